Background: an optimization exercise with open tools, aiming at small area. Do not read the settings as production practice.
At most, simulation tests tie the RTL to the original design; equivalence was not proved.
Runs are listed by start time; runs that overlapped did not see each other's results, and the first one shown may already differ from the original design.
Not every run is shown, and edits may drop behaviour that the tests do not exercise.
No functional check of the RTL was part of run 2.
Power and IR drop assume default switching activity.

### design/flow/constraint.sdc
create_clock -name core_clock -period 5.5 [get_ports {clk}]
set_input_delay 1.1000 -clock core_clock [delete_from_list [all_inputs] [get_ports {clk}]]
set_output_delay 1.1000 -clock core_clock [all_outputs]
set_load 0.01 [all_outputs]
### design/flow/design.v
module ALU (
  input wire clk,
  input wire reset,
  input wire [3:0] ALUop,
  input wire [31:0] rs1,
  input wire [31:0] rs2,
  input wire [13:0] imm,
  input wire [4:0] SA,
  input wire ALUEnable,
  output wire [31:0] result,
  output wire zero
);
  reg [31:0] reg_rd;
  reg zero_reg;
  reg [31:0] next_rd;
  always @(*) begin
      case (ALUop)
        4'b0000:  
          next_rd = rs1 & rs2;
        4'b0001:  
          next_rd = rs1 + rs2;
        4'b0010:  
          next_rd = rs1 - rs2;
        4'b0011:  
          next_rd = reg_rd;
        4'b0100:  
          next_rd = rs1 & { {18{imm[13]}}, imm };  
        4'b0101:  
          next_rd = rs1 + { {18{imm[13]}}, imm };  
        4'b0110:  
          next_rd = rs1 + imm;
        4'b0111:  
          next_rd = rs1 + imm;
        4'b1000:  
          next_rd = reg_rd;
        4'b1011:  
          next_rd = rs1 <<< SA;
        4'b1100:  
          next_rd = rs1 >>> SA;
        4'b1101:  
          next_rd = rs1 <<< rs2;
        4'b1110:  
          next_rd = rs1 >>> rs2;
        default:
          next_rd = 0;
      endcase
  end
  always @(posedge clk or posedge reset) begin
    if (reset) begin
      reg_rd <= 0;
      zero_reg <= 0;
    end
    else begin
      if (ALUEnable == 1'b1) begin
        reg_rd <= next_rd;
        if (ALUop == 4'b0011)       
          zero_reg <= (rs1 < rs2);
        else if (ALUop == 4'b1000)  
          zero_reg <= (rs1 == rs2);
        else
          zero_reg <= (next_rd == 0);
      end
    end
  end
  assign result = reg_rd;
  assign zero = zero_reg;
endmodule
### design/flow/config.mk
export PLATFORM = sky130hd
export DESIGN_NAME = ALU
export DESIGN_NICKNAME = ALU
export VERILOG_FILES = /design/flow/design.v
export SDC_FILE = /design/flow/constraint.sdc
export NUM_CORES = 4
export LEC_CHECK = 0
export CAP_MARGIN = 20
export CORE_MARGIN = 2
export CORE_UTILIZATION = 40
export SLEW_MARGIN = 20
### design/flow/run.sh
#!/bin/bash
# synth_recipe.tcl (not shown) runs the flow's synth.tcl, then flattens the netlist and writes it again
# the make line also repeats each setting of config.mk as NAME=value (left out here)
make -C /OpenROAD-flow-scripts/flow DESIGN_CONFIG=/design/flow/config.mk WORK_HOME=/design/flow/orfs CLKGATE_MAP_FILE= SYNTH_SCRIPT=/design/flow/synth_recipe.tcl finish
==> impl_metrics.tcl, run 1 <==
set metrics [dict create \
    syn_nets 1698 \
    critPathMaxFanout 11 \
    hold_viol 0 \
    dieArea_sq_um 27500 \
    die_w_microns 166 \
    grt_max_degree 42 \
    crit_arrival_ns 5.52 \
    htreeDepth 2 \
    fin_nets 1956 \
    synth_area_leaders "mux2i_1 (12%), dfrtp_1 (7.9%), ha_1 (7.9%)" \
    overflow 0 \
    drc 0 \
    antenna_found_initial 1 \
    power.leakage_nw 6.05 \
    dp_hpwl_mm 48.8 \
    rsz0062_at_grt "no" \
    drtIter0Drc 1827 \
    grt_pass1_wl_mm 85.5 \
    clk_latency_ns 0.30 \
    antennaDiodeCount 0 \
    core_sq_um 25900 \
    synth_flop_cell "dfrtp_1" \
    syn_avg_cell_area_sq_um 6.81 \
    largest_reg_flops 32 \
    placedCellCount 2123 \
    ios 123 \
    area_delta_synth_final_pct 32.3 \
    clock-sinks 33 \
    grt_pass1_vias 13312 \
    async_flop_share_pct 100 \
    n_fill_cell 2642 \
    worst_hold_path_type "reg -> reg" \
    fp.dieH_microns 166 \
    setup_viol 0 \
    postRouteAntennaNets 0 \
    finalWirelength_mm 59.0 \
    port_buffers 122 \
    max_slew_margin_pct 23.6 \
    p_per_area_nw_per_um2 176 \
    start_kind "primary input" \
    stdcell_count 2134 \
    start_util_pct 40.5 \
    drv_slew 0 \
    ir_worst_vdd_mv 0.138 \
    num_vias 14268 \
    cts_max_path_buffers 2 \
    synth_top_area_cell "mux2i_1" \
    fin_crit_ns 5.32 \
    finClkSkew_ns 0.0162 \
    synth_top_area_share_pct 12.0 \
    path_class "in -> reg" \
    fin_tns_setup_ns 0 \
    syn-cell-area_sq_um 10500 \
    max_freq_ghz 0.188 \
    via_per_inst 6.69 \
    routedWlPerCell_microns 27.7 \
    endpoint_kind "register" \
    synthDistinctLibCells 87 \
    first_pass_iters 6 \
    cts_buffers 5 \
    syn_inst 1540 \
    gp_congestion 1.08 \
    postCtsHoldBufs 0 \
    drv_cap 0 \
    worst_hold_slack_ns 0.539 \
    root_buffer "clkbuf_16" \
    synth-edff-count 0 \
    fin_crit_sh_pct 96.7 \
    critical_path_required_ns 5.70 \
    worst_pin_slew_ns 1.14 \
    ys_ff_latch 33 \
    drive_gt1_share_pct 18.4 \
    ys_warn_count 1 \
    status "timing/DRC/antenna clean" \
    grt_usage_pct 40.6 \
    cts_tree "built" \
    rows 59 \
    path_clk_slew_ns 0.07 \
    yosysSeqAreaShare_pct 7.87 \
]
where the power goes:
group | switching (W) | internal, W | leakage [nW]
clock network | 0.000131 | 0.000215 | 0.0800
registers | 0.0000588 | 0.000287 | 0.407
logic | 0.000993 | 0.000753 | 5.57
cell usage after synthesis, types with 5 or more instances:
| library cell | number |
|---|---|
| dfrtp_1 | 33 |
| nor2_1 | 118 |
| mux2_2 | 28 |
| a31oi_1 | 18 |
| o21a_1 | 31 |
| nand2b_1 | 16 |
| or3_1 | 8 |
| a221oi_1 | 24 |
| o211ai_1 | 27 |
| a21o_1 | 17 |
| clkbuf_1 | 76 |
| nand3_1 | 42 |
| xnor2_1 | 25 |
| nand2_1 | 207 |
| ha_1 | 66 |
| or2_2 | 5 |
| nor3_1 | 39 |
| a211o_1 | 9 |
| xor2_1 | 18 |
| buf_1 | 9 |
| inv_1 | 60 |
| a211oi_1 | 17 |
| o221ai_1 | 12 |
| o22ai_1 | 29 |
| buf_2 | 15 |
| o21ai_0 | 120 |
| mux4_2 | 5 |
| a21oi_1 | 130 |
| nor2b_1 | 7 |
| mux2i_1 | 126 |
| nand4_1 | 22 |
| a32oi_1 | 15 |
| and2_1 | 7 |
| a31o_2 | 5 |
| nor4_1 | 25 |
| a22oi_1 | 17 |
| and3_1 | 13 |
cell type report:
class,count,area (sq um),area share [%]
Clock inverter,3,46.3,0.333
Tap cell,335,419,3.02
Inverter,61,229,1.65
Timing Repair Buffer,358,3110,22.4
Sequential cell,33,826,5.95
Clock buffer,5,125,0.901
Multi-Input combinational cell,1339,9130,65.8
cell usage in the layout, fill, tap and decap left out, types with 18 or more instances in the layout:
| master | n |
|---|---|
| a21oi_1 | 128 |
| a221oi_1 | 23 |
| a31oi_1 | 18 |
| buf_4 | 227 |
| clkdlybuf4s50_1 | 121 |
| dfrtp_1 | 33 |
| ha_1 | 66 |
| inv_1 | 60 |
| mux2_2 | 28 |
| mux2i_1 | 121 |
| nand2_1 | 207 |
| nand3_1 | 42 |
| nand4_1 | 22 |
| nor2_1 | 117 |
| nor3_1 | 36 |
| nor4_1 | 19 |
| o211ai_1 | 27 |
| o21a_1 | 31 |
| o21ai_0 | 118 |
| o22ai_1 | 29 |
| xnor2_1 | 25 |
| xor2_1 | 18 |
per-stage QoR:
step	instance area, sq um	setup slack [ns]	total power [W]	util (%)
3_3_place_gp	13600	-0.200	0.00201	52.4
6_report	13900	0.181	0.00244	53.6
2_1_floorplan	10500	0.163	0.00122	-
5_1_grt	13900	0.00251	0.00254	53.6
3_5_place_dp	13600	-0.274	0.00201	52.4
4_1_cts	13800	0.0147	0.00236	53.1
timing repair:
action	4_1_cts	5_1_grt
resized for setup	0	19
setup buffers	0	2
endpoints found under the setup margin	0	1
per-layer routing:
| layer | vias to the layer above | wire length [microns] | GRT usage (%) |
|---|---|---|---|
| li1 | 6340 | - | - |
| met1 | 6807 | 24400 | 56.5 |
| met2 | 970 | 25200 | 62.5 |
| met3 | 151 | 6750 | 7.24 |
| met4 | 0 | 2620 | 15.0 |
| met5 | - | 0 | 0 |
path summary, 6_finish.rpt:
kind                       cells after the start          to        from  slack [ns]
min reg2reg                                    1  reg_rd[28]  reg_rd[28]        0.54
max                                           16    zero_reg    ALUop[0]        0.18
min in group asynchronous                      3  reg_rd[20]       reset        1.24
max in group asynchronous                      3   reg_rd[6]       reset        3.87
min                                            1  reg_rd[28]  reg_rd[28]        0.54
max reg2reg                                   11    zero_reg  reg_rd[12]        2.72
critical path: stages:
cell,delay (ns)
clkdlybuf4s50_1,0.50
buf_4,0.16
nand4b_4,0.17
buf_4,0.25
buf_4,0.18
mux2_2,0.44
buf_4,0.22
nand4_1,0.09
nand4_1,0.46
and3_1,0.40
nor4_1,0.43
nand2_1,0.17
nor4_2,0.32
nand4_1,0.16
nand4bb_1,0.23
o41ai_2,0.21
kinds of logic after synthesis:
family	synth area share, %
muxes	16.9
AOI/OAI and AO/OA	32.5
and+or+nand+nor	24.4
adders and majority gates	8.25
xor gates and xnor gates	3.59
DFF	7.87
buffers and inverters	6.46
==> run 2, diff against run 1 <==
==> design/flow/design.v (replaced) <==
module ALU (
  input wire clk,
  input wire reset,
  input wire [3:0] ALUop,
  input wire [31:0] rs1,
  input wire [31:0] rs2,
  input wire [13:0] imm,
  input wire [4:0] SA,
  input wire ALUEnable,
  output wire [31:0] result,
  output wire zero
);
  reg [31:0] reg_rd;
  reg zero_reg;
  wire op_and  = (ALUop == 4'b0000) | (ALUop == 4'b0100);      
  wire op_sub  = (ALUop == 4'b0010) | (ALUop == 4'b0011) | (ALUop == 4'b1000);  
  wire op_arith = (ALUop == 4'b0001) | (ALUop == 4'b0010) | (ALUop == 4'b0101) |
                  (ALUop == 4'b0110) | (ALUop == 4'b0111) | (ALUop == 4'b1000);
  wire op_cmp  = (ALUop == 4'b0011);
  wire op_hold = (ALUop == 4'b0011) | (ALUop == 4'b1000);     
  wire op_imm  = ~ALUop[3] & ALUop[2];                         
  wire op_sext = ~ALUop[3] & ALUop[2] & ~ALUop[1];             
  wire op_shl  = (ALUop == 4'b1011) | (ALUop == 4'b1101);      
  wire op_shr  = (ALUop == 4'b1100) | (ALUop == 4'b1110);      
  wire op_var  = (ALUop == 4'b1101) | (ALUop == 4'b1110);      
  wire [31:0] immx = { {18{imm[13] & op_sext}}, imm };
  wire [31:0] b = op_imm ? immx : (rs2 ^ {32{op_sub}});
  wire [32:0] sum = {1'b0, rs1} + {1'b0, b} + {32'd0, op_sub};
  wire [31:0] andv = rs1 & b;
  wire [4:0] amt = op_var ? rs2[4:0] : SA;
  wire big = op_var & (|rs2[31:5]);
  reg [31:0] shin;
  integer i;
  always @(*) for (i = 0; i < 32; i = i + 1) shin[i] = op_shr ? rs1[31-i] : rs1[i];
  wire [31:0] sho = shin << amt;
  reg [31:0] shv;
  always @(*) for (i = 0; i < 32; i = i + 1)
    shv[i] = ~big & ((op_shl & sho[i]) | (op_shr & sho[31-i]));
  wire [31:0] nr = ({32{op_arith}} & sum[31:0]) | ({32{op_and}} & andv) | shv;
  wire nz = op_cmp ? ~sum[32] : ~|nr;
  always @(posedge clk or posedge reset) begin
    if (reset) begin
      reg_rd <= 0;
      zero_reg <= 0;
    end
    else if (ALUEnable) begin
      if (!op_hold)
        reg_rd <= nr;
      zero_reg <= nz;
    end
  end
  assign result = reg_rd;
  assign zero = zero_reg;
endmodule
==> design/flow/flow/run.sh (new file) <==
#!/bin/bash
# Standard ORFS layout, with the port buffers made of the smallest buffer cell.
set -euo pipefail
bash standard.sh synth > synth.log 2>&1
bash standard.sh 'BUFFER_PORTS_ARGS=-buffer_cell sky130_fd_sc_hd__buf_1' finish > layout.log 2>&1
==> design/flow/standard.sh (new file) <==
#!/bin/bash
# synth_recipe.tcl (not shown) runs the flow's synth.tcl, then flattens the netlist and writes it again
# the make line also repeats each setting of config.mk as NAME=value (left out here)
make -C /OpenROAD-flow-scripts/flow DESIGN_CONFIG=/design/flow/config.mk WORK_HOME=/design/flow/orfs CLKGATE_MAP_FILE= SYNTH_SCRIPT=/design/flow/synth_recipe.tcl "${@:-finish}"
==> design/flow/config.mk (replaced) <==
export PLATFORM = sky130hd
export DESIGN_NAME = ALU
export DESIGN_NICKNAME = ALU
export VERILOG_FILES = /design/flow/design.v
export SDC_FILE = /design/flow/constraint.sdc
export NUM_CORES = 4
export LEC_CHECK = 0
export CAP_MARGIN = 0
export CORE_MARGIN = 2
export CORE_UTILIZATION = 60
export GPL_TIMING_DRIVEN = 0
export SLEW_MARGIN = 0
removed: design/flow/run.sh
==> run 2 against run 1 <==
Net effect: the layout now fails its checks (negative setup slack); largest cell class unchanged; combinational power fell by 31%; synthesized area fell by 37%; die area fell by 57%; utilization rose by 20 points.
==> impl_metrics.tcl, run 2 <==
set metrics [dict create \
    num_vias 8532 \
    worstHoldStart "reg_rd[0]" \
    synth_top_area_share_pct 12.5 \
    port_buffers 120 \
    synth.most_common_cell "nand2_1" \
    grt_pass1_vias 7635 \
    syn-cell-area_sq_um 6620 \
    postCtsHoldBufs 0 \
    root_buffer "clkbuf_8" \
    worst_hold_path_type "reg -> reg" \
    start_util_pct 61.3 \
    slowest_delay_ns 0.56 \
    core_sq_um 10800 \
    path_class "in -> reg" \
    yosysSeqAreaShare_pct 12.5 \
    overflow 0 \
    cp_slowest_cell "or4_4" \
    setup_viol 1 \
    worst_hold_slack_ns 0.521 \
    setup_ws_ns -0.293 \
    async_flop_share_pct 100 \
    die_w_microns 109 \
    syn_nets 1011 \
    area_delta_synth_final_pct 19.8 \
    final_common_cell "buf_1" \
    finalWirelength_mm 29.6 \
    synth_area_leaders "dfrtp_1 (12%), mux2i_1 (10%), xnor2_1 (6.5%)" \
    postRouteAntennaNets 0 \
    fin_nets 1164 \
    crit_arrival_ns 6.00 \
    clock-sinks 33 \
    start_kind "primary input" \
    so.violations "negative setup slack" \
    finClkSkew_ns 0 \
    worstPathCellList "buf_1 -> buf_6 -> a21oi_4 -> buf_12 -> buf_4 -> buf_4 -> inv_1 -> fa_2 -> inv_2 -> fa_2 -> a21o_1 -> a311oi_2 -> nor2_2 -> a211oi_2 -> o21ai_0 -> xnor2_1 -> nor2_1 -> nor4_4 -> nand2_1 -> nor4_2 -> nand4_1 -> or4_4 -> o31ai_4" \
    synthDistinctLibCells 82 \
    p_per_area_nw_per_um2 218 \
    critical_path_required_ns 5.71 \
    syn_avg_cell_area_sq_um 7.46 \
    fin_util_pct 73.5 \
    rrSetupSlack_ns 4.62 \
    cts_tree "built" \
    holdPathEnd "reg_rd[0]" \
    synth_top_area_cell "dfrtp_1" \
    critPathMaxFanout 10 \
    rsz0062_at_grt "yes" \
    htreeDepth 2 \
    syn_inst 887 \
    synth_flop_cell "dfrtp_1" \
    gp_congestion 1.17 \
    ys_warn_count 1 \
    rows 38 \
    rr_endpoint "zero_reg" \
    cts_buffers 5 \
    largest_reg_flops 32 \
    finalPower_w 0.00173 \
    endpoint_kind "register" \
    drv_cap 0 \
    drtIter0Drc 1319 \
    fp.dieH_microns 109 \
    ios 123 \
    cts_max_path_buffers 2 \
    path_clk_slew_ns 0.07 \
    dieArea_sq_um 11900 \
    hold_depth 1 \
    synth-edff-count 0 \
    status "complete, but fails checks" \
    routedWlPerCell_microns 25.1 \
    max_slew_margin_pct 29.7 \
    drv_slew 0 \
    r2r.worst_path.cells 2 \
    clk_latency_ns 0.29 \
    fin_crit_ns 5.79 \
    ys_ff_latch 33 \
    ir_worst_vdd_mv 0.210 \
    grt_pass1_wl_mm 43.2 \
    first_pass_iters 8 \
    antenna_found_initial 2 \
    worst_pin_slew_ns 1.05 \
    hold_viol 0 \
    grt_max_degree 34 \
    mostFrequentLayoutCells "buf_1 (123), nand2_1 (92), nor2_1 (86), a21oi_1 (76), mux2i_1 (67)" \
    fin_crit_sh_pct 105 \
    dp_hpwl_mm 22.8 \
    rr_startpoint "zero_reg" \
    grt_usage_pct 48.2 \
    drc 0 \
    max_freq_ghz 0.173 \
    via_per_inst 7.22 \
    power.leakage_nw 3.26 \
    drive_gt1_share_pct 14.7 \
    yosys-top-cells-count "nand2_1 (93), nor2_1 (88), a21oi_1 (82)" \
]
-- run 2: cells by family (layout without fill, tap and decap cells) --
family                   count (synthesis)  count (layout)  synth area share, %
AO/OA/AOI/OAI                          312             312                 32.8
XOR/XNOR                                57              57                 7.82
adder cells (fa/ha/maj)                 34              34                 6.65
buffers and inverters                   62             216                 4.61
flip-flops                              33              33                 12.5
multiplexers                            86              86                 13.6
other                                    0               1                    0
AND/OR/NAND/NOR                        303             303                 22.1
-- run 2: critical path, delay by kind of cell --
kind | cells | cell delay [ns]
simple gates | 7 | 1.78
fa+ha+maj | 2 | 0.60
compound gates | 6 | 1.23
xor+xnor | 1 | 0.29
buf+inv | 7 | 0.95
-- run 2: layer usage --
metal / share of wire (%) / vias to the layer above / wire length (microns) / track usage [%]
li1: - / 3691 / - / -
met1: 37 / 3887 / 10900 / 61.4
met2: 41 / 732 / 12200 / 71.4
met3: 14 / 220 / 4260 / 16.4
met4: 7.7 / 2 / 2290 / 25.5
met5: 0.044 / - / 13 / 0
-- run 2: cell type report --
cell class              count  area [sq um]
diodes                      1          2.50
plain buffers              51           325
clock buffers               7          96.3
clock inverters             1          5.00
fillers                   870          2860
inverters                   8          30.0
multi-input cells         792          5770
flip-flops and latches     33           826
well taps                 140           175
repair buffers            149           701
-- run 2: worst max-delay path by stage --
stage / start / end / slack [ns]
detailed placement: ALUop[2] / zero_reg / -1.07
finish: ALUop[2] / zero_reg / -0.29
CTS: ALUop[2] / zero_reg / 0.01
floorplan: ALUop[1] / zero_reg / 0.02
global route: ALUop[0] / zero_reg / -0.41
global placement: ALUop[2] / zero_reg / -1.04
-- run 2: through the flow --
step / setup TNS [ns] / instance area (sq um) / worst slack [ns] / instances
2_1_floorplan: 0 / 6670 / 0.0218 / 887
3_3_place_gp: -1.26 / 7290 / -1.04 / 1147
3_5_place_dp: -1.61 / 7290 / -1.07 / 1147
4_1_cts: 0 / 7750 / 0.00992 / 1172
5_1_grt: -0.407 / 7930 / -0.407 / 1181
6_report: -0.293 / 7930 / -0.293 / 1182
-- run 2: repair_timing --
| item | CTS | global route |
|---|---|---|
| cloned | 0 | 0 |
| pin swaps | 21 | 18 |
| hold endpoints to repair | 0 | 0 |
| setup endpoints to repair | 2 | 1 |
| setup buffers | 18 | 10 |
| resized for setup | 56 | 24 |
-- run 2: report_power, final --
part	total (W)	internal, W	leakage [nW]	switching [W]
Clock	0.000202	0.000113	0.0542	0.0000893
Sequential	0.000317	0.000290	0.401	0.0000270
Combinational	0.00121	0.000455	2.81	0.000752
==> run 3, diff against run 2 <==
==> design/flow/design.v (replaced) <==
module ALU (
  input wire clk,
  input wire reset,
  input wire [3:0] ALUop,
  input wire [31:0] rs1,
  input wire [31:0] rs2,
  input wire [13:0] imm,
  input wire [4:0] SA,
  input wire ALUEnable,
  output wire [31:0] result,
  output wire zero
);
  reg [31:0] reg_rd;
  reg zero_reg;
  wire op_hold  = (ALUop == 4'b0011) | (ALUop == 4'b1000);       
  wire op_and   = (ALUop == 4'b0000) | (ALUop == 4'b0100);       
  wire op_arith = (ALUop == 4'b0001) | (ALUop == 4'b0010) | (ALUop == 4'b0101) |
                  (ALUop == 4'b0110) | (ALUop == 4'b0111);       
  wire op_sub   = (ALUop == 4'b0010) | (ALUop == 4'b0011) | (ALUop == 4'b1000);  
  wire op_imm   = ~ALUop[3] & ALUop[2];                           
  wire op_sext  = ~ALUop[3] & ALUop[2] & ~ALUop[1];               
  wire op_shl   = (ALUop == 4'b1011) | (ALUop == 4'b1101);       
  wire op_shr   = (ALUop == 4'b1100) | (ALUop == 4'b1110);       
  wire op_var   = (ALUop == 4'b1101) | (ALUop == 4'b1110);       
  wire op_cmp   = (ALUop == 4'b0011);
  wire op_beq   = (ALUop == 4'b1000);
  wire nimm = ~op_imm;
  wire nsub = ~op_sub;
  wire bv = op_imm ? (imm[13] & op_sext) : op_sub;    
  wire np0;
  wire [4:0] amt = op_var ? rs2[4:0] : SA;
  wire big = op_var & (|rs2[31:5]);
  wire [4:0] sn = ~amt;
  wire [4:0] sl = {5{op_shl}} & amt;
  wire [4:0] sr = {5{op_shr}} & amt;
  wire selh  = ~ALUEnable | op_hold;
  wire sela  = ALUEnable & op_arith;
  wire nselb = ~(ALUEnable & op_and);
  wire nsels = ~(ALUEnable & (op_shl | op_shr) & ~big);
  wire [31:0] d;
  wire n1, n2, n3, n4, n5, n6, n7, n8, n9, n10, n11, n12, n13, n14, n15, n16, n17, n18, n19, n20, n21, n22, n23, n24, n25, n26, n27, n28, n29, n30, n31, n32, n33, n34, n35, n36, n37, n38, n39, n40, n41, n42, n43, n44, n45, n46, n47, n48, n49, n50, n51, n52, n53, n54, n55, n56, n57, n58, n59, n60, n61, n62, n63, n64, n65, n66, n67, n68, n69, n70, n71, n72, n73, n74, n75, n76, n77, n78, n79, n80, n81, n82, n83, n84, n85, n86, n87, n88, n89, n90, n91, n92, n93, n94, n95, n96, n97, n98, n99, n100, n101, n102, n103, n104, n105, n106, n107, n108, n109, n110, n111, n112, n113, n114, n115, n116, n117, n118, n119, n120, n121, n122, n123, n124, n125, n126, n127, n128, n129, n130, n131, n132, n133, n134, n135, n136, n137, n138, n139, n140, n141, n142, n143, n144, n145, n146, n147, n148, n149, n150, n151, n152, n153, n154, n155, n156, n157, n158, n159, n160, n161, n162, n163, n164, n165, n166, n167, n168, n169, n170, n171, n172, n173, n174, n175, n176, n177, n178, n179, n180, n181, n182, n183, n184, n185, n186, n187, n188, n189, n190, n191, n192, n193, n194, n195, n196, n197, n198, n199, n200, n201, n202, n203, n204, n205, n206, n207, n208, n209, n210, n211, n212, n213, n214, n215, n216, n217, n218, n219, n220, n221, n222, n223, n224, n225, n226, n227, n228, n229, n230, n231, n232, n233, n234, n235, n236, n237, n238, n239, n240, n241, n242, n243, n244, n245, n246, n247, n248, n249, n250, n251, n252, n253, n254, n255, n256, n257, n258, n259, n260, n261, n262, n263, n264, n265, n266, n267, n268, n269, n270, n271, n272, n273, n274, n275, n276, n277, n278, n279, n280, n281, n282, n283, n284, n285, n286, n287, n288, n289, n290, n291, n292, n293, n294, n295, n296, n297, n298, n299, n300, n301, n302, n303, n304, n305, n306, n307, n308, n309, n310, n311, n312, n313, n314, n315, n316, n317, n318, n319, n320, n321, n322, n323, n324, n325, n326, n327, n328, n329, n330, n331, n332, n333, n334, n335, n336, n337, n338, n339, n340, n341, n342, n343, n344, n345, n346, n347, n348, n349, n350, n351, n352, n353, n354, n355, n356, n357, n358, n359, n360, n361, n362, n363, n364, n365, n366, n367, n368, n369, n370, n371, n372, n373, n374, n375, n376, n377, n378, n379, n380, n381, n382, n383, n384, n385, n386, n387, n388, n389, n390, n391, n392, n393, n394, n395, n396, n397, n398, n399, n400, n401, n402, n403, n404, n405, n406, n407, n408, n409, n410, n411, n412, n413, n414, n415, n416, n417, n418, n419, n420, n421, n422, n423, n424, n425, n426, n427, n428, n430, n432, n434, n436, n438, n440, n442, n444, n446, n448, n450, n452, n454, n456, n458, n460, n462, n464, n466, n468, n470, n472, n474, n476, n478, n480, n482, n484, n486, n488, n490, n492, n493, n494, n495, n496, n497, n498, n499, n500, n501, n502;
  c_a22oi u1 (.a1(op_imm), .a2(imm[0]), .b1(nimm), .b2(rs2[0]), .y(n1));
  c_xnor2 u2 (.a(n1), .b(op_sub), .y(n2));
  c_a22oi u3 (.a1(op_imm), .a2(imm[1]), .b1(nimm), .b2(rs2[1]), .y(n3));
  c_xnor2 u4 (.a(n3), .b(op_sub), .y(n4));
  c_a22oi u5 (.a1(op_imm), .a2(imm[2]), .b1(nimm), .b2(rs2[2]), .y(n5));
  c_xnor2 u6 (.a(n5), .b(op_sub), .y(n6));
  c_a22oi u7 (.a1(op_imm), .a2(imm[3]), .b1(nimm), .b2(rs2[3]), .y(n7));
  c_xnor2 u8 (.a(n7), .b(op_sub), .y(n8));
  c_a22oi u9 (.a1(op_imm), .a2(imm[4]), .b1(nimm), .b2(rs2[4]), .y(n9));
  c_xnor2 u10 (.a(n9), .b(op_sub), .y(n10));
  c_a22oi u11 (.a1(op_imm), .a2(imm[5]), .b1(nimm), .b2(rs2[5]), .y(n11));
  c_xnor2 u12 (.a(n11), .b(op_sub), .y(n12));
  c_a22oi u13 (.a1(op_imm), .a2(imm[6]), .b1(nimm), .b2(rs2[6]), .y(n13));
  c_xnor2 u14 (.a(n13), .b(op_sub), .y(n14));
  c_a22oi u15 (.a1(op_imm), .a2(imm[7]), .b1(nimm), .b2(rs2[7]), .y(n15));
  c_xnor2 u16 (.a(n15), .b(op_sub), .y(n16));
  c_a22oi u17 (.a1(op_imm), .a2(imm[8]), .b1(nimm), .b2(rs2[8]), .y(n17));
  c_xnor2 u18 (.a(n17), .b(op_sub), .y(n18));
  c_a22oi u19 (.a1(op_imm), .a2(imm[9]), .b1(nimm), .b2(rs2[9]), .y(n19));
  c_xnor2 u20 (.a(n19), .b(op_sub), .y(n20));
  c_a22oi u21 (.a1(op_imm), .a2(imm[10]), .b1(nimm), .b2(rs2[10]), .y(n21));
  c_xnor2 u22 (.a(n21), .b(op_sub), .y(n22));
  c_a22oi u23 (.a1(op_imm), .a2(imm[11]), .b1(nimm), .b2(rs2[11]), .y(n23));
  c_xnor2 u24 (.a(n23), .b(op_sub), .y(n24));
  c_a22oi u25 (.a1(op_imm), .a2(imm[12]), .b1(nimm), .b2(rs2[12]), .y(n25));
  c_xnor2 u26 (.a(n25), .b(op_sub), .y(n26));
  c_a22oi u27 (.a1(op_imm), .a2(imm[13]), .b1(nimm), .b2(rs2[13]), .y(n27));
  c_xnor2 u28 (.a(n27), .b(op_sub), .y(n28));
  c_nand2 u29 (.a(rs2[14]), .b(nimm), .y(n29));
  c_xnor2 u30 (.a(n29), .b(bv), .y(n30));
  c_nand2 u31 (.a(rs2[15]), .b(nimm), .y(n31));
  c_xnor2 u32 (.a(n31), .b(bv), .y(n32));
  c_nand2 u33 (.a(rs2[16]), .b(nimm), .y(n33));
  c_xnor2 u34 (.a(n33), .b(bv), .y(n34));
  c_nand2 u35 (.a(rs2[17]), .b(nimm), .y(n35));
  c_xnor2 u36 (.a(n35), .b(bv), .y(n36));
  c_nand2 u37 (.a(rs2[18]), .b(nimm), .y(n37));
  c_xnor2 u38 (.a(n37), .b(bv), .y(n38));
  c_nand2 u39 (.a(rs2[19]), .b(nimm), .y(n39));
  c_xnor2 u40 (.a(n39), .b(bv), .y(n40));
  c_nand2 u41 (.a(rs2[20]), .b(nimm), .y(n41));
  c_xnor2 u42 (.a(n41), .b(bv), .y(n42));
  c_nand2 u43 (.a(rs2[21]), .b(nimm), .y(n43));
  c_xnor2 u44 (.a(n43), .b(bv), .y(n44));
  c_nand2 u45 (.a(rs2[22]), .b(nimm), .y(n45));
  c_xnor2 u46 (.a(n45), .b(bv), .y(n46));
  c_nand2 u47 (.a(rs2[23]), .b(nimm), .y(n47));
  c_xnor2 u48 (.a(n47), .b(bv), .y(n48));
  c_nand2 u49 (.a(rs2[24]), .b(nimm), .y(n49));
  c_xnor2 u50 (.a(n49), .b(bv), .y(n50));
  c_nand2 u51 (.a(rs2[25]), .b(nimm), .y(n51));
  c_xnor2 u52 (.a(n51), .b(bv), .y(n52));
  c_nand2 u53 (.a(rs2[26]), .b(nimm), .y(n53));
  c_xnor2 u54 (.a(n53), .b(bv), .y(n54));
  c_nand2 u55 (.a(rs2[27]), .b(nimm), .y(n55));
  c_xnor2 u56 (.a(n55), .b(bv), .y(n56));
  c_nand2 u57 (.a(rs2[28]), .b(nimm), .y(n57));
  c_xnor2 u58 (.a(n57), .b(bv), .y(n58));
  c_nand2 u59 (.a(rs2[29]), .b(nimm), .y(n59));
  c_xnor2 u60 (.a(n59), .b(bv), .y(n60));
  c_nand2 u61 (.a(rs2[30]), .b(nimm), .y(n61));
  c_xnor2 u62 (.a(n61), .b(bv), .y(n62));
  c_nand2 u63 (.a(rs2[31]), .b(nimm), .y(n63));
  c_xnor2 u64 (.a(n63), .b(bv), .y(n64));
  c_xor2 u65 (.a(rs1[0]), .b(n2), .y(n65));
  c_xor2 u66 (.a(rs1[1]), .b(n4), .y(n66));
  c_xor2 u67 (.a(rs1[2]), .b(n6), .y(n67));
  c_xor2 u68 (.a(rs1[3]), .b(n8), .y(n68));
  c_xor2 u69 (.a(rs1[4]), .b(n10), .y(n69));
  c_xor2 u70 (.a(rs1[5]), .b(n12), .y(n70));
  c_xor2 u71 (.a(rs1[6]), .b(n14), .y(n71));
  c_xor2 u72 (.a(rs1[7]), .b(n16), .y(n72));
  c_xor2 u73 (.a(rs1[8]), .b(n18), .y(n73));
  c_xor2 u74 (.a(rs1[9]), .b(n20), .y(n74));
  c_xor2 u75 (.a(rs1[10]), .b(n22), .y(n75));
  c_xor2 u76 (.a(rs1[11]), .b(n24), .y(n76));
  c_xor2 u77 (.a(rs1[12]), .b(n26), .y(n77));
  c_xor2 u78 (.a(rs1[13]), .b(n28), .y(n78));
  c_xor2 u79 (.a(rs1[14]), .b(n30), .y(n79));
  c_xor2 u80 (.a(rs1[15]), .b(n32), .y(n80));
  c_xor2 u81 (.a(rs1[16]), .b(n34), .y(n81));
  c_xor2 u82 (.a(rs1[17]), .b(n36), .y(n82));
  c_xor2 u83 (.a(rs1[18]), .b(n38), .y(n83));
  c_xor2 u84 (.a(rs1[19]), .b(n40), .y(n84));
  c_xor2 u85 (.a(rs1[20]), .b(n42), .y(n85));
  c_xor2 u86 (.a(rs1[21]), .b(n44), .y(n86));
  c_xor2 u87 (.a(rs1[22]), .b(n46), .y(n87));
  c_xor2 u88 (.a(rs1[23]), .b(n48), .y(n88));
  c_xor2 u89 (.a(rs1[24]), .b(n50), .y(n89));
  c_xor2 u90 (.a(rs1[25]), .b(n52), .y(n90));
  c_xor2 u91 (.a(rs1[26]), .b(n54), .y(n91));
  c_xor2 u92 (.a(rs1[27]), .b(n56), .y(n92));
  c_xor2 u93 (.a(rs1[28]), .b(n58), .y(n93));
  c_xor2 u94 (.a(rs1[29]), .b(n60), .y(n94));
  c_xor2 u95 (.a(rs1[30]), .b(n62), .y(n95));
  c_xor2 u96 (.a(rs1[31]), .b(n64), .y(n96));
  c_nand2 u97 (.a(rs1[0]), .b(n2), .y(n97));
  c_nand2 u98 (.a(rs1[1]), .b(n4), .y(n98));
  c_nand2 u99 (.a(rs1[2]), .b(n6), .y(n99));
  c_nand2 u100 (.a(rs1[3]), .b(n8), .y(n100));
  c_nand2 u101 (.a(rs1[4]), .b(n10), .y(n101));
  c_nand2 u102 (.a(rs1[5]), .b(n12), .y(n102));
  c_nand2 u103 (.a(rs1[6]), .b(n14), .y(n103));
  c_nand2 u104 (.a(rs1[7]), .b(n16), .y(n104));
  c_nand2 u105 (.a(rs1[8]), .b(n18), .y(n105));
  c_nand2 u106 (.a(rs1[9]), .b(n20), .y(n106));
  c_nand2 u107 (.a(rs1[10]), .b(n22), .y(n107));
  c_nand2 u108 (.a(rs1[11]), .b(n24), .y(n108));
  c_nand2 u109 (.a(rs1[12]), .b(n26), .y(n109));
  c_nand2 u110 (.a(rs1[13]), .b(n28), .y(n110));
  c_nand2 u111 (.a(rs1[14]), .b(n30), .y(n111));
  c_nand2 u112 (.a(rs1[15]), .b(n32), .y(n112));
  c_nand2 u113 (.a(rs1[16]), .b(n34), .y(n113));
  c_nand2 u114 (.a(rs1[17]), .b(n36), .y(n114));
  c_nand2 u115 (.a(rs1[18]), .b(n38), .y(n115));
  c_nand2 u116 (.a(rs1[19]), .b(n40), .y(n116));
  c_nand2 u117 (.a(rs1[20]), .b(n42), .y(n117));
  c_nand2 u118 (.a(rs1[21]), .b(n44), .y(n118));
  c_nand2 u119 (.a(rs1[22]), .b(n46), .y(n119));
  c_nand2 u120 (.a(rs1[23]), .b(n48), .y(n120));
  c_nand2 u121 (.a(rs1[24]), .b(n50), .y(n121));
  c_nand2 u122 (.a(rs1[25]), .b(n52), .y(n122));
  c_nand2 u123 (.a(rs1[26]), .b(n54), .y(n123));
  c_nand2 u124 (.a(rs1[27]), .b(n56), .y(n124));
  c_nand2 u125 (.a(rs1[28]), .b(n58), .y(n125));
  c_nand2 u126 (.a(rs1[29]), .b(n60), .y(n126));
  c_nand2 u127 (.a(rs1[30]), .b(n62), .y(n127));
  c_nand2 u128 (.a(rs1[31]), .b(n64), .y(n128));
  c_o21ai u129 (.a1(np0), .a2(nsub), .b1(n97), .y(n129));
  c_a21boi u130 (.a1(n66), .a2(n129), .b1n(n98), .y(n130));
  c_inv u131 (.a(n99), .y(n131));
  c_a21boi u132 (.a1(n68), .a2(n131), .b1n(n100), .y(n132));
  c_nand2 u133 (.a(n68), .b(n67), .y(n133));
  c_inv u134 (.a(n101), .y(n134));
  c_a21boi u135 (.a1(n70), .a2(n134), .b1n(n102), .y(n135));
  c_nand2 u136 (.a(n70), .b(n69), .y(n136));
  c_inv u137 (.a(n103), .y(n137));
  c_a21boi u138 (.a1(n72), .a2(n137), .b1n(n104), .y(n138));
  c_nand2 u139 (.a(n72), .b(n71), .y(n139));
  c_inv u140 (.a(n105), .y(n140));
  c_a21boi u141 (.a1(n74), .a2(n140), .b1n(n106), .y(n141));
  c_nand2 u142 (.a(n74), .b(n73), .y(n142));
  c_inv u143 (.a(n107), .y(n143));
  c_a21boi u144 (.a1(n76), .a2(n143), .b1n(n108), .y(n144));
  c_nand2 u145 (.a(n76), .b(n75), .y(n145));
  c_inv u146 (.a(n109), .y(n146));
  c_a21boi u147 (.a1(n78), .a2(n146), .b1n(n110), .y(n147));
  c_nand2 u148 (.a(n78), .b(n77), .y(n148));
  c_inv u149 (.a(n111), .y(n149));
  c_a21boi u150 (.a1(n80), .a2(n149), .b1n(n112), .y(n150));
  c_nand2 u151 (.a(n80), .b(n79), .y(n151));
  c_inv u152 (.a(n113), .y(n152));
  c_a21boi u153 (.a1(n82), .a2(n152), .b1n(n114), .y(n153));
  c_nand2 u154 (.a(n82), .b(n81), .y(n154));
  c_inv u155 (.a(n115), .y(n155));
  c_a21boi u156 (.a1(n84), .a2(n155), .b1n(n116), .y(n156));
  c_nand2 u157 (.a(n84), .b(n83), .y(n157));
  c_inv u158 (.a(n117), .y(n158));
  c_a21boi u159 (.a1(n86), .a2(n158), .b1n(n118), .y(n159));
  c_nand2 u160 (.a(n86), .b(n85), .y(n160));
  c_inv u161 (.a(n119), .y(n161));
  c_a21boi u162 (.a1(n88), .a2(n161), .b1n(n120), .y(n162));
  c_nand2 u163 (.a(n88), .b(n87), .y(n163));
  c_inv u164 (.a(n121), .y(n164));
  c_a21boi u165 (.a1(n90), .a2(n164), .b1n(n122), .y(n165));
  c_nand2 u166 (.a(n90), .b(n89), .y(n166));
  c_inv u167 (.a(n123), .y(n167));
  c_a21boi u168 (.a1(n92), .a2(n167), .b1n(n124), .y(n168));
  c_nand2 u169 (.a(n92), .b(n91), .y(n169));
  c_inv u170 (.a(n125), .y(n170));
  c_a21boi u171 (.a1(n94), .a2(n170), .b1n(n126), .y(n171));
  c_nand2 u172 (.a(n94), .b(n93), .y(n172));
  c_inv u173 (.a(n127), .y(n173));
  c_a21boi u174 (.a1(n96), .a2(n173), .b1n(n128), .y(n174));
  c_nand2 u175 (.a(n96), .b(n95), .y(n175));
  c_o21ai u176 (.a1(n133), .a2(n130), .b1(n132), .y(n176));
  c_o21ai u177 (.a1(n139), .a2(n135), .b1(n138), .y(n177));
  c_nor2 u178 (.a(n139), .b(n136), .y(n178));
  c_o21ai u179 (.a1(n145), .a2(n141), .b1(n144), .y(n179));
  c_nor2 u180 (.a(n145), .b(n142), .y(n180));
  c_o21ai u181 (.a1(n151), .a2(n147), .b1(n150), .y(n181));
  c_nor2 u182 (.a(n151), .b(n148), .y(n182));
  c_o21ai u183 (.a1(n157), .a2(n153), .b1(n156), .y(n183));
  c_nor2 u184 (.a(n157), .b(n154), .y(n184));
  c_o21ai u185 (.a1(n163), .a2(n159), .b1(n162), .y(n185));
  c_nor2 u186 (.a(n163), .b(n160), .y(n186));
  c_o21ai u187 (.a1(n169), .a2(n165), .b1(n168), .y(n187));
  c_nor2 u188 (.a(n169), .b(n166), .y(n188));
  c_o21ai u189 (.a1(n175), .a2(n171), .b1(n174), .y(n189));
  c_nor2 u190 (.a(n175), .b(n172), .y(n190));
  c_a21oi u191 (.a1(n178), .a2(n176), .b1(n177), .y(n191));
  c_a21oi u192 (.a1(n182), .a2(n179), .b1(n181), .y(n192));
  c_nand2 u193 (.a(n182), .b(n180), .y(n193));
  c_a21oi u194 (.a1(n186), .a2(n183), .b1(n185), .y(n194));
  c_nand2 u195 (.a(n186), .b(n184), .y(n195));
  c_a21oi u196 (.a1(n190), .a2(n187), .b1(n189), .y(n196));
  c_nand2 u197 (.a(n190), .b(n188), .y(n197));
  c_o21ai u198 (.a1(n193), .a2(n191), .b1(n192), .y(n198));
  c_o21ai u199 (.a1(n197), .a2(n194), .b1(n196), .y(n199));
  c_nor2 u200 (.a(n197), .b(n195), .y(n200));
  c_a21oi u201 (.a1(n200), .a2(n198), .b1(n199), .y(n201));
  c_inv u202 (.a(n198), .y(n202));
  c_o21ai u203 (.a1(n195), .a2(n202), .b1(n194), .y(n203));
  c_inv u204 (.a(n191), .y(n204));
  c_a21oi u205 (.a1(n180), .a2(n204), .b1(n179), .y(n205));
  c_a21oi u206 (.a1(n184), .a2(n198), .b1(n183), .y(n206));
  c_a21oi u207 (.a1(n188), .a2(n203), .b1(n187), .y(n207));
  c_inv u208 (.a(n176), .y(n208));
  c_o21ai u209 (.a1(n136), .a2(n208), .b1(n135), .y(n209));
  c_o21ai u210 (.a1(n142), .a2(n191), .b1(n141), .y(n210));
  c_o21ai u211 (.a1(n148), .a2(n205), .b1(n147), .y(n211));
  c_o21ai u212 (.a1(n154), .a2(n202), .b1(n153), .y(n212));
  c_o21ai u213 (.a1(n160), .a2(n206), .b1(n159), .y(n213));
  c_inv u214 (.a(n203), .y(n214));
  c_o21ai u215 (.a1(n166), .a2(n214), .b1(n165), .y(n215));
  c_o21ai u216 (.a1(n172), .a2(n207), .b1(n171), .y(n216));
  c_inv u217 (.a(n67), .y(n217));
  c_o21ai u218 (.a1(n217), .a2(n130), .b1(n99), .y(n218));
  c_a21boi u219 (.a1(n69), .a2(n176), .b1n(n101), .y(n219));
  c_a21boi u220 (.a1(n71), .a2(n209), .b1n(n103), .y(n220));
  c_a21boi u221 (.a1(n73), .a2(n204), .b1n(n105), .y(n221));
  c_a21boi u222 (.a1(n75), .a2(n210), .b1n(n107), .y(n222));
  c_inv u223 (.a(n77), .y(n223));
  c_o21ai u224 (.a1(n223), .a2(n205), .b1(n109), .y(n224));
  c_a21boi u225 (.a1(n79), .a2(n211), .b1n(n111), .y(n225));
  c_a21boi u226 (.a1(n81), .a2(n198), .b1n(n113), .y(n226));
  c_a21boi u227 (.a1(n83), .a2(n212), .b1n(n115), .y(n227));
  c_inv u228 (.a(n85), .y(n228));
  c_o21ai u229 (.a1(n228), .a2(n206), .b1(n117), .y(n229));
  c_a21boi u230 (.a1(n87), .a2(n213), .b1n(n119), .y(n230));
  c_a21boi u231 (.a1(n89), .a2(n203), .b1n(n121), .y(n231));
  c_a21boi u232 (.a1(n91), .a2(n215), .b1n(n123), .y(n232));
  c_inv u233 (.a(n93), .y(n233));
  c_o21ai u234 (.a1(n233), .a2(n207), .b1(n125), .y(n234));
  c_a21boi u235 (.a1(n95), .a2(n216), .b1n(n127), .y(n235));
  c_xor2 u236 (.a(n65), .b(op_sub), .y(n236));
  c_xor2 u237 (.a(n66), .b(n129), .y(n237));
  c_xnor2 u238 (.a(n67), .b(n130), .y(n238));
  c_xor2 u239 (.a(n68), .b(n218), .y(n239));
  c_xor2 u240 (.a(n69), .b(n176), .y(n240));
  c_xnor2 u241 (.a(n70), .b(n219), .y(n241));
  c_xor2 u242 (.a(n71), .b(n209), .y(n242));
  c_xnor2 u243 (.a(n72), .b(n220), .y(n243));
  c_xnor2 u244 (.a(n73), .b(n191), .y(n244));
  c_xnor2 u245 (.a(n74), .b(n221), .y(n245));
  c_xor2 u246 (.a(n75), .b(n210), .y(n246));
  c_xnor2 u247 (.a(n76), .b(n222), .y(n247));
  c_xnor2 u248 (.a(n77), .b(n205), .y(n248));
  c_xor2 u249 (.a(n78), .b(n224), .y(n249));
  c_xor2 u250 (.a(n79), .b(n211), .y(n250));
  c_xnor2 u251 (.a(n80), .b(n225), .y(n251));
  c_xor2 u252 (.a(n81), .b(n198), .y(n252));
  c_xnor2 u253 (.a(n82), .b(n226), .y(n253));
  c_xor2 u254 (.a(n83), .b(n212), .y(n254));
  c_xnor2 u255 (.a(n84), .b(n227), .y(n255));
  c_xnor2 u256 (.a(n85), .b(n206), .y(n256));
  c_xor2 u257 (.a(n86), .b(n229), .y(n257));
  c_xor2 u258 (.a(n87), .b(n213), .y(n258));
  c_xnor2 u259 (.a(n88), .b(n230), .y(n259));
  c_xor2 u260 (.a(n89), .b(n203), .y(n260));
  c_xnor2 u261 (.a(n90), .b(n231), .y(n261));
  c_xor2 u262 (.a(n91), .b(n215), .y(n262));
  c_xnor2 u263 (.a(n92), .b(n232), .y(n263));
  c_xnor2 u264 (.a(n93), .b(n207), .y(n264));
  c_xor2 u265 (.a(n94), .b(n234), .y(n265));
  c_xor2 u266 (.a(n95), .b(n216), .y(n266));
  c_xnor2 u267 (.a(n96), .b(n235), .y(n267));
  c_a22oi u268 (.a1(sn[4]), .a2(rs1[0]), .b1(sr[4]), .b2(rs1[16]), .y(n268));
  c_a22oi u269 (.a1(sn[4]), .a2(rs1[1]), .b1(sr[4]), .b2(rs1[17]), .y(n269));
  c_a22oi u270 (.a1(sn[4]), .a2(rs1[2]), .b1(sr[4]), .b2(rs1[18]), .y(n270));
  c_a22oi u271 (.a1(sn[4]), .a2(rs1[3]), .b1(sr[4]), .b2(rs1[19]), .y(n271));
  c_a22oi u272 (.a1(sn[4]), .a2(rs1[4]), .b1(sr[4]), .b2(rs1[20]), .y(n272));
  c_a22oi u273 (.a1(sn[4]), .a2(rs1[5]), .b1(sr[4]), .b2(rs1[21]), .y(n273));
  c_a22oi u274 (.a1(sn[4]), .a2(rs1[6]), .b1(sr[4]), .b2(rs1[22]), .y(n274));
  c_a22oi u275 (.a1(sn[4]), .a2(rs1[7]), .b1(sr[4]), .b2(rs1[23]), .y(n275));
  c_a22oi u276 (.a1(sn[4]), .a2(rs1[8]), .b1(sr[4]), .b2(rs1[24]), .y(n276));
  c_a22oi u277 (.a1(sn[4]), .a2(rs1[9]), .b1(sr[4]), .b2(rs1[25]), .y(n277));
  c_a22oi u278 (.a1(sn[4]), .a2(rs1[10]), .b1(sr[4]), .b2(rs1[26]), .y(n278));
  c_a22oi u279 (.a1(sn[4]), .a2(rs1[11]), .b1(sr[4]), .b2(rs1[27]), .y(n279));
  c_a22oi u280 (.a1(sn[4]), .a2(rs1[12]), .b1(sr[4]), .b2(rs1[28]), .y(n280));
  c_a22oi u281 (.a1(sn[4]), .a2(rs1[13]), .b1(sr[4]), .b2(rs1[29]), .y(n281));
  c_a22oi u282 (.a1(sn[4]), .a2(rs1[14]), .b1(sr[4]), .b2(rs1[30]), .y(n282));
  c_a22oi u283 (.a1(sn[4]), .a2(rs1[15]), .b1(sr[4]), .b2(rs1[31]), .y(n283));
  c_a22oi u284 (.a1(sn[4]), .a2(rs1[16]), .b1(sl[4]), .b2(rs1[0]), .y(n284));
  c_a22oi u285 (.a1(sn[4]), .a2(rs1[17]), .b1(sl[4]), .b2(rs1[1]), .y(n285));
  c_a22oi u286 (.a1(sn[4]), .a2(rs1[18]), .b1(sl[4]), .b2(rs1[2]), .y(n286));
  c_a22oi u287 (.a1(sn[4]), .a2(rs1[19]), .b1(sl[4]), .b2(rs1[3]), .y(n287));
  c_a22oi u288 (.a1(sn[4]), .a2(rs1[20]), .b1(sl[4]), .b2(rs1[4]), .y(n288));
  c_a22oi u289 (.a1(sn[4]), .a2(rs1[21]), .b1(sl[4]), .b2(rs1[5]), .y(n289));
  c_a22oi u290 (.a1(sn[4]), .a2(rs1[22]), .b1(sl[4]), .b2(rs1[6]), .y(n290));
  c_a22oi u291 (.a1(sn[4]), .a2(rs1[23]), .b1(sl[4]), .b2(rs1[7]), .y(n291));
  c_a22oi u292 (.a1(sn[4]), .a2(rs1[24]), .b1(sl[4]), .b2(rs1[8]), .y(n292));
  c_a22oi u293 (.a1(sn[4]), .a2(rs1[25]), .b1(sl[4]), .b2(rs1[9]), .y(n293));
  c_a22oi u294 (.a1(sn[4]), .a2(rs1[26]), .b1(sl[4]), .b2(rs1[10]), .y(n294));
  c_a22oi u295 (.a1(sn[4]), .a2(rs1[27]), .b1(sl[4]), .b2(rs1[11]), .y(n295));
  c_a22oi u296 (.a1(sn[4]), .a2(rs1[28]), .b1(sl[4]), .b2(rs1[12]), .y(n296));
  c_a22oi u297 (.a1(sn[4]), .a2(rs1[29]), .b1(sl[4]), .b2(rs1[13]), .y(n297));
  c_a22oi u298 (.a1(sn[4]), .a2(rs1[30]), .b1(sl[4]), .b2(rs1[14]), .y(n298));
  c_a22oi u299 (.a1(sn[4]), .a2(rs1[31]), .b1(sl[4]), .b2(rs1[15]), .y(n299));
  c_a221oi u300 (.a1(sn[0]), .a2(n268), .b1(sr[0]), .b2(n269), .c1(sl[0]), .y(n300));
  c_a222oi u301 (.a1(sn[0]), .a2(n269), .b1(sl[0]), .b2(n268), .c1(sr[0]), .c2(n270), .y(n301));
  c_a222oi u302 (.a1(sn[0]), .a2(n270), .b1(sl[0]), .b2(n269), .c1(sr[0]), .c2(n271), .y(n302));
  c_a222oi u303 (.a1(sn[0]), .a2(n271), .b1(sl[0]), .b2(n270), .c1(sr[0]), .c2(n272), .y(n303));
  c_a222oi u304 (.a1(sn[0]), .a2(n272), .b1(sl[0]), .b2(n271), .c1(sr[0]), .c2(n273), .y(n304));
  c_a222oi u305 (.a1(sn[0]), .a2(n273), .b1(sl[0]), .b2(n272), .c1(sr[0]), .c2(n274), .y(n305));
  c_a222oi u306 (.a1(sn[0]), .a2(n274), .b1(sl[0]), .b2(n273), .c1(sr[0]), .c2(n275), .y(n306));
  c_a222oi u307 (.a1(sn[0]), .a2(n275), .b1(sl[0]), .b2(n274), .c1(sr[0]), .c2(n276), .y(n307));
  c_a222oi u308 (.a1(sn[0]), .a2(n276), .b1(sl[0]), .b2(n275), .c1(sr[0]), .c2(n277), .y(n308));
  c_a222oi u309 (.a1(sn[0]), .a2(n277), .b1(sl[0]), .b2(n276), .c1(sr[0]), .c2(n278), .y(n309));
  c_a222oi u310 (.a1(sn[0]), .a2(n278), .b1(sl[0]), .b2(n277), .c1(sr[0]), .c2(n279), .y(n310));
  c_a222oi u311 (.a1(sn[0]), .a2(n279), .b1(sl[0]), .b2(n278), .c1(sr[0]), .c2(n280), .y(n311));
  c_a222oi u312 (.a1(sn[0]), .a2(n280), .b1(sl[0]), .b2(n279), .c1(sr[0]), .c2(n281), .y(n312));
  c_a222oi u313 (.a1(sn[0]), .a2(n281), .b1(sl[0]), .b2(n280), .c1(sr[0]), .c2(n282), .y(n313));
  c_a222oi u314 (.a1(sn[0]), .a2(n282), .b1(sl[0]), .b2(n281), .c1(sr[0]), .c2(n283), .y(n314));
  c_a222oi u315 (.a1(sn[0]), .a2(n283), .b1(sl[0]), .b2(n282), .c1(sr[0]), .c2(n284), .y(n315));
  c_a222oi u316 (.a1(sn[0]), .a2(n284), .b1(sl[0]), .b2(n283), .c1(sr[0]), .c2(n285), .y(n316));
  c_a222oi u317 (.a1(sn[0]), .a2(n285), .b1(sl[0]), .b2(n284), .c1(sr[0]), .c2(n286), .y(n317));
  c_a222oi u318 (.a1(sn[0]), .a2(n286), .b1(sl[0]), .b2(n285), .c1(sr[0]), .c2(n287), .y(n318));
  c_a222oi u319 (.a1(sn[0]), .a2(n287), .b1(sl[0]), .b2(n286), .c1(sr[0]), .c2(n288), .y(n319));
  c_a222oi u320 (.a1(sn[0]), .a2(n288), .b1(sl[0]), .b2(n287), .c1(sr[0]), .c2(n289), .y(n320));
  c_a222oi u321 (.a1(sn[0]), .a2(n289), .b1(sl[0]), .b2(n288), .c1(sr[0]), .c2(n290), .y(n321));
  c_a222oi u322 (.a1(sn[0]), .a2(n290), .b1(sl[0]), .b2(n289), .c1(sr[0]), .c2(n291), .y(n322));
  c_a222oi u323 (.a1(sn[0]), .a2(n291), .b1(sl[0]), .b2(n290), .c1(sr[0]), .c2(n292), .y(n323));
  c_a222oi u324 (.a1(sn[0]), .a2(n292), .b1(sl[0]), .b2(n291), .c1(sr[0]), .c2(n293), .y(n324));
  c_a222oi u325 (.a1(sn[0]), .a2(n293), .b1(sl[0]), .b2(n292), .c1(sr[0]), .c2(n294), .y(n325));
  c_a222oi u326 (.a1(sn[0]), .a2(n294), .b1(sl[0]), .b2(n293), .c1(sr[0]), .c2(n295), .y(n326));
  c_a222oi u327 (.a1(sn[0]), .a2(n295), .b1(sl[0]), .b2(n294), .c1(sr[0]), .c2(n296), .y(n327));
  c_a222oi u328 (.a1(sn[0]), .a2(n296), .b1(sl[0]), .b2(n295), .c1(sr[0]), .c2(n297), .y(n328));
  c_a222oi u329 (.a1(sn[0]), .a2(n297), .b1(sl[0]), .b2(n296), .c1(sr[0]), .c2(n298), .y(n329));
  c_a222oi u330 (.a1(sn[0]), .a2(n298), .b1(sl[0]), .b2(n297), .c1(sr[0]), .c2(n299), .y(n330));
  c_a221oi u331 (.a1(sn[0]), .a2(n299), .b1(sl[0]), .b2(n298), .c1(sr[0]), .y(n331));
  c_a22oi u332 (.a1(sn[3]), .a2(n300), .b1(sr[3]), .b2(n308), .y(n332));
  c_a22oi u333 (.a1(sn[3]), .a2(n301), .b1(sr[3]), .b2(n309), .y(n333));
  c_a22oi u334 (.a1(sn[3]), .a2(n302), .b1(sr[3]), .b2(n310), .y(n334));
  c_a22oi u335 (.a1(sn[3]), .a2(n303), .b1(sr[3]), .b2(n311), .y(n335));
  c_a22oi u336 (.a1(sn[3]), .a2(n304), .b1(sr[3]), .b2(n312), .y(n336));
  c_a22oi u337 (.a1(sn[3]), .a2(n305), .b1(sr[3]), .b2(n313), .y(n337));
  c_a22oi u338 (.a1(sn[3]), .a2(n306), .b1(sr[3]), .b2(n314), .y(n338));
  c_a22oi u339 (.a1(sn[3]), .a2(n307), .b1(sr[3]), .b2(n315), .y(n339));
  c_a222oi u340 (.a1(sn[3]), .a2(n308), .b1(sl[3]), .b2(n300), .c1(sr[3]), .c2(n316), .y(n340));
  c_a222oi u341 (.a1(sn[3]), .a2(n309), .b1(sl[3]), .b2(n301), .c1(sr[3]), .c2(n317), .y(n341));
  c_a222oi u342 (.a1(sn[3]), .a2(n310), .b1(sl[3]), .b2(n302), .c1(sr[3]), .c2(n318), .y(n342));
  c_a222oi u343 (.a1(sn[3]), .a2(n311), .b1(sl[3]), .b2(n303), .c1(sr[3]), .c2(n319), .y(n343));
  c_a222oi u344 (.a1(sn[3]), .a2(n312), .b1(sl[3]), .b2(n304), .c1(sr[3]), .c2(n320), .y(n344));
  c_a222oi u345 (.a1(sn[3]), .a2(n313), .b1(sl[3]), .b2(n305), .c1(sr[3]), .c2(n321), .y(n345));
  c_a222oi u346 (.a1(sn[3]), .a2(n314), .b1(sl[3]), .b2(n306), .c1(sr[3]), .c2(n322), .y(n346));
  c_a222oi u347 (.a1(sn[3]), .a2(n315), .b1(sl[3]), .b2(n307), .c1(sr[3]), .c2(n323), .y(n347));
  c_a222oi u348 (.a1(sn[3]), .a2(n316), .b1(sl[3]), .b2(n308), .c1(sr[3]), .c2(n324), .y(n348));
  c_a222oi u349 (.a1(sn[3]), .a2(n317), .b1(sl[3]), .b2(n309), .c1(sr[3]), .c2(n325), .y(n349));
  c_a222oi u350 (.a1(sn[3]), .a2(n318), .b1(sl[3]), .b2(n310), .c1(sr[3]), .c2(n326), .y(n350));
  c_a222oi u351 (.a1(sn[3]), .a2(n319), .b1(sl[3]), .b2(n311), .c1(sr[3]), .c2(n327), .y(n351));
  c_a222oi u352 (.a1(sn[3]), .a2(n320), .b1(sl[3]), .b2(n312), .c1(sr[3]), .c2(n328), .y(n352));
  c_a222oi u353 (.a1(sn[3]), .a2(n321), .b1(sl[3]), .b2(n313), .c1(sr[3]), .c2(n329), .y(n353));
  c_a222oi u354 (.a1(sn[3]), .a2(n322), .b1(sl[3]), .b2(n314), .c1(sr[3]), .c2(n330), .y(n354));
  c_a222oi u355 (.a1(sn[3]), .a2(n323), .b1(sl[3]), .b2(n315), .c1(sr[3]), .c2(n331), .y(n355));
  c_a22oi u356 (.a1(sn[3]), .a2(n324), .b1(sl[3]), .b2(n316), .y(n356));
  c_a22oi u357 (.a1(sn[3]), .a2(n325), .b1(sl[3]), .b2(n317), .y(n357));
  c_a22oi u358 (.a1(sn[3]), .a2(n326), .b1(sl[3]), .b2(n318), .y(n358));
  c_a22oi u359 (.a1(sn[3]), .a2(n327), .b1(sl[3]), .b2(n319), .y(n359));
  c_a22oi u360 (.a1(sn[3]), .a2(n328), .b1(sl[3]), .b2(n320), .y(n360));
  c_a22oi u361 (.a1(sn[3]), .a2(n329), .b1(sl[3]), .b2(n321), .y(n361));
  c_a22oi u362 (.a1(sn[3]), .a2(n330), .b1(sl[3]), .b2(n322), .y(n362));
  c_a22oi u363 (.a1(sn[3]), .a2(n331), .b1(sl[3]), .b2(n323), .y(n363));
  c_a221oi u364 (.a1(sn[1]), .a2(n332), .b1(sr[1]), .b2(n334), .c1(sl[1]), .y(n364));
  c_a221oi u365 (.a1(sn[1]), .a2(n333), .b1(sr[1]), .b2(n335), .c1(sl[1]), .y(n365));
  c_a222oi u366 (.a1(sn[1]), .a2(n334), .b1(sl[1]), .b2(n332), .c1(sr[1]), .c2(n336), .y(n366));
  c_a222oi u367 (.a1(sn[1]), .a2(n335), .b1(sl[1]), .b2(n333), .c1(sr[1]), .c2(n337), .y(n367));
  c_a222oi u368 (.a1(sn[1]), .a2(n336), .b1(sl[1]), .b2(n334), .c1(sr[1]), .c2(n338), .y(n368));
  c_a222oi u369 (.a1(sn[1]), .a2(n337), .b1(sl[1]), .b2(n335), .c1(sr[1]), .c2(n339), .y(n369));
  c_a222oi u370 (.a1(sn[1]), .a2(n338), .b1(sl[1]), .b2(n336), .c1(sr[1]), .c2(n340), .y(n370));
  c_a222oi u371 (.a1(sn[1]), .a2(n339), .b1(sl[1]), .b2(n337), .c1(sr[1]), .c2(n341), .y(n371));
  c_a222oi u372 (.a1(sn[1]), .a2(n340), .b1(sl[1]), .b2(n338), .c1(sr[1]), .c2(n342), .y(n372));
  c_a222oi u373 (.a1(sn[1]), .a2(n341), .b1(sl[1]), .b2(n339), .c1(sr[1]), .c2(n343), .y(n373));
  c_a222oi u374 (.a1(sn[1]), .a2(n342), .b1(sl[1]), .b2(n340), .c1(sr[1]), .c2(n344), .y(n374));
  c_a222oi u375 (.a1(sn[1]), .a2(n343), .b1(sl[1]), .b2(n341), .c1(sr[1]), .c2(n345), .y(n375));
  c_a222oi u376 (.a1(sn[1]), .a2(n344), .b1(sl[1]), .b2(n342), .c1(sr[1]), .c2(n346), .y(n376));
  c_a222oi u377 (.a1(sn[1]), .a2(n345), .b1(sl[1]), .b2(n343), .c1(sr[1]), .c2(n347), .y(n377));
  c_a222oi u378 (.a1(sn[1]), .a2(n346), .b1(sl[1]), .b2(n344), .c1(sr[1]), .c2(n348), .y(n378));
  c_a222oi u379 (.a1(sn[1]), .a2(n347), .b1(sl[1]), .b2(n345), .c1(sr[1]), .c2(n349), .y(n379));
  c_a222oi u380 (.a1(sn[1]), .a2(n348), .b1(sl[1]), .b2(n346), .c1(sr[1]), .c2(n350), .y(n380));
  c_a222oi u381 (.a1(sn[1]), .a2(n349), .b1(sl[1]), .b2(n347), .c1(sr[1]), .c2(n351), .y(n381));
  c_a222oi u382 (.a1(sn[1]), .a2(n350), .b1(sl[1]), .b2(n348), .c1(sr[1]), .c2(n352), .y(n382));
  c_a222oi u383 (.a1(sn[1]), .a2(n351), .b1(sl[1]), .b2(n349), .c1(sr[1]), .c2(n353), .y(n383));
  c_a222oi u384 (.a1(sn[1]), .a2(n352), .b1(sl[1]), .b2(n350), .c1(sr[1]), .c2(n354), .y(n384));
  c_a222oi u385 (.a1(sn[1]), .a2(n353), .b1(sl[1]), .b2(n351), .c1(sr[1]), .c2(n355), .y(n385));
  c_a222oi u386 (.a1(sn[1]), .a2(n354), .b1(sl[1]), .b2(n352), .c1(sr[1]), .c2(n356), .y(n386));
  c_a222oi u387 (.a1(sn[1]), .a2(n355), .b1(sl[1]), .b2(n353), .c1(sr[1]), .c2(n357), .y(n387));
  c_a222oi u388 (.a1(sn[1]), .a2(n356), .b1(sl[1]), .b2(n354), .c1(sr[1]), .c2(n358), .y(n388));
  c_a222oi u389 (.a1(sn[1]), .a2(n357), .b1(sl[1]), .b2(n355), .c1(sr[1]), .c2(n359), .y(n389));
  c_a222oi u390 (.a1(sn[1]), .a2(n358), .b1(sl[1]), .b2(n356), .c1(sr[1]), .c2(n360), .y(n390));
  c_a222oi u391 (.a1(sn[1]), .a2(n359), .b1(sl[1]), .b2(n357), .c1(sr[1]), .c2(n361), .y(n391));
  c_a222oi u392 (.a1(sn[1]), .a2(n360), .b1(sl[1]), .b2(n358), .c1(sr[1]), .c2(n362), .y(n392));
  c_a222oi u393 (.a1(sn[1]), .a2(n361), .b1(sl[1]), .b2(n359), .c1(sr[1]), .c2(n363), .y(n393));
  c_a221oi u394 (.a1(sn[1]), .a2(n362), .b1(sl[1]), .b2(n360), .c1(sr[1]), .y(n394));
  c_a221oi u395 (.a1(sn[1]), .a2(n363), .b1(sl[1]), .b2(n361), .c1(sr[1]), .y(n395));
  c_a22oi u396 (.a1(sn[2]), .a2(n364), .b1(sr[2]), .b2(n368), .y(n396));
  c_a22oi u397 (.a1(sn[2]), .a2(n365), .b1(sr[2]), .b2(n369), .y(n397));
  c_a22oi u398 (.a1(sn[2]), .a2(n366), .b1(sr[2]), .b2(n370), .y(n398));
  c_a22oi u399 (.a1(sn[2]), .a2(n367), .b1(sr[2]), .b2(n371), .y(n399));
  c_a222oi u400 (.a1(sn[2]), .a2(n368), .b1(sl[2]), .b2(n364), .c1(sr[2]), .c2(n372), .y(n400));
  c_a222oi u401 (.a1(sn[2]), .a2(n369), .b1(sl[2]), .b2(n365), .c1(sr[2]), .c2(n373), .y(n401));
  c_a222oi u402 (.a1(sn[2]), .a2(n370), .b1(sl[2]), .b2(n366), .c1(sr[2]), .c2(n374), .y(n402));
  c_a222oi u403 (.a1(sn[2]), .a2(n371), .b1(sl[2]), .b2(n367), .c1(sr[2]), .c2(n375), .y(n403));
  c_a222oi u404 (.a1(sn[2]), .a2(n372), .b1(sl[2]), .b2(n368), .c1(sr[2]), .c2(n376), .y(n404));
  c_a222oi u405 (.a1(sn[2]), .a2(n373), .b1(sl[2]), .b2(n369), .c1(sr[2]), .c2(n377), .y(n405));
  c_a222oi u406 (.a1(sn[2]), .a2(n374), .b1(sl[2]), .b2(n370), .c1(sr[2]), .c2(n378), .y(n406));
  c_a222oi u407 (.a1(sn[2]), .a2(n375), .b1(sl[2]), .b2(n371), .c1(sr[2]), .c2(n379), .y(n407));
  c_a222oi u408 (.a1(sn[2]), .a2(n376), .b1(sl[2]), .b2(n372), .c1(sr[2]), .c2(n380), .y(n408));
  c_a222oi u409 (.a1(sn[2]), .a2(n377), .b1(sl[2]), .b2(n373), .c1(sr[2]), .c2(n381), .y(n409));
  c_a222oi u410 (.a1(sn[2]), .a2(n378), .b1(sl[2]), .b2(n374), .c1(sr[2]), .c2(n382), .y(n410));
  c_a222oi u411 (.a1(sn[2]), .a2(n379), .b1(sl[2]), .b2(n375), .c1(sr[2]), .c2(n383), .y(n411));
  c_a222oi u412 (.a1(sn[2]), .a2(n380), .b1(sl[2]), .b2(n376), .c1(sr[2]), .c2(n384), .y(n412));
  c_a222oi u413 (.a1(sn[2]), .a2(n381), .b1(sl[2]), .b2(n377), .c1(sr[2]), .c2(n385), .y(n413));
  c_a222oi u414 (.a1(sn[2]), .a2(n382), .b1(sl[2]), .b2(n378), .c1(sr[2]), .c2(n386), .y(n414));
  c_a222oi u415 (.a1(sn[2]), .a2(n383), .b1(sl[2]), .b2(n379), .c1(sr[2]), .c2(n387), .y(n415));
  c_a222oi u416 (.a1(sn[2]), .a2(n384), .b1(sl[2]), .b2(n380), .c1(sr[2]), .c2(n388), .y(n416));
  c_a222oi u417 (.a1(sn[2]), .a2(n385), .b1(sl[2]), .b2(n381), .c1(sr[2]), .c2(n389), .y(n417));
  c_a222oi u418 (.a1(sn[2]), .a2(n386), .b1(sl[2]), .b2(n382), .c1(sr[2]), .c2(n390), .y(n418));
  c_a222oi u419 (.a1(sn[2]), .a2(n387), .b1(sl[2]), .b2(n383), .c1(sr[2]), .c2(n391), .y(n419));
  c_a222oi u420 (.a1(sn[2]), .a2(n388), .b1(sl[2]), .b2(n384), .c1(sr[2]), .c2(n392), .y(n420));
  c_a222oi u421 (.a1(sn[2]), .a2(n389), .b1(sl[2]), .b2(n385), .c1(sr[2]), .c2(n393), .y(n421));
  c_a222oi u422 (.a1(sn[2]), .a2(n390), .b1(sl[2]), .b2(n386), .c1(sr[2]), .c2(n394), .y(n422));
  c_a222oi u423 (.a1(sn[2]), .a2(n391), .b1(sl[2]), .b2(n387), .c1(sr[2]), .c2(n395), .y(n423));
  c_a22oi u424 (.a1(sn[2]), .a2(n392), .b1(sl[2]), .b2(n388), .y(n424));
  c_a22oi u425 (.a1(sn[2]), .a2(n393), .b1(sl[2]), .b2(n389), .y(n425));
  c_a22oi u426 (.a1(sn[2]), .a2(n394), .b1(sl[2]), .b2(n390), .y(n426));
  c_a22oi u427 (.a1(sn[2]), .a2(n395), .b1(sl[2]), .b2(n391), .y(n427));
  c_a22oi u428 (.a1(selh), .a2(reg_rd[0]), .b1(sela), .b2(n236), .y(n428));
  c_o221ai u429 (.a1(nsels), .a2(n396), .b1(nselb), .b2(n97), .c1(n428), .y(d[0]));
  c_a22oi u430 (.a1(selh), .a2(reg_rd[1]), .b1(sela), .b2(n237), .y(n430));
  c_o221ai u431 (.a1(nsels), .a2(n397), .b1(nselb), .b2(n98), .c1(n430), .y(d[1]));
  c_a22oi u432 (.a1(selh), .a2(reg_rd[2]), .b1(sela), .b2(n238), .y(n432));
  c_o221ai u433 (.a1(nsels), .a2(n398), .b1(nselb), .b2(n99), .c1(n432), .y(d[2]));
  c_a22oi u434 (.a1(selh), .a2(reg_rd[3]), .b1(sela), .b2(n239), .y(n434));
  c_o221ai u435 (.a1(nsels), .a2(n399), .b1(nselb), .b2(n100), .c1(n434), .y(d[3]));
  c_a22oi u436 (.a1(selh), .a2(reg_rd[4]), .b1(sela), .b2(n240), .y(n436));
  c_o221ai u437 (.a1(nsels), .a2(n400), .b1(nselb), .b2(n101), .c1(n436), .y(d[4]));
  c_a22oi u438 (.a1(selh), .a2(reg_rd[5]), .b1(sela), .b2(n241), .y(n438));
  c_o221ai u439 (.a1(nsels), .a2(n401), .b1(nselb), .b2(n102), .c1(n438), .y(d[5]));
  c_a22oi u440 (.a1(selh), .a2(reg_rd[6]), .b1(sela), .b2(n242), .y(n440));
  c_o221ai u441 (.a1(nsels), .a2(n402), .b1(nselb), .b2(n103), .c1(n440), .y(d[6]));
  c_a22oi u442 (.a1(selh), .a2(reg_rd[7]), .b1(sela), .b2(n243), .y(n442));
  c_o221ai u443 (.a1(nsels), .a2(n403), .b1(nselb), .b2(n104), .c1(n442), .y(d[7]));
  c_a22oi u444 (.a1(selh), .a2(reg_rd[8]), .b1(sela), .b2(n244), .y(n444));
  c_o221ai u445 (.a1(nsels), .a2(n404), .b1(nselb), .b2(n105), .c1(n444), .y(d[8]));
  c_a22oi u446 (.a1(selh), .a2(reg_rd[9]), .b1(sela), .b2(n245), .y(n446));
  c_o221ai u447 (.a1(nsels), .a2(n405), .b1(nselb), .b2(n106), .c1(n446), .y(d[9]));
  c_a22oi u448 (.a1(selh), .a2(reg_rd[10]), .b1(sela), .b2(n246), .y(n448));
  c_o221ai u449 (.a1(nsels), .a2(n406), .b1(nselb), .b2(n107), .c1(n448), .y(d[10]));
  c_a22oi u450 (.a1(selh), .a2(reg_rd[11]), .b1(sela), .b2(n247), .y(n450));
  c_o221ai u451 (.a1(nsels), .a2(n407), .b1(nselb), .b2(n108), .c1(n450), .y(d[11]));
  c_a22oi u452 (.a1(selh), .a2(reg_rd[12]), .b1(sela), .b2(n248), .y(n452));
  c_o221ai u453 (.a1(nsels), .a2(n408), .b1(nselb), .b2(n109), .c1(n452), .y(d[12]));
  c_a22oi u454 (.a1(selh), .a2(reg_rd[13]), .b1(sela), .b2(n249), .y(n454));
  c_o221ai u455 (.a1(nsels), .a2(n409), .b1(nselb), .b2(n110), .c1(n454), .y(d[13]));
  c_a22oi u456 (.a1(selh), .a2(reg_rd[14]), .b1(sela), .b2(n250), .y(n456));
  c_o221ai u457 (.a1(nsels), .a2(n410), .b1(nselb), .b2(n111), .c1(n456), .y(d[14]));
  c_a22oi u458 (.a1(selh), .a2(reg_rd[15]), .b1(sela), .b2(n251), .y(n458));
  c_o221ai u459 (.a1(nsels), .a2(n411), .b1(nselb), .b2(n112), .c1(n458), .y(d[15]));
  c_a22oi u460 (.a1(selh), .a2(reg_rd[16]), .b1(sela), .b2(n252), .y(n460));
  c_o221ai u461 (.a1(nsels), .a2(n412), .b1(nselb), .b2(n113), .c1(n460), .y(d[16]));
  c_a22oi u462 (.a1(selh), .a2(reg_rd[17]), .b1(sela), .b2(n253), .y(n462));
  c_o221ai u463 (.a1(nsels), .a2(n413), .b1(nselb), .b2(n114), .c1(n462), .y(d[17]));
  c_a22oi u464 (.a1(selh), .a2(reg_rd[18]), .b1(sela), .b2(n254), .y(n464));
  c_o221ai u465 (.a1(nsels), .a2(n414), .b1(nselb), .b2(n115), .c1(n464), .y(d[18]));
  c_a22oi u466 (.a1(selh), .a2(reg_rd[19]), .b1(sela), .b2(n255), .y(n466));
  c_o221ai u467 (.a1(nsels), .a2(n415), .b1(nselb), .b2(n116), .c1(n466), .y(d[19]));
  c_a22oi u468 (.a1(selh), .a2(reg_rd[20]), .b1(sela), .b2(n256), .y(n468));
  c_o221ai u469 (.a1(nsels), .a2(n416), .b1(nselb), .b2(n117), .c1(n468), .y(d[20]));
  c_a22oi u470 (.a1(selh), .a2(reg_rd[21]), .b1(sela), .b2(n257), .y(n470));
  c_o221ai u471 (.a1(nsels), .a2(n417), .b1(nselb), .b2(n118), .c1(n470), .y(d[21]));
  c_a22oi u472 (.a1(selh), .a2(reg_rd[22]), .b1(sela), .b2(n258), .y(n472));
  c_o221ai u473 (.a1(nsels), .a2(n418), .b1(nselb), .b2(n119), .c1(n472), .y(d[22]));
  c_a22oi u474 (.a1(selh), .a2(reg_rd[23]), .b1(sela), .b2(n259), .y(n474));
  c_o221ai u475 (.a1(nsels), .a2(n419), .b1(nselb), .b2(n120), .c1(n474), .y(d[23]));
  c_a22oi u476 (.a1(selh), .a2(reg_rd[24]), .b1(sela), .b2(n260), .y(n476));
  c_o221ai u477 (.a1(nsels), .a2(n420), .b1(nselb), .b2(n121), .c1(n476), .y(d[24]));
  c_a22oi u478 (.a1(selh), .a2(reg_rd[25]), .b1(sela), .b2(n261), .y(n478));
  c_o221ai u479 (.a1(nsels), .a2(n421), .b1(nselb), .b2(n122), .c1(n478), .y(d[25]));
  c_a22oi u480 (.a1(selh), .a2(reg_rd[26]), .b1(sela), .b2(n262), .y(n480));
  c_o221ai u481 (.a1(nsels), .a2(n422), .b1(nselb), .b2(n123), .c1(n480), .y(d[26]));
  c_a22oi u482 (.a1(selh), .a2(reg_rd[27]), .b1(sela), .b2(n263), .y(n482));
  c_o221ai u483 (.a1(nsels), .a2(n423), .b1(nselb), .b2(n124), .c1(n482), .y(d[27]));
  c_a22oi u484 (.a1(selh), .a2(reg_rd[28]), .b1(sela), .b2(n264), .y(n484));
  c_o221ai u485 (.a1(nsels), .a2(n424), .b1(nselb), .b2(n125), .c1(n484), .y(d[28]));
  c_a22oi u486 (.a1(selh), .a2(reg_rd[29]), .b1(sela), .b2(n265), .y(n486));
  c_o221ai u487 (.a1(nsels), .a2(n425), .b1(nselb), .b2(n126), .c1(n486), .y(d[29]));
  c_a22oi u488 (.a1(selh), .a2(reg_rd[30]), .b1(sela), .b2(n266), .y(n488));
  c_o221ai u489 (.a1(nsels), .a2(n426), .b1(nselb), .b2(n127), .c1(n488), .y(d[30]));
  c_a22oi u490 (.a1(selh), .a2(reg_rd[31]), .b1(sela), .b2(n267), .y(n490));
  c_o221ai u491 (.a1(nsels), .a2(n427), .b1(nselb), .b2(n128), .c1(n490), .y(d[31]));
  c_nand4 u492 (.a(n65), .b(n66), .c(n67), .d(n68), .y(n492));
  c_nand4 u493 (.a(n69), .b(n70), .c(n71), .d(n72), .y(n493));
  c_nand4 u494 (.a(n73), .b(n74), .c(n75), .d(n76), .y(n494));
  c_nand4 u495 (.a(n77), .b(n78), .c(n79), .d(n80), .y(n495));
  c_nand4 u496 (.a(n81), .b(n82), .c(n83), .d(n84), .y(n496));
  c_nand4 u497 (.a(n85), .b(n86), .c(n87), .d(n88), .y(n497));
  c_nand4 u498 (.a(n89), .b(n90), .c(n91), .d(n92), .y(n498));
  c_nand4 u499 (.a(n93), .b(n94), .c(n95), .d(n96), .y(n499));
  c_nor4 u500 (.a(n492), .b(n493), .c(n494), .d(n495), .y(n500));
  c_nor4 u501 (.a(n496), .b(n497), .c(n498), .d(n499), .y(n501));
  c_nand2 u502 (.a(n500), .b(n501), .y(n502));
  assign np0 = ~n65;
  reg zmode;
  wire cmp_lt = n201;
  wire flag_next = op_cmp ? cmp_lt : ~n502;
  always @(posedge clk or posedge reset) begin
    if (reset) begin
      reg_rd <= 0;
      zero_reg <= 0;
      zmode <= 0;
    end
    else begin
      reg_rd <= d;
      if (ALUEnable) begin
        zmode <= ~op_hold;
        if (op_hold)
          zero_reg <= flag_next;
      end
    end
  end
  assign result = reg_rd;
  assign zero = zmode ? ~|reg_rd : zero_reg;
endmodule
module c_a21boi (input wire a1, input wire a2, input wire b1n, output wire y);
  assign y = ~((a1 & a2) | ~b1n);
endmodule
module c_a21oi (input wire a1, input wire a2, input wire b1, output wire y);
  assign y = ~((a1 & a2) | b1);
endmodule
module c_a221oi (input wire a1, input wire a2, input wire b1, input wire b2, input wire c1, output wire y);
  assign y = ~((a1 & a2) | (b1 & b2) | c1);
endmodule
module c_a222oi (input wire a1, input wire a2, input wire b1, input wire b2, input wire c1, input wire c2, output wire y);
  assign y = ~((a1 & a2) | (b1 & b2) | (c1 & c2));
endmodule
module c_a22oi (input wire a1, input wire a2, input wire b1, input wire b2, output wire y);
  assign y = ~((a1 & a2) | (b1 & b2));
endmodule
module c_inv (input wire a, output wire y);
  assign y = ~a;
endmodule
module c_nand2 (input wire a, input wire b, output wire y);
  assign y = ~(a & b);
endmodule
module c_nand4 (input wire a, input wire b, input wire c, input wire d, output wire y);
  assign y = ~(a & b & c & d);
endmodule
module c_nor2 (input wire a, input wire b, output wire y);
  assign y = ~(a | b);
endmodule
module c_nor4 (input wire a, input wire b, input wire c, input wire d, output wire y);
  assign y = ~(a | b | c | d);
endmodule
module c_o21ai (input wire a1, input wire a2, input wire b1, output wire y);
  assign y = ~((a1 | a2) & b1);
endmodule
module c_o221ai (input wire a1, input wire a2, input wire b1, input wire b2, input wire c1, output wire y);
  assign y = ~((a1 | a2) & (b1 | b2) & c1);
endmodule
module c_xnor2 (input wire a, input wire b, output wire y);
  assign y = ~(a ^ b);
endmodule
module c_xor2 (input wire a, input wire b, output wire y);
  assign y = a ^ b;
endmodule
==> design/flow/flow/run.sh (replaced) <==
#!/bin/bash
# The standard layout, with two changes: every logic cell starts from its smallest size before
# floorplanning (repair sizes up where timing needs it), and the port buffers are the smallest
# buffer cell. Each step's full output is in the logs of orfs/logs and in synth.log/layout.log.
set -euo pipefail
W=$(pwd)
bash standard.sh synth > synth.log 2>&1
bash standard.sh "PRE_FLOORPLAN_TCL=$W/flow/downsize.tcl" \
  'BUFFER_PORTS_ARGS=-buffer_cell sky130_fd_sc_hd__buf_1' finish > layout.log 2>&1
==> design/flow/flow/downsize.tcl (new file) <==
# Before floorplanning: every logic cell at its smallest drive strength. The flow's repair
# steps size up again where timing needs it. Flip-flops, clock cells and ties stay as they are.
set db [ord::get_db]
set n 0
foreach inst [[ord::get_db_block] getInsts] {
  set m [[$inst getMaster] getName]
  if { ![regexp {^(sky130_fd_sc_hd__([a-z0-9]+))_([0-9]+)$} $m -> base kind sz] } { continue }
  if { $sz <= 1 } { continue }
  if { [regexp {^(df|dl|sdf|edf|sedf|clk|conb|tap|fill|decap|diode|lpflow)} $kind] } { continue }
  foreach cand [list ${base}_1 ${base}_0] {
    if { [$db findMaster $cand] != "NULL" && [llength [get_lib_cells -quiet */$cand]] > 0 } {
      replace_cell [$inst getName] $cand
      incr n
      break
    }
  }
}
puts "downsize: $n cells set to their smallest size"
--- a/design/flow/config.mk
+++ b/design/flow/config.mk
@@ -7,6 +7,7 @@
 export LEC_CHECK = 0
 export CAP_MARGIN = 0
 export CORE_MARGIN = 2
-export CORE_UTILIZATION = 60
-export GPL_TIMING_DRIVEN = 0
+export CORE_UTILIZATION = 45
+export GPL_TIMING_DRIVEN = 1
 export SLEW_MARGIN = 0
+export SYNTH_HIERARCHICAL = 1
==> run 3 against run 2 <==
Net effect: the run now finishes clean; wire length decreased by 25%; largest cell class unchanged; critical path type unchanged; worst setup slack gained 0.54 ns; fmax rose by 10%.
==> impl_metrics.tcl, run 3 <==
set metrics [dict create \
    worst_pin_slew_ns 1.23 \
    rr_endpoint "reg_rd[25]" \
    final_area_sq_um 6020 \
    core_sq_um 10800 \
    rsz0062_at_grt "no" \
    cts_max_path_buffers 2 \
    path_clk_slew_ns 0.08 \
    fin_crit_ns 5.25 \
    hold_depth 1 \
    place_area_sq_um 5900 \
    switching_power_w 0.000736 \
    worst_hold_slack_ns 0.522 \
    crit_family "compound AO/OA/AOI/OAI gates" \
    grt_pass1_vias 5837 \
    cts_tree "built" \
    drtIter0Drc 1377 \
    path_common_cell "a222oi_1" \
    ios 123 \
    rrSetupSlack_ns 4.55 \
    slowest_delay_ns 0.94 \
    setup_ws_ns 0.245 \
    worstHoldStart "zero_reg" \
    path_buf_inv 2 \
    power_frac_clock_pct 17.0 \
    postCtsHoldBufs 0 \
    n_fill_cell 1058 \
    overflow 0 \
    dp_hpwl_mm 17.1 \
    path_class "in -> reg" \
    fin_util_pct 55.5 \
    mostFrequentLayoutCells "buf_1 (122), a22oi_1 (102), a222oi_1 (98), nand2_1 (71), xor2_1 (50)" \
    drc 0 \
    port_buffers 122 \
    grt_usage_pct 37.3 \
    num_vias 6745 \
    gp_congestion 0.937 \
    htreeDepth 2 \
    critical_path_required_ns 5.73 \
    via_per_inst 7.45 \
    cp_slowest_cell "nor2_1" \
    hold_viol 0 \
    fin_tns_setup_ns 0 \
    worstPathCellList "buf_1 -> and3_1 -> mux2i_2 -> nor2_1 -> a22oi_1 -> a222oi_1 -> a222oi_1 -> buf_4 -> a222oi_1 -> a222oi_1 -> o221ai_1" \
    drive_gt1_share_pct 6.27 \
    start_util_pct 46.1 \
    status "timing/DRC/antenna clean" \
    start_kind "primary input" \
    syn_inst 609 \
    seq_power_share_pct 23.9 \
    rows 38 \
    cts_buffers 5 \
    drv_slew 0 \
    final_common_cell "buf_1" \
    grt_pass1_wl_mm 33.7 \
    pre_cts_ws_ns -0.0319 \
    rr_startpoint "reg_rd[25]" \
    antenna_found_initial 0 \
    cts_resized 0 \
    endpoint_kind "register" \
    routedWlPerCell_microns 24.6 \
    fin_nets 855 \
    postCtsSetupBuffers 0 \
    r2r.worst_path.cells 2 \
    clock-sinks 34 \
    syn_nets 699 \
    ys_warn_count 7 \
    crit_arrival_ns 5.48 \
    power.leakage_nw 2.15 \
    finalWirelength_mm 22.3 \
    p_sw_share_pct 47.7 \
    max_freq_ghz 0.190 \
    pwr-share-comb_pct 59.1 \
    root_buffer "clkbuf_8" \
    die_w_microns 109 \
    drv_cap 0 \
    antennaDiodeCount 0 \
    p_per_area_nw_per_um2 256 \
    setup_viol 0 \
    holdPathEnd "zero_reg" \
    fin_crit_sh_pct 95.5 \
    worst_hold_path_type "reg -> reg" \
    grt_max_degree 35 \
    p_int_w 0.000808 \
    max_slew_margin_pct 17.7 \
    postRouteAntennaNets 0 \
    clk_latency_ns 0.31 \
    largest_reg_flops 32 \
    fp.dieH_microns 109 \
    critPathMaxFanout 16 \
    first_pass_iters 17 \
    ir_worst_vdd_mv 0.154 \
    dieArea_sq_um 12000 \
    finClkSkew_ns 0 \
]
-- run 3: cell type report --
cell class | instances | area, sq um | area share [%]
sequential | 34 | 851 | 14.1
multi-input combinational | 543 | 4090 | 67.9
inverter | 28 | 105 | 1.75
tap | 140 | 175 | 2.91
clock inverter | 1 | 30.0 | 0.499
clock buffer | 6 | 82.6 | 1.37
timing repair buffer | 153 | 691 | 11.5
-- run 3: power groups by stage --
stage | clock (W) | combinational [W] | sequential, W
after floorplan | 0 | 0.000586 | 0.000378
after global placement | 0 | 0.000880 | 0.000368
after detailed placement | 0 | 0.000887 | 0.000369
after CTS | 0.000267 | 0.000892 | 0.000364
after global routing | 0.000276 | 0.000988 | 0.000372
final | 0.000263 | 0.000912 | 0.000368
-- run 3: how the worst max path moves through the flow --
| stage | cells past startpoint | slack, ns | endpoint | startpoint |
|---|---|---|---|---|
| finish | 11 | 0.25 | reg_rd[19] | ALUop[3] |
| global route | 20 | 0.02 | reg_rd[31] | ALUop[3] |
| CTS | 20 | 0.31 | reg_rd[31] | ALUop[3] |
| detailed placement | 20 | -0.03 | reg_rd[31] | ALUop[3] |
| global placement | 20 | 0.04 | reg_rd[31] | ALUop[3] |
| floorplan | 20 | 0.07 | reg_rd[31] | ALUop[1] |
-- run 3: per-layer routing --
| layer | global-route usage [%] | part of all wire, % | vias up | wire length (microns) |
|---|---|---|---|---|
| met5 | 0 | 0 | - | 0 |
| met4 | 18.2 | 4.6 | 0 | 1020 |
| met3 | 7.71 | 12 | 57 | 2600 |
| met2 | 58.0 | 45 | 520 | 10100 |
| met1 | 49.1 | 38 | 3192 | 8570 |
| li1 | - | - | 2976 | - |
-- run 3: metrics by stage --
step	power [W]	std cells
after global placement	0.00125	898
after detailed placement	0.00126	898
after floorplan	0.000965	609
after global routing	0.00164	905
after CTS	0.00152	905
final	0.00154	905
==> run 4, diff against run 3 <==
==> design/flow/design.v (replaced) <==
module ALU (
  input wire clk,
  input wire reset,
  input wire [3:0] ALUop,
  input wire [31:0] rs1,
  input wire [31:0] rs2,
  input wire [13:0] imm,
  input wire [4:0] SA,
  input wire ALUEnable,
  output wire [31:0] result,
  output wire zero
);
  reg [31:0] reg_rd;
  reg zero_reg;
  wire op_hold  = (ALUop == 4'b0011) | (ALUop == 4'b1000);       
  wire op_and   = (ALUop == 4'b0000) | (ALUop == 4'b0100);       
  wire op_arith = (ALUop == 4'b0001) | (ALUop == 4'b0010) | (ALUop == 4'b0101) |
                  (ALUop == 4'b0110) | (ALUop == 4'b0111);       
  wire op_sub   = (ALUop == 4'b0010) | (ALUop == 4'b0011) | (ALUop == 4'b1000);  
  wire op_imm   = ~ALUop[3] & ALUop[2];                           
  wire op_sext  = ~ALUop[3] & ALUop[2] & ~ALUop[1];               
  wire op_shl   = (ALUop == 4'b1011) | (ALUop == 4'b1101);       
  wire op_shr   = (ALUop == 4'b1100) | (ALUop == 4'b1110);       
  wire op_var   = (ALUop == 4'b1101) | (ALUop == 4'b1110);       
  wire op_cmp   = (ALUop == 4'b0011);
  wire op_beq   = (ALUop == 4'b1000);
  wire nimm = ~op_imm;
  wire nsub = ~op_sub;
  wire bv = op_imm ? (imm[13] & op_sext) : op_sub;    
  wire big = op_var & (|rs2[31:5]);
  wire nvar = ~op_var;
  wire nshr = ~op_shr;
  wire [4:0] namt, amt;
  wire selh  = ~ALUEnable | op_hold;
  wire sela  = ALUEnable & op_arith;
  wire nselb = ~(ALUEnable & op_and);
  wire sels = ALUEnable & (op_shl | op_shr) & ~big;
  wire gl = sels & op_shl;
  wire gr = sels & op_shr;
  wire [31:0] d;
  wire n1, n2, n3, n4, n5, n6, n7, n8, n9, n10, n11, n12, n13, n14, n15, n16, n17, n18, n19, n20, n21, n22, n23, n24, n25, n26, n27, n28, n29, n30, n31, n32, n33, n34, n35, n36, n37, n38, n39, n40, n41, n42, n43, n44, n45, n46, n47, n48, n49, n50, n51, n52, n53, n54, n55, n56, n57, n58, n59, n60, n61, n62, n63, n64, n65, n66, n67, n68, n69, n70, n71, n72, n73, n74, n75, n76, n77, n78, n79, n80, n81, n82, n83, n84, n85, n86, n87, n88, n89, n90, n91, n92, n93, n94, n95, n96, n97, n98, n99, n100, n101, n102, n103, n104, n105, n106, n107, n108, n109, n110, n111, n112, n113, n114, n115, n116, n117, n118, n119, n120, n121, n122, n123, n124, n125, n126, n127, n128, n129, n130, n131, n132, n133, n134, n135, n136, n137, n138, n139, n140, n141, n142, n143, n144, n145, n146, n147, n148, n149, n150, n151, n152, n153, n154, n155, n156, n157, n158, n159, n160, n161, n162, n163, n164, n165, n166, n167, n168, n169, n170, n171, n172, n173, n174, n175, n176, n177, n178, n179, n180, n181, n182, n183, n184, n185, n186, n187, n188, n189, n190, n191, n192, n193, n194, n195, n196, n197, n198, n199, n200, n201, n202, n203, n204, n205, n206, n207, n208, n209, n210, n211, n212, n213, n214, n215, n216, n217, n218, n219, n220, n221, n222, n223, n224, n225, n226, n227, n228, n229, n230, n231, n232, n233, n234, n235, n236, n237, n238, n239, n240, n241, n242, n243, n244, n245, n246, n247, n248, n249, n250, n251, n252, n253, n264, n265, n266, n267, n268, n269, n270, n271, n272, n273, n274, n275, n276, n277, n278, n279, n280, n281, n282, n283, n284, n285, n286, n287, n288, n289, n290, n291, n292, n293, n294, n295, n296, n297, n298, n299, n300, n301, n302, n303, n304, n305, n306, n307, n308, n309, n310, n311, n312, n313, n314, n315, n316, n317, n318, n319, n320, n321, n322, n323, n324, n325, n326, n327, n328, n329, n330, n331, n332, n333, n334, n335, n336, n337, n338, n339, n340, n341, n342, n343, n344, n345, n346, n347, n348, n349, n350, n351, n352, n353, n354, n355, n356, n357, n358, n359, n360, n361, n362, n363, n364, n365, n366, n367, n368, n369, n370, n371, n372, n373, n374, n375, n376, n377, n378, n379, n380, n381, n382, n383, n384, n385, n386, n387, n388, n389, n390, n391, n392, n393, n394, n395, n396, n397, n398, n399, n400, n401, n402, n403, n404, n405, n406, n407, n408, n409, n410, n411, n412, n413, n414, n415, n416, n417, n418, n419, n420, n421, n422, n423, n424, n425, n426, n427, n428, n429, n430, n431, n432, n433, n434, n435, n436, n437, n438, n439, n440, n441, n442, n443, n444, n445, n446, n447, n448, n449, n450, n451, n452, n453, n454, n455, n456, n457, n458, n459, n460, n461, n462, n463, n464, n465, n466, n467, n468, n469, n470, n471, n472, n473, n474, n475, n476, n477, n478, n479, n480, n481, n482, n483, n484, n485, n486, n487, n488, n490, n492, n494, n496, n498, n500, n502, n504, n506, n508, n510, n512, n514, n516, n518, n520, n522, n524, n526, n528, n530, n532, n534, n536, n538, n540, n542, n544, n546, n548, n550, n552, n553;
  c_o22ai u1 (.a1(nimm), .a2(imm[0]), .b1(op_imm), .b2(rs2[0]), .y(n1));
  c_xnor2 u2 (.a(n1), .b(op_sub), .y(n2));
  c_o22ai u3 (.a1(nimm), .a2(imm[1]), .b1(op_imm), .b2(rs2[1]), .y(n3));
  c_xnor2 u4 (.a(n3), .b(op_sub), .y(n4));
  c_o22ai u5 (.a1(nimm), .a2(imm[2]), .b1(op_imm), .b2(rs2[2]), .y(n5));
  c_xnor2 u6 (.a(n5), .b(op_sub), .y(n6));
  c_o22ai u7 (.a1(nimm), .a2(imm[3]), .b1(op_imm), .b2(rs2[3]), .y(n7));
  c_xnor2 u8 (.a(n7), .b(op_sub), .y(n8));
  c_o22ai u9 (.a1(nimm), .a2(imm[4]), .b1(op_imm), .b2(rs2[4]), .y(n9));
  c_xnor2 u10 (.a(n9), .b(op_sub), .y(n10));
  c_o22ai u11 (.a1(nimm), .a2(imm[5]), .b1(op_imm), .b2(rs2[5]), .y(n11));
  c_xnor2 u12 (.a(n11), .b(op_sub), .y(n12));
  c_o22ai u13 (.a1(nimm), .a2(imm[6]), .b1(op_imm), .b2(rs2[6]), .y(n13));
  c_xnor2 u14 (.a(n13), .b(op_sub), .y(n14));
  c_o22ai u15 (.a1(nimm), .a2(imm[7]), .b1(op_imm), .b2(rs2[7]), .y(n15));
  c_xnor2 u16 (.a(n15), .b(op_sub), .y(n16));
  c_o22ai u17 (.a1(nimm), .a2(imm[8]), .b1(op_imm), .b2(rs2[8]), .y(n17));
  c_xnor2 u18 (.a(n17), .b(op_sub), .y(n18));
  c_o22ai u19 (.a1(nimm), .a2(imm[9]), .b1(op_imm), .b2(rs2[9]), .y(n19));
  c_xnor2 u20 (.a(n19), .b(op_sub), .y(n20));
  c_o22ai u21 (.a1(nimm), .a2(imm[10]), .b1(op_imm), .b2(rs2[10]), .y(n21));
  c_xnor2 u22 (.a(n21), .b(op_sub), .y(n22));
  c_o22ai u23 (.a1(nimm), .a2(imm[11]), .b1(op_imm), .b2(rs2[11]), .y(n23));
  c_xnor2 u24 (.a(n23), .b(op_sub), .y(n24));
  c_o22ai u25 (.a1(nimm), .a2(imm[12]), .b1(op_imm), .b2(rs2[12]), .y(n25));
  c_xnor2 u26 (.a(n25), .b(op_sub), .y(n26));
  c_o22ai u27 (.a1(nimm), .a2(imm[13]), .b1(op_imm), .b2(rs2[13]), .y(n27));
  c_xnor2 u28 (.a(n27), .b(op_sub), .y(n28));
  c_nand2 u29 (.a(rs2[14]), .b(nimm), .y(n29));
  c_xnor2 u30 (.a(n29), .b(bv), .y(n30));
  c_nand2 u31 (.a(rs2[15]), .b(nimm), .y(n31));
  c_xnor2 u32 (.a(n31), .b(bv), .y(n32));
  c_nand2 u33 (.a(rs2[16]), .b(nimm), .y(n33));
  c_xnor2 u34 (.a(n33), .b(bv), .y(n34));
  c_nand2 u35 (.a(rs2[17]), .b(nimm), .y(n35));
  c_xnor2 u36 (.a(n35), .b(bv), .y(n36));
  c_nand2 u37 (.a(rs2[18]), .b(nimm), .y(n37));
  c_xnor2 u38 (.a(n37), .b(bv), .y(n38));
  c_nand2 u39 (.a(rs2[19]), .b(nimm), .y(n39));
  c_xnor2 u40 (.a(n39), .b(bv), .y(n40));
  c_nand2 u41 (.a(rs2[20]), .b(nimm), .y(n41));
  c_xnor2 u42 (.a(n41), .b(bv), .y(n42));
  c_nand2 u43 (.a(rs2[21]), .b(nimm), .y(n43));
  c_xnor2 u44 (.a(n43), .b(bv), .y(n44));
  c_nand2 u45 (.a(rs2[22]), .b(nimm), .y(n45));
  c_xnor2 u46 (.a(n45), .b(bv), .y(n46));
  c_nand2 u47 (.a(rs2[23]), .b(nimm), .y(n47));
  c_xnor2 u48 (.a(n47), .b(bv), .y(n48));
  c_nand2 u49 (.a(rs2[24]), .b(nimm), .y(n49));
  c_xnor2 u50 (.a(n49), .b(bv), .y(n50));
  c_nand2 u51 (.a(rs2[25]), .b(nimm), .y(n51));
  c_xnor2 u52 (.a(n51), .b(bv), .y(n52));
  c_nand2 u53 (.a(rs2[26]), .b(nimm), .y(n53));
  c_xnor2 u54 (.a(n53), .b(bv), .y(n54));
  c_nand2 u55 (.a(rs2[27]), .b(nimm), .y(n55));
  c_xnor2 u56 (.a(n55), .b(bv), .y(n56));
  c_nand2 u57 (.a(rs2[28]), .b(nimm), .y(n57));
  c_xnor2 u58 (.a(n57), .b(bv), .y(n58));
  c_nand2 u59 (.a(rs2[29]), .b(nimm), .y(n59));
  c_xnor2 u60 (.a(n59), .b(bv), .y(n60));
  c_nand2 u61 (.a(rs2[30]), .b(nimm), .y(n61));
  c_xnor2 u62 (.a(n61), .b(bv), .y(n62));
  c_nand2 u63 (.a(rs2[31]), .b(nimm), .y(n63));
  c_xnor2 u64 (.a(n63), .b(bv), .y(n64));
  c_xnor2 u65 (.a(rs1[0]), .b(n2), .y(n65));
  c_xnor2 u66 (.a(rs1[1]), .b(n4), .y(n66));
  c_xnor2 u67 (.a(rs1[2]), .b(n6), .y(n67));
  c_xnor2 u68 (.a(rs1[3]), .b(n8), .y(n68));
  c_xnor2 u69 (.a(rs1[4]), .b(n10), .y(n69));
  c_xnor2 u70 (.a(rs1[5]), .b(n12), .y(n70));
  c_xnor2 u71 (.a(rs1[6]), .b(n14), .y(n71));
  c_xnor2 u72 (.a(rs1[7]), .b(n16), .y(n72));
  c_xnor2 u73 (.a(rs1[8]), .b(n18), .y(n73));
  c_xnor2 u74 (.a(rs1[9]), .b(n20), .y(n74));
  c_xnor2 u75 (.a(rs1[10]), .b(n22), .y(n75));
  c_xnor2 u76 (.a(rs1[11]), .b(n24), .y(n76));
  c_xnor2 u77 (.a(rs1[12]), .b(n26), .y(n77));
  c_xnor2 u78 (.a(rs1[13]), .b(n28), .y(n78));
  c_xnor2 u79 (.a(rs1[14]), .b(n30), .y(n79));
  c_xnor2 u80 (.a(rs1[15]), .b(n32), .y(n80));
  c_xnor2 u81 (.a(rs1[16]), .b(n34), .y(n81));
  c_xnor2 u82 (.a(rs1[17]), .b(n36), .y(n82));
  c_xnor2 u83 (.a(rs1[18]), .b(n38), .y(n83));
  c_xnor2 u84 (.a(rs1[19]), .b(n40), .y(n84));
  c_xnor2 u85 (.a(rs1[20]), .b(n42), .y(n85));
  c_xnor2 u86 (.a(rs1[21]), .b(n44), .y(n86));
  c_xnor2 u87 (.a(rs1[22]), .b(n46), .y(n87));
  c_xnor2 u88 (.a(rs1[23]), .b(n48), .y(n88));
  c_xnor2 u89 (.a(rs1[24]), .b(n50), .y(n89));
  c_xnor2 u90 (.a(rs1[25]), .b(n52), .y(n90));
  c_xnor2 u91 (.a(rs1[26]), .b(n54), .y(n91));
  c_xnor2 u92 (.a(rs1[27]), .b(n56), .y(n92));
  c_xnor2 u93 (.a(rs1[28]), .b(n58), .y(n93));
  c_xnor2 u94 (.a(rs1[29]), .b(n60), .y(n94));
  c_xnor2 u95 (.a(rs1[30]), .b(n62), .y(n95));
  c_xnor2 u96 (.a(rs1[31]), .b(n64), .y(n96));
  c_nand2 u97 (.a(rs1[0]), .b(n2), .y(n97));
  c_nand2 u98 (.a(rs1[1]), .b(n4), .y(n98));
  c_nand2 u99 (.a(rs1[2]), .b(n6), .y(n99));
  c_nand2 u100 (.a(rs1[3]), .b(n8), .y(n100));
  c_nand2 u101 (.a(rs1[4]), .b(n10), .y(n101));
  c_nand2 u102 (.a(rs1[5]), .b(n12), .y(n102));
  c_nand2 u103 (.a(rs1[6]), .b(n14), .y(n103));
  c_nand2 u104 (.a(rs1[7]), .b(n16), .y(n104));
  c_nand2 u105 (.a(rs1[8]), .b(n18), .y(n105));
  c_nand2 u106 (.a(rs1[9]), .b(n20), .y(n106));
  c_nand2 u107 (.a(rs1[10]), .b(n22), .y(n107));
  c_nand2 u108 (.a(rs1[11]), .b(n24), .y(n108));
  c_nand2 u109 (.a(rs1[12]), .b(n26), .y(n109));
  c_nand2 u110 (.a(rs1[13]), .b(n28), .y(n110));
  c_nand2 u111 (.a(rs1[14]), .b(n30), .y(n111));
  c_nand2 u112 (.a(rs1[15]), .b(n32), .y(n112));
  c_nand2 u113 (.a(rs1[16]), .b(n34), .y(n113));
  c_nand2 u114 (.a(rs1[17]), .b(n36), .y(n114));
  c_nand2 u115 (.a(rs1[18]), .b(n38), .y(n115));
  c_nand2 u116 (.a(rs1[19]), .b(n40), .y(n116));
  c_nand2 u117 (.a(rs1[20]), .b(n42), .y(n117));
  c_nand2 u118 (.a(rs1[21]), .b(n44), .y(n118));
  c_nand2 u119 (.a(rs1[22]), .b(n46), .y(n119));
  c_nand2 u120 (.a(rs1[23]), .b(n48), .y(n120));
  c_nand2 u121 (.a(rs1[24]), .b(n50), .y(n121));
  c_nand2 u122 (.a(rs1[25]), .b(n52), .y(n122));
  c_nand2 u123 (.a(rs1[26]), .b(n54), .y(n123));
  c_nand2 u124 (.a(rs1[27]), .b(n56), .y(n124));
  c_nand2 u125 (.a(rs1[28]), .b(n58), .y(n125));
  c_nand2 u126 (.a(rs1[29]), .b(n60), .y(n126));
  c_nand2 u127 (.a(rs1[30]), .b(n62), .y(n127));
  c_nand2 u128 (.a(rs1[31]), .b(n64), .y(n128));
  c_o21ai u129 (.a1(n65), .a2(nsub), .b1(n97), .y(n129));
  c_inv u130 (.a(n129), .y(n130));
  c_o21ai u131 (.a1(n66), .a2(n130), .b1(n98), .y(n131));
  c_o21ai u132 (.a1(n68), .a2(n99), .b1(n100), .y(n132));
  c_nor2 u133 (.a(n68), .b(n67), .y(n133));
  c_o21ai u134 (.a1(n70), .a2(n101), .b1(n102), .y(n134));
  c_nor2 u135 (.a(n70), .b(n69), .y(n135));
  c_o21ai u136 (.a1(n72), .a2(n103), .b1(n104), .y(n136));
  c_nor2 u137 (.a(n72), .b(n71), .y(n137));
  c_o21ai u138 (.a1(n74), .a2(n105), .b1(n106), .y(n138));
  c_nor2 u139 (.a(n74), .b(n73), .y(n139));
  c_o21ai u140 (.a1(n76), .a2(n107), .b1(n108), .y(n140));
  c_nor2 u141 (.a(n76), .b(n75), .y(n141));
  c_o21ai u142 (.a1(n78), .a2(n109), .b1(n110), .y(n142));
  c_nor2 u143 (.a(n78), .b(n77), .y(n143));
  c_o21ai u144 (.a1(n80), .a2(n111), .b1(n112), .y(n144));
  c_nor2 u145 (.a(n80), .b(n79), .y(n145));
  c_o21ai u146 (.a1(n82), .a2(n113), .b1(n114), .y(n146));
  c_nor2 u147 (.a(n82), .b(n81), .y(n147));
  c_o21ai u148 (.a1(n84), .a2(n115), .b1(n116), .y(n148));
  c_nor2 u149 (.a(n84), .b(n83), .y(n149));
  c_o21ai u150 (.a1(n86), .a2(n117), .b1(n118), .y(n150));
  c_nor2 u151 (.a(n86), .b(n85), .y(n151));
  c_o21ai u152 (.a1(n88), .a2(n119), .b1(n120), .y(n152));
  c_nor2 u153 (.a(n88), .b(n87), .y(n153));
  c_o21ai u154 (.a1(n90), .a2(n121), .b1(n122), .y(n154));
  c_nor2 u155 (.a(n90), .b(n89), .y(n155));
  c_o21ai u156 (.a1(n92), .a2(n123), .b1(n124), .y(n156));
  c_nor2 u157 (.a(n92), .b(n91), .y(n157));
  c_o21ai u158 (.a1(n94), .a2(n125), .b1(n126), .y(n158));
  c_nor2 u159 (.a(n94), .b(n93), .y(n159));
  c_o21ai u160 (.a1(n96), .a2(n127), .b1(n128), .y(n160));
  c_nor2 u161 (.a(n96), .b(n95), .y(n161));
  c_a21oi u162 (.a1(n133), .a2(n131), .b1(n132), .y(n162));
  c_a21oi u163 (.a1(n137), .a2(n134), .b1(n136), .y(n163));
  c_nand2 u164 (.a(n137), .b(n135), .y(n164));
  c_a21oi u165 (.a1(n141), .a2(n138), .b1(n140), .y(n165));
  c_nand2 u166 (.a(n141), .b(n139), .y(n166));
  c_a21oi u167 (.a1(n145), .a2(n142), .b1(n144), .y(n167));
  c_nand2 u168 (.a(n145), .b(n143), .y(n168));
  c_a21oi u169 (.a1(n149), .a2(n146), .b1(n148), .y(n169));
  c_nand2 u170 (.a(n149), .b(n147), .y(n170));
  c_a21oi u171 (.a1(n153), .a2(n150), .b1(n152), .y(n171));
  c_nand2 u172 (.a(n153), .b(n151), .y(n172));
  c_a21oi u173 (.a1(n157), .a2(n154), .b1(n156), .y(n173));
  c_nand2 u174 (.a(n157), .b(n155), .y(n174));
  c_a21oi u175 (.a1(n161), .a2(n158), .b1(n160), .y(n175));
  c_nand2 u176 (.a(n161), .b(n159), .y(n176));
  c_o21ai u177 (.a1(n164), .a2(n162), .b1(n163), .y(n177));
  c_o21ai u178 (.a1(n168), .a2(n165), .b1(n167), .y(n178));
  c_nor2 u179 (.a(n168), .b(n166), .y(n179));
  c_o21ai u180 (.a1(n172), .a2(n169), .b1(n171), .y(n180));
  c_nor2 u181 (.a(n172), .b(n170), .y(n181));
  c_o21ai u182 (.a1(n176), .a2(n173), .b1(n175), .y(n182));
  c_nor2 u183 (.a(n176), .b(n174), .y(n183));
  c_a21oi u184 (.a1(n179), .a2(n177), .b1(n178), .y(n184));
  c_a21oi u185 (.a1(n183), .a2(n180), .b1(n182), .y(n185));
  c_nand2 u186 (.a(n183), .b(n181), .y(n186));
  c_o21ai u187 (.a1(n186), .a2(n184), .b1(n185), .y(n187));
  c_inv u188 (.a(n184), .y(n188));
  c_a21oi u189 (.a1(n181), .a2(n188), .b1(n180), .y(n189));
  c_inv u190 (.a(n177), .y(n190));
  c_o21ai u191 (.a1(n166), .a2(n190), .b1(n165), .y(n191));
  c_o21ai u192 (.a1(n170), .a2(n184), .b1(n169), .y(n192));
  c_o21ai u193 (.a1(n174), .a2(n189), .b1(n173), .y(n193));
  c_inv u194 (.a(n162), .y(n194));
  c_a21oi u195 (.a1(n135), .a2(n194), .b1(n134), .y(n195));
  c_a21oi u196 (.a1(n139), .a2(n177), .b1(n138), .y(n196));
  c_a21oi u197 (.a1(n143), .a2(n191), .b1(n142), .y(n197));
  c_a21oi u198 (.a1(n147), .a2(n188), .b1(n146), .y(n198));
  c_a21oi u199 (.a1(n151), .a2(n192), .b1(n150), .y(n199));
  c_inv u200 (.a(n189), .y(n200));
  c_a21oi u201 (.a1(n155), .a2(n200), .b1(n154), .y(n201));
  c_a21oi u202 (.a1(n159), .a2(n193), .b1(n158), .y(n202));
  c_inv u203 (.a(n131), .y(n203));
  c_o21ai u204 (.a1(n67), .a2(n203), .b1(n99), .y(n204));
  c_o21ai u205 (.a1(n69), .a2(n162), .b1(n101), .y(n205));
  c_o21ai u206 (.a1(n71), .a2(n195), .b1(n103), .y(n206));
  c_o21ai u207 (.a1(n73), .a2(n190), .b1(n105), .y(n207));
  c_o21ai u208 (.a1(n75), .a2(n196), .b1(n107), .y(n208));
  c_inv u209 (.a(n191), .y(n209));
  c_o21ai u210 (.a1(n77), .a2(n209), .b1(n109), .y(n210));
  c_o21ai u211 (.a1(n79), .a2(n197), .b1(n111), .y(n211));
  c_o21ai u212 (.a1(n81), .a2(n184), .b1(n113), .y(n212));
  c_o21ai u213 (.a1(n83), .a2(n198), .b1(n115), .y(n213));
  c_inv u214 (.a(n192), .y(n214));
  c_o21ai u215 (.a1(n85), .a2(n214), .b1(n117), .y(n215));
  c_o21ai u216 (.a1(n87), .a2(n199), .b1(n119), .y(n216));
  c_o21ai u217 (.a1(n89), .a2(n189), .b1(n121), .y(n217));
  c_o21ai u218 (.a1(n91), .a2(n201), .b1(n123), .y(n218));
  c_inv u219 (.a(n193), .y(n219));
  c_o21ai u220 (.a1(n93), .a2(n219), .b1(n125), .y(n220));
  c_o21ai u221 (.a1(n95), .a2(n202), .b1(n127), .y(n221));
  c_xnor2 u222 (.a(n65), .b(op_sub), .y(n222));
  c_xnor2 u223 (.a(n66), .b(n129), .y(n223));
  c_xnor2 u224 (.a(n67), .b(n131), .y(n224));
  c_xnor2 u225 (.a(n68), .b(n204), .y(n225));
  c_xor2 u226 (.a(n69), .b(n162), .y(n226));
  c_xnor2 u227 (.a(n70), .b(n205), .y(n227));
  c_xor2 u228 (.a(n71), .b(n195), .y(n228));
  c_xnor2 u229 (.a(n72), .b(n206), .y(n229));
  c_xnor2 u230 (.a(n73), .b(n177), .y(n230));
  c_xnor2 u231 (.a(n74), .b(n207), .y(n231));
  c_xor2 u232 (.a(n75), .b(n196), .y(n232));
  c_xnor2 u233 (.a(n76), .b(n208), .y(n233));
  c_xnor2 u234 (.a(n77), .b(n191), .y(n234));
  c_xnor2 u235 (.a(n78), .b(n210), .y(n235));
  c_xor2 u236 (.a(n79), .b(n197), .y(n236));
  c_xnor2 u237 (.a(n80), .b(n211), .y(n237));
  c_xor2 u238 (.a(n81), .b(n184), .y(n238));
  c_xnor2 u239 (.a(n82), .b(n212), .y(n239));
  c_xor2 u240 (.a(n83), .b(n198), .y(n240));
  c_xnor2 u241 (.a(n84), .b(n213), .y(n241));
  c_xnor2 u242 (.a(n85), .b(n192), .y(n242));
  c_xnor2 u243 (.a(n86), .b(n215), .y(n243));
  c_xor2 u244 (.a(n87), .b(n199), .y(n244));
  c_xnor2 u245 (.a(n88), .b(n216), .y(n245));
  c_xor2 u246 (.a(n89), .b(n189), .y(n246));
  c_xnor2 u247 (.a(n90), .b(n217), .y(n247));
  c_xor2 u248 (.a(n91), .b(n201), .y(n248));
  c_xnor2 u249 (.a(n92), .b(n218), .y(n249));
  c_xnor2 u250 (.a(n93), .b(n193), .y(n250));
  c_xnor2 u251 (.a(n94), .b(n220), .y(n251));
  c_xor2 u252 (.a(n95), .b(n202), .y(n252));
  c_xnor2 u253 (.a(n96), .b(n221), .y(n253));
  c_o22ai u254 (.a1(nvar), .a2(rs2[0]), .b1(op_var), .b2(SA[0]), .y(namt[0]));
  c_inv u255 (.a(namt[0]), .y(amt[0]));
  c_o22ai u256 (.a1(nvar), .a2(rs2[1]), .b1(op_var), .b2(SA[1]), .y(namt[1]));
  c_inv u257 (.a(namt[1]), .y(amt[1]));
  c_o22ai u258 (.a1(nvar), .a2(rs2[2]), .b1(op_var), .b2(SA[2]), .y(namt[2]));
  c_inv u259 (.a(namt[2]), .y(amt[2]));
  c_o22ai u260 (.a1(nvar), .a2(rs2[3]), .b1(op_var), .b2(SA[3]), .y(namt[3]));
  c_inv u261 (.a(namt[3]), .y(amt[3]));
  c_o22ai u262 (.a1(nvar), .a2(rs2[4]), .b1(op_var), .b2(SA[4]), .y(namt[4]));
  c_inv u263 (.a(namt[4]), .y(amt[4]));
  c_o22ai u264 (.a1(op_shr), .a2(rs1[0]), .b1(nshr), .b2(rs1[31]), .y(n264));
  c_o22ai u265 (.a1(op_shr), .a2(rs1[1]), .b1(nshr), .b2(rs1[30]), .y(n265));
  c_o22ai u266 (.a1(op_shr), .a2(rs1[2]), .b1(nshr), .b2(rs1[29]), .y(n266));
  c_o22ai u267 (.a1(op_shr), .a2(rs1[3]), .b1(nshr), .b2(rs1[28]), .y(n267));
  c_o22ai u268 (.a1(op_shr), .a2(rs1[4]), .b1(nshr), .b2(rs1[27]), .y(n268));
  c_o22ai u269 (.a1(op_shr), .a2(rs1[5]), .b1(nshr), .b2(rs1[26]), .y(n269));
  c_o22ai u270 (.a1(op_shr), .a2(rs1[6]), .b1(nshr), .b2(rs1[25]), .y(n270));
  c_o22ai u271 (.a1(op_shr), .a2(rs1[7]), .b1(nshr), .b2(rs1[24]), .y(n271));
  c_o22ai u272 (.a1(op_shr), .a2(rs1[8]), .b1(nshr), .b2(rs1[23]), .y(n272));
  c_o22ai u273 (.a1(op_shr), .a2(rs1[9]), .b1(nshr), .b2(rs1[22]), .y(n273));
  c_o22ai u274 (.a1(op_shr), .a2(rs1[10]), .b1(nshr), .b2(rs1[21]), .y(n274));
  c_o22ai u275 (.a1(op_shr), .a2(rs1[11]), .b1(nshr), .b2(rs1[20]), .y(n275));
  c_o22ai u276 (.a1(op_shr), .a2(rs1[12]), .b1(nshr), .b2(rs1[19]), .y(n276));
  c_o22ai u277 (.a1(op_shr), .a2(rs1[13]), .b1(nshr), .b2(rs1[18]), .y(n277));
  c_o22ai u278 (.a1(op_shr), .a2(rs1[14]), .b1(nshr), .b2(rs1[17]), .y(n278));
  c_o22ai u279 (.a1(op_shr), .a2(rs1[15]), .b1(nshr), .b2(rs1[16]), .y(n279));
  c_o22ai u280 (.a1(op_shr), .a2(rs1[16]), .b1(nshr), .b2(rs1[15]), .y(n280));
  c_o22ai u281 (.a1(op_shr), .a2(rs1[17]), .b1(nshr), .b2(rs1[14]), .y(n281));
  c_o22ai u282 (.a1(op_shr), .a2(rs1[18]), .b1(nshr), .b2(rs1[13]), .y(n282));
  c_o22ai u283 (.a1(op_shr), .a2(rs1[19]), .b1(nshr), .b2(rs1[12]), .y(n283));
  c_o22ai u284 (.a1(op_shr), .a2(rs1[20]), .b1(nshr), .b2(rs1[11]), .y(n284));
  c_o22ai u285 (.a1(op_shr), .a2(rs1[21]), .b1(nshr), .b2(rs1[10]), .y(n285));
  c_o22ai u286 (.a1(op_shr), .a2(rs1[22]), .b1(nshr), .b2(rs1[9]), .y(n286));
  c_o22ai u287 (.a1(op_shr), .a2(rs1[23]), .b1(nshr), .b2(rs1[8]), .y(n287));
  c_o22ai u288 (.a1(op_shr), .a2(rs1[24]), .b1(nshr), .b2(rs1[7]), .y(n288));
  c_o22ai u289 (.a1(op_shr), .a2(rs1[25]), .b1(nshr), .b2(rs1[6]), .y(n289));
  c_o22ai u290 (.a1(op_shr), .a2(rs1[26]), .b1(nshr), .b2(rs1[5]), .y(n290));
  c_o22ai u291 (.a1(op_shr), .a2(rs1[27]), .b1(nshr), .b2(rs1[4]), .y(n291));
  c_o22ai u292 (.a1(op_shr), .a2(rs1[28]), .b1(nshr), .b2(rs1[3]), .y(n292));
  c_o22ai u293 (.a1(op_shr), .a2(rs1[29]), .b1(nshr), .b2(rs1[2]), .y(n293));
  c_o22ai u294 (.a1(op_shr), .a2(rs1[30]), .b1(nshr), .b2(rs1[1]), .y(n294));
  c_o22ai u295 (.a1(op_shr), .a2(rs1[31]), .b1(nshr), .b2(rs1[0]), .y(n295));
  c_nor2 u296 (.a(amt[4]), .b(n264), .y(n296));
  c_nor2 u297 (.a(amt[4]), .b(n265), .y(n297));
  c_nor2 u298 (.a(amt[4]), .b(n266), .y(n298));
  c_nor2 u299 (.a(amt[4]), .b(n267), .y(n299));
  c_nor2 u300 (.a(amt[4]), .b(n268), .y(n300));
  c_nor2 u301 (.a(amt[4]), .b(n269), .y(n301));
  c_nor2 u302 (.a(amt[4]), .b(n270), .y(n302));
  c_nor2 u303 (.a(amt[4]), .b(n271), .y(n303));
  c_nor2 u304 (.a(amt[4]), .b(n272), .y(n304));
  c_nor2 u305 (.a(amt[4]), .b(n273), .y(n305));
  c_nor2 u306 (.a(amt[4]), .b(n274), .y(n306));
  c_nor2 u307 (.a(amt[4]), .b(n275), .y(n307));
  c_nor2 u308 (.a(amt[4]), .b(n276), .y(n308));
  c_nor2 u309 (.a(amt[4]), .b(n277), .y(n309));
  c_nor2 u310 (.a(amt[4]), .b(n278), .y(n310));
  c_nor2 u311 (.a(amt[4]), .b(n279), .y(n311));
  c_o22ai u312 (.a1(amt[4]), .a2(n280), .b1(namt[4]), .b2(n264), .y(n312));
  c_o22ai u313 (.a1(amt[4]), .a2(n281), .b1(namt[4]), .b2(n265), .y(n313));
  c_o22ai u314 (.a1(amt[4]), .a2(n282), .b1(namt[4]), .b2(n266), .y(n314));
  c_o22ai u315 (.a1(amt[4]), .a2(n283), .b1(namt[4]), .b2(n267), .y(n315));
  c_o22ai u316 (.a1(amt[4]), .a2(n284), .b1(namt[4]), .b2(n268), .y(n316));
  c_o22ai u317 (.a1(amt[4]), .a2(n285), .b1(namt[4]), .b2(n269), .y(n317));
  c_o22ai u318 (.a1(amt[4]), .a2(n286), .b1(namt[4]), .b2(n270), .y(n318));
  c_o22ai u319 (.a1(amt[4]), .a2(n287), .b1(namt[4]), .b2(n271), .y(n319));
  c_o22ai u320 (.a1(amt[4]), .a2(n288), .b1(namt[4]), .b2(n272), .y(n320));
  c_o22ai u321 (.a1(amt[4]), .a2(n289), .b1(namt[4]), .b2(n273), .y(n321));
  c_o22ai u322 (.a1(amt[4]), .a2(n290), .b1(namt[4]), .b2(n274), .y(n322));
  c_o22ai u323 (.a1(amt[4]), .a2(n291), .b1(namt[4]), .b2(n275), .y(n323));
  c_o22ai u324 (.a1(amt[4]), .a2(n292), .b1(namt[4]), .b2(n276), .y(n324));
  c_o22ai u325 (.a1(amt[4]), .a2(n293), .b1(namt[4]), .b2(n277), .y(n325));
  c_o22ai u326 (.a1(amt[4]), .a2(n294), .b1(namt[4]), .b2(n278), .y(n326));
  c_o22ai u327 (.a1(amt[4]), .a2(n295), .b1(namt[4]), .b2(n279), .y(n327));
  c_nand2 u328 (.a(namt[0]), .b(n296), .y(n328));
  c_o22ai u329 (.a1(amt[0]), .a2(n297), .b1(namt[0]), .b2(n296), .y(n329));
  c_o22ai u330 (.a1(amt[0]), .a2(n298), .b1(namt[0]), .b2(n297), .y(n330));
  c_o22ai u331 (.a1(amt[0]), .a2(n299), .b1(namt[0]), .b2(n298), .y(n331));
  c_o22ai u332 (.a1(amt[0]), .a2(n300), .b1(namt[0]), .b2(n299), .y(n332));
  c_o22ai u333 (.a1(amt[0]), .a2(n301), .b1(namt[0]), .b2(n300), .y(n333));
  c_o22ai u334 (.a1(amt[0]), .a2(n302), .b1(namt[0]), .b2(n301), .y(n334));
  c_o22ai u335 (.a1(amt[0]), .a2(n303), .b1(namt[0]), .b2(n302), .y(n335));
  c_o22ai u336 (.a1(amt[0]), .a2(n304), .b1(namt[0]), .b2(n303), .y(n336));
  c_o22ai u337 (.a1(amt[0]), .a2(n305), .b1(namt[0]), .b2(n304), .y(n337));
  c_o22ai u338 (.a1(amt[0]), .a2(n306), .b1(namt[0]), .b2(n305), .y(n338));
  c_o22ai u339 (.a1(amt[0]), .a2(n307), .b1(namt[0]), .b2(n306), .y(n339));
  c_o22ai u340 (.a1(amt[0]), .a2(n308), .b1(namt[0]), .b2(n307), .y(n340));
  c_o22ai u341 (.a1(amt[0]), .a2(n309), .b1(namt[0]), .b2(n308), .y(n341));
  c_o22ai u342 (.a1(amt[0]), .a2(n310), .b1(namt[0]), .b2(n309), .y(n342));
  c_o22ai u343 (.a1(amt[0]), .a2(n311), .b1(namt[0]), .b2(n310), .y(n343));
  c_o22ai u344 (.a1(amt[0]), .a2(n312), .b1(namt[0]), .b2(n311), .y(n344));
  c_o22ai u345 (.a1(amt[0]), .a2(n313), .b1(namt[0]), .b2(n312), .y(n345));
  c_o22ai u346 (.a1(amt[0]), .a2(n314), .b1(namt[0]), .b2(n313), .y(n346));
  c_o22ai u347 (.a1(amt[0]), .a2(n315), .b1(namt[0]), .b2(n314), .y(n347));
  c_o22ai u348 (.a1(amt[0]), .a2(n316), .b1(namt[0]), .b2(n315), .y(n348));
  c_o22ai u349 (.a1(amt[0]), .a2(n317), .b1(namt[0]), .b2(n316), .y(n349));
  c_o22ai u350 (.a1(amt[0]), .a2(n318), .b1(namt[0]), .b2(n317), .y(n350));
  c_o22ai u351 (.a1(amt[0]), .a2(n319), .b1(namt[0]), .b2(n318), .y(n351));
  c_o22ai u352 (.a1(amt[0]), .a2(n320), .b1(namt[0]), .b2(n319), .y(n352));
  c_o22ai u353 (.a1(amt[0]), .a2(n321), .b1(namt[0]), .b2(n320), .y(n353));
  c_o22ai u354 (.a1(amt[0]), .a2(n322), .b1(namt[0]), .b2(n321), .y(n354));
  c_o22ai u355 (.a1(amt[0]), .a2(n323), .b1(namt[0]), .b2(n322), .y(n355));
  c_o22ai u356 (.a1(amt[0]), .a2(n324), .b1(namt[0]), .b2(n323), .y(n356));
  c_o22ai u357 (.a1(amt[0]), .a2(n325), .b1(namt[0]), .b2(n324), .y(n357));
  c_o22ai u358 (.a1(amt[0]), .a2(n326), .b1(namt[0]), .b2(n325), .y(n358));
  c_o22ai u359 (.a1(amt[0]), .a2(n327), .b1(namt[0]), .b2(n326), .y(n359));
  c_nor2 u360 (.a(amt[3]), .b(n328), .y(n360));
  c_nor2 u361 (.a(amt[3]), .b(n329), .y(n361));
  c_nor2 u362 (.a(amt[3]), .b(n330), .y(n362));
  c_nor2 u363 (.a(amt[3]), .b(n331), .y(n363));
  c_nor2 u364 (.a(amt[3]), .b(n332), .y(n364));
  c_nor2 u365 (.a(amt[3]), .b(n333), .y(n365));
  c_nor2 u366 (.a(amt[3]), .b(n334), .y(n366));
  c_nor2 u367 (.a(amt[3]), .b(n335), .y(n367));
  c_o22ai u368 (.a1(amt[3]), .a2(n336), .b1(namt[3]), .b2(n328), .y(n368));
  c_o22ai u369 (.a1(amt[3]), .a2(n337), .b1(namt[3]), .b2(n329), .y(n369));
  c_o22ai u370 (.a1(amt[3]), .a2(n338), .b1(namt[3]), .b2(n330), .y(n370));
  c_o22ai u371 (.a1(amt[3]), .a2(n339), .b1(namt[3]), .b2(n331), .y(n371));
  c_o22ai u372 (.a1(amt[3]), .a2(n340), .b1(namt[3]), .b2(n332), .y(n372));
  c_o22ai u373 (.a1(amt[3]), .a2(n341), .b1(namt[3]), .b2(n333), .y(n373));
  c_o22ai u374 (.a1(amt[3]), .a2(n342), .b1(namt[3]), .b2(n334), .y(n374));
  c_o22ai u375 (.a1(amt[3]), .a2(n343), .b1(namt[3]), .b2(n335), .y(n375));
  c_o22ai u376 (.a1(amt[3]), .a2(n344), .b1(namt[3]), .b2(n336), .y(n376));
  c_o22ai u377 (.a1(amt[3]), .a2(n345), .b1(namt[3]), .b2(n337), .y(n377));
  c_o22ai u378 (.a1(amt[3]), .a2(n346), .b1(namt[3]), .b2(n338), .y(n378));
  c_o22ai u379 (.a1(amt[3]), .a2(n347), .b1(namt[3]), .b2(n339), .y(n379));
  c_o22ai u380 (.a1(amt[3]), .a2(n348), .b1(namt[3]), .b2(n340), .y(n380));
  c_o22ai u381 (.a1(amt[3]), .a2(n349), .b1(namt[3]), .b2(n341), .y(n381));
  c_o22ai u382 (.a1(amt[3]), .a2(n350), .b1(namt[3]), .b2(n342), .y(n382));
  c_o22ai u383 (.a1(amt[3]), .a2(n351), .b1(namt[3]), .b2(n343), .y(n383));
  c_o22ai u384 (.a1(amt[3]), .a2(n352), .b1(namt[3]), .b2(n344), .y(n384));
  c_o22ai u385 (.a1(amt[3]), .a2(n353), .b1(namt[3]), .b2(n345), .y(n385));
  c_o22ai u386 (.a1(amt[3]), .a2(n354), .b1(namt[3]), .b2(n346), .y(n386));
  c_o22ai u387 (.a1(amt[3]), .a2(n355), .b1(namt[3]), .b2(n347), .y(n387));
  c_o22ai u388 (.a1(amt[3]), .a2(n356), .b1(namt[3]), .b2(n348), .y(n388));
  c_o22ai u389 (.a1(amt[3]), .a2(n357), .b1(namt[3]), .b2(n349), .y(n389));
  c_o22ai u390 (.a1(amt[3]), .a2(n358), .b1(namt[3]), .b2(n350), .y(n390));
  c_o22ai u391 (.a1(amt[3]), .a2(n359), .b1(namt[3]), .b2(n351), .y(n391));
  c_nand2 u392 (.a(namt[1]), .b(n360), .y(n392));
  c_nand2 u393 (.a(namt[1]), .b(n361), .y(n393));
  c_o22ai u394 (.a1(amt[1]), .a2(n362), .b1(namt[1]), .b2(n360), .y(n394));
  c_o22ai u395 (.a1(amt[1]), .a2(n363), .b1(namt[1]), .b2(n361), .y(n395));
  c_o22ai u396 (.a1(amt[1]), .a2(n364), .b1(namt[1]), .b2(n362), .y(n396));
  c_o22ai u397 (.a1(amt[1]), .a2(n365), .b1(namt[1]), .b2(n363), .y(n397));
  c_o22ai u398 (.a1(amt[1]), .a2(n366), .b1(namt[1]), .b2(n364), .y(n398));
  c_o22ai u399 (.a1(amt[1]), .a2(n367), .b1(namt[1]), .b2(n365), .y(n399));
  c_o22ai u400 (.a1(amt[1]), .a2(n368), .b1(namt[1]), .b2(n366), .y(n400));
  c_o22ai u401 (.a1(amt[1]), .a2(n369), .b1(namt[1]), .b2(n367), .y(n401));
  c_o22ai u402 (.a1(amt[1]), .a2(n370), .b1(namt[1]), .b2(n368), .y(n402));
  c_o22ai u403 (.a1(amt[1]), .a2(n371), .b1(namt[1]), .b2(n369), .y(n403));
  c_o22ai u404 (.a1(amt[1]), .a2(n372), .b1(namt[1]), .b2(n370), .y(n404));
  c_o22ai u405 (.a1(amt[1]), .a2(n373), .b1(namt[1]), .b2(n371), .y(n405));
  c_o22ai u406 (.a1(amt[1]), .a2(n374), .b1(namt[1]), .b2(n372), .y(n406));
  c_o22ai u407 (.a1(amt[1]), .a2(n375), .b1(namt[1]), .b2(n373), .y(n407));
  c_o22ai u408 (.a1(amt[1]), .a2(n376), .b1(namt[1]), .b2(n374), .y(n408));
  c_o22ai u409 (.a1(amt[1]), .a2(n377), .b1(namt[1]), .b2(n375), .y(n409));
  c_o22ai u410 (.a1(amt[1]), .a2(n378), .b1(namt[1]), .b2(n376), .y(n410));
  c_o22ai u411 (.a1(amt[1]), .a2(n379), .b1(namt[1]), .b2(n377), .y(n411));
  c_o22ai u412 (.a1(amt[1]), .a2(n380), .b1(namt[1]), .b2(n378), .y(n412));
  c_o22ai u413 (.a1(amt[1]), .a2(n381), .b1(namt[1]), .b2(n379), .y(n413));
  c_o22ai u414 (.a1(amt[1]), .a2(n382), .b1(namt[1]), .b2(n380), .y(n414));
  c_o22ai u415 (.a1(amt[1]), .a2(n383), .b1(namt[1]), .b2(n381), .y(n415));
  c_o22ai u416 (.a1(amt[1]), .a2(n384), .b1(namt[1]), .b2(n382), .y(n416));
  c_o22ai u417 (.a1(amt[1]), .a2(n385), .b1(namt[1]), .b2(n383), .y(n417));
  c_o22ai u418 (.a1(amt[1]), .a2(n386), .b1(namt[1]), .b2(n384), .y(n418));
  c_o22ai u419 (.a1(amt[1]), .a2(n387), .b1(namt[1]), .b2(n385), .y(n419));
  c_o22ai u420 (.a1(amt[1]), .a2(n388), .b1(namt[1]), .b2(n386), .y(n420));
  c_o22ai u421 (.a1(amt[1]), .a2(n389), .b1(namt[1]), .b2(n387), .y(n421));
  c_o22ai u422 (.a1(amt[1]), .a2(n390), .b1(namt[1]), .b2(n388), .y(n422));
  c_o22ai u423 (.a1(amt[1]), .a2(n391), .b1(namt[1]), .b2(n389), .y(n423));
  c_nor2 u424 (.a(amt[2]), .b(n392), .y(n424));
  c_nor2 u425 (.a(amt[2]), .b(n393), .y(n425));
  c_nor2 u426 (.a(amt[2]), .b(n394), .y(n426));
  c_nor2 u427 (.a(amt[2]), .b(n395), .y(n427));
  c_o22ai u428 (.a1(amt[2]), .a2(n396), .b1(namt[2]), .b2(n392), .y(n428));
  c_o22ai u429 (.a1(amt[2]), .a2(n397), .b1(namt[2]), .b2(n393), .y(n429));
  c_o22ai u430 (.a1(amt[2]), .a2(n398), .b1(namt[2]), .b2(n394), .y(n430));
  c_o22ai u431 (.a1(amt[2]), .a2(n399), .b1(namt[2]), .b2(n395), .y(n431));
  c_o22ai u432 (.a1(amt[2]), .a2(n400), .b1(namt[2]), .b2(n396), .y(n432));
  c_o22ai u433 (.a1(amt[2]), .a2(n401), .b1(namt[2]), .b2(n397), .y(n433));
  c_o22ai u434 (.a1(amt[2]), .a2(n402), .b1(namt[2]), .b2(n398), .y(n434));
  c_o22ai u435 (.a1(amt[2]), .a2(n403), .b1(namt[2]), .b2(n399), .y(n435));
  c_o22ai u436 (.a1(amt[2]), .a2(n404), .b1(namt[2]), .b2(n400), .y(n436));
  c_o22ai u437 (.a1(amt[2]), .a2(n405), .b1(namt[2]), .b2(n401), .y(n437));
  c_o22ai u438 (.a1(amt[2]), .a2(n406), .b1(namt[2]), .b2(n402), .y(n438));
  c_o22ai u439 (.a1(amt[2]), .a2(n407), .b1(namt[2]), .b2(n403), .y(n439));
  c_o22ai u440 (.a1(amt[2]), .a2(n408), .b1(namt[2]), .b2(n404), .y(n440));
  c_o22ai u441 (.a1(amt[2]), .a2(n409), .b1(namt[2]), .b2(n405), .y(n441));
  c_o22ai u442 (.a1(amt[2]), .a2(n410), .b1(namt[2]), .b2(n406), .y(n442));
  c_o22ai u443 (.a1(amt[2]), .a2(n411), .b1(namt[2]), .b2(n407), .y(n443));
  c_o22ai u444 (.a1(amt[2]), .a2(n412), .b1(namt[2]), .b2(n408), .y(n444));
  c_o22ai u445 (.a1(amt[2]), .a2(n413), .b1(namt[2]), .b2(n409), .y(n445));
  c_o22ai u446 (.a1(amt[2]), .a2(n414), .b1(namt[2]), .b2(n410), .y(n446));
  c_o22ai u447 (.a1(amt[2]), .a2(n415), .b1(namt[2]), .b2(n411), .y(n447));
  c_o22ai u448 (.a1(amt[2]), .a2(n416), .b1(namt[2]), .b2(n412), .y(n448));
  c_o22ai u449 (.a1(amt[2]), .a2(n417), .b1(namt[2]), .b2(n413), .y(n449));
  c_o22ai u450 (.a1(amt[2]), .a2(n418), .b1(namt[2]), .b2(n414), .y(n450));
  c_o22ai u451 (.a1(amt[2]), .a2(n419), .b1(namt[2]), .b2(n415), .y(n451));
  c_o22ai u452 (.a1(amt[2]), .a2(n420), .b1(namt[2]), .b2(n416), .y(n452));
  c_o22ai u453 (.a1(amt[2]), .a2(n421), .b1(namt[2]), .b2(n417), .y(n453));
  c_o22ai u454 (.a1(amt[2]), .a2(n422), .b1(namt[2]), .b2(n418), .y(n454));
  c_o22ai u455 (.a1(amt[2]), .a2(n423), .b1(namt[2]), .b2(n419), .y(n455));
  c_nand2 u456 (.a(gr), .b(n455), .y(n456));
  c_nand2 u457 (.a(gr), .b(n454), .y(n457));
  c_nand2 u458 (.a(gr), .b(n453), .y(n458));
  c_nand2 u459 (.a(gr), .b(n452), .y(n459));
  c_nand2 u460 (.a(gr), .b(n451), .y(n460));
  c_nand2 u461 (.a(gr), .b(n450), .y(n461));
  c_nand2 u462 (.a(gr), .b(n449), .y(n462));
  c_nand2 u463 (.a(gr), .b(n448), .y(n463));
  c_nand2 u464 (.a(gr), .b(n447), .y(n464));
  c_nand2 u465 (.a(gr), .b(n446), .y(n465));
  c_nand2 u466 (.a(gr), .b(n445), .y(n466));
  c_nand2 u467 (.a(gr), .b(n444), .y(n467));
  c_nand2 u468 (.a(gr), .b(n443), .y(n468));
  c_nand2 u469 (.a(gr), .b(n442), .y(n469));
  c_nand2 u470 (.a(gr), .b(n441), .y(n470));
  c_nand2 u471 (.a(gr), .b(n440), .y(n471));
  c_nand2 u472 (.a(gr), .b(n439), .y(n472));
  c_nand2 u473 (.a(gr), .b(n438), .y(n473));
  c_nand2 u474 (.a(gr), .b(n437), .y(n474));
  c_nand2 u475 (.a(gr), .b(n436), .y(n475));
  c_nand2 u476 (.a(gr), .b(n435), .y(n476));
  c_nand2 u477 (.a(gr), .b(n434), .y(n477));
  c_nand2 u478 (.a(gr), .b(n433), .y(n478));
  c_nand2 u479 (.a(gr), .b(n432), .y(n479));
  c_nand2 u480 (.a(gr), .b(n431), .y(n480));
  c_nand2 u481 (.a(gr), .b(n430), .y(n481));
  c_nand2 u482 (.a(gr), .b(n429), .y(n482));
  c_nand2 u483 (.a(gr), .b(n428), .y(n483));
  c_nand2 u484 (.a(gr), .b(n427), .y(n484));
  c_nand2 u485 (.a(gr), .b(n426), .y(n485));
  c_nand2 u486 (.a(gr), .b(n425), .y(n486));
  c_nand2 u487 (.a(gr), .b(n424), .y(n487));
  c_a222oi u488 (.a1(selh), .a2(reg_rd[0]), .b1(sela), .b2(n222), .c1(gl), .c2(n424), .y(n488));
  c_o211ai u489 (.a1(nselb), .a2(n97), .b1(n456), .c1(n488), .y(d[0]));
  c_a222oi u490 (.a1(selh), .a2(reg_rd[1]), .b1(sela), .b2(n223), .c1(gl), .c2(n425), .y(n490));
  c_o211ai u491 (.a1(nselb), .a2(n98), .b1(n457), .c1(n490), .y(d[1]));
  c_a222oi u492 (.a1(selh), .a2(reg_rd[2]), .b1(sela), .b2(n224), .c1(gl), .c2(n426), .y(n492));
  c_o211ai u493 (.a1(nselb), .a2(n99), .b1(n458), .c1(n492), .y(d[2]));
  c_a222oi u494 (.a1(selh), .a2(reg_rd[3]), .b1(sela), .b2(n225), .c1(gl), .c2(n427), .y(n494));
  c_o211ai u495 (.a1(nselb), .a2(n100), .b1(n459), .c1(n494), .y(d[3]));
  c_a222oi u496 (.a1(selh), .a2(reg_rd[4]), .b1(sela), .b2(n226), .c1(gl), .c2(n428), .y(n496));
  c_o211ai u497 (.a1(nselb), .a2(n101), .b1(n460), .c1(n496), .y(d[4]));
  c_a222oi u498 (.a1(selh), .a2(reg_rd[5]), .b1(sela), .b2(n227), .c1(gl), .c2(n429), .y(n498));
  c_o211ai u499 (.a1(nselb), .a2(n102), .b1(n461), .c1(n498), .y(d[5]));
  c_a222oi u500 (.a1(selh), .a2(reg_rd[6]), .b1(sela), .b2(n228), .c1(gl), .c2(n430), .y(n500));
  c_o211ai u501 (.a1(nselb), .a2(n103), .b1(n462), .c1(n500), .y(d[6]));
  c_a222oi u502 (.a1(selh), .a2(reg_rd[7]), .b1(sela), .b2(n229), .c1(gl), .c2(n431), .y(n502));
  c_o211ai u503 (.a1(nselb), .a2(n104), .b1(n463), .c1(n502), .y(d[7]));
  c_a222oi u504 (.a1(selh), .a2(reg_rd[8]), .b1(sela), .b2(n230), .c1(gl), .c2(n432), .y(n504));
  c_o211ai u505 (.a1(nselb), .a2(n105), .b1(n464), .c1(n504), .y(d[8]));
  c_a222oi u506 (.a1(selh), .a2(reg_rd[9]), .b1(sela), .b2(n231), .c1(gl), .c2(n433), .y(n506));
  c_o211ai u507 (.a1(nselb), .a2(n106), .b1(n465), .c1(n506), .y(d[9]));
  c_a222oi u508 (.a1(selh), .a2(reg_rd[10]), .b1(sela), .b2(n232), .c1(gl), .c2(n434), .y(n508));
  c_o211ai u509 (.a1(nselb), .a2(n107), .b1(n466), .c1(n508), .y(d[10]));
  c_a222oi u510 (.a1(selh), .a2(reg_rd[11]), .b1(sela), .b2(n233), .c1(gl), .c2(n435), .y(n510));
  c_o211ai u511 (.a1(nselb), .a2(n108), .b1(n467), .c1(n510), .y(d[11]));
  c_a222oi u512 (.a1(selh), .a2(reg_rd[12]), .b1(sela), .b2(n234), .c1(gl), .c2(n436), .y(n512));
  c_o211ai u513 (.a1(nselb), .a2(n109), .b1(n468), .c1(n512), .y(d[12]));
  c_a222oi u514 (.a1(selh), .a2(reg_rd[13]), .b1(sela), .b2(n235), .c1(gl), .c2(n437), .y(n514));
  c_o211ai u515 (.a1(nselb), .a2(n110), .b1(n469), .c1(n514), .y(d[13]));
  c_a222oi u516 (.a1(selh), .a2(reg_rd[14]), .b1(sela), .b2(n236), .c1(gl), .c2(n438), .y(n516));
  c_o211ai u517 (.a1(nselb), .a2(n111), .b1(n470), .c1(n516), .y(d[14]));
  c_a222oi u518 (.a1(selh), .a2(reg_rd[15]), .b1(sela), .b2(n237), .c1(gl), .c2(n439), .y(n518));
  c_o211ai u519 (.a1(nselb), .a2(n112), .b1(n471), .c1(n518), .y(d[15]));
  c_a222oi u520 (.a1(selh), .a2(reg_rd[16]), .b1(sela), .b2(n238), .c1(gl), .c2(n440), .y(n520));
  c_o211ai u521 (.a1(nselb), .a2(n113), .b1(n472), .c1(n520), .y(d[16]));
  c_a222oi u522 (.a1(selh), .a2(reg_rd[17]), .b1(sela), .b2(n239), .c1(gl), .c2(n441), .y(n522));
  c_o211ai u523 (.a1(nselb), .a2(n114), .b1(n473), .c1(n522), .y(d[17]));
  c_a222oi u524 (.a1(selh), .a2(reg_rd[18]), .b1(sela), .b2(n240), .c1(gl), .c2(n442), .y(n524));
  c_o211ai u525 (.a1(nselb), .a2(n115), .b1(n474), .c1(n524), .y(d[18]));
  c_a222oi u526 (.a1(selh), .a2(reg_rd[19]), .b1(sela), .b2(n241), .c1(gl), .c2(n443), .y(n526));
  c_o211ai u527 (.a1(nselb), .a2(n116), .b1(n475), .c1(n526), .y(d[19]));
  c_a222oi u528 (.a1(selh), .a2(reg_rd[20]), .b1(sela), .b2(n242), .c1(gl), .c2(n444), .y(n528));
  c_o211ai u529 (.a1(nselb), .a2(n117), .b1(n476), .c1(n528), .y(d[20]));
  c_a222oi u530 (.a1(selh), .a2(reg_rd[21]), .b1(sela), .b2(n243), .c1(gl), .c2(n445), .y(n530));
  c_o211ai u531 (.a1(nselb), .a2(n118), .b1(n477), .c1(n530), .y(d[21]));
  c_a222oi u532 (.a1(selh), .a2(reg_rd[22]), .b1(sela), .b2(n244), .c1(gl), .c2(n446), .y(n532));
  c_o211ai u533 (.a1(nselb), .a2(n119), .b1(n478), .c1(n532), .y(d[22]));
  c_a222oi u534 (.a1(selh), .a2(reg_rd[23]), .b1(sela), .b2(n245), .c1(gl), .c2(n447), .y(n534));
  c_o211ai u535 (.a1(nselb), .a2(n120), .b1(n479), .c1(n534), .y(d[23]));
  c_a222oi u536 (.a1(selh), .a2(reg_rd[24]), .b1(sela), .b2(n246), .c1(gl), .c2(n448), .y(n536));
  c_o211ai u537 (.a1(nselb), .a2(n121), .b1(n480), .c1(n536), .y(d[24]));
  c_a222oi u538 (.a1(selh), .a2(reg_rd[25]), .b1(sela), .b2(n247), .c1(gl), .c2(n449), .y(n538));
  c_o211ai u539 (.a1(nselb), .a2(n122), .b1(n481), .c1(n538), .y(d[25]));
  c_a222oi u540 (.a1(selh), .a2(reg_rd[26]), .b1(sela), .b2(n248), .c1(gl), .c2(n450), .y(n540));
  c_o211ai u541 (.a1(nselb), .a2(n123), .b1(n482), .c1(n540), .y(d[26]));
  c_a222oi u542 (.a1(selh), .a2(reg_rd[27]), .b1(sela), .b2(n249), .c1(gl), .c2(n451), .y(n542));
  c_o211ai u543 (.a1(nselb), .a2(n124), .b1(n483), .c1(n542), .y(d[27]));
  c_a222oi u544 (.a1(selh), .a2(reg_rd[28]), .b1(sela), .b2(n250), .c1(gl), .c2(n452), .y(n544));
  c_o211ai u545 (.a1(nselb), .a2(n125), .b1(n484), .c1(n544), .y(d[28]));
  c_a222oi u546 (.a1(selh), .a2(reg_rd[29]), .b1(sela), .b2(n251), .c1(gl), .c2(n453), .y(n546));
  c_o211ai u547 (.a1(nselb), .a2(n126), .b1(n485), .c1(n546), .y(d[29]));
  c_a222oi u548 (.a1(selh), .a2(reg_rd[30]), .b1(sela), .b2(n252), .c1(gl), .c2(n454), .y(n548));
  c_o211ai u549 (.a1(nselb), .a2(n127), .b1(n486), .c1(n548), .y(d[30]));
  c_a222oi u550 (.a1(selh), .a2(reg_rd[31]), .b1(sela), .b2(n253), .c1(gl), .c2(n455), .y(n550));
  c_o211ai u551 (.a1(nselb), .a2(n128), .b1(n487), .c1(n550), .y(d[31]));
  c_nor4 u552 (.a(n186), .b(n164), .c(n66), .d(n65), .y(n552));
  c_and3 u553 (.a(n179), .b(n133), .c(n552), .y(n553));
  reg zmode;
  wire cmp_lt = ~n187;
  wire flag_next = op_cmp ? cmp_lt : n553;
  always @(posedge clk or posedge reset) begin
    if (reset) begin
      reg_rd <= 0;
      zero_reg <= 0;
      zmode <= 0;
    end
    else begin
      reg_rd <= d;
      if (ALUEnable) begin
        zmode <= ~op_hold;
        if (op_hold)
          zero_reg <= flag_next;
      end
    end
  end
  assign result = reg_rd;
  assign zero = zmode ? ~|reg_rd : zero_reg;
endmodule
module c_a21oi (input wire a1, input wire a2, input wire b1, output wire y);
  assign y = ~((a1 & a2) | b1);
endmodule
module c_a222oi (input wire a1, input wire a2, input wire b1, input wire b2, input wire c1, input wire c2, output wire y);
  assign y = ~((a1 & a2) | (b1 & b2) | (c1 & c2));
endmodule
module c_and3 (input wire a, input wire b, input wire c, output wire y);
  assign y = a & b & c;
endmodule
module c_inv (input wire a, output wire y);
  assign y = ~a;
endmodule
module c_nand2 (input wire a, input wire b, output wire y);
  assign y = ~(a & b);
endmodule
module c_nor2 (input wire a, input wire b, output wire y);
  assign y = ~(a | b);
endmodule
module c_nor4 (input wire a, input wire b, input wire c, input wire d, output wire y);
  assign y = ~(a | b | c | d);
endmodule
module c_o211ai (input wire a1, input wire a2, input wire b1, input wire c1, output wire y);
  assign y = ~((a1 | a2) & b1 & c1);
endmodule
module c_o21ai (input wire a1, input wire a2, input wire b1, output wire y);
  assign y = ~((a1 | a2) & b1);
endmodule
module c_o22ai (input wire a1, input wire a2, input wire b1, input wire b2, output wire y);
  assign y = ~((a1 | a2) & (b1 | b2));
endmodule
module c_xnor2 (input wire a, input wire b, output wire y);
  assign y = ~(a ^ b);
endmodule
module c_xor2 (input wire a, input wire b, output wire y);
  assign y = a ^ b;
endmodule
--- a/design/flow/config.mk
+++ b/design/flow/config.mk
@@ -8,6 +8,7 @@
 export CAP_MARGIN = 0
 export CORE_MARGIN = 2
 export CORE_UTILIZATION = 45
+export CTS_BUF_LIST = sky130_fd_sc_hd__clkbuf_4
 export GPL_TIMING_DRIVEN = 1
 export SLEW_MARGIN = 0
 export SYNTH_HIERARCHICAL = 1
==> run 4 against run 3 <==
Net effect: worst setup slack gained 0.22 ns; fmax grew 4.3%; sequential power is 2% higher; utilization down 0.14 points; synthesized cell count up 5.9%; non-clock buffer count decreased by 9; sequential share of layout area increased by 1.4 points; critical path depth up 9; via count down 3.0%; critical path type unchanged; largest power group unchanged.
==> impl_metrics.tcl, run 4 <==
set metrics [dict create \
    status "timing/DRC/antenna clean" \
    grt.met1_usage_pct 53.8 \
    rr_startpoint "reg_rd[2]" \
    cts_max_path_buffers 2 \
    path_class "in -> reg" \
    ir_worst_vdd_mv 0.135 \
    port_buffers 122 \
    place_area_sq_um 5410 \
    cts_buffers 5 \
    rr_endpoint "reg_rd[2]" \
    hold_viol 0 \
    fp.dieH_microns 105 \
    max_freq_ghz 0.198 \
    finalPower_w 0.00147 \
    final_common_cell "o22ai_1" \
    mostFrequentLayoutCells "o22ai_1 (178), buf_1 (122), nand2_1 (97), xnor2_1 (86), nor2_1 (50)" \
    start_kind "primary input" \
    grt_pass1_vias 5885 \
    grt_usage_pct 38.5 \
    critical_path_required_ns 5.71 \
    drive_gt1_share_pct 4.40 \
    postCtsSetupBuffers 0 \
    path_clk_slew_ns 0.12 \
    syn_inst 645 \
    fin_nets 884 \
    grt_pass1_wl_mm 33.3 \
    grt_max_degree 35 \
    n_fill_cell 964 \
    fin_crit_ns 5.04 \
    fin_crit_sh_pct 91.6 \
    drv_slew 0 \
    rrSetupSlack_ns 4.38 \
    drc 0 \
    rows 36 \
    dp_hpwl_mm 18.1 \
    gp_congestion 0.996 \
    ys_warn_count 7 \
    dieArea_sq_um 11000 \
    root_buffer "clkbuf_4" \
    die_w_microns 105 \
    critPathMaxFanout 12 \
    max_slew_margin_pct 10.2 \
    use_met3_pct 7.61 \
    clk_latency_ns 0.34 \
    crit_arrival_ns 5.25 \
    drtIter0Drc 1065 \
    worstHoldStart "zero_reg" \
    finClkSkew_ns 0 \
    grt_use_met2_pct 59.5 \
    r2r.worst_path.cells 2 \
    via_per_inst 7.05 \
    holdPathEnd "zero_reg" \
    routedWlPerCell_microns 23.8 \
    first_pass_iters 11 \
    antennaDiodeCount 0 \
    largest_reg_flops 32 \
    overflow 0 \
    setup_viol 0 \
    power.leakage_nw 1.76 \
    syn_nets 735 \
    endpoint_kind "register" \
    start_util_pct 46.6 \
    postCtsHoldBufs 0 \
    clock-sinks 34 \
    p_per_area_nw_per_um2 269 \
    ios 123 \
    htreeDepth 2 \
    postRouteAntennaNets 0 \
    final_area_sq_um 5460 \
    drv_cap 0 \
    worst_pin_slew_ns 1.35 \
    core_sq_um 9860 \
    worst_hold_path_type "reg -> reg" \
    hold_depth 2 \
    grt_most_used_layer "met2" \
    cts_tree "built" \
    rsz0062_at_grt "no" \
    finalWirelength_mm 22.1 \
    antenna_found_initial 0 \
    cts_resized 0 \
    fin_tns_setup_ns 0 \
    num_vias 6544 \
]
## run 4: worst max-delay path, cell delays in order
cell and delay, ns:
buf_1 0.16, nor2_1 0.26, nand2_1 0.15, a21oi_2 0.36
inv_1 0.12, o21ai_2 0.32, xnor2_1 0.22, xnor2_1 0.32
nor2_1 0.11, a21oi_1 0.15, o21ai_1 0.07, a21oi_1 0.20
inv_1 0.10, a21oi_1 0.39, o21ai_1 0.24, a21oi_1 0.26
o21ai_1 0.14, xnor2_1 0.14, a222oi_1 0.29, o211ai_1 0.14
## run 4: worst max-delay path by stage
stage                   from          to  depth (start not counted)
finish              ALUop[1]  reg_rd[31]                         20
floorplan           ALUop[2]  reg_rd[31]                         20
detailed placement  ALUop[1]  reg_rd[31]                         20
global placement    ALUop[1]  reg_rd[31]                         20
global route        ALUop[1]  reg_rd[31]                         20
CTS                 ALUop[1]  reg_rd[31]                         20
## run 4: area by class of cell
type | instances | area (sq um) | share of cell area (%)
clock buffers | 5 | 37.5 | 0.687
repair buffers | 144 | 623 | 11.4
multi-input cells | 588 | 3690 | 67.6
inverters | 21 | 78.8 | 1.44
clock inverters | 3 | 16.3 | 0.298
flip-flops and latches | 34 | 851 | 15.6
well taps | 133 | 166 | 3.05
## run 4: routing by layer
| metal | share of wire [%] | routed length (microns) |
|---|---|---|
| met1 | 41 | 8970 |
| met2 | 43 | 9460 |
| met3 | 13 | 2870 |
| met4 | 3.4 | 757 |
| met5 | 0 | 0 |
## run 4: through the flow
step / util [%] / hold slack (ns) / worst slack [ns] / cells
after floorplan: - / 0.473 / 0.0955 / 645
after global placement: 54.8 / 0.507 / 0.543 / 920
after detailed placement: 54.8 / 0.518 / 0.242 / 920
after CTS: 55.4 / 0.545 / 0.579 / 928
after global routing: 55.4 / 0.574 / 0.0479 / 928
final: 55.4 / 0.543 / 0.462 / 928
## run 4: where the power goes
group / switching (W) / internal [W]
registers: 0.0000651 / 0.000309
logic: 0.000602 / 0.000353
clock network: 0.0000934 / 0.0000475
total: 0.000761 / 0.000709
==> run 5, diff against run 4 <==
--- a/design/flow/design.v
+++ b/design/flow/design.v
@@ -38,7 +38,8 @@
   wire gl = sels & op_shl;
   wire gr = sels & op_shr;
   wire [31:0] d;
-  wire n1, n2, n3, n4, n5, n6, n7, n8, n9, n10, n11, n12, n13, n14, n15, n16, n17, n18, n19, n20, n21, n22, n23, n24, n25, n26, n27, n28, n29, n30, n31, n32, n33, n34, n35, n36, n37, n38, n39, n40, n41, n42, n43, n44, n45, n46, n47, n48, n49, n50, n51, n52, n53, n54, n55, n56, n57, n58, n59, n60, n61, n62, n63, n64, n65, n66, n67, n68, n69, n70, n71, n72, n73, n74, n75, n76, n77, n78, n79, n80, n81, n82, n83, n84, n85, n86, n87, n88, n89, n90, n91, n92, n93, n94, n95, n96, n97, n98, n99, n100, n101, n102, n103, n104, n105, n106, n107, n108, n109, n110, n111, n112, n113, n114, n115, n116, n117, n118, n119, n120, n121, n122, n123, n124, n125, n126, n127, n128, n129, n130, n131, n132, n133, n134, n135, n136, n137, n138, n139, n140, n141, n142, n143, n144, n145, n146, n147, n148, n149, n150, n151, n152, n153, n154, n155, n156, n157, n158, n159, n160, n161, n162, n163, n164, n165, n166, n167, n168, n169, n170, n171, n172, n173, n174, n175, n176, n177, n178, n179, n180, n181, n182, n183, n184, n185, n186, n187, n188, n189, n190, n191, n192, n193, n194, n195, n196, n197, n198, n199, n200, n201, n202, n203, n204, n205, n206, n207, n208, n209, n210, n211, n212, n213, n214, n215, n216, n217, n218, n219, n220, n221, n222, n223, n224, n225, n226, n227, n228, n229, n230, n231, n232, n233, n234, n235, n236, n237, n238, n239, n240, n241, n242, n243, n244, n245, n246, n247, n248, n249, n250, n251, n252, n253, n264, n265, n266, n267, n268, n269, n270, n271, n272, n273, n274, n275, n276, n277, n278, n279, n280, n281, n282, n283, n284, n285, n286, n287, n288, n289, n290, n291, n292, n293, n294, n295, n296, n297, n298, n299, n300, n301, n302, n303, n304, n305, n306, n307, n308, n309, n310, n311, n312, n313, n314, n315, n316, n317, n318, n319, n320, n321, n322, n323, n324, n325, n326, n327, n328, n329, n330, n331, n332, n333, n334, n335, n336, n337, n338, n339, n340, n341, n342, n343, n344, n345, n346, n347, n348, n349, n350, n351, n352, n353, n354, n355, n356, n357, n358, n359, n360, n361, n362, n363, n364, n365, n366, n367, n368, n369, n370, n371, n372, n373, n374, n375, n376, n377, n378, n379, n380, n381, n382, n383, n384, n385, n386, n387, n388, n389, n390, n391, n392, n393, n394, n395, n396, n397, n398, n399, n400, n401, n402, n403, n404, n405, n406, n407, n408, n409, n410, n411, n412, n413, n414, n415, n416, n417, n418, n419, n420, n421, n422, n423, n424, n425, n426, n427, n428, n429, n430, n431, n432, n433, n434, n435, n436, n437, n438, n439, n440, n441, n442, n443, n444, n445, n446, n447, n448, n449, n450, n451, n452, n453, n454, n455, n456, n457, n458, n459, n460, n461, n462, n463, n464, n465, n466, n467, n468, n469, n470, n471, n472, n473, n474, n475, n476, n477, n478, n479, n480, n481, n482, n483, n484, n485, n486, n487, n488, n490, n492, n494, n496, n498, n500, n502, n504, n506, n508, n510, n512, n514, n516, n518, n520, n522, n524, n526, n528, n530, n532, n534, n536, n538, n540, n542, n544, n546, n548, n550, n552, n553;
+  wire dz;
+  wire n1, n2, n3, n4, n5, n6, n7, n8, n9, n10, n11, n12, n13, n14, n15, n16, n17, n18, n19, n20, n21, n22, n23, n24, n25, n26, n27, n28, n29, n30, n31, n32, n33, n34, n35, n36, n37, n38, n39, n40, n41, n42, n43, n44, n45, n46, n47, n48, n49, n50, n51, n52, n53, n54, n55, n56, n57, n58, n59, n60, n61, n62, n63, n64, n65, n66, n67, n68, n69, n70, n71, n72, n73, n74, n75, n76, n77, n78, n79, n80, n81, n82, n83, n84, n85, n86, n87, n88, n89, n90, n91, n92, n93, n94, n95, n96, n97, n98, n99, n100, n101, n102, n103, n104, n105, n106, n107, n108, n109, n110, n111, n112, n113, n114, n115, n116, n117, n118, n119, n120, n121, n122, n123, n124, n125, n126, n127, n128, n129, n130, n131, n132, n133, n134, n135, n136, n137, n138, n139, n140, n141, n142, n143, n144, n145, n146, n147, n148, n149, n150, n151, n152, n153, n154, n155, n156, n157, n158, n159, n160, n161, n162, n163, n164, n165, n166, n167, n168, n169, n170, n171, n172, n173, n174, n175, n176, n177, n178, n179, n180, n181, n182, n183, n184, n185, n186, n187, n188, n189, n190, n191, n192, n193, n194, n195, n196, n197, n198, n199, n200, n201, n202, n203, n204, n205, n206, n207, n208, n209, n210, n211, n212, n213, n214, n215, n216, n217, n218, n219, n220, n221, n222, n223, n224, n225, n226, n227, n228, n229, n230, n231, n232, n233, n234, n235, n236, n237, n238, n239, n240, n241, n242, n243, n244, n245, n246, n247, n248, n249, n250, n251, n252, n253, n264, n265, n266, n267, n268, n269, n270, n271, n272, n273, n274, n275, n276, n277, n278, n279, n280, n281, n282, n283, n284, n285, n286, n287, n288, n289, n290, n291, n292, n293, n294, n295, n296, n297, n298, n299, n300, n301, n302, n303, n304, n305, n306, n307, n308, n309, n310, n311, n312, n313, n314, n315, n316, n317, n318, n319, n320, n321, n322, n323, n324, n325, n326, n327, n328, n329, n330, n331, n332, n333, n334, n335, n336, n337, n338, n339, n340, n341, n342, n343, n344, n345, n346, n347, n348, n349, n350, n351, n352, n353, n354, n355, n356, n357, n358, n359, n360, n361, n362, n363, n364, n365, n366, n367, n368, n369, n370, n371, n372, n373, n374, n375, n376, n377, n378, n379, n380, n381, n382, n383, n384, n385, n386, n387, n388, n389, n390, n391, n392, n393, n394, n395, n396, n397, n398, n399, n400, n401, n402, n403, n404, n405, n406, n407, n408, n409, n410, n411, n412, n413, n414, n415, n416, n417, n418, n419, n420, n421, n422, n423, n424, n425, n426, n427, n428, n429, n430, n431, n432, n433, n434, n435, n436, n437, n438, n439, n440, n441, n442, n443, n444, n445, n446, n447, n448, n449, n450, n451, n452, n453, n454, n455, n456, n457, n458, n459, n460, n461, n462, n463, n464, n465, n466, n467, n468, n469, n470, n471, n472, n473, n474, n475, n476, n477, n478, n479, n480, n481, n482, n483, n484, n485, n486, n487, n488, n490, n492, n494, n496, n498, n500, n502, n504, n506, n508, n510, n512, n514, n516, n518, n520, n522, n524, n526, n528, n530, n532, n534, n536, n538, n540, n542, n544, n546, n548, n550, n552, n553, n554, n555, n556, n557, n558, n559, n560, n561, n562, n563, n564, n565, n566, n567, n568, n569, n570, n571, n572, n573, n575, n576;
   c_o22ai u1 (.a1(nimm), .a2(imm[0]), .b1(op_imm), .b2(rs2[0]), .y(n1));
   c_xnor2 u2 (.a(n1), .b(op_sub), .y(n2));
   c_o22ai u3 (.a1(nimm), .a2(imm[1]), .b1(op_imm), .b2(rs2[1]), .y(n3));
@@ -590,28 +591,46 @@
   c_o211ai u549 (.a1(nselb), .a2(n127), .b1(n486), .c1(n548), .y(d[30]));
   c_a222oi u550 (.a1(selh), .a2(reg_rd[31]), .b1(sela), .b2(n253), .c1(gl), .c2(n455), .y(n550));
   c_o211ai u551 (.a1(nselb), .a2(n128), .b1(n487), .c1(n550), .y(d[31]));
-  c_nor4 u552 (.a(n186), .b(n164), .c(n66), .d(n65), .y(n552));
-  c_and3 u553 (.a(n179), .b(n133), .c(n552), .y(n553));
-  reg zmode;
-  wire cmp_lt = ~n187;
-  wire flag_next = op_cmp ? cmp_lt : n553;
+  c_nor2 u552 (.a(d[0]), .b(d[1]), .y(n552));
+  c_nor2 u553 (.a(d[2]), .b(d[3]), .y(n553));
+  c_nor2 u554 (.a(d[4]), .b(d[5]), .y(n554));
+  c_nor2 u555 (.a(d[6]), .b(d[7]), .y(n555));
+  c_nor2 u556 (.a(d[8]), .b(d[9]), .y(n556));
+  c_nor2 u557 (.a(d[10]), .b(d[11]), .y(n557));
+  c_nor2 u558 (.a(d[12]), .b(d[13]), .y(n558));
+  c_nor2 u559 (.a(d[14]), .b(d[15]), .y(n559));
+  c_nor2 u560 (.a(d[16]), .b(d[17]), .y(n560));
+  c_nor2 u561 (.a(d[18]), .b(d[19]), .y(n561));
+  c_nor2 u562 (.a(d[20]), .b(d[21]), .y(n562));
+  c_nor2 u563 (.a(d[22]), .b(d[23]), .y(n563));
+  c_nor2 u564 (.a(d[24]), .b(d[25]), .y(n564));
+  c_nor2 u565 (.a(d[26]), .b(d[27]), .y(n565));
+  c_nor2 u566 (.a(d[28]), .b(d[29]), .y(n566));
+  c_nor2 u567 (.a(d[30]), .b(d[31]), .y(n567));
+  c_nand4 u568 (.a(n552), .b(n553), .c(n554), .d(n555), .y(n568));
+  c_nand4 u569 (.a(n556), .b(n557), .c(n558), .d(n559), .y(n569));
+  c_nand4 u570 (.a(n560), .b(n561), .c(n562), .d(n563), .y(n570));
+  c_nand4 u571 (.a(n564), .b(n565), .c(n566), .d(n567), .y(n571));
+  c_nor2 u572 (.a(n568), .b(n569), .y(n572));
+  c_nor2 u573 (.a(n570), .b(n571), .y(n573));
+  c_a31o u574 (.a1(n572), .a2(n573), .a3(zx), .b1(zy), .y(dz));
+  c_nor4 u575 (.a(n186), .b(n164), .c(n66), .d(n65), .y(n575));
+  c_and3 u576 (.a(n179), .b(n133), .c(n575), .y(n576));
+  wire zx = ALUEnable & ~op_cmp & ~op_beq;
+  wire zy = (~ALUEnable & zero_reg) | (ALUEnable & op_cmp & ~n187) |
+            (ALUEnable & op_beq & n576);
   always @(posedge clk or posedge reset) begin
     if (reset) begin
       reg_rd <= 0;
       zero_reg <= 0;
-      zmode <= 0;
     end
     else begin
       reg_rd <= d;
-      if (ALUEnable) begin
-        zmode <= ~op_hold;
-        if (op_hold)
-          zero_reg <= flag_next;
-      end
+      zero_reg <= dz;
     end
   end
   assign result = reg_rd;
-  assign zero = zmode ? ~|reg_rd : zero_reg;
+  assign zero = zero_reg;
 endmodule
 module c_a21oi (input wire a1, input wire a2, input wire b1, output wire y);
   assign y = ~((a1 & a2) | b1);
@@ -619,6 +638,9 @@
 module c_a222oi (input wire a1, input wire a2, input wire b1, input wire b2, input wire c1, input wire c2, output wire y);
   assign y = ~((a1 & a2) | (b1 & b2) | (c1 & c2));
 endmodule
+module c_a31o (input wire a1, input wire a2, input wire a3, input wire b1, output wire y);
+  assign y = (a1 & a2 & a3) | b1;
+endmodule
 module c_and3 (input wire a, input wire b, input wire c, output wire y);
   assign y = a & b & c;
 endmodule
@@ -628,6 +650,9 @@
 module c_nand2 (input wire a, input wire b, output wire y);
   assign y = ~(a & b);
 endmodule
+module c_nand4 (input wire a, input wire b, input wire c, input wire d, output wire y);
+  assign y = ~(a & b & c & d);
+endmodule
 module c_nor2 (input wire a, input wire b, output wire y);
   assign y = ~(a | b);
 endmodule
==> design/flow/flow/run.sh (replaced) <==
#!/bin/bash
# The standard layout, with three changes: every logic cell starts from its smallest size before
# floorplanning (repair sizes up where timing needs it), the port buffers are the smallest
# buffer cell, and clock tree synthesis adds no dummy loads. Each step's full output is in the
# logs of orfs/logs, and make's output in synth.log and layout.log.
set -euo pipefail
W=$(pwd)
bash standard.sh synth > synth.log 2>&1
bash standard.sh "PRE_FLOORPLAN_TCL=$W/flow/downsize.tcl" \
  'BUFFER_PORTS_ARGS=-buffer_cell sky130_fd_sc_hd__buf_1' \
  'CTS_ARGS=-sink_clustering_enable -repair_clock_nets -buf_list {sky130_fd_sc_hd__clkbuf_4 sky130_fd_sc_hd__clkbuf_8} -dont_use_dummy_load' \
  finish > layout.log 2>&1
==> design/flow/config.mk (replaced) <==
export PLATFORM = sky130hd
export DESIGN_NAME = ALU
export DESIGN_NICKNAME = ALU
export VERILOG_FILES = /design/flow/design.v
export SDC_FILE = /design/flow/constraint.sdc
export NUM_CORES = 4
export LEC_CHECK = 0
export CAP_MARGIN = 20
export CORE_MARGIN = 2
export CORE_UTILIZATION = 45
export GPL_TIMING_DRIVEN = 1
export SETUP_SLACK_MARGIN = 0.2
export SLEW_MARGIN = 20
export SYNTH_HIERARCHICAL = 1
==> run 5 against run 4 <==
Net effect: still clean on timing, DRC and antenna; wire length down 3.4%; fmax about the same; non-clock buffer count up 7; sequential power down 9.6%; global-route usage down 1.6 points; combinational power up 4.2%; final cell count up 1.2%; flip-flop and latch count down 1; first-iteration DRC count down 9.4%; clock skew up 0.0041 ns; synthesized cell count up 0.93%; largest cell class unchanged.
==> impl_metrics.tcl, run 5 <==
set metrics [dict create \
    overflow 0 \
    finClkSkew_ns 0.00411 \
    drive_gt1_share_pct 6.58 \
    num_vias 6553 \
    worstHoldStart "reg_rd[19]" \
    rr_startpoint "reg_rd[8]" \
    worst_hold_slack_ns 0.599 \
    n_fill_cell 991 \
    critical_path_required_ns 5.73 \
    worst_pin_slew_ns 0.898 \
    clock-sinks 33 \
    slowest_delay_ns 0.25 \
    gp_congestion 1.02 \
    syn_inst 651 \
    path_class "in -> reg" \
    htreeDepth 2 \
    crit_arrival_ns 5.27 \
    power_frac_clock_pct 11.6 \
    largest_reg_flops 32 \
    grt_max_degree 34 \
    seq_power_share_pct 22.4 \
    critPathMaxFanout 9 \
    cp_slowest_cell "xnor2_1" \
    dp_hpwl_mm 16.9 \
    hold_depth 2 \
    antenna_found_initial 0 \
    rsz0062_at_grt "no" \
    port_buffers 122 \
    core_sq_um 9820 \
    first_pass_iters 8 \
    rr_endpoint "zero_reg" \
    switching_power_w 0.000759 \
    ir_worst_vdd_mv 0.151 \
    worst_hold_path_type "reg -> reg" \
    fin_nets 898 \
    hold_viol 0 \
    rows 36 \
    drv_cap 0 \
    grt_pass1_vias 5845 \
    grt_usage_pct 36.9 \
    start_util_pct 46.6 \
    fp.dieH_microns 105 \
    worstPathCellList "clkbuf_2 -> nand2b_4 -> clkinvlp_4 -> buf_4 -> o22ai_1 -> xnor2_1 -> xnor2_1 -> nor2_1 -> nand2_1 -> o21ai_1 -> a21oi_1 -> buf_4 -> o21ai_2 -> a21oi_1 -> o21ai_1 -> xnor2_1 -> a222oi_1 -> o211ai_1 -> nor2_1 -> nand4_1 -> nor2_1 -> a31o_1" \
    grt.met1_usage_pct 51.1 \
    pwr-share-comb_pct 66.0 \
    power.leakage_nw 1.85 \
    clk_latency_ns 0.29 \
    cts_max_path_buffers 2 \
    drc 0 \
    cts_buffers 5 \
    drv_slew 0 \
    fin_tns_setup_ns 0 \
    p_per_area_nw_per_um2 269 \
    rrSetupSlack_ns 3.52 \
    grt_pass1_wl_mm 31.7 \
    r2r.worst_path.cells 6 \
    path_clk_slew_ns 0.07 \
    start_kind "primary input" \
    max_freq_ghz 0.199 \
    via_per_inst 6.98 \
    fin_crit_ns 5.04 \
    endpoint_kind "register" \
    drtIter0Drc 965 \
    p_sw_share_pct 50.3 \
    status "timing/DRC/antenna clean" \
    finalWirelength_mm 21.3 \
    syn_nets 741 \
    p_int_w 0.000749 \
    ys_warn_count 7 \
    antennaDiodeCount 0 \
    ios 123 \
    path_buf_inv 4 \
    grt_use_met2_pct 56.8 \
    setup_viol 0 \
    fin_crit_sh_pct 91.6 \
    mostFrequentLayoutCells "o22ai_1 (177), buf_1 (121), nand2_1 (96), xnor2_1 (82), nor2_1 (66)" \
    cts_tree "built" \
    crit_family "compound AO/OA/AOI/OAI gates" \
    routedWlPerCell_microns 22.7 \
    final_common_cell "o22ai_1" \
    grt_most_used_layer "met2" \
    use_met3_pct 7.61 \
    die_w_microns 105 \
    holdPathEnd "reg_rd[19]" \
    dieArea_sq_um 11000 \
    root_buffer "clkbuf_8" \
    postRouteAntennaNets 0 \
    max_slew_margin_pct 40.1 \
    fin_util_pct 57.0 \
]
==> run 5: final cells by class <==
cell class | count | area (sq um) | share of cell area, %
timing repair buffer | 151 | 677 | 12.1
sequential | 33 | 826 | 14.8
inverter | 20 | 81.3 | 1.45
tap | 133 | 166 | 2.97
clock buffer | 5 | 68.8 | 1.23
multi-input combinational | 597 | 3770 | 67.5
==> run 5: per-layer routing <==
layer / wire length [microns] / share of wire (%)
met1: 8360 / 39
met2: 9060 / 43
met3: 2950 / 14
met4: 933 / 4.4
met5: 0 / 0
==> run 5: how the worst max path moves through the flow <==
stage                     slack (ns)  startpoint        to  depth (start not counted)
after floorplan                 0.23    ALUop[2]  zero_reg                         21
after global placement          0.08    ALUop[0]  zero_reg                         24
after detailed placement       -0.20    ALUop[0]  zero_reg                         24
after CTS                       0.28    ALUop[1]  zero_reg                         24
after global routing            0.21    ALUop[3]  zero_reg                         23
final                           0.46    ALUop[3]  zero_reg                         22
==> run 5: what timing repair did <==
item                       CTS  global route
gates resized for setup      2            11
buffers inserted             0             0
setup endpoints to repair    1             1
pin swaps                    0             2
hold endpoints to repair     0             0
hold buffers                 0             0
==> run 5: power groups by stage <==
stage | Sequential, W | Combinational, W | Clock (W)
4_1_cts | 0.000337 | 0.000945 | 0.000175
2_1_floorplan | 0.000362 | 0.000610 | 0
6_report | 0.000338 | 0.000995 | 0.000175
5_1_grt | 0.000343 | 0.00105 | 0.000188
3_3_place_gp | 0.000340 | 0.000934 | 0
3_5_place_dp | 0.000341 | 0.000940 | 0
==> run 5: worst register-to-register path: stages (launching register included) <==
cell and delay [ns]:
dfrtp_1 0.40, a222oi_1 0.44, o211ai_1 0.27, nor2_1 0.25, nand4_1 0.23, nor2_1 0.19, a31o_1 0.15
==> run 5: per-stage QoR <==
stage,instance area (sq um),power [W],std cells,worst slack (ns)
2_1_floorplan,4600,0.000972,651,0.232
3_3_place_gp,5460,0.00127,934,0.0766
3_5_place_dp,5460,0.00128,934,-0.196
4_1_cts,5540,0.00146,939,0.281
5_1_grt,5590,0.00159,939,0.205
6_report,5590,0.00151,939,0.463
==> run 6, diff against run 5 <==
==> design/flow/design.v: back to that of run 4 <==
--- a/design/flow/config.mk
+++ b/design/flow/config.mk
@@ -9,6 +9,5 @@
 export CORE_MARGIN = 2
 export CORE_UTILIZATION = 45
 export GPL_TIMING_DRIVEN = 1
-export SETUP_SLACK_MARGIN = 0.2
 export SLEW_MARGIN = 20
 export SYNTH_HIERARCHICAL = 1
==> run 6 against run 5 <==
Net effect: sequential share of layout area is 0.74 points higher; worst setup slack better by 0.11 ns; clock skew is 0.0041 ns lower; still clean; non-clock buffer count is 7 lower; combinational power is 3.7% lower; largest power group unchanged; register-to-register slack better by 0.86 ns; design area is 1.9% lower.
==> impl_metrics.tcl, run 6 <==
set metrics [dict create \
    status "timing/DRC/antenna clean" \
    crit_arrival_ns 5.07 \
    fin_crit_sh_pct 89.7 \
    start_util_pct 46.6 \
    rr_endpoint "reg_rd[2]" \
    drv_cap 0 \
    crit_end "reg_rd[31]" \
    worst_pin_slew_ns 0.991 \
    grt_pass1_wl_mm 33.2 \
    gp_congestion 0.996 \
    path_buf_inv 3 \
    max_freq_ghz 0.203 \
    routedWlPerCell_microns 23.9 \
    ys_warn_count 7 \
    finClkSkew_ns 0 \
    pre_cts_ws_ns 0.242 \
    setup_viol 0 \
    fin_nets 884 \
    crit_family "compound AO/OA/AOI/OAI gates" \
    slowest_delay_ns 0.35 \
    ios 123 \
    r2r.worst_path.cells 2 \
    antennaDiodeCount 0 \
    postCtsHoldBufs 0 \
    finalWirelength_mm 22.1 \
    drive_gt1_share_pct 4.67 \
    clock-sinks 34 \
    port_buffers 122 \
    htreeDepth 2 \
    crit_start "ALUop[0]" \
    worstPathCellList "buf_1 -> nor2_1 -> nand2_1 -> a21oi_2 -> inv_1 -> o21ai_2 -> xnor2_1 -> xnor2_1 -> nor2_1 -> a21oi_1 -> o21ai_1 -> a21oi_1 -> inv_1 -> a21oi_2 -> o21ai_1 -> a21oi_1 -> o21ai_1 -> xnor2_1 -> a222oi_1 -> o211ai_1" \
    cp_slowest_cell "a21oi_2" \
    die_w_microns 105 \
    largest_reg_flops 32 \
    drtIter0Drc 1166 \
    grt_usage_pct 38.5 \
    grt_pass1_vias 5842 \
    final_common_cell "o22ai_1" \
    antenna_found_initial 0 \
    via_per_inst 7.09 \
    dp_hpwl_mm 18.1 \
    fp.dieH_microns 105 \
    cp_num_cells 20 \
    cts_resized 0 \
    place_area_sq_um 5410 \
    critPathMaxFanout 12 \
    fin_tns_setup_ns 0 \
    postRouteAntennaNets 0 \
    core_sq_um 9860 \
    postCtsSetupBuffers 0 \
    cts_buffers 5 \
    clk_latency_ns 0.27 \
    drc 0 \
    mostFrequentLayoutCells "o22ai_1 (178), buf_1 (122), nand2_1 (96), xnor2_1 (86), nor2_1 (50)" \
    rr_startpoint "reg_rd[2]" \
    rows 36 \
    max_slew_margin_pct 33.8 \
    critical_path_required_ns 5.64 \
    start_kind "primary input" \
    root_buffer "clkbuf_8" \
    first_pass_iters 10 \
    drv_slew 0 \
    dieArea_sq_um 11000 \
    grt_max_degree 35 \
    ir_worst_vdd_mv 0.110 \
    final_area_sq_um 5490 \
    cts_max_path_buffers 2 \
    p_per_area_nw_per_um2 273 \
    power.leakage_nw 1.77 \
    hold_viol 0 \
    finalPower_w 0.00150 \
    path_class "in -> reg" \
    syn_nets 735 \
    rrSetupSlack_ns 4.38 \
    num_vias 6561 \
    worst_hold_path_type "reg -> reg" \
    path_clk_slew_ns 0.08 \
    fin_crit_ns 4.93 \
    setup_ws_ns 0.568 \
    syn_inst 645 \
    rsz0062_at_grt "no" \
    endpoint_kind "register" \
    overflow 0 \
    cts_tree "built" \
]
-- run 6: worst min-delay path by stage --
stage	start	slack, ns	end	depth (start not counted)
after CTS	zero_reg	0.54	zero_reg	2
final	zero_reg	0.54	zero_reg	2
after floorplan	zmode	0.47	zmode	2
after global placement	zero_reg	0.51	zero_reg	2
after global routing	zero_reg	0.57	zero_reg	2
after detailed placement	zero_reg	0.52	zero_reg	2
-- run 6: through the flow --
step / hold WS (ns) / util (%) / instances
after global routing: 0.568 / 55.6 / 925
after global placement: 0.507 / 54.8 / 920
after detailed placement: 0.518 / 54.8 / 920
final: 0.536 / 55.6 / 925
after floorplan: 0.473 / - / 645
after CTS: 0.540 / 55.5 / 925
-- run 6: worst register-to-register path: cells and delay by family, from the launching register on --
kind	cells	cell delay, ns
AOI/OAI and AO/OA	2	0.55
DFF	1	0.42
-- run 6: report_power, final --
part           leakage, nW  switching [W]  internal, W  total [W]
logic                 1.30       0.000605     0.000353   0.000958
clock network       0.0359      0.0000851    0.0000816   0.000167
registers            0.436      0.0000639     0.000309   0.000373
-- run 6: layout make-up --
class / count / area [sq um]
inverters: 21 / 78.8
flip-flops and latches: 34 / 851
clock buffers: 5 / 68.8
fillers: 960 / 4380
well taps: 133 / 166
multi-input cells: 588 / 3700
repair buffers: 144 / 623
-- run 6: layer usage --
layer | global-route usage, % | part of all wire (%) | vias up
met5 | 0 | 0 | -
li1 | - | - | 2918
met1 | 54.1 | 40 | 3002
met3 | 6.61 | 14 | 76
met2 | 59.7 | 43 | 565
met4 | 12.0 | 3.3 | 0

-- afterwards: timing with drivers on the ports --
The flow's constraints put no driver on any port. The routed layouts listed below were extracted and timed again, unchanged, in two steps.
Step 1, drivers: a clkbuf_16 drives clk and a buf_2 each remaining input, both assumed.
Step 2, shift: input delay + t, output delay - t, t = (earliest + latest rising clock arrival at the registers) / 2. This alone moves slack from input paths to output paths.
a / b / c = ideal / step 1 / step 2; a / b = the first two.
run | t (ns) | setup slack, ns | slew at the worst register clock pin (ns) | worst slew at a driven data input, ns | cell pins on the clock port's net
run 1 | 0.335 | 0.181 / 0.199 / -0.136 | 0.07 / 0.07 | 0.09 | 1
run 2 | 0.317 | -0.293 / -0.295 / -0.612 | 0.07 / 0.07 | 0.06 | 1
run 3 | 0.354 | 0.245 / 0.258 / -0.096 | 0.09 / 0.09 | 0.05 | 1
run 4 | 0.368 | 0.462 / 0.457 / 0.089 | 0.12 / 0.12 | 0.04 | 1
run 5 | 0.326 | 0.463 / 0.477 / 0.151 | 0.07 / 0.07 | 0.04 | 1
run 6 | 0.308 | 0.568 / 0.565 / 0.257 | 0.08 / 0.08 | 0.04 | 1
Met with ideal ports but missed after step 2: setup timing in run 1 and run 3. The setup slack of run 4, which loses most, moves by -0.005 ns with the drivers and by -0.373 ns with both steps.
